Context: an optimization exercise on an open-source flow, tuned for small area. The choices shown serve that exercise and are no tape-out recipe. Where RTL was checked, it was by simulation tests only, not by an equivalence proof against the original. Runs are listed by start time; runs that overlapped did not see each other's results, and the first one shown may already differ from the original design. Some runs may be left out. An edit can pass the tests and still lose a function that they never use. No functional check of the RTL was part of runs 1, 9 and 14. Power and IR drop assume default switching activity.

==> flow/run.sh <==
#!/bin/bash
# synth_recipe.tcl (not shown) runs the flow's synth.tcl, then flattens the netlist and writes it again
# the make line also repeats each setting of config.mk as NAME=value (left out here)
make -C /OpenROAD-flow-scripts/flow DESIGN_CONFIG=/design/flow/config.mk WORK_HOME=/design/flow/orfs CLKGATE_MAP_FILE= SYNTH_SCRIPT=/design/flow/synth_recipe.tcl finish
==> flow/design.v <==
module DIGITAL_CLOCK(
	RESETN, CLK,
	KEY,
	LCD_RS, LCD_RW,
	LCD_DATA, PIEZO
);
input RESETN, CLK;
input [4:0] KEY;
output reg LCD_RS, LCD_RW;
output reg [7:0] LCD_DATA;
output wire PIEZO;
wire rst = !RESETN;
localparam OP_MENU = 3'd1, OP_SETV = 3'd2, OP_SETC = 3'd3, OP_CANC = 3'd4,
           OP_INC = 3'd5, OP_DEC = 3'd6, OP_NOP = 3'd0;
reg [14:0] kcnt;
reg [1:0] ph;           
reg [2:0] op;           
reg [3:0] mode;         
reg [3:0] modep;        
reg meridian, ae;
wire k_menu = (KEY == 5'b10000);
wire k_set = (KEY == 5'b01000);
wire k_cancel = (KEY == 5'b00100);
wire k_up = (KEY == 5'b00010);
wire k_down = (KEY == 5'b00001);
wire kvalid = k_menu | k_set | k_cancel | k_up | k_down;
wire m_view = (mode[2:0] == 3'd0);
wire setc = (op == OP_SETC);
wire setting_ok = setc & ph[1];                  
wire s_or_as = setc & (ph[1] ^ ph[0]);           
wire kterm = (kcnt == 15'd23269);
wire act = kvalid & !setting_ok & kterm;
reg [2:0] eff_op;
always @(*) begin
	eff_op = OP_NOP;
	if (k_menu) eff_op = OP_MENU;
	if (k_set) eff_op = m_view ? OP_SETV : OP_SETC;
	if (k_cancel) eff_op = m_view ? OP_NOP : OP_CANC;
	if (k_up) eff_op = m_view ? OP_NOP : OP_INC;
	if (k_down) eff_op = m_view ? OP_NOP : OP_DEC;
end
always @(posedge CLK) begin
	if (rst) kcnt <= 0;
	else if (!setting_ok && kvalid) kcnt <= kterm ? 15'd0 : {kcnt[13:0], ~(kcnt[14] ^ kcnt[13])};
end
always @(posedge CLK) begin
	if (rst) ph <= 2'd0;
	else if (act) ph <= 2'd1;
	else if (ph != 2'd0) ph <= ph + 2'd1;
	if (act) op <= eff_op;
end
always @(posedge CLK) begin
	if (rst) begin
		meridian <= 1'b0;
		ae <= 1'b0;
	end else if (act && k_cancel && m_view) begin
		if (mode[3]) ae <= !ae;
		else meridian <= !meridian;
	end
end
reg [2:0] fnext;
always @(*) begin
	fnext = mode[2:0];
	case (op)
		OP_MENU: if (mode[3]) fnext = (mode[2:0] == 3'd3) ? 3'd1 : mode[2:0] + 3'd1;
		         else fnext = (mode[2:0] == 3'd6) ? 3'd1 : mode[2:0] + 3'd1;
		OP_SETV: fnext = 3'd1;
		OP_SETC, OP_CANC: fnext = 3'd0;
		default: ;
	endcase
end
always @(posedge CLK) begin
	if (rst) begin
		mode <= 4'd0;
		modep <= 4'd0;
	end else begin
		modep <= mode;
		if (ph == 2'd1) begin
			mode[2:0] <= (op == OP_MENU && m_view) ? 3'd0 : fnext;
			if (op == OP_MENU && m_view) mode[3] <= !mode[3];
		end
	end
end
wire ctl_d1 = !modep[3] & (modep[2:0] != 3'd0);    
reg ctl_d2;                                         
wire cont_start = (modep[2:0] != 3'd0);
always @(posedge CLK) begin
	if (rst) ctl_d2 <= 1'b0;
	else ctl_d2 <= ctl_d1;
end
reg [16:0] tcnt;
reg tick_d1, tick_d2;
wire tterm = (tcnt == 17'd117024);
always @(posedge CLK) begin
	if (rst || s_or_as || tterm) tcnt <= 0;
	else tcnt <= {tcnt[15:0], ~(tcnt[16] ^ tcnt[14])};
	if (rst) begin
		tick_d1 <= 1'b0;
		tick_d2 <= 1'b0;
	end else begin
		tick_d1 <= tterm;
		tick_d2 <= tick_d1;
	end
end
reg [5:0] k_sec, k_min;
reg [4:0] k_hour, k_day;
reg [6:0] k_year;
reg [3:0] k_mon;
reg [5:0] a_sec, a_min;
reg [4:0] a_hour;
reg [5:0] r_sec, r_min;
reg [4:0] r_hour, r_day;
reg [6:0] r_year;
reg [3:0] r_mon;
reg [6:0] e_val, e_hi, e_lo;
always @(*) begin
	case (mode[2:0])
		3'd1: begin e_val = mode[3] ? {2'd0, a_hour} : {2'd0, k_hour}; e_hi = 7'd23; e_lo = 7'd0; end
		3'd2: begin e_val = mode[3] ? {1'd0, a_min} : {1'd0, k_min}; e_hi = 7'd59; e_lo = 7'd0; end
		3'd3: begin e_val = mode[3] ? {1'd0, a_sec} : {1'd0, k_sec}; e_hi = 7'd59; e_lo = 7'd0; end
		3'd4: begin e_val = k_year; e_hi = 7'd99; e_lo = 7'd0; end
		3'd5: begin e_val = {3'd0, k_mon}; e_hi = 7'd12; e_lo = 7'd1; end
		default: begin e_val = {2'd0, k_day}; e_hi = 7'd31; e_lo = 7'd1; end
	endcase
end
wire e_up = (op == OP_INC);
wire [6:0] e_res = e_up ? ((e_val == e_hi) ? e_lo : e_val + 7'd1)
                        : ((e_val == e_lo) ? e_hi : e_val - 7'd1);
wire e_step = (op == OP_INC) | (op == OP_DEC);
wire k_edit = (ph == 2'd3) & e_step & !mode[3];
wire a_edit = (ph == 2'd2) & e_step & mode[3];
wire a_clr = (ph == 2'd2) & (op == OP_CANC) & mode[3];
reg [5:0] kn_sec, kn_min;
reg [4:0] kn_hour, kn_day;
reg [6:0] kn_year;
reg [3:0] kn_mon;
always @(*) begin
	kn_sec = k_sec; kn_min = k_min; kn_hour = k_hour;
	kn_day = k_day; kn_mon = k_mon; kn_year = k_year;
	if (k_edit) case (mode[2:0])
		3'd1: kn_hour = e_res[4:0];
		3'd2: kn_min = e_res[5:0];
		3'd3: kn_sec = e_res[5:0];
		3'd4: kn_year = e_res;
		3'd5: kn_mon = e_res[3:0];
		default: kn_day = e_res[4:0];
	endcase
end
reg [5:0] an_sec, an_min;
reg [4:0] an_hour;
always @(*) begin
	an_sec = a_sec; an_min = a_min; an_hour = a_hour;
	if (a_clr) begin
		an_sec = 6'd0; an_min = 6'd0; an_hour = 5'd0;
	end else if (a_edit) case (mode[2:0])
		3'd1: an_hour = e_res[4:0];
		3'd2: an_min = e_res[5:0];
		default: an_sec = e_res[5:0];
	endcase
end
wire r_load = (ph == 2'd3) & setc & !mode[3];
wire s59 = (r_sec == 6'd59);
wire m59 = (r_min == 6'd59);
wire h23 = (r_hour == 5'd23);
wire d31 = (r_day == 5'd31);
wire mo12 = (r_mon == 4'd12);
reg [5:0] rn_sec, rn_min;
reg [4:0] rn_hour, rn_day;
reg [6:0] rn_year;
reg [3:0] rn_mon;
always @(*) begin
	rn_sec = r_sec; rn_min = r_min; rn_hour = r_hour;
	rn_day = r_day; rn_mon = r_mon; rn_year = r_year;
	if (r_load) begin
		rn_sec = k_sec; rn_min = k_min; rn_hour = k_hour;
		rn_day = k_day; rn_mon = k_mon; rn_year = k_year;
	end else if (tick_d2) begin
		rn_sec = s59 ? 6'd0 : r_sec + 6'd1;
		if (s59) rn_min = m59 ? 6'd0 : r_min + 6'd1;
		if (s59 && m59) rn_hour = h23 ? 5'd0 : r_hour + 5'd1;
		if (s59 && m59 && h23) rn_day = d31 ? 5'd1 : r_day + 5'd1;
		if (s59 && m59 && h23 && d31) rn_mon = r_mon + 4'd1;
		if (s59 && m59 && h23 && d31 && mo12) rn_year = (r_year == 7'd99) ? 7'd0 : r_year + 7'd1;
	end
end
always @(posedge CLK) begin
	if (rst) begin
		k_sec <= 6'd1; k_min <= 6'd0; k_hour <= 5'd0;
		k_year <= 7'd16; k_mon <= 4'd1; k_day <= 5'd1;
		a_sec <= 6'd0; a_min <= 6'd0; a_hour <= 5'd0;
		r_sec <= 6'd0; r_min <= 6'd0; r_hour <= 5'd0;
		r_year <= 7'd16; r_mon <= 4'd1; r_day <= 5'd1;
	end else begin
		k_sec <= kn_sec; k_min <= kn_min; k_hour <= kn_hour;
		k_year <= kn_year; k_mon <= kn_mon; k_day <= kn_day;
		a_sec <= an_sec; a_min <= an_min; a_hour <= an_hour;
		r_sec <= rn_sec; r_min <= rn_min; r_hour <= rn_hour;
		r_year <= rn_year; r_mon <= rn_mon; r_day <= rn_day;
	end
end
wire [5:0] d_sec = ctl_d2 ? k_sec : r_sec;
wire [5:0] d_min = ctl_d2 ? k_min : r_min;
wire [4:0] d_hour = ctl_d2 ? k_hour : r_hour;
wire [6:0] d_year = ctl_d2 ? k_year : r_year;
wire [3:0] d_mon = ctl_d2 ? k_mon : r_mon;
wire [4:0] d_day = ctl_d2 ? k_day : r_day;
wire [16:0] o_time = ctl_d1 ? {kn_hour, kn_min, kn_sec} : {rn_hour, rn_min, rn_sec};
wire [16:0] o_alarm = {an_hour, an_min, an_sec};
wire eq = (o_time == o_alarm);
reg [21:0] ccnt;
reg stop, doing;
wire cterm = (ccnt == 22'd3906453);
always @(posedge CLK) begin
	if (rst) begin
		ccnt <= 0;
		stop <= 1'b0;
		doing <= 1'b0;
	end else begin
		if (doing) begin
			ccnt <= cterm ? 22'd0 : {ccnt[20:0], ~(ccnt[21] ^ ccnt[20])};
			if (cterm) stop <= 1'b1;
		end else
			stop <= 1'b0;
		if (ae && eq) doing <= 1'b1;
		else if (stop) doing <= 1'b0;
	end
end
reg [14:0] pcnt;
reg [6:0] ord;        
reg [7:0] snd_cnt;    
reg buff;
wire pterm = (pcnt == 15'd25566);
reg snd_ge;
always @(*) begin
	case (ord)
		7'd0: snd_ge = 1'b1;
		7'd1: snd_ge = (snd_cnt >= 8'd151);
		7'd2: snd_ge = (snd_cnt >= 8'd151);
		7'd3: snd_ge = (snd_cnt >= 8'd169);
		7'd4: snd_ge = (snd_cnt >= 8'd169);
		7'd5: snd_ge = (snd_cnt >= 8'd190);
		7'd6: snd_ge = (snd_cnt >= 8'd190);
		7'd7: snd_ge = (snd_cnt >= 8'd169);
		7'd8: snd_ge = (snd_cnt >= 8'd169);
		7'd9: snd_ge = (snd_cnt >= 8'd151);
		7'd10: snd_ge = 1'b1;
		7'd11: snd_ge = (snd_cnt >= 8'd151);
		7'd12: snd_ge = 1'b1;
		7'd13: snd_ge = (snd_cnt >= 8'd151);
		7'd14: snd_ge = 1'b1;
		7'd15: snd_ge = 1'b1;
		7'd16: snd_ge = 1'b1;
		7'd17: snd_ge = (snd_cnt >= 8'd169);
		7'd18: snd_ge = 1'b1;
		7'd19: snd_ge = (snd_cnt >= 8'd169);
		7'd20: snd_ge = 1'b1;
		7'd21: snd_ge = (snd_cnt >= 8'd169);
		7'd22: snd_ge = 1'b1;
		7'd23: snd_ge = 1'b1;
		7'd24: snd_ge = 1'b1;
		7'd25: snd_ge = (snd_cnt >= 8'd151);
		7'd26: snd_ge = 1'b1;
		7'd27: snd_ge = (snd_cnt >= 8'd127);
		7'd28: snd_ge = 1'b1;
		7'd29: snd_ge = (snd_cnt >= 8'd127);
		7'd30: snd_ge = 1'b1;
		7'd31: snd_ge = 1'b1;
		7'd32: snd_ge = 1'b1;
		7'd33: snd_ge = (snd_cnt >= 8'd151);
		7'd34: snd_ge = (snd_cnt >= 8'd151);
		7'd35: snd_ge = (snd_cnt >= 8'd169);
		7'd36: snd_ge = (snd_cnt >= 8'd169);
		7'd37: snd_ge = (snd_cnt >= 8'd190);
		7'd38: snd_ge = (snd_cnt >= 8'd190);
		7'd39: snd_ge = (snd_cnt >= 8'd169);
		7'd40: snd_ge = (snd_cnt >= 8'd169);
		7'd41: snd_ge = (snd_cnt >= 8'd151);
		7'd42: snd_ge = 1'b1;
		7'd43: snd_ge = (snd_cnt >= 8'd151);
		7'd44: snd_ge = 1'b1;
		7'd45: snd_ge = (snd_cnt >= 8'd151);
		7'd46: snd_ge = 1'b1;
		7'd47: snd_ge = 1'b1;
		7'd48: snd_ge = 1'b1;
		7'd49: snd_ge = (snd_cnt >= 8'd169);
		7'd50: snd_ge = 1'b1;
		7'd51: snd_ge = (snd_cnt >= 8'd169);
		7'd52: snd_ge = 1'b1;
		7'd53: snd_ge = (snd_cnt >= 8'd151);
		7'd54: snd_ge = (snd_cnt >= 8'd151);
		7'd55: snd_ge = (snd_cnt >= 8'd169);
		7'd56: snd_ge = (snd_cnt >= 8'd169);
		7'd57: snd_ge = (snd_cnt >= 8'd190);
		7'd58: snd_ge = (snd_cnt >= 8'd190);
		7'd59: snd_ge = (snd_cnt >= 8'd190);
		7'd60: snd_ge = (snd_cnt >= 8'd190);
		7'd61: snd_ge = 1'b1;
		7'd62: snd_ge = 1'b1;
		7'd63: snd_ge = 1'b1;
		7'd64: snd_ge = 1'b1;
		7'd65: snd_ge = 1'b1;
		7'd66: snd_ge = 1'b1;
		7'd67: snd_ge = 1'b1;
		7'd68: snd_ge = 1'b1;
		default: snd_ge = 1'b1;
	endcase
end
wire snd_hit = ae & snd_ge;
always @(posedge CLK) begin
	if (rst) begin
		pcnt <= 0;
		ord <= 7'd0;
		snd_cnt <= 8'd0;
		buff <= 1'b0;
	end else begin
		if (pterm) begin
			pcnt <= 0;
			ord <= (ord == 7'd68) ? 7'd2 : ord + 7'd1;
		end else
			pcnt <= {pcnt[13:0], ~(pcnt[14] ^ pcnt[13])};
		if (snd_hit) snd_cnt <= 8'd0;
		else if (snd_cnt != 8'd255) snd_cnt <= snd_cnt + 8'd1;
		if (snd_hit && doing) buff <= !buff;
	end
end
assign PIEZO = buff;
reg [14:0] bcnt;
reg blink;
wire bterm = (bcnt == 15'd30649);
always @(posedge CLK) begin
	if (rst) begin
		bcnt <= 0;
		blink <= 1'b0;
	end else if (cont_start) begin
		if (bterm) begin
			bcnt <= 0;
			blink <= !blink;
		end else
			bcnt <= {bcnt[13:0], ~(bcnt[14] ^ bcnt[13])};
	end else
		blink <= 1'b0;
end
reg [4:0] f_h;    
reg [5:0] f_m;    
reg [5:0] f_s;    
reg [6:0] f_y;    
reg [4:0] f_mo;   
reg [4:0] f_d;    
reg ap, merp, aep, doingp;
wire [2:0] f = mode[2:0];
wire al = mode[3];
reg [4:0] hc;
reg [5:0] mc, sc;
reg [6:0] yc;
reg [4:0] moc, dc;
always @(*) begin
	hc = f_h; mc = f_m; sc = f_s; yc = f_y; moc = f_mo; dc = f_d;
	if (m_view) begin
		hc = al ? a_hour : d_hour;
		mc = al ? a_min : d_min;
		sc = al ? a_sec : d_sec;
		yc = al ? 7'd127 : d_year;
		moc = al ? 5'd16 : {1'b0, d_mon};
		dc = al ? 5'd0 : d_day;
	end else begin
		if (f == 3'd1) hc = blink ? 5'd31 : (al ? a_hour : d_hour);
		if (f == 3'd2 && blink) hc = al ? a_hour : d_hour;
		if (f == 3'd2) mc = blink ? 6'd63 : (al ? a_min : d_min);
		if (f == 3'd3 && blink) mc = al ? a_min : d_min;
		if (f == 3'd3) sc = blink ? 6'd63 : (al ? a_sec : d_sec);
		if (((!al && f == 3'd4) || (al && f == 3'd1)) && blink) sc = al ? a_sec : d_sec;
		if (!al && f == 3'd4) yc = blink ? 7'd127 : d_year;
		if (!al && f == 3'd5 && blink) yc = d_year;
		if (!al && f == 3'd5) moc = blink ? 5'd16 : {1'b0, d_mon};
		if (!al && f == 3'd6 && blink) moc = {1'b0, d_mon};
		if (!al && f == 3'd6) dc = blink ? 5'd0 : d_day;
		if (!al && f == 3'd1 && blink) dc = d_day;
	end
end
wire h_blank = (hc == 5'd31);
wire pm = (d_hour >= 5'd12);
always @(posedge CLK) begin
	f_h <= (meridian && !h_blank && pm) ? d_hour - 5'd12 : hc;
	f_m <= mc; f_s <= sc; f_y <= yc; f_mo <= moc; f_d <= dc;
	if (meridian && !h_blank) ap <= pm;
	merp <= meridian;
	aep <= ae;
	doingp <= doing;
end
localparam S_DELAY = 3'd0, S_FSET = 3'd1, S_EMODE = 3'd2, S_DISP = 3'd3,
           S_LINE1 = 3'd4, S_LINE2 = 3'd5;
reg [2:0] state;
reg [6:0] lcnt;
always @(posedge CLK) begin
	if (rst) begin
		state <= S_DELAY;
		lcnt <= 7'd0;
	end else begin
		case (state)
			S_DELAY: begin
				if (lcnt == 7'd70) begin state <= S_FSET; lcnt <= 7'd0; end
				else lcnt <= lcnt + 7'd1;
			end
			S_FSET, S_DISP, S_EMODE: begin
				if (lcnt == 7'd30) begin
					state <= (state == S_FSET) ? S_DISP : (state == S_DISP) ? S_EMODE : S_LINE1;
					lcnt <= 7'd0;
				end else lcnt <= lcnt + 7'd1;
			end
			S_LINE1, S_LINE2: begin
				if (lcnt == 7'd17) begin state <= (state == S_LINE1) ? S_LINE2 : S_LINE1; lcnt <= 7'd0; end
				else lcnt <= lcnt + 7'd1;
			end
			default: begin state <= S_DELAY; lcnt <= 7'd0; end
		endcase
	end
end
wire line2 = (state == S_LINE2);
wire [3:0] pos = lcnt[3:0] - 4'd1;
reg [6:0] fv;
reg fblank, ftens;
reg [7:0] ch;
reg isdig;
always @(*) begin
	fv = 7'd0; fblank = 1'b1; ftens = 1'b0; isdig = 1'b0; ch = 8'h20;
	case ({line2, pos})
		5'd1, 5'd2: begin isdig = 1'b1; fv = {2'd0, f_h}; fblank = (f_h[4] & f_h[3]); end
		5'd4, 5'd5: begin isdig = 1'b1; fv = {1'd0, f_m}; fblank = (f_m[5:2] == 4'hf); end
		5'd7, 5'd8: begin isdig = 1'b1; fv = {1'd0, f_s}; fblank = (f_s[5:2] == 4'hf); end
		5'd19, 5'd20: begin isdig = 1'b1; fv = f_y; fblank = (f_y[6:4] == 3'h7); end
		5'd22, 5'd23: begin isdig = 1'b1; fv = {3'd0, f_mo[3:0]}; fblank = f_mo[4]; end
		5'd25, 5'd26: begin isdig = 1'b1; fv = {2'd0, f_d}; fblank = (f_d == 5'd0); end
		5'd3, 5'd6: ch = 8'h3a;
		5'd10: ch = merp ? (ap ? 8'h50 : 8'h41) : 8'h20;
		5'd11: ch = merp ? 8'h4d : 8'h20;
		5'd13: ch = modep[3] ? 8'h98 : 8'h20;
		5'd14: ch = cont_start ? 8'ha9 : 8'h20;
		5'd17: ch = modep[3] ? 8'h20 : 8'h32;
		5'd18: ch = modep[3] ? 8'h20 : 8'h30;
		5'd21: ch = modep[3] ? 8'h20 : 8'h59;
		5'd24: ch = modep[3] ? 8'h20 : 8'h4d;
		5'd27: ch = modep[3] ? 8'h20 : 8'h44;
		5'd29: ch = doingp ? 8'h91 : 8'h20;
		5'd30: ch = aep ? 8'h98 : 8'h20;
		default: ch = 8'h20;
	endcase
	ftens = ({line2, pos} == 5'd1) | ({line2, pos} == 5'd4) | ({line2, pos} == 5'd7) |
	        ({line2, pos} == 5'd19) | ({line2, pos} == 5'd22) | ({line2, pos} == 5'd25);
end
function [7:0] bcd7;
	input [6:0] b;
	integer i;
	reg [7:0] r;
	begin
		r = 8'd0;
		for (i = 6; i >= 0; i = i - 1) begin
			if (r[3:0] >= 4'd5) r[3:0] = r[3:0] + 4'd3;
			if (r[7:4] >= 4'd5) r[7:4] = r[7:4] + 4'd3;
			r = {r[6:0], b[i]};
		end
		bcd7 = r;
	end
endfunction
wire [7:0] fbcd = bcd7(fv);
wire [3:0] digit = ftens ? fbcd[7:4] : fbcd[3:0];
wire [7:0] chr = isdig ? (fblank ? 8'h20 : {4'h3, digit}) : ch;
always @(posedge CLK) begin
	if (rst) begin
		LCD_RS <= 1'b1;
		LCD_RW <= 1'b1;
		LCD_DATA <= 8'h00;
	end else begin
		case (state)
			S_FSET: begin LCD_RS <= 1'b0; LCD_RW <= 1'b0; LCD_DATA <= 8'h3c; end
			S_DISP: begin LCD_RS <= 1'b0; LCD_RW <= 1'b0; LCD_DATA <= 8'h0c; end
			S_EMODE: begin LCD_RS <= 1'b0; LCD_RW <= 1'b0; LCD_DATA <= 8'h06; end
			S_LINE1, S_LINE2: begin
				LCD_RW <= 1'b0;
				if (lcnt == 7'd0) begin
					LCD_RS <= 1'b0;
					LCD_DATA <= line2 ? 8'hc0 : 8'h80;
				end else if (lcnt <= 7'd16) begin
					LCD_RS <= 1'b1;
					LCD_DATA <= chr;
				end else begin
					LCD_RS <= 1'b1;
					LCD_DATA <= 8'h20;
				end
			end
			default: begin LCD_RS <= 1'b1; LCD_RW <= 1'b1; LCD_DATA <= 8'h00; end
		endcase
	end
end
endmodule
==> flow/config.mk <==
export PLATFORM = sky130hd
export DESIGN_NAME = DIGITAL_CLOCK
export DESIGN_NICKNAME = DIGITAL_CLOCK
export VERILOG_FILES = /design/flow/design.v
export SDC_FILE = /design/flow/constraint.sdc
export NUM_CORES = 4
export LEC_CHECK = 0
export CAP_MARGIN = 20
export CORE_MARGIN = 2
export CORE_UTILIZATION = 45
export SLEW_MARGIN = 20
==> flow/constraint.sdc <==
create_clock -name core_clock -period 10.0 [get_ports {CLK}]
set_input_delay 2.0000 -clock core_clock [delete_from_list [all_inputs] [get_ports {CLK}]]
set_output_delay 2.0000 -clock core_clock [all_outputs]
set_load 0.01 [all_outputs]
==> flow_summary_export.csv, run 1 <==
group,metric,value,unit
worst_setup_path,cp.required,10.44,ns
worst_setup_path,worstSetupStartpoint,"lcnt[0]",
worst_setup_path,endpoint,"LCD_DATA[2]",
logic_synthesis,synth-warning-count,1,
layout,fillers,3332,
clock_tree,path_clk_slew,0.06,ns
timing,slew_viol_final,0,
layout,diodes,0,
floorplanning,std_cell_rows,68,
power,power.switching,745,µW
logic_synthesis,avgSynthCellArea,8.20,µm²
global_routing,antenna_found_initial,0,
floorplanning,die_x,191,µm
floorplanning,ios,18,
worst_setup_path,critPathLaunchType,"flip-flop",
global_routing,overflow,0,
power,p_comb_frac,0.154,
power,clkPwrFrac,0.415,
logic_synthesis,ys_seq_area_frac,0.355,
timing,max_freq,153,MHz
timing,maxSlewHeadroom,0.337,
timing,post-route-min-period,6.52,ns
worst_setup_path,crit_fanout,13,
routing,postRouteAntennaNets,0,
clock_tree,cts.repair.resized,0,
worst_setup_path,slowest_delay,0.56,ns
floorplanning,core-area,0.0345,mm²
clock_tree,cts_tree,"done",
clock_tree,cts_setup_buffers,0,
layout,fin_nets,1928,
clock_tree,cts_root_buffer,"clkbuf_16",
worst_setup_path,crit_path_end_kind,"flip-flop",
global_routing,grt_start_max_net_pins,109,
layout,fin_cells,2348,
global_routing,grt_first_pass_wirelength,71300,µm
global_routing,grt_use_total,0.244,
worst_setup_path,critPathKind,"flip-flop to flip-flop",
placement,placed_cell_area,0.0161,mm²
routing,drt-total-wl,44500,µm
layout,drive_gt1_frac,0.0528,
logic_synthesis,synth_top_area_frac,0.292,
placement,hpwl,31900,µm
worst_setup_path,worstReg2RegStart,"lcnt[0]",
worst_setup_path,cp_slowest_cell,"dfxtp_1",
placement,routabilityCongestion,0.916,
placement,io_buffer_count,17,
power,internal_power,1.87,mW
routing,via_per_inst,5.95,
power,p_total,2.62,mW
routing,drc,0,
logic_synthesis,ys_seq_elements,262,
power,ir_drop,0.144,mV
timing,rsz0062_at_grt,"false",
logic_synthesis,yosys-top-cells-area,"dfxtp_1, edfxtp_1, nand2_1",
power,switching_share,0.285,
layout,post-route-util,0.497,
logic_synthesis,async_flop_share,0,
worst_setup_path,r2r.worst_path.cells,31,
logic_synthesis,syn_inst,1916,
logic_synthesis,yosysTopAreaCell,"dfxtp_1",
routing,wire_per_inst,18.9,µm
layout,design_area,0.0171,mm²
run_status,status,"complete, no violations",
logic_synthesis,syn_area,0.0157,mm²
clock_tree,hold_buffers,0,
clock_tree,cts_made_buffers,31,
layout,syn_to_final_growth,9.02,%
timing,tightest_slew,0.990,ns
routing,drt_iter0_drc,1319,
floorplanning,initial_core_util,0.456,
routing,vias,13971,
power,seq_power_share,0.431,
worst_setup_path,r2r_slack,3.48,ns
logic_synthesis,synth_nets,1973,
timing,hold_viol,0,
logic_synthesis,synth_ff_type,"dfxtp_1",
timing,setup_tns,0,ns
clock_tree,clk_latency,0.57,ns
timing,setup_viol,0,
worst_setup_path,worstPathArrival,6.95,ns
timing,hold_slack,0.437,ns
routing,first_pass_iters,7,
floorplanning,dieArea,0.0364,mm²
timing,fin_crit_sh,0.652,
power,leakage,6.40,nW
worst_setup_path,reg2reg_to,"LCD_DATA[2]",
clock_tree,cts.sinks,262,
timing,finClkSkew,0.0178,ns
floorplanning,die_h,191,µm
global_routing,grt_pass1_vias,13119,
logic_synthesis,synth_edf_count,33,
min_path,min-delay-path-class,"flip-flop to flip-flop",
clock_tree,clockBufferDepth,3,
placement,placed_cells,2293,
timing,finalWorstSetupSlack,3.48,ns
placement,pre_cts_slack,3.61,ns
power,power_per_cell_area,153,mW/mm²
clock_tree,htree_levels,1,
run,max_cap_viol_count,0,
logic_synthesis,synth_cell_types,95,
==> cells by family after synthesis <==
logic type | share of synthesized area
AOI/OAI and AO/OA | 0.209
xor gates and xnor gates | 0.0321
adders and majority gates | 0.0398
buffers and inverters | 0.0407
DFF | 0.355
muxes | 0.0665
and+or+nand+nor | 0.257
==> sequential cells by signal (all words and copies together), names as in the netlist, 8 cells and up <==
register and cells:
ccnt 22, tcnt 17, bcnt 15, kcnt 15, pcnt 15, LCD_DATA 8
snd_cnt 8
==> per-layer routing <==
metal,vias up,routed length [µm],track usage
met5,-,0,0
met4,0,1710,0.100
met3,115,2780,0.0397
met2,458,19600,0.381
met1,6569,20400,0.334
li1,6829,-,-
==> Yosys cell counts (7+ instances only) <==
library cell and count:
a22oi_1 16, a32oi_1 7, and2_1 65, nand4b_1 14
buf_1 8, nand3_1 71, inv_1 49, or3_1 9
nor3_1 65, mux2i_1 86, mux2_2 9, dfxtp_1 229
a22o_1 15, ha_1 50, nor3b_1 11, nor2b_1 48
a211oi_1 17, o21ai_0 90, and3_1 17, o211ai_1 20
nand4_1 23, a21oi_1 95, a31oi_1 16, a211o_1 7
a21boi_0 42, xnor2_1 36, nor2_1 174, nor4_1 15
nand2_1 230, nand2b_1 29, buf_2 12, o31ai_1 8
nand3b_1 8, edfxtp_1 33, clkbuf_1 84, o21a_1 15
o22ai_1 20, o211a_1 21, xor2_1 19
==> power by group through the flow <==
stage | clock network [mW] | registers [mW] | logic, mW
2_1_floorplan | 0 | 1.13 | 0.296
3_3_place_gp | 0 | 1.15 | 0.392
3_5_place_dp | 0 | 1.15 | 0.395
4_1_cts | 1.11 | 1.13 | 0.397
5_1_grt | 1.15 | 1.13 | 0.437
6_report | 1.08 | 1.13 | 0.403
==> worst max-delay path: cells and delay by family (launching register included) <==
family	cells	cell delay (ns)
and+or+nand+nor	7	0.97
DFF	1	0.56
AOI/OAI and AO/OA	11	2.63
muxes	1	0.22
adders and majority gates	6	1.43
buffers and inverters	6	0.58
==> layout by cell type (no fill, tap or decap), drive strengths merged, types with 15 or more instances in the layout <==
master,instances
nand3,72
a22o,15
mux2i,87
ha,50
dfxtp,229
o21ai,96
xor2,19
clkdlybuf4s50,16
nor4,16
a31oi,16
o21a,16
a211oi,17
a22oi,17
nor2b,48
inv,51
clkbuf,44
nor3,66
nand2b,30
xnor2,36
and3,17
nand4,23
o211a,21
o211ai,20
a21oi,97
o22ai,20
edfxtp,33
and2,65
nor2,175
a21boi,42
nand2,230
==> layout make-up <==
| cell class | count | area, µm² | area share |
|---|---|---|---|
| repair buffers | 30 | 278 | 0.0162 |
| multi-input cells | 1492 | 9510 | 0.555 |
| clock inverters | 11 | 88.8 | 0.00519 |
| clock buffers | 44 | 896 | 0.0523 |
| inverters | 54 | 203 | 0.0118 |
| well taps | 455 | 569 | 0.0332 |
| flip-flops and latches | 262 | 5580 | 0.326 |
==> worst min-delay path by stage <==
stage / from / to / cells after the start
detailed placement: tick_d1 / tick_d2 / 1
finish: tick_d1 / tick_d2 / 1
CTS: tick_d1 / tick_d2 / 1
floorplan: doing / doingp / 0
global route: tick_d1 / tick_d2 / 1
global placement: tick_d1 / tick_d2 / 1
==> run 2, diff against run 1 <==
--- a/flow/design.v
+++ b/flow/design.v
@@ -205,23 +205,23 @@
 wire [3:0] d_mon = ctl_d2 ? k_mon : r_mon;
 wire [4:0] d_day = ctl_d2 ? k_day : r_day;
-wire [16:0] o_time = ctl_d1 ? {kn_hour, kn_min, kn_sec} : {rn_hour, rn_min, rn_sec};
-wire [16:0] o_alarm = {an_hour, an_min, an_sec};
-wire eq = (o_time == o_alarm);
+wire eqp = ({d_hour, d_min, d_sec} == {a_hour, a_min, a_sec});
 reg [21:0] ccnt;
-reg stop, doing;
+reg stopp, doingp, aep;
 wire cterm = (ccnt == 22'd3906453);
+wire doing = (aep & eqp) | (!stopp & doingp);
 always @(posedge CLK) begin
 	if (rst) begin
 		ccnt <= 0;
-		stop <= 1'b0;
-		doing <= 1'b0;
+		stopp <= 1'b0;
+		doingp <= 1'b0;
+		aep <= 1'b0;
 	end else begin
-		if (doing) begin
+		if (doingp) begin
 			ccnt <= cterm ? 22'd0 : {ccnt[20:0], ~(ccnt[21] ^ ccnt[20])};
-			if (cterm) stop <= 1'b1;
+			if (cterm) stopp <= 1'b1;
 		end else
-			stop <= 1'b0;
-		if (ae && eq) doing <= 1'b1;
-		else if (stop) doing <= 1'b0;
+			stopp <= 1'b0;
+		doingp <= doing;
+		aep <= ae;
 	end
 end
@@ -231,79 +231,11 @@
 reg buff;
 wire pterm = (pcnt == 15'd25566);
-reg snd_ge;
-always @(*) begin
-	case (ord)
-		7'd0: snd_ge = 1'b1;
-		7'd1: snd_ge = (snd_cnt >= 8'd151);
-		7'd2: snd_ge = (snd_cnt >= 8'd151);
-		7'd3: snd_ge = (snd_cnt >= 8'd169);
-		7'd4: snd_ge = (snd_cnt >= 8'd169);
-		7'd5: snd_ge = (snd_cnt >= 8'd190);
-		7'd6: snd_ge = (snd_cnt >= 8'd190);
-		7'd7: snd_ge = (snd_cnt >= 8'd169);
-		7'd8: snd_ge = (snd_cnt >= 8'd169);
-		7'd9: snd_ge = (snd_cnt >= 8'd151);
-		7'd10: snd_ge = 1'b1;
-		7'd11: snd_ge = (snd_cnt >= 8'd151);
-		7'd12: snd_ge = 1'b1;
-		7'd13: snd_ge = (snd_cnt >= 8'd151);
-		7'd14: snd_ge = 1'b1;
-		7'd15: snd_ge = 1'b1;
-		7'd16: snd_ge = 1'b1;
-		7'd17: snd_ge = (snd_cnt >= 8'd169);
-		7'd18: snd_ge = 1'b1;
-		7'd19: snd_ge = (snd_cnt >= 8'd169);
-		7'd20: snd_ge = 1'b1;
-		7'd21: snd_ge = (snd_cnt >= 8'd169);
-		7'd22: snd_ge = 1'b1;
-		7'd23: snd_ge = 1'b1;
-		7'd24: snd_ge = 1'b1;
-		7'd25: snd_ge = (snd_cnt >= 8'd151);
-		7'd26: snd_ge = 1'b1;
-		7'd27: snd_ge = (snd_cnt >= 8'd127);
-		7'd28: snd_ge = 1'b1;
-		7'd29: snd_ge = (snd_cnt >= 8'd127);
-		7'd30: snd_ge = 1'b1;
-		7'd31: snd_ge = 1'b1;
-		7'd32: snd_ge = 1'b1;
-		7'd33: snd_ge = (snd_cnt >= 8'd151);
-		7'd34: snd_ge = (snd_cnt >= 8'd151);
-		7'd35: snd_ge = (snd_cnt >= 8'd169);
-		7'd36: snd_ge = (snd_cnt >= 8'd169);
-		7'd37: snd_ge = (snd_cnt >= 8'd190);
-		7'd38: snd_ge = (snd_cnt >= 8'd190);
-		7'd39: snd_ge = (snd_cnt >= 8'd169);
-		7'd40: snd_ge = (snd_cnt >= 8'd169);
-		7'd41: snd_ge = (snd_cnt >= 8'd151);
-		7'd42: snd_ge = 1'b1;
-		7'd43: snd_ge = (snd_cnt >= 8'd151);
-		7'd44: snd_ge = 1'b1;
-		7'd45: snd_ge = (snd_cnt >= 8'd151);
-		7'd46: snd_ge = 1'b1;
-		7'd47: snd_ge = 1'b1;
-		7'd48: snd_ge = 1'b1;
-		7'd49: snd_ge = (snd_cnt >= 8'd169);
-		7'd50: snd_ge = 1'b1;
-		7'd51: snd_ge = (snd_cnt >= 8'd169);
-		7'd52: snd_ge = 1'b1;
-		7'd53: snd_ge = (snd_cnt >= 8'd151);
-		7'd54: snd_ge = (snd_cnt >= 8'd151);
-		7'd55: snd_ge = (snd_cnt >= 8'd169);
-		7'd56: snd_ge = (snd_cnt >= 8'd169);
-		7'd57: snd_ge = (snd_cnt >= 8'd190);
-		7'd58: snd_ge = (snd_cnt >= 8'd190);
-		7'd59: snd_ge = (snd_cnt >= 8'd190);
-		7'd60: snd_ge = (snd_cnt >= 8'd190);
-		7'd61: snd_ge = 1'b1;
-		7'd62: snd_ge = 1'b1;
-		7'd63: snd_ge = 1'b1;
-		7'd64: snd_ge = 1'b1;
-		7'd65: snd_ge = 1'b1;
-		7'd66: snd_ge = 1'b1;
-		7'd67: snd_ge = 1'b1;
-		7'd68: snd_ge = 1'b1;
-		default: snd_ge = 1'b1;
-	endcase
-end
+wire [2:0] note;
+assign note[0] = (ord == 7'd1) | (ord == 7'd2) | (ord == 7'd5) | (ord == 7'd6) | (ord == 7'd9) | (ord == 7'd11) | (ord == 7'd13) | (ord == 7'd25) | (ord == 7'd33) | (ord == 7'd34) | (ord == 7'd37) | (ord == 7'd38) | (ord == 7'd41) | (ord == 7'd43) | (ord == 7'd45) | (ord == 7'd53) | (ord == 7'd54) | (ord == 7'd57) | (ord == 7'd58) | (ord == 7'd59) | (ord == 7'd60);
+assign note[1] = (ord == 7'd3) | (ord == 7'd4) | (ord == 7'd5) | (ord == 7'd6) | (ord == 7'd7) | (ord == 7'd8) | (ord == 7'd17) | (ord == 7'd19) | (ord == 7'd21) | (ord == 7'd35) | (ord == 7'd36) | (ord == 7'd37) | (ord == 7'd38) | (ord == 7'd39) | (ord == 7'd40) | (ord == 7'd49) | (ord == 7'd51) | (ord == 7'd55) | (ord == 7'd56) | (ord == 7'd57) | (ord == 7'd58) | (ord == 7'd59) | (ord == 7'd60);
+assign note[2] = (ord == 7'd27) | (ord == 7'd29);
+wire snd_ge = (note == 3'd0) | ((note == 3'd1) & (snd_cnt >= 8'd151)) |
+              ((note == 3'd2) & (snd_cnt >= 8'd169)) | ((note == 3'd3) & (snd_cnt >= 8'd190)) |
+              ((note == 3'd4) & (snd_cnt >= 8'd127));
 wire snd_hit = ae & snd_ge;
 always @(posedge CLK) begin
@@ -347,5 +279,5 @@
 reg [4:0] f_mo;   
 reg [4:0] f_d;    
-reg ap, merp, aep, doingp;
+reg ap, merp;
 wire [2:0] f = mode[2:0];
 wire al = mode[3];
@@ -385,6 +317,4 @@
 	if (meridian && !h_blank) ap <= pm;
 	merp <= meridian;
-	aep <= ae;
-	doingp <= doing;
 end
 localparam S_DELAY = 3'd0, S_FSET = 3'd1, S_EMODE = 3'd2, S_DISP = 3'd3,
@@ -417,34 +347,38 @@
 end
 wire line2 = (state == S_LINE2);
-wire [3:0] pos = lcnt[3:0] - 4'd1;
+wire [4:0] lc = lcnt[4:0];
 reg [6:0] fv;
-reg fblank, ftens;
+reg fblank, ftens, isdig;
 reg [7:0] ch;
-reg isdig;
 always @(*) begin
-	fv = 7'd0; fblank = 1'b1; ftens = 1'b0; isdig = 1'b0; ch = 8'h20;
-	case ({line2, pos})
-		5'd1, 5'd2: begin isdig = 1'b1; fv = {2'd0, f_h}; fblank = (f_h[4] & f_h[3]); end
-		5'd4, 5'd5: begin isdig = 1'b1; fv = {1'd0, f_m}; fblank = (f_m[5:2] == 4'hf); end
-		5'd7, 5'd8: begin isdig = 1'b1; fv = {1'd0, f_s}; fblank = (f_s[5:2] == 4'hf); end
-		5'd19, 5'd20: begin isdig = 1'b1; fv = f_y; fblank = (f_y[6:4] == 3'h7); end
-		5'd22, 5'd23: begin isdig = 1'b1; fv = {3'd0, f_mo[3:0]}; fblank = f_mo[4]; end
-		5'd25, 5'd26: begin isdig = 1'b1; fv = {2'd0, f_d}; fblank = (f_d == 5'd0); end
-		5'd3, 5'd6: ch = 8'h3a;
-		5'd10: ch = merp ? (ap ? 8'h50 : 8'h41) : 8'h20;
-		5'd11: ch = merp ? 8'h4d : 8'h20;
-		5'd13: ch = modep[3] ? 8'h98 : 8'h20;
-		5'd14: ch = cont_start ? 8'ha9 : 8'h20;
-		5'd17: ch = modep[3] ? 8'h20 : 8'h32;
-		5'd18: ch = modep[3] ? 8'h20 : 8'h30;
-		5'd21: ch = modep[3] ? 8'h20 : 8'h59;
-		5'd24: ch = modep[3] ? 8'h20 : 8'h4d;
-		5'd27: ch = modep[3] ? 8'h20 : 8'h44;
-		5'd29: ch = doingp ? 8'h91 : 8'h20;
-		5'd30: ch = aep ? 8'h98 : 8'h20;
+	fv = 7'd0; fblank = 1'b0; ftens = 1'b0; isdig = 1'b1; ch = 8'h20;
+	case ({line2, lc})
+		{1'b0, 5'd2}, {1'b0, 5'd3}: begin fv = {2'd0, f_h}; fblank = (f_h[4] & f_h[3]); end
+		{1'b0, 5'd5}, {1'b0, 5'd6}: begin fv = {1'd0, f_m}; fblank = (f_m[5:2] == 4'hf); end
+		{1'b0, 5'd8}, {1'b0, 5'd9}: begin fv = {1'd0, f_s}; fblank = (f_s[5:2] == 4'hf); end
+		{1'b1, 5'd4}, {1'b1, 5'd5}: begin fv = f_y; fblank = (f_y[6:4] == 3'h7); end
+		{1'b1, 5'd7}, {1'b1, 5'd8}: begin fv = {3'd0, f_mo[3:0]}; fblank = f_mo[4]; end
+		{1'b1, 5'd10}, {1'b1, 5'd11}: begin fv = {2'd0, f_d}; fblank = (f_d == 5'd0); end
+		default: isdig = 1'b0;
+	endcase
+	case ({line2, lc})
+		{1'b0, 5'd2}, {1'b0, 5'd5}, {1'b0, 5'd8}, {1'b1, 5'd4}, {1'b1, 5'd7}, {1'b1, 5'd10}: ftens = 1'b1;
+		default: ftens = 1'b0;
+	endcase
+	case ({line2, lc})
+		{1'b0, 5'd4}, {1'b0, 5'd7}: ch = 8'h3a;
+		{1'b0, 5'd11}: ch = merp ? (ap ? 8'h50 : 8'h41) : 8'h20;
+		{1'b0, 5'd12}: ch = merp ? 8'h4d : 8'h20;
+		{1'b0, 5'd14}: ch = modep[3] ? 8'h98 : 8'h20;
+		{1'b0, 5'd15}: ch = cont_start ? 8'ha9 : 8'h20;
+		{1'b1, 5'd2}: ch = modep[3] ? 8'h20 : 8'h32;
+		{1'b1, 5'd3}: ch = modep[3] ? 8'h20 : 8'h30;
+		{1'b1, 5'd6}: ch = modep[3] ? 8'h20 : 8'h59;
+		{1'b1, 5'd9}: ch = modep[3] ? 8'h20 : 8'h4d;
+		{1'b1, 5'd12}: ch = modep[3] ? 8'h20 : 8'h44;
+		{1'b1, 5'd14}: ch = doingp ? 8'h91 : 8'h20;
+		{1'b1, 5'd15}: ch = aep ? 8'h98 : 8'h20;
 		default: ch = 8'h20;
 	endcase
-	ftens = ({line2, pos} == 5'd1) | ({line2, pos} == 5'd4) | ({line2, pos} == 5'd7) |
-	        ({line2, pos} == 5'd19) | ({line2, pos} == 5'd22) | ({line2, pos} == 5'd25);
 end
 function [7:0] bcd7;
--- a/flow/config.mk
+++ b/flow/config.mk
@@ -6,6 +6,8 @@
 export NUM_CORES = 4
 export LEC_CHECK = 0
+export ABC_AREA = 1
 export CAP_MARGIN = 20
 export CORE_MARGIN = 2
 export CORE_UTILIZATION = 45
+export CTS_BUF_LIST = sky130_fd_sc_hd__clkbuf_4
 export SLEW_MARGIN = 20
==> run 2 against run 1 <==
  * Non-clock buffer count decreased by 3
  * Clock-buffer cell count increased by 68
  * Register-to-register slack better by 1.5 ns
  * Critical endpoint unchanged
  * Clock skew rose by 0.018 ns
  * Critical path depth grew 5
  * Synthesized area is 9.2% lower
  * Cell count grew 6.6%
  * Flip-flop and latch count decreased by 1
  * Sequential power is essentially flat
==> flow_summary_export.csv, run 2 <==
group,metric,value,unit
clock_tree,cts.repair.resized,0,
worst_setup_path,r2r.worst_path.cells,36,
worst_setup_path,crit_fanout,8,
layout,regMostFlops,"ccnt",
power,ir_drop,0.102,mV
logic_synthesis,synth_top_area_frac,0.320,
routing,vias,13461,
floorplanning,die_h,182,µm
clock_tree,clk_latency,0.74,ns
logic_synthesis,yosysTopAreaCell,"dfxtp_1",
global_routing,grt_first_pass_wirelength,64500,µm
clock_tree,cts.sinks,261,
global_routing,grt_pass1_vias,12676,
clock_tree,clockBufferDepth,3,
worst_setup_path,cp.required,10.60,ns
worst_setup_path,crit_top_cell,"nand2_1",
floorplanning,ios,18,
timing,maxSlewHeadroom,0.272,
global_routing,grt_use_total,0.241,
power,leakage,6.56,nW
worst_setup_path,worstReg2RegStart,"lcnt[0]",
layout,fillers,3210,
floorplanning,core-area,0.0314,mm²
timing,finClkSkew,0.0361,ns
layout,syn_to_final_growth,10.8,%
logic_synthesis,syn_area,0.0143,mm²
timing,fin_crit_sh,0.499,
global_routing,grt_start_max_net_pins,65,
logic_synthesis,ys_seq_area_frac,0.389,
placement,placed_cells,2367,
logic_synthesis,synth_cell_types,60,
floorplanning,die_x,182,µm
global_routing,overflow,0,
routing,drt-total-wl,39800,µm
logic_synthesis,synth-warning-count,1,
placement,io_buffer_count,17,
logic_synthesis,syn_inst,1991,
clock_tree,hold_buffers,0,
placement,hpwl,28700,µm
placement,placed_cell_area,0.0148,mm²
layout,largest_reg_flops,22,
timing,max_freq,200,MHz
min_path,hold_end,"tcnt[2]",
min_path,min-delay-path-class,"flip-flop to flip-flop",
timing,post-route-min-period,4.99,ns
worst_setup_path,slowest_delay,0.40,ns
timing,setup_tns,0,ns
logic_synthesis,synth_common_cells,"inv_1, nand2_1, dfxtp_1",
clock_tree,cts_setup_buffers,0,
clock_tree,cts_root_buffer,"clkbuf_4",
timing,hold_viol,0,
min_path,hold_start,"tcnt[1]",
layout,drive_gt1_frac,0.0964,
logic_synthesis,yosys-top-cells-area,"dfxtp_1, inv_1, nand2_1",
worst_setup_path,r2r_slack,5.01,ns
routing,wire_per_inst,15.9,µm
layout,final_common_cell,"inv_1",
power,p_total,2.54,mW
layout,design_area,0.0158,mm²
global_routing,antenna_found_initial,2,
placement,routabilityCongestion,0.959,
run_status,status,"complete, no violations",
floorplanning,initial_core_util,0.455,
worst_setup_path,critPathKind,"flip-flop to flip-flop",
worst_setup_path,reg2reg_to,"LCD_DATA[2]",
timing,rsz0062_at_grt,"false",
routing,postRouteAntennaNets,0,
worst_setup_path,crit_path_end_kind,"flip-flop",
logic_synthesis,yosysMostFrequentCell,"inv_1",
timing,slew_viol_final,0,
worst_setup_path,critPathLaunchType,"flip-flop",
logic_synthesis,synth_nets,2042,
timing,tightest_slew,1.08,ns
clock_tree,cts_made_buffers,76,
logic_synthesis,synth_ff_type,"dfxtp_1",
logic_synthesis,avgSynthCellArea,7.17,µm²
floorplanning,dieArea,0.0332,mm²
power,power_per_cell_area,161,mW/mm²
layout,fin_nets,2094,
clock_tree,htree_levels,3,
clock_tree,path_clk_slew,0.06,ns
floorplanning,std_cell_rows,65,
logic_synthesis,async_flop_share,0,
worst_setup_path,cp_slowest_cell,"dfxtp_1",
layout,fin_cells,2502,
routing,drt_iter0_drc,950,
run,max_cap_viol_count,0,
worst_setup_path,worstPathArrival,5.60,ns
routing,first_pass_iters,5,
routing,drc,0,
logic_synthesis,ys_seq_elements,261,
routing,via_per_inst,5.38,
clock_tree,cts_tree,"done",
min_path,hold_depth,2,
timing,setup_viol,0,
layout,final_cell_mix,"inv_1, nand2_1, dfxtp_1",
logic_synthesis,synth_edf_count,33,
layout,largest_registers,"ccnt: 22 flops, tcnt: 17 flops",
[run 2: report_power, final]
group          switching, mW  total, mW  leakage [nW]  internal (mW)
Sequential            0.0294       1.13          2.22           1.10
Combinational          0.261      0.356          3.75         0.0945
Clock                  0.464       1.05         0.590          0.586
Total                  0.755       2.54          6.56           1.79
[run 2: how the worst max path moves through the flow]
stage	to	startpoint
2_1_floorplan	LCD_DATA[2]	lcnt[0]
3_3_place_gp	LCD_DATA[1]	lcnt[0]
3_5_place_dp	LCD_DATA[1]	lcnt[0]
4_1_cts	LCD_DATA[2]	lcnt[0]
5_1_grt	LCD_DATA[2]	lcnt[0]
6_report	LCD_DATA[2]	lcnt[0]
[run 2: logic make-up (layout without fill, tap and decap cells)]
group / after synthesis / after routing / share of synthesized area
AND/OR/NAND/NOR: 777 / 777 / 0.240
adder cells (fa/ha/maj): 44 / 44 / 0.0386
multiplexers: 2 / 2 / 0.00140
flip-flops: 261 / 261 / 0.389
XOR/XNOR: 33 / 33 / 0.0203
other: 0 / 4 / 0
buffers and inverters: 397 / 502 / 0.105
AO/OA/AOI/OAI: 477 / 477 / 0.205
[run 2: layout make-up]
class	count	area [µm²]	area share
Multi-Input combinational cell	1333	7210	0.456
Sequential cell	261	5560	0.352
Inverter	344	1290	0.0817
Clock buffer	112	841	0.0532
Tap cell	402	503	0.0318
Timing Repair Buffer	27	243	0.0154
Clock inverter	19	151	0.00958
Antenna cell	4	10.0	0.000633
[run 2: per-stage QoR]
stage,utilization,setup WS (ns),hold slack (ns)
2_1_floorplan,-,5.59,0.361
3_3_place_gp,0.472,5.19,0.413
3_5_place_dp,0.472,5.01,0.401
4_1_cts,0.503,5.01,0.422
5_1_grt,0.503,4.42,0.431
6_report,0.504,5.01,0.420
[run 2: layer usage]
| layer | wire length, µm | track usage | vias to the layer above | share of wire |
|---|---|---|---|---|
| li1 | - | - | 6833 | - |
| met1 | 18400 | 0.321 | 6132 | 0.46 |
| met2 | 17900 | 0.383 | 409 | 0.45 |
| met3 | 2190 | 0.0471 | 87 | 0.055 |
| met4 | 1340 | 0.106 | 0 | 0.034 |
| met5 | 0 | 0 | - | 0 |
[run 2: worst max-delay path: cells and delay by family (launching register included)]
kind	cells	cell delay (ns)
AOI/OAI and AO/OA	2	0.41
DFF	1	0.40
adders and majority gates	6	1.21
and+or+nand+nor	23	2.51
buffers and inverters	5	0.34
==> run 3, diff against run 2 <==
--- a/flow/config.mk
+++ b/flow/config.mk
@@ -9,5 +9,6 @@
 export CAP_MARGIN = 20
 export CORE_MARGIN = 2
-export CORE_UTILIZATION = 45
-export CTS_BUF_LIST = sky130_fd_sc_hd__clkbuf_4
+export CORE_UTILIZATION = 60
+export CTS_BUF_LIST = sky130_fd_sc_hd__clkbuf_2
+export CTS_CLUSTER_SIZE = 30
 export SLEW_MARGIN = 20
==> run 3 against run 2 <==
  * Still clean
  * Cell area fell by 2.8%
  * Power fell by 11%
  * Clock skew rose by 0.041 ns
  * Critical path type unchanged
  * Largest cell class unchanged
==> flow_summary_export.csv, run 3 <==
group,metric,value,unit
run_status,status,"complete, no violations",
floorplanning,die_x,158,µm
floorplanning,std_cell_rows,56,
layout,fin_nets,2083,
power,switching_share,0.321,
clock_tree,hold_buffers,0,
global_routing,grt_pass1_vias,12395,
worst_setup_path,cp.required,10.67,ns
layout,final_common_cell,"inv_1",
power,clkPwrFrac,0.348,
clock_tree,cts_tree,"done",
min_path,hold_depth,2,
clock_tree,clockBufferDepth,3,
timing,post-route-min-period,5.06,ns
clock_tree,cts_made_buffers,68,
timing,maxSlewHeadroom,0.272,
floorplanning,die_h,158,µm
worst_setup_path,worstSetupStartpoint,"lcnt[0]",
worst_setup_path,cp_slowest_cell,"dfxtp_1",
clock_tree,cts.sinks,261,
clock_tree,cts_setup_buffers,0,
placement,hpwl,27100,µm
logic_synthesis,yosysTopAreaCell,"dfxtp_1",
layout,largest_reg_flops,22,
routing,via_per_inst,5.63,
logic_synthesis,yosysMostFrequentCell,"inv_1",
logic_synthesis,synth_nets,2042,
logic_synthesis,yosys-top-cells-area,"dfxtp_1, inv_1, nand2_1",
layout,regMostFlops,"ccnt",
timing,max_freq,198,MHz
routing,wire_per_inst,15.6,µm
layout,drive_gt1_frac,0.0910,
routing,vias,13542,
logic_synthesis,synth_cell_types,60,
floorplanning,dieArea,0.0250,mm²
layout,fillers,2190,
floorplanning,initial_core_util,0.610,
routing,postRouteAntennaNets,0,
logic_synthesis,synth_ff_type,"dfxtp_1",
clock_tree,htree_levels,3,
floorplanning,ios,18,
power,seq_power_share,0.500,
layout,fin_cells,2407,
timing,fin_crit_sh,0.506,
logic_synthesis,synth-warning-count,1,
logic_synthesis,synth_common_cells,"inv_1, nand2_1, dfxtp_1",
worst_setup_path,cp.depth,38,
power,leakage,6.46,nW
clock_tree,cts.repair.resized,0,
routing,drt-total-wl,37600,µm
power,p_comb_frac,0.152,
worst_setup_path,crit_family,"simple AND/OR/NAND/NOR gates",
placement,io_buffer_count,17,
timing,tightest_slew,1.09,ns
logic_synthesis,syn_inst,1991,
routing,drt_iter0_drc,1269,
worst_setup_path,r2r.worst_path.cells,38,
worst_setup_path,critPathBufInv,6,
min_path,hold_start,"pcnt[0]",
logic_synthesis,ys_seq_elements,261,
worst_setup_path,crit_fanout,8,
worst_setup_path,crit_top_cell,"nand2_1",
global_routing,grt_first_pass_wirelength,60600,µm
global_routing,overflow,0,
logic_synthesis,async_flop_share,0,
layout,largest_registers,"ccnt: 22 flops, tcnt: 17 flops",
timing,setup_tns,0,ns
logic_synthesis,avgSynthCellArea,7.17,µm²
timing,rsz0062_at_grt,"false",
power,power_per_cell_area,148,mW/mm²
power,ir_drop,0.103,mV
timing,hold_viol,0,
clock_tree,clk_latency,0.87,ns
worst_setup_path,slowest_delay,0.41,ns
layout,final_cell_mix,"inv_1, nand2_1, dfxtp_1",
timing,finClkSkew,0.0769,ns
routing,first_pass_iters,8,
min_path,min-delay-path-class,"flip-flop to flip-flop",
placement,placed_cells,2281,
global_routing,grt_start_max_net_pins,61,
timing,setup_viol,0,
power,p_total,2.27,mW
run,max_cap_viol_count,0,
layout,multi_input_area,0.00722,mm²
worst_setup_path,critPathKind,"flip-flop to flip-flop",
timing,slew_viol_final,0,
placement,routabilityCongestion,0.991,
floorplanning,core-area,0.0234,mm²
worst_setup_path,worstPathArrival,5.73,ns
layout,seqCellArea,0.00556,mm²
routing,drc,0,
layout,post-route-util,0.657,
clock_tree,cts_root_buffer,"clkbuf_2",
global_routing,grt_use_total,0.303,
clock_tree,path_clk_slew,0.11,ns
worst_setup_path,critPathLaunchType,"flip-flop",
layout,syn_to_final_growth,7.67,%
logic_synthesis,synth_top_area_frac,0.320,
power,power.switching,729,µW
worst_setup_path,crit_path_end_kind,"flip-flop",
logic_synthesis,ys_seq_area_frac,0.389,
worst_setup_path,worstReg2RegStart,"lcnt[0]",
global_routing,antenna_found_initial,2,
power,internal_power,1.54,mW
logic_synthesis,syn_area,0.0143,mm²
logic_synthesis,synth_edf_count,33,
==> run 3: changes by cell type in the layout (fill, tap and decap cells not counted), moves of 3 or more <==
cell      previous run  this run
clkinv_2             1         4
diode_2              4         1
buf_4               11         7
clkinv_1            16        21
clkbuf_4           112         0
clkbuf_2             0        99
==> run 3: path summary, 6_finish.rpt <==
check	end	slack [ns]
max reg2reg	LCD_DATA[2]	4.94
min reg2reg	pcnt[1]	0.43
min	pcnt[1]	0.43
max	LCD_DATA[2]	4.94
==> run 3: tightest hold or removal path: stages (launching register included) <==
cell and delay, ns:
dfxtp_1 0.31, inv_1 0.06, nor2_1 0.04
==> run 3: routing by layer <==
layer / track usage / part of all wire
met5: 0 / 0
met4: 0.112 / 0.032
met3: 0.0602 / 0.077
met2: 0.480 / 0.44
met1: 0.411 / 0.45
==> run 3: power by group through the flow <==
| stage | logic (mW) | registers, mW | clock network [mW] |
|---|---|---|---|
| 5_1_grt | 0.379 | 1.14 | 0.862 |
| 4_1_cts | 0.338 | 1.13 | 0.811 |
| 6_report | 0.345 | 1.13 | 0.790 |
| 3_3_place_gp | 0.334 | 1.16 | 0 |
| 3_5_place_dp | 0.337 | 1.16 | 0 |
| 2_1_floorplan | 0.239 | 1.15 | 0 |
==> run 3: logic make-up (layout without fill, tap and decap cells) <==
group,after synthesis,count (layout),share of synthesized area
AOI/OAI and AO/OA,477,477,0.205
xor gates and xnor gates,33,33,0.0203
adders and majority gates,44,44,0.0386
buffers and inverters,397,493,0.105
DFF,261,261,0.389
muxes,2,2,0.00140
other,0,1,0
and+or+nand+nor,777,777,0.240
==> run 3: final cells by class <==
class / count / area share
tap: 319 / 0.0260
inverter: 344 / 0.0840
antenna: 1 / 0.000163
sequential: 261 / 0.362
clock buffer: 99 / 0.0322
clock inverter: 26 / 0.0118
multi-input combinational: 1333 / 0.470
timing repair buffer: 24 / 0.0142
==> run 3: through the flow <==
step / setup slack, ns / area, µm² / hold WS (ns)
global route: 4.45 / 15400 / 0.431
global placement: 5.24 / 14700 / 0.406
detailed placement: 4.98 / 14700 / 0.406
floorplan: 5.59 / 14300 / 0.361
CTS: 4.97 / 15400 / 0.427
finish: 4.94 / 15400 / 0.425
==> run 4, diff against run 3 <==
==> flow/flow/run.sh (new file) <==
#!/bin/bash
# Own flow: the standard synthesis, then the combinational cells re-mapped by a stronger
# ABC script (flip-flops untouched), then the standard layout of that netlist.
set -euo pipefail
W=$(pwd)
R=$W/orfs/results/${FLOW_PLATFORM}/DIGITAL_CLOCK/base
YOSYS=$FLOW_HOME/../tools/install/yosys/bin/yosys
[ -x "$YOSYS" ] || YOSYS=yosys

bash standard.sh synth > std_synth.log 2>&1
cp "$R/1_2_yosys.v" "$W/std_synth_netlist.v"

export REOPT_LIB=$FLOW_HOME/platforms/${FLOW_PLATFORM}/lib/sky130_fd_sc_hd__tt_025C_1v80.lib
export REOPT_IN=$W/std_synth_netlist.v
export REOPT_OUT=$W/reopt_netlist.v
export REOPT_ABC=$W/flow/reopt.abc
"$YOSYS" -c "$W/flow/reopt.tcl" > reopt.log 2>&1

grep -oE '^\s*sky130_fd_sc_hd__\w*df\w*\s+\S+' "$REOPT_IN" | sort > ff_std.txt
grep -oE '^\s*sky130_fd_sc_hd__\w*df\w*\s+\S+' "$REOPT_OUT" | sort > ff_reopt.txt
cmp ff_std.txt ff_reopt.txt

cp "$REOPT_OUT" "$R/1_2_yosys.v"
touch "$R/1_2_yosys.v"
bash standard.sh > std_layout.log 2>&1
==> flow/flow/reopt.abc (new file) <==
strash
dch -f
map -a
mfs2
strash
dch -f
amap
topo
==> flow/flow/reopt.tcl (new file) <==
# Re-map the combinational cells of the standard synthesis netlist with a stronger ABC
# script. Flip-flops stay the same instances (names and cell types): they are made black
# boxes before the netlist is flattened, so only the logic between them changes.
yosys -import
set lib $::env(REOPT_LIB)
read_liberty -overwrite -ignore_miss_func -setattr liberty_cell $lib
foreach m [split [string trim [tee -q -s result.string select -list-mod A:liberty_cell]] "\n"] {
  if {[regexp {__(df|edf|sdf|dl|sdl|einv|ebuf|conb|tap|fill|decap|diode)} $m]} { blackbox $m }
}
read_verilog -overwrite $::env(REOPT_IN)
hierarchy -top DIGITAL_CLOCK
flatten
opt_clean -purge
set du {}
foreach c {sky130_fd_sc_hd__probe_p_8 sky130_fd_sc_hd__probec_p_8 sky130_fd_sc_hd__lpflow_bleeder_1 sky130_fd_sc_hd__lpflow_clkbufkapwr_1 sky130_fd_sc_hd__lpflow_clkbufkapwr_16 sky130_fd_sc_hd__lpflow_clkbufkapwr_2 sky130_fd_sc_hd__lpflow_clkbufkapwr_4 sky130_fd_sc_hd__lpflow_clkbufkapwr_8 sky130_fd_sc_hd__lpflow_clkinvkapwr_1 sky130_fd_sc_hd__lpflow_clkinvkapwr_16 sky130_fd_sc_hd__lpflow_clkinvkapwr_2 sky130_fd_sc_hd__lpflow_clkinvkapwr_4 sky130_fd_sc_hd__lpflow_clkinvkapwr_8 sky130_fd_sc_hd__lpflow_decapkapwr_12 sky130_fd_sc_hd__lpflow_decapkapwr_3 sky130_fd_sc_hd__lpflow_decapkapwr_4 sky130_fd_sc_hd__lpflow_decapkapwr_6 sky130_fd_sc_hd__lpflow_decapkapwr_8 sky130_fd_sc_hd__lpflow_inputiso0n_1 sky130_fd_sc_hd__lpflow_inputiso0p_1 sky130_fd_sc_hd__lpflow_inputiso1n_1 sky130_fd_sc_hd__lpflow_inputiso1p_1 sky130_fd_sc_hd__lpflow_inputisolatch_1 sky130_fd_sc_hd__lpflow_isobufsrc_1 sky130_fd_sc_hd__lpflow_isobufsrc_16 sky130_fd_sc_hd__lpflow_isobufsrc_2 sky130_fd_sc_hd__lpflow_isobufsrc_4 sky130_fd_sc_hd__lpflow_isobufsrc_8 sky130_fd_sc_hd__lpflow_isobufsrckapwr_16 sky130_fd_sc_hd__lpflow_lsbuf_lh_hl_isowell_tap_1 sky130_fd_sc_hd__lpflow_lsbuf_lh_hl_isowell_tap_2 sky130_fd_sc_hd__lpflow_lsbuf_lh_hl_isowell_tap_4 sky130_fd_sc_hd__lpflow_lsbuf_lh_isowell_4 sky130_fd_sc_hd__lpflow_lsbuf_lh_isowell_tap_1 sky130_fd_sc_hd__lpflow_lsbuf_lh_isowell_tap_2 sky130_fd_sc_hd__lpflow_lsbuf_lh_isowell_tap_4} { lappend du -dont_use $c }
abc -script $::env(REOPT_ABC) -liberty $lib {*}$du
select -assert-none t:$*
opt_clean -purge
hilomap -singleton -hicell sky130_fd_sc_hd__conb_1 HI -locell sky130_fd_sc_hd__conb_1 LO
splitnets
opt_clean -purge
tee -o $::env(REOPT_OUT).stat stat -liberty $lib
write_verilog -noattr -nohex -nodec $::env(REOPT_OUT)
==> flow/standard.sh (new file) <==
#!/bin/bash
# synth_recipe.tcl (not shown) runs the flow's synth.tcl, then flattens the netlist and writes it again
# the make line also repeats each setting of config.mk as NAME=value (left out here)
make -C /OpenROAD-flow-scripts/flow DESIGN_CONFIG=/design/flow/config.mk WORK_HOME=/design/flow/orfs CLKGATE_MAP_FILE= SYNTH_SCRIPT=/design/flow/synth_recipe.tcl "${@:-finish}"
--- a/flow/config.mk
+++ b/flow/config.mk
@@ -10,5 +10,5 @@
 export CORE_MARGIN = 2
 export CORE_UTILIZATION = 60
-export CTS_BUF_LIST = sky130_fd_sc_hd__clkbuf_2
+export CTS_BUF_LIST = sky130_fd_sc_hd__clkbuf_2 sky130_fd_sc_hd__clkbuf_4
 export CTS_CLUSTER_SIZE = 30
 export SLEW_MARGIN = 20
removed: flow/run.sh
==> run 4 against run 3 <==
  * Non-clock buffer count rose by 4
  * Clock power rose by 21%
  * Register-to-register slack got worse by 1.1 ns
  * Maximum frequency fell by 18%
  * Utilization rose by 3.6 points
  * First-iteration DRC count fell by 6.1%
  * Clock-buffer cell count rose by 2
  * Power fell by 4.9%
  * Cell area fell by 12%
  * Critical path type unchanged
  * Largest power group unchanged
  * Highest routed layer unchanged
==> flow_summary_export.csv, run 4 <==
group,metric,value,unit
placement,hpwl,24200,µm
layout,drive_gt1_frac,0.0756,
timing,setup_viol,0,
floorplanning,std_cell_rows,51,
timing,rsz0062_at_grt,"false",
logic_synthesis,synth_nets,1527,
run_status,status,"complete, no violations",
clock_tree,clk_latency,0.70,ns
placement,placed_cell_area,0.0126,mm²
routing,drc,0,
layout,syn_to_final_growth,12.4,%
clock_tree,cts_setup_buffers,0,
routing,drt_iter0_drc,1191,
routing,wire_per_inst,17.5,µm
worst_setup_path,critPathLaunchType,"flip-flop",
layout,fin_cells,1933,
clock_tree,htree_levels,3,
timing,fin_crit_sh,0.615,
routing,first_pass_iters,7,
timing,setup_tns,0,ns
run,max_cap_viol_count,0,
floorplanning,ios,18,
layout,design_area,0.0136,mm²
clock_tree,cts_root_buffer,"clkbuf_4",
layout,regMostFlops,"ccnt",
floorplanning,die_h,146,µm
floorplanning,core-area,0.0196,mm²
min_path,min-delay-path-class,"flip-flop to flip-flop",
global_routing,top_usage_layer,"met2",
layout,largest_reg_flops,22,
placement,io_buffer_count,17,
clock_tree,cts.sinks,261,
logic_synthesis,synth-warning-count,1,
layout,fin_nets,1627,
timing,post-route-min-period,6.15,ns
power,seq_power_share,0.501,
worst_setup_path,crit_path_end_kind,"flip-flop",
layout,fillers,1721,
worst_setup_path,worstPathArrival,6.67,ns
clock_tree,path_clk_slew,0.06,ns
worst_setup_path,cp.required,10.52,ns
power,ir_drop,0.123,mV
global_routing,overflow,0,
timing,finClkSkew,0.0409,ns
global_routing,grtUsageMet3,0.0627,
power,leakage,4.66,nW
clock_tree,cts.repair.resized,0,
worst_setup_path,slowest_delay,0.66,ns
floorplanning,dieArea,0.0213,mm²
clock_tree,cts_made_buffers,70,
layout,largest_registers,"ccnt: 22 flops, tcnt: 17 flops",
routing,postRouteAntennaNets,0,
routing,vias,11955,
timing,maxSlewHeadroom,0.194,
timing,slew_viol_final,0,
power,clkPwrFrac,0.443,
logic_synthesis,syn_area,0.0121,mm²
clock_tree,cts_tree,"done",
global_routing,use_met2,0.499,
global_routing,grt_start_max_net_pins,59,
worst_setup_path,crit_top_cell,"nor2_1",
power,switching_share,0.245,
logic_synthesis,syn_inst,1520,
placement,routabilityCongestion,0.948,
timing,hold_viol,0,
worst_setup_path,crit_fanout,7,
layout,post-route-util,0.692,
timing,max_freq,163,MHz
global_routing,grt_first_pass_wirelength,55300,µm
logic_synthesis,avgSynthCellArea,7.94,µm²
global_routing,antenna_found_initial,1,
floorplanning,initial_core_util,0.616,
power,internal_power,1.63,mW
placement,placed_cells,1812,
timing,tightest_slew,1.20,ns
layout,final_common_cell,"nor2_1",
power,p_comb_frac,0.056,
power,power.switching,530,µW
global_routing,grt_pass1_vias,11168,
clock_tree,clockBufferDepth,3,
routing,drt-total-wl,33900,µm
layout,final_cell_mix,"nor2_1, clkinv_1, dfxtp_1",
power,power_per_cell_area,159,mW/mm²
worst_setup_path,critPathKind,"flip-flop to flip-flop",
clock_tree,hold_buffers,0,
routing,via_per_inst,6.18,
worst_setup_path,cp_slowest_cell,"nor3_1",
floorplanning,die_x,146,µm
global_routing,grt_use_total,0.315,
global_routing,gr-usage-met1,0.418,
[run 4: cell types whose count changed in the layout (fill, tap and decap cells not counted), sizes merged, moves of 60 or more]
cell    previous run  this run
nand3            132        31
nand2            334        85
o22ai             22        82
a21oi            147        65
inv              342         2
clkinv            25       239
o21ai            154        62
nor2             216       338
[run 4: power by group through the flow]
stage / sequential, mW / clock, mW / combinational [mW]
CTS: 1.08 / 0.972 / 0.119
global route: 1.08 / 1.03 / 0.134
global placement: 1.10 / 0 / 0.120
floorplan: 1.10 / 0 / 0.0775
detailed placement: 1.10 / 0 / 0.118
finish: 1.08 / 0.957 / 0.120
[run 4: per-stage QoR]
stage	worst slack, ns	power (mW)	hold slack, ns
floorplan	4.04	1.18	0.338
global placement	4.37	1.22	0.354
detailed placement	4.03	1.22	0.357
CTS	4.00	2.17	0.359
global route	3.15	2.25	0.380
finish	3.85	2.16	0.380
[run 4: path summary, 6_finish.rpt]
kind / start / endpoint / slack [ns] / cells past startpoint
max: state[1] / LCD_DATA[2] / 3.85 / 31
min: meridian / merp / 0.38 / 0
max reg2reg: state[1] / LCD_DATA[2] / 3.85 / 31
min reg2reg: meridian / merp / 0.38 / 0
[run 4: final cells by class]
type	count	area, µm²	share of cell area
Inverter	226	848	0.0625
Tap cell	265	332	0.0244
Timing Repair Buffer	28	248	0.0183
Multi-Input combinational cell	1033	5680	0.419
Sequential cell	261	5560	0.410
Clock buffer	101	758	0.0559
Clock inverter	18	143	0.0105
Antenna cell	1	2.50	0.000185
[run 4: worst max-delay path, delay by kind of cell, from the launching register on]
kind                   cells  cell delay (ns)
AOI/OAI and AO/OA          9             2.01
buffers and inverters      6             1.02
DFF                        1             0.42
and+or+nand+nor           16             2.53
[run 4: per-layer routing]
layer	routed length (µm)	vias up
met3	2890	106
li1	-	5822
met2	15300	538
met5	0	-
met1	14400	5489
met4	1280	0
==> run 5, diff against run 4 <==
--- a/flow/design.v
+++ b/flow/design.v
@@ -12,10 +12,9 @@
 wire rst = !RESETN;
 localparam OP_MENU = 3'd1, OP_SETV = 3'd2, OP_SETC = 3'd3, OP_CANC = 3'd4,
-           OP_INC = 3'd5, OP_DEC = 3'd6, OP_NOP = 3'd0;
+           OP_INC = 3'd5, OP_DEC = 3'd6, OP_TOG = 3'd7, OP_NOP = 3'd0;
 reg [14:0] kcnt;
 reg [1:0] ph;           
 reg [2:0] op;           
 reg [3:0] mode;         
-reg [3:0] modep;        
 reg meridian, ae;
 wire k_menu = (KEY == 5'b10000);
@@ -36,5 +35,5 @@
 	if (k_menu) eff_op = OP_MENU;
 	if (k_set) eff_op = m_view ? OP_SETV : OP_SETC;
-	if (k_cancel) eff_op = m_view ? OP_NOP : OP_CANC;
+	if (k_cancel) eff_op = m_view ? OP_TOG : OP_CANC;
 	if (k_up) eff_op = m_view ? OP_NOP : OP_INC;
 	if (k_down) eff_op = m_view ? OP_NOP : OP_DEC;
@@ -73,7 +72,5 @@
 	if (rst) begin
 		mode <= 4'd0;
-		modep <= 4'd0;
 	end else begin
-		modep <= mode;
 		if (ph == 2'd1) begin
 			mode[2:0] <= (op == OP_MENU && m_view) ? 3'd0 : fnext;
@@ -82,24 +79,19 @@
 	end
 end
-wire ctl_d1 = !modep[3] & (modep[2:0] != 3'd0);    
-reg ctl_d2;                                         
-wire cont_start = (modep[2:0] != 3'd0);
-always @(posedge CLK) begin
-	if (rst) ctl_d2 <= 1'b0;
-	else ctl_d2 <= ctl_d1;
-end
+wire flip_ctl = (op == OP_SETV) | (op == OP_SETC) | (op == OP_CANC);    
+wire ph2 = (ph == 2'd2);
+wire alarm_d1 = mode[3] ^ (ph2 & (op == OP_MENU) & m_view);
+wire cont_start = !m_view ^ (ph2 & flip_ctl);                           
+wire ctl_d1 = (!mode[3] & !m_view) ^ (ph2 & flip_ctl & !mode[3]);       
+wire ctl_d2 = (!mode[3] & !m_view) ^ (ph[1] & flip_ctl & !mode[3]);     
+wire merp = meridian ^ ((ph == 2'd1) & (op == OP_TOG) & !mode[3]);
+wire aep = ae ^ ((ph == 2'd1) & (op == OP_TOG) & mode[3]);
 reg [16:0] tcnt;
-reg tick_d1, tick_d2;
-wire tterm = (tcnt == 17'd117024);
+wire tick_d2 = (tcnt == 17'd117024);
 always @(posedge CLK) begin
-	if (rst || s_or_as || tterm) tcnt <= 0;
+	if (rst) tcnt <= 17'd98304;
+	else if ((ph == 2'd3) && setc) tcnt <= 17'd65536;
+	else if (tick_d2) tcnt <= 0;
 	else tcnt <= {tcnt[15:0], ~(tcnt[16] ^ tcnt[14])};
-	if (rst) begin
-		tick_d1 <= 1'b0;
-		tick_d2 <= 1'b0;
-	end else begin
-		tick_d1 <= tterm;
-		tick_d2 <= tick_d1;
-	end
 end
 reg [5:0] k_sec, k_min;
@@ -207,5 +199,5 @@
 wire eqp = ({d_hour, d_min, d_sec} == {a_hour, a_min, a_sec});
 reg [21:0] ccnt;
-reg stopp, doingp, aep;
+reg stopp, doingp;
 wire cterm = (ccnt == 22'd3906453);
 wire doing = (aep & eqp) | (!stopp & doingp);
@@ -215,5 +207,4 @@
 		stopp <= 1'b0;
 		doingp <= 1'b0;
-		aep <= 1'b0;
 	end else begin
 		if (doingp) begin
@@ -223,5 +214,4 @@
 			stopp <= 1'b0;
 		doingp <= doing;
-		aep <= ae;
 	end
 end
@@ -279,5 +269,5 @@
 reg [4:0] f_mo;   
 reg [4:0] f_d;    
-reg ap, merp;
+reg ap;
 wire [2:0] f = mode[2:0];
 wire al = mode[3];
@@ -316,5 +306,4 @@
 	f_m <= mc; f_s <= sc; f_y <= yc; f_mo <= moc; f_d <= dc;
 	if (meridian && !h_blank) ap <= pm;
-	merp <= meridian;
 end
 localparam S_DELAY = 3'd0, S_FSET = 3'd1, S_EMODE = 3'd2, S_DISP = 3'd3,
@@ -370,11 +359,11 @@
 		{1'b0, 5'd11}: ch = merp ? (ap ? 8'h50 : 8'h41) : 8'h20;
 		{1'b0, 5'd12}: ch = merp ? 8'h4d : 8'h20;
-		{1'b0, 5'd14}: ch = modep[3] ? 8'h98 : 8'h20;
+		{1'b0, 5'd14}: ch = alarm_d1 ? 8'h98 : 8'h20;
 		{1'b0, 5'd15}: ch = cont_start ? 8'ha9 : 8'h20;
-		{1'b1, 5'd2}: ch = modep[3] ? 8'h20 : 8'h32;
-		{1'b1, 5'd3}: ch = modep[3] ? 8'h20 : 8'h30;
-		{1'b1, 5'd6}: ch = modep[3] ? 8'h20 : 8'h59;
-		{1'b1, 5'd9}: ch = modep[3] ? 8'h20 : 8'h4d;
-		{1'b1, 5'd12}: ch = modep[3] ? 8'h20 : 8'h44;
+		{1'b1, 5'd2}: ch = alarm_d1 ? 8'h20 : 8'h32;
+		{1'b1, 5'd3}: ch = alarm_d1 ? 8'h20 : 8'h30;
+		{1'b1, 5'd6}: ch = alarm_d1 ? 8'h20 : 8'h59;
+		{1'b1, 5'd9}: ch = alarm_d1 ? 8'h20 : 8'h4d;
+		{1'b1, 5'd12}: ch = alarm_d1 ? 8'h20 : 8'h44;
 		{1'b1, 5'd14}: ch = doingp ? 8'h91 : 8'h20;
 		{1'b1, 5'd15}: ch = aep ? 8'h98 : 8'h20;
--- a/flow/flow/run.sh
+++ b/flow/flow/run.sh
@@ -23,3 +23,7 @@
 cp "$REOPT_OUT" "$R/1_2_yosys.v"
 touch "$R/1_2_yosys.v"
+
+# port buffers: the smallest buffer; clock tree: small buffers, no dummy loads
+export BUFFER_PORTS_ARGS="-buffer_cell sky130_fd_sc_hd__buf_1"
+export CTS_ARGS="-sink_clustering_enable -repair_clock_nets -dont_use_dummy_load -buf_list {sky130_fd_sc_hd__clkbuf_16} -sink_clustering_size 40 -sink_clustering_max_diameter 80"
 bash standard.sh > std_layout.log 2>&1
--- a/flow/config.mk
+++ b/flow/config.mk
@@ -10,5 +10,3 @@
 export CORE_MARGIN = 2
 export CORE_UTILIZATION = 60
-export CTS_BUF_LIST = sky130_fd_sc_hd__clkbuf_2 sky130_fd_sc_hd__clkbuf_4
-export CTS_CLUSTER_SIZE = 30
 export SLEW_MARGIN = 20
==> run 5 against run 4 <==
  * Still clean on timing, DRC and antenna
  * Critical path depth fell by 5
  * Worst setup slack better by 0.89 ns
  * Wire length decreased by 0.74%
  * Utilization is 3.5 points lower
  * Non-clock buffer count up 4
  * Register-to-register slack better by 0.89 ns
  * Hold slack improved by 0.054 ns
  * Critical path type unchanged
  * Largest cell class unchanged
  * Largest power group unchanged
==> flow_summary_export.csv, run 5 <==
group,metric,value,unit
logic_synthesis,synth-warning-count,1,
timing,setup_tns,0,ns
layout,fillers,1726,
global_routing,overflow,0,
routing,drc,0,
placement,hpwl,25000,µm
layout,regMostFlops,"ccnt",
min_path,min-delay-path-class,"flip-flop to flip-flop",
routing,via_per_inst,6.34,
power,leakage,4.22,nW
global_routing,grt_start_max_net_pins,48,
routing,wire_per_inst,18.3,µm
timing,post-route-min-period,5.26,ns
worst_setup_path,worstPathArrival,5.64,ns
run_status,status,"complete, no violations",
timing,finClkSkew,0.0667,ns
global_routing,grt_first_pass_wirelength,54000,µm
floorplanning,std_cell_rows,51,
global_routing,antenna_found_initial,0,
worst_setup_path,crit_family,"simple AND/OR/NAND/NOR gates",
clock_tree,clk_latency,0.50,ns
clock_tree,clockBufferDepth,3,
layout,multi_input_area,0.00581,mm²
placement,routabilityCongestion,1.00,
floorplanning,initial_core_util,0.613,
logic_synthesis,avgSynthCellArea,7.82,µm²
global_routing,grt_pass1_vias,10496,
floorplanning,die_x,145,µm
placement,io_buffer_count,17,
timing,rsz0062_at_grt,"false",
layout,fin_cells,1837,
floorplanning,core-area,0.0195,mm²
routing,vias,11638,
logic_synthesis,syn_area,0.0119,mm²
worst_setup_path,cp.required,10.38,ns
clock_tree,cts.repair.resized,0,
routing,drt_iter0_drc,1172,
clock_tree,htree_levels,1,
worst_setup_path,crit_top_cell,"nor2_1",
routing,first_pass_iters,5,
routing,drt-total-wl,33600,µm
worst_setup_path,critPathBufInv,5,
worst_setup_path,crit_fanout,12,
timing,fin_crit_sh,0.526,
worst_setup_path,critPathKind,"flip-flop to flip-flop",
floorplanning,ios,18,
clock_tree,cts.sinks,252,
worst_setup_path,crit_path_end_kind,"flip-flop",
placement,placed_cells,1824,
layout,syn_to_final_growth,7.18,%
layout,fin_nets,1581,
timing,slew_viol_final,0,
timing,max_freq,190,MHz
routing,postRouteAntennaNets,0,
layout,largest_registers,"ccnt: 22 flops, tcnt: 17 flops",
timing,hold_viol,0,
layout,drive_gt1_frac,0.0223,
worst_setup_path,cp_slowest_cell,"nor3_1",
layout,diodes,0,
clock_tree,cts_setup_buffers,0,
timing,setup_viol,0,
clock_tree,path_clk_slew,0.12,ns
layout,final_cell_mix,"nor2_1, dfxtp_1, clkinv_1",
worst_setup_path,slowest_delay,0.77,ns
clock_tree,cts_root_buffer,"clkbuf_16",
floorplanning,dieArea,0.0210,mm²
power,power_per_cell_area,133,mW/mm²
global_routing,grt_use_total,0.311,
power,ir_drop,0.125,mV
logic_synthesis,syn_inst,1527,
floorplanning,die_h,145,µm
clock_tree,hold_buffers,0,
run,max_cap_viol_count,0,
logic_synthesis,synth_nets,1534,
layout,final_common_cell,"nor2_1",
layout,seqCellArea,0.00538,mm²
timing,maxSlewHeadroom,0.260,
timing,tightest_slew,1.10,ns
clock_tree,cts_tree,"done",
layout,largest_reg_flops,22,
clock_tree,cts_made_buffers,13,
worst_setup_path,critPathLaunchType,"flip-flop",
-- run 5: cell count changes in the layout (fill, tap and decap cells not counted), moves of 15 or more --
cell             before  now
clkbuf_4            102    0
clkinv_1            234  205
nor2_1              337  317
nand2_1              85  104
o21ai_0              59   77
buf_1                 0   16
clkdlybuf4s50_1      16    0
a22oi_1              22   37
-- run 5: where the power goes --
group / switching [mW] / internal (mW) / total, mW
clock network: 0.305 / 0.235 / 0.540
registers: 0.0141 / 1.04 / 1.05
logic: 0.0768 / 0.0343 / 0.111
-- run 5: final timing paths --
check	startpoint	endpoint	slack, ns	cells after the start
setup / recovery	state[0]	LCD_DATA[1]	4.74	26
hold / removal	tcnt[2]	tcnt[3]	0.43	2
setup reg to reg	state[0]	LCD_DATA[1]	4.74	26
hold reg to reg	tcnt[2]	tcnt[3]	0.43	2
-- run 5: cell type report --
cell class | instances | share of cell area
tap | 265 | 0.0259
timing repair buffer | 32 | 0.0139
clock buffer | 13 | 0.0254
inverter | 206 | 0.0604
multi-input combinational | 1069 | 0.454
sequential | 252 | 0.420
-- run 5: metal layers --
layer / share of wire / up-vias / wire (µm) / track usage
li1: - / 5701 / - / -
met1: 0.44 / 5397 / 14700 / 0.435
met2: 0.45 / 459 / 15200 / 0.504
met3: 0.080 / 81 / 2700 / 0.0406
met4: 0.031 / 0 / 1060 / 0.0995
met5: 0 / - / 0 / 0
-- run 5: worst min-delay path: stages (launching register included) --
cell and delay, ns:
dfxtp_1 0.32, clkinv_1 0.05, nor2_1 0.04
-- run 5: metrics by stage --
step	total power, mW	setup slack, ns	hold slack [ns]	util	cell area (µm²)
after global routing	1.76	4.06	0.469	0.657	12800
after global placement	1.18	5.05	0.404	0.641	12500
after detailed placement	1.18	4.88	0.419	0.641	12500
after CTS	1.71	4.81	0.438	0.657	12800
after floorplan	1.15	3.67	0.403	-	11900
final	1.70	4.74	0.434	0.657	12800
==> run 6, diff against run 5 <==
--- a/flow/flow/run.sh
+++ b/flow/flow/run.sh
@@ -26,4 +26,4 @@
 # port buffers: the smallest buffer; clock tree: small buffers, no dummy loads
 export BUFFER_PORTS_ARGS="-buffer_cell sky130_fd_sc_hd__buf_1"
-export CTS_ARGS="-sink_clustering_enable -repair_clock_nets -dont_use_dummy_load -buf_list {sky130_fd_sc_hd__clkbuf_16} -sink_clustering_size 40 -sink_clustering_max_diameter 80"
+export CTS_ARGS="-sink_clustering_enable -repair_clock_nets -dont_use_dummy_load -buf_list {sky130_fd_sc_hd__clkbuf_8} -sink_clustering_size 20 -sink_clustering_max_diameter 60"
 bash standard.sh > std_layout.log 2>&1
==> run 6 against run 5 <==
  * Still clean
  * Cell count rose by 0.49%
  * Power shrank 2.1%
  * Clock skew is 0.016 ns lower
  * Combinational power is essentially flat
  * Maximum frequency is 0.11% lower
  * Wire length is 0.41% higher
  * Critical path type unchanged
  * Critical endpoint is now LCD_DATA[2]
==> flow_summary_export.csv, run 6 <==
group,metric,value,unit
routing,drt-total-wl,33700,µm
logic_synthesis,avgSynthCellArea,7.82,µm²
global_routing,grt_first_pass_wirelength,54200,µm
clock_tree,path_clk_slew,0.10,ns
power,ir_drop,0.127,mV
min_path,hold_start,"tcnt[2]",
min_path,hold_end,"tcnt[3]",
placement,routabilityCongestion,1.00,
timing,max_freq,190,MHz
routing,drt_iter0_drc,1079,
timing,setup_viol,0,
worst_setup_path,critPathKind,"flip-flop to flip-flop",
min_path,hold_depth,2,
layout,final_common_cell,"nor2_1",
worst_setup_path,crit_path_end_kind,"flip-flop",
power,seq_power_share,0.631,
worst_setup_path,crit_fanout,12,
floorplanning,ios,18,
clock_tree,cts.sinks,252,
floorplanning,std_cell_rows,51,
power,internal_power,1.26,mW
global_routing,grt_pass1_vias,10578,
routing,drc,0,
floorplanning,die_h,145,µm
floorplanning,die_x,145,µm
power,power_per_cell_area,131,mW/mm²
min_path,min-delay-path-class,"flip-flop to flip-flop",
floorplanning,initial_core_util,0.613,
worst_setup_path,cp.required,10.43,ns
power,switching_share,0.244,
placement,placed_cells,1824,
clock_tree,clockBufferDepth,3,
run_status,status,"complete, no violations",
clock_tree,cts_made_buffers,21,
timing,rsz0062_at_grt,"false",
layout,drive_gt1_frac,0.0272,
layout,diodes,0,
timing,post-route-min-period,5.27,ns
worst_setup_path,r2r_slack,4.73,ns
floorplanning,dieArea,0.0210,mm²
layout,regMostFlops,"ccnt",
global_routing,antenna_found_initial,0,
layout,largest_registers,"ccnt: 22 flops, tcnt: 17 flops",
timing,hold_viol,0,
layout,seqCellArea,0.00538,mm²
logic_synthesis,syn_inst,1527,
routing,via_per_inst,6.34,
routing,vias,11698,
global_routing,overflow,0,
power,leakage,4.22,nW
timing,hold_slack,0.422,ns
worst_setup_path,worstReg2RegStart,"state[0]",
logic_synthesis,synth-warning-count,1,
timing,setup_tns,0,ns
clock_tree,hold_buffers,0,
layout,fin_cells,1846,
power,clkPwrFrac,0.303,
power,p_comb_frac,0.067,
worst_setup_path,critPathLaunchType,"flip-flop",
placement,io_buffer_count,17,
global_routing,grt_use_total,0.312,
logic_synthesis,synth_nets,1534,
placement,pre_cts_slack,4.88,ns
clock_tree,clk_latency,0.57,ns
layout,fin_nets,1590,
timing,finClkSkew,0.0503,ns
layout,multi_input_area,0.00581,mm²
power,power.switching,408,µW
timing,slew_viol_final,0,
clock_tree,htree_levels,1,
clock_tree,cts_root_buffer,"clkbuf_8",
clock_tree,cts.repair.resized,0,
routing,postRouteAntennaNets,0,
clock_tree,cts_setup_buffers,0,
timing,maxSlewHeadroom,0.248,
layout,syn_to_final_growth,6.92,%
layout,largest_reg_flops,22,
timing,tightest_slew,1.13,ns
timing,finalWorstSetupSlack,4.73,ns
worst_setup_path,r2r.worst_path.cells,26,
run,max_cap_viol_count,0,
routing,wire_per_inst,18.3,µm
logic_synthesis,syn_area,0.0119,mm²
timing,fin_crit_sh,0.527,
floorplanning,core-area,0.0195,mm²
placement,hpwl,25000,µm
layout,final_cell_mix,"nor2_1, dfxtp_1, clkinv_1",
routing,first_pass_iters,7,
power,p_total,1.67,mW
global_routing,grt_start_max_net_pins,48,
layout,fillers,1723,
worst_setup_path,worstPathArrival,5.70,ns
worst_setup_path,reg2reg_to,"LCD_DATA[2]",
clock_tree,cts_tree,"done",
[run 6: how the worst max path moves through the flow]
stage	startpoint	endpoint	slack, ns	cells past startpoint
after floorplan	mode[0]	buff	3.67	15
after global routing	state[0]	LCD_DATA[1]	4.11	26
after detailed placement	state[0]	LCD_DATA[2]	4.88	26
final	state[0]	LCD_DATA[2]	4.73	26
after global placement	state[0]	LCD_DATA[2]	5.05	24
after CTS	state[0]	LCD_DATA[2]	4.84	26
[run 6: routing by layer]
layer  GRT usage  routed length [µm]  part of all wire  up-vias
met1       0.435               14800              0.44     5414
met3      0.0472                2740             0.081       87
met4       0.101                1030             0.031        0
met5           0                   0                 0        -
li1            -                   -                 -     5718
met2       0.503               15100              0.45      479
[run 6: layout make-up]
| class | count | share of cell area |
|---|---|---|
| Timing Repair Buffer | 33 | 0.0145 |
| Tap cell | 265 | 0.0260 |
| Inverter | 206 | 0.0606 |
| Sequential cell | 252 | 0.421 |
| Multi-Input combinational cell | 1069 | 0.455 |
| Clock buffer | 21 | 0.0226 |
[run 6: worst max-delay path, stage by stage (launching register included)]
cell and delay, ns:
dfxtp_1 0.39, clkinv_1 0.12, nor3_1 0.33, clkinv_1 0.14, nor2_1 0.18, clkinv_1 0.29
nor3_1 0.80, a222oi_1 0.35, a21oi_1 0.32, nand2_1 0.10, o21ai_0 0.11, o21ai_0 0.15
nand2_1 0.15, clkinv_1 0.07, o22ai_1 0.18, nor2_1 0.06, nor2_1 0.14, nor2_1 0.09
nor2_1 0.09, a21oi_1 0.07, a21oi_1 0.21, nor2_1 0.09, nor2b_1 0.15, o22ai_1 0.09
o22ai_1 0.14, o21ai_0 0.09, a31o_1 0.23
[run 6: power by group through the flow]
stage	logic [mW]	registers (mW)	clock network (mW)
final	0.111	1.05	0.505
after global routing	0.125	1.05	0.550
after CTS	0.110	1.05	0.514
after detailed placement	0.109	1.07	0
after global placement	0.109	1.07	0
after floorplan	0.0744	1.07	0
[run 6: through the flow]
stage                     cell area [µm²]   util
after floorplan                     11900      -
after global placement              12500  0.641
after detailed placement            12500  0.641
after CTS                           12800  0.655
after global routing                12800  0.656
final                               12800  0.656
==> run 7, diff against run 6 <==
--- a/flow/flow/run.sh
+++ b/flow/flow/run.sh
@@ -26,4 +26,4 @@
 # port buffers: the smallest buffer; clock tree: small buffers, no dummy loads
 export BUFFER_PORTS_ARGS="-buffer_cell sky130_fd_sc_hd__buf_1"
-export CTS_ARGS="-sink_clustering_enable -repair_clock_nets -dont_use_dummy_load -buf_list {sky130_fd_sc_hd__clkbuf_8} -sink_clustering_size 20 -sink_clustering_max_diameter 60"
+export CTS_ARGS="-sink_clustering_enable -repair_clock_nets -dont_use_dummy_load -buf_list {sky130_fd_sc_hd__clkbuf_2 sky130_fd_sc_hd__clkbuf_4} -sink_clustering_size 30"
 bash standard.sh > std_layout.log 2>&1
==> run 7 against run 6 <==
  * Flip-flop and latch count unchanged
  * Cell count increased by 2.5%
  * Wire length increased by 1.5%
  * Cell area increased by 1.6%
  * Synthesized area unchanged
  * Sequential share of layout area decreased by 0.68 points
  * Utilization increased by 1.1 points
  * Critical path type unchanged
  * Combinational power about the same
==> flow_summary_export.csv, run 7 <==
group,metric,value,unit
global_routing,grt_use_total,0.319,
clock_tree,cts_root_buffer,"clkbuf_4",
floorplanning,die_h,145,µm
clock_tree,cts_setup_buffers,0,
clock_tree,cts.sinks,252,
layout,design_area,0.0130,mm²
placement,io_buffer_count,17,
worst_setup_path,crit_fanout,12,
floorplanning,std_cell_rows,51,
global_routing,grt_pass1_vias,10916,
routing,dr.max_layer_used,"met5",
timing,setup_tns,0,ns
worst_setup_path,crit_top_cell,"nor2_1",
run_status,status,"complete, no violations",
layout,fin_cells,1892,
routing,drc,0,
clock_tree,path_clk_slew,0.06,ns
worst_setup_path,critPathLaunchType,"flip-flop",
routing,drt-total-wl,34300,µm
clock_tree,clockBufferDepth,3,
logic_synthesis,synth-warning-count,1,
timing,setup_viol,0,
power,power_per_cell_area,141,mW/mm²
placement,placed_cell_area,0.0125,mm²
worst_setup_path,crit_path_end_kind,"flip-flop",
min_path,min-delay-path-class,"flip-flop to flip-flop",
floorplanning,initial_core_util,0.613,
timing,maxSlewHeadroom,0.266,
routing,postRouteAntennaNets,0,
floorplanning,core-area,0.0195,mm²
clock_tree,cts_made_buffers,67,
timing,finalWorstSetupSlack,4.77,ns
timing,fin_crit_sh,0.523,
placement,placed_cells,1824,
global_routing,grt_start_max_net_pins,48,
routing,met1Wirelength,14900,µm
power,leakage,4.37,nW
placement,pre_cts_slack,4.88,ns
timing,max_freq,191,MHz
global_routing,grt_first_pass_wirelength,54800,µm
layout,regMostFlops,"ccnt",
timing,post-route-min-period,5.23,ns
layout,syn_to_final_growth,8.67,%
layout,drive_gt1_frac,0.0541,
layout,final_cell_mix,"nor2_1, dfxtp_1, clkinv_1",
logic_synthesis,syn_inst,1527,
floorplanning,die_x,145,µm
global_routing,antenna_found_initial,2,
layout,fillers,1731,
power,ir_drop,0.123,mV
logic_synthesis,avgSynthCellArea,7.82,µm²
routing,wl_met3,2770,µm
placement,hpwl,25000,µm
placement,routabilityCongestion,1.00,
worst_setup_path,critPathKind,"flip-flop to flip-flop",
routing,via_per_inst,6.32,
floorplanning,dieArea,0.0210,mm²
layout,largest_reg_flops,22,
power,p_total,1.83,mW
timing,finClkSkew,0.0647,ns
routing,first_pass_iters,6,
floorplanning,ios,18,
timing,slew_viol_final,0,
timing,rsz0062_at_grt,"false",
worst_setup_path,worstPathArrival,5.75,ns
run,max_cap_viol_count,0,
routing,drt_iter0_drc,1146,
clock_tree,hold_buffers,0,
routing,wire_per_inst,18.1,µm
layout,fin_nets,1635,
routing,vias,11963,
layout,final_common_cell,"nor2_1",
timing,hold_slack,0.420,ns
clock_tree,htree_levels,3,
worst_setup_path,slowest_delay,0.78,ns
clock_tree,clk_latency,0.68,ns
layout,post-route-util,0.667,
global_routing,overflow,0,
timing,tightest_slew,1.09,ns
clock_tree,cts.repair.resized,0,
worst_setup_path,cp_slowest_cell,"nor3_1",
logic_synthesis,synth_nets,1534,
routing,routed-wl-met2,15300,µm
timing,hold_viol,0,
logic_synthesis,syn_area,0.0119,mm²
layout,largest_registers,"ccnt: 22 flops, tcnt: 17 flops",
worst_setup_path,cp.required,10.52,ns
clock_tree,cts_tree,"done",
[run 7: cell types whose count changed in the layout (fill, tap and decap cells not counted), sizes merged]
cell / delta
buf: -1
diode: +1
clkbuf: +46
[run 7: per-layer routing]
layer	GRT usage	vias up
met5	0	-
met4	0.128	2
met3	0.0673	111
met2	0.506	500
met1	0.426	5525
li1	-	5825
[run 7: path summary, 6_finish.rpt]
check                              start           to  slack [ns]  cells past startpoint
worst max-delay path            state[0]  LCD_DATA[2]        4.77                     26
worst max register to register  state[0]  LCD_DATA[2]        4.77                     26
worst min register to register   tcnt[2]      tcnt[3]        0.42                      2
worst min-delay path             tcnt[2]      tcnt[3]        0.42                      2
[run 7: worst max-delay path, delay by kind of cell, from the launching register on]
family	cells	cell delay, ns
buffers and inverters	4	0.63
DFF	1	0.39
and+or+nand+nor	11	2.16
AOI/OAI and AO/OA	11	1.93
[run 7: cell type report]
cell class	instances	area, µm²	area share
flip-flops and latches	252	5380	0.414
clock buffers	67	503	0.0388
diodes	1	2.50	0.000193
well taps	265	332	0.0256
multi-input cells	1069	5810	0.448
inverters	206	773	0.0596
repair buffers	32	178	0.0137
[run 7: power breakdown]
part	internal [mW]	switching [mW]	leakage, nW	total [mW]
logic	0.0343	0.0771	1.91	0.111
registers	1.04	0.0144	2.15	1.05
clock network	0.304	0.358	0.308	0.663
==> run 8, diff against run 7 <==
--- a/flow/flow/run.sh
+++ b/flow/flow/run.sh
@@ -26,4 +26,4 @@
 # port buffers: the smallest buffer; clock tree: small buffers, no dummy loads
 export BUFFER_PORTS_ARGS="-buffer_cell sky130_fd_sc_hd__buf_1"
-export CTS_ARGS="-sink_clustering_enable -repair_clock_nets -dont_use_dummy_load -buf_list {sky130_fd_sc_hd__clkbuf_2 sky130_fd_sc_hd__clkbuf_4} -sink_clustering_size 30"
+export CTS_ARGS="-sink_clustering_enable -repair_clock_nets -dont_use_dummy_load -buf_list {sky130_fd_sc_hd__clkbuf_4 sky130_fd_sc_hd__clkbuf_8} -sink_clustering_size 12 -sink_clustering_max_diameter 40"
 bash standard.sh > std_layout.log 2>&1
==> run 8 against run 7 <==
  * Cell count shrank 1.7%
  * Highest routed layer is now met4
  * Die area did not move
  * Clock skew fell by 0.023 ns
  * Clock power down 1%
  * Synthesized cell count unchanged
  * First-iteration DRC count is 4.4% higher
  * Cell area fell by 0.12%
  * Clock-buffer cell count shrank 32
  * Power fell by 0.46%
  * Largest power group unchanged
  * Sequential power about the same
  * Wire length is 1.1% lower
==> flow_summary_export.csv, run 8 <==
group,metric,value,unit
run_status,status,"complete, no violations",
timing,setup_tns,0,ns
floorplanning,die_x,145,µm
timing,finalWorstSetupSlack,4.78,ns
timing,finClkSkew,0.0414,ns
clock_tree,cts_setup_buffers,0,
min_path,hold_end,"tcnt[3]",
routing,wire_per_inst,18.2,µm
clock_tree,cts.sinks,252,
global_routing,grt_use_total,0.317,
clock_tree,htree_levels,2,
clock_tree,cts_made_buffers,35,
worst_setup_path,worstPathArrival,5.68,ns
floorplanning,std_cell_rows,51,
clock_tree,cts.repair.resized,0,
floorplanning,dieArea,0.0210,mm²
timing,hold_slack,0.411,ns
worst_setup_path,critPathKind,"flip-flop to flip-flop",
logic_synthesis,synth-warning-count,1,
worst_setup_path,reg2reg_to,"LCD_DATA[1]",
logic_synthesis,syn_area,0.0119,mm²
layout,drive_gt1_frac,0.0357,
logic_synthesis,synth_nets,1534,
routing,drc,0,
worst_setup_path,crit_fanout,12,
clock_tree,path_clk_slew,0.07,ns
layout,final_common_cell,"nor2_1",
timing,setup_viol,0,
run,max_cap_viol_count,0,
timing,fin_crit_sh,0.522,
worst_setup_path,critPathLaunchType,"flip-flop",
floorplanning,ios,18,
placement,io_buffer_count,17,
worst_setup_path,r2r.worst_path.cells,26,
routing,drt-total-wl,33900,µm
routing,drt_iter0_drc,1196,
timing,max_freq,191,MHz
worst_setup_path,cp.required,10.45,ns
global_routing,grt_pass1_vias,10772,
layout,diodes,0,
timing,tightest_slew,1.11,ns
floorplanning,die_h,145,µm
routing,first_pass_iters,8,
global_routing,overflow,0,
clock_tree,cts_root_buffer,"clkbuf_8",
logic_synthesis,avgSynthCellArea,7.82,µm²
worst_setup_path,r2r_slack,4.78,ns
worst_setup_path,worstReg2RegStart,"state[0]",
clock_tree,cts_tree,"done",
layout,regMostFlops,"ccnt",
clock_tree,clockBufferDepth,3,
clock_tree,hold_buffers,0,
min_path,min-delay-path-class,"flip-flop to flip-flop",
placement,routabilityCongestion,1.00,
placement,pre_cts_slack,4.88,ns
global_routing,grt_start_max_net_pins,48,
power,leakage,4.32,nW
min_path,hold_start,"tcnt[2]",
timing,maxSlewHeadroom,0.254,
global_routing,antenna_found_initial,0,
placement,hpwl,25000,µm
worst_setup_path,crit_path_end_kind,"flip-flop",
timing,post-route-min-period,5.22,ns
power,power_per_cell_area,140,mW/mm²
timing,rsz0062_at_grt,"false",
layout,final_cell_mix,"nor2_1, dfxtp_1, clkinv_1",
global_routing,grt_first_pass_wirelength,54600,µm
layout,largest_reg_flops,22,
timing,hold_viol,0,
floorplanning,initial_core_util,0.613,
timing,slew_viol_final,0,
power,ir_drop,0.112,mV
floorplanning,core-area,0.0195,mm²
layout,syn_to_final_growth,8.53,%
power,p_total,1.82,mW
layout,fin_nets,1604,
clock_tree,clk_latency,0.54,ns
logic_synthesis,syn_inst,1527,
min_path,hold_depth,2,
routing,vias,11868,
routing,postRouteAntennaNets,0,
layout,largest_registers,"ccnt: 22 flops, tcnt: 17 flops",
routing,via_per_inst,6.38,
## run 8: final cells by class
class,instances,area (µm²)
Sequential cell,252,5380
Timing Repair Buffer,33,185
Tap cell,265,332
Multi-Input combinational cell,1069,5810
Inverter,206,773
Clock buffer,35,482
Fill cell,1701,6510
## run 8: layer usage
layer / vias up / part of all wire / GRT usage / routed length, µm
met1: 5481 / 0.43 / 0.432 / 14500
met2: 537 / 0.45 / 0.505 / 15200
met5: - / 0 / 0 / 0
met3: 110 / 0.087 / 0.0522 / 2940
met4: 0 / 0.036 / 0.127 / 1240
li1: 5740 / - / - / -
## run 8: how the worst max path moves through the flow
stage	startpoint	endpoint	slack, ns	cells past startpoint
6_report	state[0]	LCD_DATA[1]	4.78	26
5_1_grt	state[0]	LCD_DATA[1]	4.11	26
4_1_cts	state[0]	LCD_DATA[2]	4.85	26
3_5_place_dp	state[0]	LCD_DATA[2]	4.88	26
3_3_place_gp	state[0]	LCD_DATA[2]	5.05	24
2_1_floorplan	mode[0]	buff	3.67	15
## run 8: worst max-delay path, stage by stage, from the launching register on
cell and delay, ns:
dfxtp_1 0.39, clkinv_1 0.12, nor3_1 0.34, clkinv_1 0.14
nor2_1 0.18, clkinv_1 0.30, nor3_1 0.77, a222oi_1 0.34
a21oi_1 0.31, o21ai_0 0.14, o21ai_0 0.26, nand2_1 0.14
clkinv_1 0.06, o22ai_1 0.08, nor2_1 0.09, nor2_1 0.06
nor2_1 0.19, nor2_1 0.06, a21oi_1 0.21, a21oi_1 0.12
nor2_1 0.16, clkinv_1 0.11, o21ai_0 0.15, o21ai_0 0.09
o21ai_0 0.15, nand3_1 0.09, nand2_1 0.08
## run 8: power by group
part | switching (mW) | internal [mW] | leakage, nW
clock | 0.345 | 0.310 | 0.252
combinational | 0.0767 | 0.0342 | 1.92
sequential | 0.0142 | 1.04 | 2.15
## run 8: through the flow
step,std cells,util,area (µm²)
after floorplan,1527,-,11900
after global placement,1824,0.641,12500
after detailed placement,1824,0.641,12500
after CTS,1859,0.665,12900
after global routing,1860,0.666,13000
final,1860,0.666,13000
==> run 9, diff against run 8 <==
--- a/flow/design.v
+++ b/flow/design.v
@@ -335,11 +335,14 @@
 	end
 end
+localparam C_SP = 5'd10, C_COL = 5'd11, C_A = 5'd12, C_P = 5'd13, C_M = 5'd14, C_Y = 5'd15,
+           C_D = 5'd16, C_BELL = 5'd17, C_SET = 5'd18, C_NOTE = 5'd19, C_INIT = 5'd20,
+           C_FSET = 5'd21, C_DISP = 5'd22, C_EMODE = 5'd23, C_L1 = 5'd24, C_L2 = 5'd25;
 wire line2 = (state == S_LINE2);
 wire [4:0] lc = lcnt[4:0];
 reg [6:0] fv;
 reg fblank, ftens, isdig;
-reg [7:0] ch;
+reg [4:0] ch;
 always @(*) begin
-	fv = 7'd0; fblank = 1'b0; ftens = 1'b0; isdig = 1'b1; ch = 8'h20;
+	fv = 7'd0; fblank = 1'b0; ftens = 1'b0; isdig = 1'b1; ch = C_SP;
 	case ({line2, lc})
 		{1'b0, 5'd2}, {1'b0, 5'd3}: begin fv = {2'd0, f_h}; fblank = (f_h[4] & f_h[3]); end
@@ -356,17 +359,17 @@
 	endcase
 	case ({line2, lc})
-		{1'b0, 5'd4}, {1'b0, 5'd7}: ch = 8'h3a;
-		{1'b0, 5'd11}: ch = merp ? (ap ? 8'h50 : 8'h41) : 8'h20;
-		{1'b0, 5'd12}: ch = merp ? 8'h4d : 8'h20;
-		{1'b0, 5'd14}: ch = alarm_d1 ? 8'h98 : 8'h20;
-		{1'b0, 5'd15}: ch = cont_start ? 8'ha9 : 8'h20;
-		{1'b1, 5'd2}: ch = alarm_d1 ? 8'h20 : 8'h32;
-		{1'b1, 5'd3}: ch = alarm_d1 ? 8'h20 : 8'h30;
-		{1'b1, 5'd6}: ch = alarm_d1 ? 8'h20 : 8'h59;
-		{1'b1, 5'd9}: ch = alarm_d1 ? 8'h20 : 8'h4d;
-		{1'b1, 5'd12}: ch = alarm_d1 ? 8'h20 : 8'h44;
-		{1'b1, 5'd14}: ch = doingp ? 8'h91 : 8'h20;
-		{1'b1, 5'd15}: ch = aep ? 8'h98 : 8'h20;
-		default: ch = 8'h20;
+		{1'b0, 5'd4}, {1'b0, 5'd7}: ch = C_COL;
+		{1'b0, 5'd11}: ch = merp ? (ap ? C_P : C_A) : C_SP;
+		{1'b0, 5'd12}: ch = merp ? C_M : C_SP;
+		{1'b0, 5'd14}: ch = alarm_d1 ? C_BELL : C_SP;
+		{1'b0, 5'd15}: ch = cont_start ? C_SET : C_SP;
+		{1'b1, 5'd2}: ch = alarm_d1 ? C_SP : 5'd2;
+		{1'b1, 5'd3}: ch = alarm_d1 ? C_SP : 5'd0;
+		{1'b1, 5'd6}: ch = alarm_d1 ? C_SP : C_Y;
+		{1'b1, 5'd9}: ch = alarm_d1 ? C_SP : C_M;
+		{1'b1, 5'd12}: ch = alarm_d1 ? C_SP : C_D;
+		{1'b1, 5'd14}: ch = doingp ? C_NOTE : C_SP;
+		{1'b1, 5'd15}: ch = aep ? C_BELL : C_SP;
+		default: ch = C_SP;
 	endcase
 end
@@ -387,31 +390,44 @@
 wire [7:0] fbcd = bcd7(fv);
 wire [3:0] digit = ftens ? fbcd[7:4] : fbcd[3:0];
-wire [7:0] chr = isdig ? (fblank ? 8'h20 : {4'h3, digit}) : ch;
+wire [4:0] chr = isdig ? (fblank ? C_SP : {1'b0, digit}) : ch;
+reg [4:0] lcd;
 always @(posedge CLK) begin
-	if (rst) begin
-		LCD_RS <= 1'b1;
-		LCD_RW <= 1'b1;
-		LCD_DATA <= 8'h00;
-	end else begin
+	if (rst) lcd <= C_INIT;
+	else begin
 		case (state)
-			S_FSET: begin LCD_RS <= 1'b0; LCD_RW <= 1'b0; LCD_DATA <= 8'h3c; end
-			S_DISP: begin LCD_RS <= 1'b0; LCD_RW <= 1'b0; LCD_DATA <= 8'h0c; end
-			S_EMODE: begin LCD_RS <= 1'b0; LCD_RW <= 1'b0; LCD_DATA <= 8'h06; end
+			S_FSET: lcd <= C_FSET;
+			S_DISP: lcd <= C_DISP;
+			S_EMODE: lcd <= C_EMODE;
 			S_LINE1, S_LINE2: begin
-				LCD_RW <= 1'b0;
-				if (lcnt == 7'd0) begin
-					LCD_RS <= 1'b0;
-					LCD_DATA <= line2 ? 8'hc0 : 8'h80;
-				end else if (lcnt <= 7'd16) begin
-					LCD_RS <= 1'b1;
-					LCD_DATA <= chr;
-				end else begin
-					LCD_RS <= 1'b1;
-					LCD_DATA <= 8'h20;
-				end
+				if (lcnt == 7'd0) lcd <= line2 ? C_L2 : C_L1;
+				else if (lcnt <= 7'd16) lcd <= chr;
+				else lcd <= C_SP;
 			end
-			default: begin LCD_RS <= 1'b1; LCD_RW <= 1'b1; LCD_DATA <= 8'h00; end
+			default: lcd <= C_INIT;
 		endcase
 	end
 end
+always @(*) begin
+	LCD_RS = 1'b1;
+	LCD_RW = 1'b0;
+	case (lcd)
+		C_SP: LCD_DATA = 8'h20;
+		C_COL: LCD_DATA = 8'h3a;
+		C_A: LCD_DATA = 8'h41;
+		C_P: LCD_DATA = 8'h50;
+		C_M: LCD_DATA = 8'h4d;
+		C_Y: LCD_DATA = 8'h59;
+		C_D: LCD_DATA = 8'h44;
+		C_BELL: LCD_DATA = 8'h98;
+		C_SET: LCD_DATA = 8'ha9;
+		C_NOTE: LCD_DATA = 8'h91;
+		C_INIT: begin LCD_RW = 1'b1; LCD_DATA = 8'h00; end
+		C_FSET: begin LCD_RS = 1'b0; LCD_DATA = 8'h3c; end
+		C_DISP: begin LCD_RS = 1'b0; LCD_DATA = 8'h0c; end
+		C_EMODE: begin LCD_RS = 1'b0; LCD_DATA = 8'h06; end
+		C_L1: begin LCD_RS = 1'b0; LCD_DATA = 8'h80; end
+		C_L2: begin LCD_RS = 1'b0; LCD_DATA = 8'hc0; end
+		default: LCD_DATA = {4'h3, lcd[3:0]};
+	endcase
+end
 endmodule
--- a/flow/flow/run.sh
+++ b/flow/flow/run.sh
@@ -26,4 +26,4 @@
 # port buffers: the smallest buffer; clock tree: small buffers, no dummy loads
 export BUFFER_PORTS_ARGS="-buffer_cell sky130_fd_sc_hd__buf_1"
-export CTS_ARGS="-sink_clustering_enable -repair_clock_nets -dont_use_dummy_load -buf_list {sky130_fd_sc_hd__clkbuf_4 sky130_fd_sc_hd__clkbuf_8} -sink_clustering_size 12 -sink_clustering_max_diameter 40"
+export CTS_ARGS="-sink_clustering_enable -repair_clock_nets -dont_use_dummy_load -buf_list {sky130_fd_sc_hd__clkbuf_2 sky130_fd_sc_hd__clkbuf_4} -sink_clustering_size 30"
 bash standard.sh > std_layout.log 2>&1
==> run 9 against run 8 <==
  * Utilization up 0.54 points
  * Highest routed layer unchanged
  * Synthesized cell count up 2.8%
  * Largest power group unchanged
  * Still clean on timing, DRC and antenna
  * Hold slack worse by 0.012 ns
  * Sequential share of layout area down 1.4 points
  * Clock skew up 0.032 ns
==> flow_summary_export.csv, run 9 <==
group,metric,value,unit
power,leakage,4.43,nW
worst_setup_path,worstPathArrival,6.59,ns
power,power_per_cell_area,135,mW/mm²
routing,vias,12166,
global_routing,grt_start_max_net_pins,53,
logic_synthesis,syn_area,0.0121,mm²
global_routing,grt_use_total,0.313,
run_status,status,"complete, no violations",
run,max_cap_viol_count,0,
clock_tree,cts_setup_buffers,0,
floorplanning,die_x,146,µm
timing,fin_crit_sh,0.604,
logic_synthesis,synth-warning-count,1,
clock_tree,cts_made_buffers,68,
worst_setup_path,critPathLaunchType,"flip-flop",
layout,regMostFlops,"ccnt",
power,p_total,1.78,mW
layout,fillers,1752,
floorplanning,dieArea,0.0213,mm²
worst_setup_path,slowest_delay,0.85,ns
global_routing,grt_pass1_vias,10855,
layout,fin_nets,1677,
clock_tree,htree_levels,3,
worst_setup_path,cp.required,10.55,ns
timing,max_freq,166,MHz
placement,io_buffer_count,17,
clock_tree,hold_buffers,0,
floorplanning,core-area,0.0196,mm²
floorplanning,std_cell_rows,51,
timing,rsz0062_at_grt,"false",
worst_setup_path,critPathKind,"flip-flop to flip-flop",
clock_tree,cts.repair.resized,0,
worst_setup_path,cp_slowest_cell,"nor3_1",
timing,finClkSkew,0.0735,ns
placement,routabilityCongestion,1.03,
layout,drive_gt1_frac,0.0516,
logic_synthesis,avgSynthCellArea,7.70,µm²
routing,postRouteAntennaNets,0,
timing,setup_tns,0,ns
routing,drc,0,
min_path,min-delay-path-class,"flip-flop to flip-flop",
clock_tree,cts.sinks,247,
global_routing,overflow,0,
worst_setup_path,crit_fanout,10,
clock_tree,clk_latency,0.68,ns
worst_setup_path,crit_top_cell,"clkinv_1",
logic_synthesis,synth_nets,1576,
timing,hold_slack,0.399,ns
timing,slew_viol_final,0,
logic_synthesis,syn_inst,1569,
layout,final_common_cell,"nor2_1",
clock_tree,clockBufferDepth,3,
routing,wire_per_inst,17.5,µm
timing,maxSlewHeadroom,0.288,
routing,drt-total-wl,33800,µm
power,ir_drop,0.0982,mV
floorplanning,die_h,146,µm
global_routing,grt_first_pass_wirelength,54500,µm
floorplanning,initial_core_util,0.617,
timing,setup_viol,0,
floorplanning,ios,18,
timing,tightest_slew,1.06,ns
layout,final_cell_mix,"nor2_1, clkinv_1, dfxtp_1",
routing,via_per_inst,6.29,
timing,post-route-min-period,6.04,ns
clock_tree,path_clk_slew,0.06,ns
routing,first_pass_iters,9,
timing,hold_viol,0,
clock_tree,cts_root_buffer,"clkbuf_4",
placement,hpwl,24900,µm
routing,drt_iter0_drc,1198,
layout,largest_reg_flops,22,
layout,syn_to_final_growth,8.85,%
layout,largest_registers,"ccnt: 22 flops, tcnt: 17 flops",
global_routing,antenna_found_initial,1,
worst_setup_path,crit_path_end_kind,"flip-flop",
clock_tree,cts_tree,"done",
## run 9: power breakdown
group | switching (mW) | internal [mW]
logic | 0.0653 | 0.0280
clock network | 0.359 | 0.309
registers | 0.00699 | 1.01
total | 0.431 | 1.35
## run 9: layer usage
metal,GRT usage,part of all wire,up-vias,routed length [µm]
met5,0,0,-,0
met4,0.128,0.031,0,1060
met3,0.0514,0.079,90,2660
met2,0.483,0.44,539,14800
met1,0.439,0.45,5592,15300
li1,-,-,5945,-
## run 9: path summary, 6_finish.rpt
kind,startpoint,end,slack [ns],cells after the start
worst max register to register,state[0],lcd[1],3.96,30
worst min register to register,tcnt[5],tcnt[6],0.40,2
worst min-delay path,tcnt[5],tcnt[6],0.40,2
worst max-delay path,state[0],lcd[1],3.96,30
## run 9: critical path, delay by kind of cell (launching register included)
| kind | cells | cell delay, ns |
|---|---|---|
| AND/OR/NAND/NOR | 11 | 2.28 |
| AO/OA/AOI/OAI | 11 | 2.15 |
| flip-flops | 1 | 0.35 |
| buffers and inverters | 8 | 1.15 |
## run 9: metrics by stage
step / utilization / area (µm²) / setup slack (ns) / instances
after floorplan: - / 12100 / 3.60 / 1569
after global placement: 0.643 / 12600 / 4.60 / 1863
after detailed placement: 0.643 / 12600 / 4.14 / 1864
after CTS: 0.669 / 13100 / 4.08 / 1932
after global routing: 0.671 / 13100 / 3.22 / 1935
final: 0.671 / 13100 / 3.96 / 1935
## run 9: cell type report
class / count / area, µm² / area share
flip-flops and latches: 247 / 5280 / 0.401
multi-input cells: 1102 / 6010 / 0.457
clock buffers: 68 / 510 / 0.0388
repair buffers: 31 / 190 / 0.0145
diodes: 2 / 5.00 / 0.000381
well taps: 265 / 332 / 0.0252
inverters: 220 / 826 / 0.0628
==> run 10, diff against run 9 <==
--- a/flow/design.v
+++ b/flow/design.v
@@ -307,37 +307,21 @@
 	if (meridian && !h_blank) ap <= pm;
 end
-localparam S_DELAY = 3'd0, S_FSET = 3'd1, S_EMODE = 3'd2, S_DISP = 3'd3,
-           S_LINE1 = 3'd4, S_LINE2 = 3'd5;
-reg [2:0] state;
-reg [6:0] lcnt;
+reg [7:0] lseq;
+wire lloop = lseq[7] & lseq[6];
+wire [4:0] lcnt5 = lseq[4:0];
 always @(posedge CLK) begin
-	if (rst) begin
-		state <= S_DELAY;
-		lcnt <= 7'd0;
-	end else begin
-		case (state)
-			S_DELAY: begin
-				if (lcnt == 7'd70) begin state <= S_FSET; lcnt <= 7'd0; end
-				else lcnt <= lcnt + 7'd1;
-			end
-			S_FSET, S_DISP, S_EMODE: begin
-				if (lcnt == 7'd30) begin
-					state <= (state == S_FSET) ? S_DISP : (state == S_DISP) ? S_EMODE : S_LINE1;
-					lcnt <= 7'd0;
-				end else lcnt <= lcnt + 7'd1;
-			end
-			S_LINE1, S_LINE2: begin
-				if (lcnt == 7'd17) begin state <= (state == S_LINE1) ? S_LINE2 : S_LINE1; lcnt <= 7'd0; end
-				else lcnt <= lcnt + 7'd1;
-			end
-			default: begin state <= S_DELAY; lcnt <= 7'd0; end
-		endcase
-	end
+	if (rst) lseq <= 8'd0;
+	else if (lseq == 8'd163) lseq <= 8'd192;
+	else if (lloop && lcnt5 == 5'd17) lseq <= {2'b11, !lseq[5], 5'd0};
+	else lseq <= lseq + 8'd1;
 end
+wire s_fset = !lloop && (lseq > 8'd70) && (lseq <= 8'd101);
+wire s_disp = !lloop && (lseq > 8'd101) && (lseq <= 8'd132);
+wire s_emode = !lloop && (lseq > 8'd132);
 localparam C_SP = 5'd10, C_COL = 5'd11, C_A = 5'd12, C_P = 5'd13, C_M = 5'd14, C_Y = 5'd15,
            C_D = 5'd16, C_BELL = 5'd17, C_SET = 5'd18, C_NOTE = 5'd19, C_INIT = 5'd20,
            C_FSET = 5'd21, C_DISP = 5'd22, C_EMODE = 5'd23, C_L1 = 5'd24, C_L2 = 5'd25;
-wire line2 = (state == S_LINE2);
-wire [4:0] lc = lcnt[4:0];
+wire line2 = lseq[5];
+wire [4:0] lc = lcnt5;
 reg [6:0] fv;
 reg fblank, ftens, isdig;
@@ -395,15 +379,12 @@
 	if (rst) lcd <= C_INIT;
 	else begin
-		case (state)
-			S_FSET: lcd <= C_FSET;
-			S_DISP: lcd <= C_DISP;
-			S_EMODE: lcd <= C_EMODE;
-			S_LINE1, S_LINE2: begin
-				if (lcnt == 7'd0) lcd <= line2 ? C_L2 : C_L1;
-				else if (lcnt <= 7'd16) lcd <= chr;
-				else lcd <= C_SP;
-			end
-			default: lcd <= C_INIT;
-		endcase
+		if (lloop) begin
+			if (lcnt5 == 5'd0) lcd <= line2 ? C_L2 : C_L1;
+			else if (lcnt5 <= 5'd16) lcd <= chr;
+			else lcd <= C_SP;
+		end else if (s_fset) lcd <= C_FSET;
+		else if (s_disp) lcd <= C_DISP;
+		else if (s_emode) lcd <= C_EMODE;
+		else lcd <= C_INIT;
 	end
 end
--- a/flow/flow/run.sh
+++ b/flow/flow/run.sh
@@ -26,4 +26,4 @@
 # port buffers: the smallest buffer; clock tree: small buffers, no dummy loads
 export BUFFER_PORTS_ARGS="-buffer_cell sky130_fd_sc_hd__buf_1"
-export CTS_ARGS="-sink_clustering_enable -repair_clock_nets -dont_use_dummy_load -buf_list {sky130_fd_sc_hd__clkbuf_2 sky130_fd_sc_hd__clkbuf_4} -sink_clustering_size 30"
+export CTS_ARGS="-sink_clustering_enable -repair_clock_nets -dont_use_dummy_load -buf_list {sky130_fd_sc_hd__clkbuf_16} -sink_clustering_size 20 -sink_clustering_max_diameter 50"
 bash standard.sh > std_layout.log 2>&1
--- a/flow/config.mk
+++ b/flow/config.mk
@@ -10,3 +10,4 @@
 export CORE_MARGIN = 2
 export CORE_UTILIZATION = 60
+export GPL_TIMING_DRIVEN = 0
 export SLEW_MARGIN = 20
==> run 10 against run 9 <==
  * Via count shrank 4.7%
  * Still clean on timing, DRC and antenna
  * Synthesized cell count shrank 3.3%
  * Largest power group unchanged
  * Die area shrank 2.2%
  * Clock power grew 23%
  * Hold slack gained 0.023 ns
  * Highest routed layer unchanged
  * Power grew 4.8%
  * Worst setup slack lost 0.17 ns
==> flow_summary_export.csv, run 10 <==
group,metric,value,unit
global_routing,grt_start_max_net_pins,74,
power,p_comb_frac,0.021,
logic_synthesis,synth_nets,1524,
timing,setup_tns,0,ns
run,max_cap_viol_count,0,
floorplanning,die_x,144,µm
routing,drt-total-wl,33500,µm
layout,largest_reg_flops,22,
logic_synthesis,syn_inst,1517,
clock_tree,hold_buffers,0,
power,internal_power,1.48,mW
clock_tree,htree_levels,1,
routing,first_pass_iters,9,
layout,final_common_cell,"nor2_1",
timing,max_freq,161,MHz
worst_setup_path,slowest_delay,1.09,ns
power,leakage,4.17,nW
worst_setup_path,worstPathArrival,6.58,ns
power,clkPwrFrac,0.441,
worst_setup_path,crit_path_end_kind,"flip-flop",
layout,fin_nets,1577,
clock_tree,cts_setup_buffers,0,
layout,syn_to_final_growth,10.4,%
timing,finClkSkew,0.0520,ns
min_path,min-delay-path-class,"flip-flop to flip-flop",
timing,setup_viol,0,
timing,maxSlewHeadroom,0.209,
worst_setup_path,crit_fanout,45,
clock_tree,cts.repair.resized,0,
layout,regMostFlops,"ccnt",
worst_setup_path,critPathKind,"flip-flop to flip-flop",
power,ir_drop,0.125,mV
power,seq_power_share,0.537,
layout,diodes,0,
worst_setup_path,critPathLaunchType,"flip-flop",
power,power.switching,386,µW
layout,largest_registers,"ccnt: 22 flops, tcnt: 17 flops",
worst_setup_path,cp_slowest_cell,"clkinv_1",
logic_synthesis,syn_area,0.0118,mm²
global_routing,grt_first_pass_wirelength,53000,µm
routing,postRouteAntennaNets,0,
layout,final_cell_mix,"nor2_1, clkinv_1, dfxtp_1",
layout,design_area,0.0130,mm²
worst_setup_path,cp.required,10.37,ns
floorplanning,core-area,0.0194,mm²
clock_tree,clk_latency,0.55,ns
power,power_per_cell_area,143,mW/mm²
placement,placed_cell_area,0.0123,mm²
global_routing,grt_use_total,0.320,
floorplanning,dieArea,0.0208,mm²
clock_tree,cts_root_buffer,"clkbuf_16",
routing,vias,11594,
placement,io_buffer_count,17,
run_status,status,"complete, no violations",
layout,drive_gt1_frac,0.0287,
timing,fin_crit_sh,0.621,
timing,slew_viol_final,0,
placement,hpwl,24400,µm
placement,routabilityCongestion,1.02,
timing,rsz0062_at_grt,"false",
floorplanning,initial_core_util,0.608,
timing,tightest_slew,1.17,ns
routing,wire_per_inst,18.3,µm
worst_setup_path,critPathBufInv,4,
global_routing,overflow,0,
routing,drt_iter0_drc,1257,
worst_setup_path,cp_cell_sequence,"clkinv_2 > nand2_1 > clkinv_1 > nor2_1 > clkinv_1 > o21ai_1 > nor2_1 > o21ai_0 > clkinv_1 > a22oi_1 > nor2_1",
clock_tree,path_clk_slew,0.07,ns
timing,hold_viol,0,
floorplanning,std_cell_rows,51,
global_routing,antenna_found_initial,0,
clock_tree,cts_tree,"done",
global_routing,grt_pass1_vias,10451,
worst_setup_path,crit_family,"buffers and inverters",
floorplanning,ios,18,
power,switching_share,0.207,
routing,via_per_inst,6.33,
clock_tree,clockBufferDepth,3,
logic_synthesis,avgSynthCellArea,7.78,µm²
logic_synthesis,synth-warning-count,1,
routing,drc,0,
floorplanning,die_h,144,µm
clock_tree,cts_made_buffers,27,
clock_tree,cts.sinks,245,
timing,post-route-min-period,6.21,ns
-- run 10: through the flow --
| stage | cells | hold WS [ns] | total power [mW] | utilization | worst slack, ns |
|---|---|---|---|---|---|
| finish | 1833 | 0.422 | 1.86 | 0.671 | 3.79 |
| CTS | 1833 | 0.424 | 1.87 | 0.671 | 3.37 |
| detailed placement | 1806 | 0.414 | 1.06 | 0.637 | 3.40 |
| global route | 1833 | 0.439 | 1.91 | 0.671 | 3.35 |
| floorplan | 1517 | 0.403 | 1.05 | - | 4.33 |
| global placement | 1799 | 0.412 | 1.06 | 0.629 | 1.01 |
-- run 10: cell type report --
cell class | count | area [µm²]
clock buffers | 27 | 676
fillers | 1702 | 6370
well taps | 265 | 332
multi-input cells | 1040 | 5750
inverters | 232 | 877
repair buffers | 24 | 154
flip-flops and latches | 245 | 5240
-- run 10: worst min-delay path: stages (launching register included) --
cell and delay, ns:
dfxtp_1 0.30, clkinv_1 0.05, nor2_1 0.03
-- run 10: path summary, 6_finish.rpt --
path / slack (ns) / endpoint / start / depth (start not counted)
worst max-delay path: 3.79 / r_day[2] / mode[3] / 11
worst min register to register: 0.42 / tcnt[8] / tcnt[7] / 2
worst min-delay path: 0.42 / tcnt[8] / tcnt[7] / 2
worst max register to register: 3.79 / r_day[2] / mode[3] / 11
-- run 10: power groups by stage --
stage / sequential (mW) / combinational, mW / clock (mW)
2_1_floorplan: 1.02 / 0.0237 / 0
3_3_place_gp: 1.02 / 0.0365 / 0
3_5_place_dp: 1.02 / 0.0389 / 0
4_1_cts: 1.00 / 0.0391 / 0.834
5_1_grt: 1.00 / 0.0436 / 0.870
6_report: 1.00 / 0.0396 / 0.823
-- run 10: routing by layer --
metal  routed length [µm]  global-route usage  part of all wire  vias to the layer above
li1                     -                   -                 -                     5642
met1                14500               0.428              0.43                     5322
met2                15000               0.519              0.45                      517
met3                 2460              0.0447             0.073                      113
met4                 1640               0.146             0.049                        0
met5                    0                   0                 0                        -
==> run 11, diff against run 10 <==
--- a/flow/flow/run.sh
+++ b/flow/flow/run.sh
@@ -26,4 +26,4 @@
 # port buffers: the smallest buffer; clock tree: small buffers, no dummy loads
 export BUFFER_PORTS_ARGS="-buffer_cell sky130_fd_sc_hd__buf_1"
-export CTS_ARGS="-sink_clustering_enable -repair_clock_nets -dont_use_dummy_load -buf_list {sky130_fd_sc_hd__clkbuf_16} -sink_clustering_size 20 -sink_clustering_max_diameter 50"
+export CTS_ARGS="-sink_clustering_enable -repair_clock_nets -dont_use_dummy_load -buf_list {sky130_fd_sc_hd__clkbuf_4} -sink_clustering_size 12 -sink_clustering_max_diameter 40"
 bash standard.sh > std_layout.log 2>&1
==> run 11 against run 10 <==
  * Still clean on timing, DRC and antenna
  * Synthesized area did not move
  * Power fell by 19%
  * Sequential share of layout area rose by 1.3 points
  * Sequential power barely moved
  * Hold slack improved by 0.0027 ns
  * Maximum frequency rose by 0.80%
  * Synthesized cell count did not move
  * Utilization fell by 2.2 points
  * Global-route usage fell by 0.22 points
  * Register-to-register slack improved by 0.05 ns
  * Wire length fell by 1.1%
==> flow_summary_export.csv, run 11 <==
group,metric,value,unit
min_path,hold_start,"pcnt[9]",
worst_setup_path,critPathBufInv,4,
layout,final_cell_mix,"nor2_1, clkinv_1, dfxtp_1",
placement,placed_cells,1806,
layout,regMostFlops,"ccnt",
timing,setup_viol,0,
routing,drc,0,
global_routing,antenna_found_initial,0,
worst_setup_path,crit_family,"buffers and inverters",
worst_setup_path,crit_path_end_kind,"flip-flop",
global_routing,grt_pass1_vias,10402,
worst_setup_path,worstReg2RegStart,"mode[3]",
global_routing,grt_start_max_net_pins,74,
timing,fin_crit_sh,0.616,
layout,seqCellArea,0.00524,mm²
timing,maxSlewHeadroom,0.201,
clock_tree,path_clk_slew,0.10,ns
worst_setup_path,worstSetupStartpoint,"mode[3]",
routing,vias,11591,
worst_setup_path,slowest_delay,1.08,ns
clock_tree,cts_setup_buffers,0,
routing,via_per_inst,6.30,
layout,final_common_cell,"nor2_1",
layout,fin_cells,1841,
routing,drt_iter0_drc,1151,
clock_tree,clockBufferDepth,3,
layout,syn_to_final_growth,6.83,%
layout,fillers,1777,
clock_tree,cts.sinks,245,
floorplanning,dieArea,0.0208,mm²
layout,largest_registers,"ccnt: 22 flops, tcnt: 17 flops",
floorplanning,ios,18,
layout,drive_gt1_frac,0.0330,
worst_setup_path,critPathKind,"flip-flop to flip-flop",
logic_synthesis,syn_area,0.0118,mm²
power,power_per_cell_area,120,mW/mm²
clock_tree,cts_tree,"done",
placement,routabilityCongestion,1.02,
run_status,status,"complete, no violations",
clock_tree,clk_latency,0.67,ns
power,ir_drop,0.0970,mV
worst_setup_path,cp_cell_sequence,"clkinv_2 > nand2_1 > clkinv_1 > nor2_1 > clkinv_1 > o21ai_1 > nor2_1 > o21ai_0 > clkinv_1 > a22oi_1 > nor2_1",
layout,post-route-util,0.650,
global_routing,grt_first_pass_wirelength,52500,µm
min_path,min-delay-path-class,"flip-flop to flip-flop",
power,p_total,1.51,mW
timing,setup_tns,0,ns
logic_synthesis,avgSynthCellArea,7.78,µm²
timing,tightest_slew,1.19,ns
routing,wire_per_inst,18.0,µm
global_routing,overflow,0,
routing,wl_met3,2370,µm
clock_tree,hold_buffers,0,
clock_tree,cts_root_buffer,"clkbuf_4",
layout,largest_reg_flops,22,
clock_tree,cts_made_buffers,34,
global_routing,grt_use_total,0.318,
run,max_cap_viol_count,0,
routing,routed-wl-met2,14600,µm
layout,fin_nets,1584,
clock_tree,htree_levels,2,
placement,hpwl,24400,µm
layout,multi_input_area,0.00575,mm²
floorplanning,std_cell_rows,51,
timing,slew_viol_final,0,
logic_synthesis,synth_nets,1524,
routing,drt-total-wl,33200,µm
worst_setup_path,critPathLaunchType,"flip-flop",
timing,finClkSkew,0.110,ns
timing,max_freq,162,MHz
floorplanning,initial_core_util,0.608,
floorplanning,core-area,0.0194,mm²
routing,met1Wirelength,14600,µm
timing,post-route-min-period,6.16,ns
floorplanning,die_x,144,µm
logic_synthesis,syn_inst,1517,
worst_setup_path,worstPathArrival,6.61,ns
routing,dr.max_layer_used,"met4",
placement,io_buffer_count,17,
worst_setup_path,crit_fanout,45,
logic_synthesis,synth-warning-count,1,
floorplanning,die_h,144,µm
worst_setup_path,cp_slowest_cell,"clkinv_1",
timing,hold_viol,0,
clock_tree,cts.repair.resized,0,
timing,rsz0062_at_grt,"false",
worst_setup_path,cp.required,10.45,ns
routing,postRouteAntennaNets,0,
power,leakage,4.00,nW
routing,first_pass_iters,6,
## run 11: final cells by class
cell class                      instances  share of cell area
Antenna cell                            1            0.000198
Sequential cell                       245               0.415
Clock buffer                           34              0.0202
Timing Repair Buffer                   24              0.0122
Multi-Input combinational cell       1040               0.456
Inverter                              232              0.0696
Tap cell                              265              0.0263
## run 11: path summary, 6_finish.rpt
| kind | endpoint | slack (ns) | cells after the start |
|---|---|---|---|
| setup / recovery | r_day[2] | 3.84 | 11 |
| hold / removal | pcnt[10] | 0.42 | 2 |
| setup reg to reg | r_day[2] | 3.84 | 11 |
| hold reg to reg | pcnt[10] | 0.42 | 2 |
## run 11: routing by layer
layer,up-vias,track usage
li1,5668,-
met1,5326,0.424
met2,481,0.502
met3,116,0.0586
met4,0,0.152
met5,-,0
## run 11: per-stage QoR
step	cell area, µm²	setup WS [ns]	hold WS [ns]
4_1_cts	12600	3.40	0.427
6_report	12600	3.84	0.424
5_1_grt	12600	3.37	0.436
3_5_place_dp	12300	3.40	0.414
3_3_place_gp	12200	1.01	0.412
2_1_floorplan	11800	4.33	0.403
## run 11: tightest hold or removal path: cells and delay by family (launching register included)
family	cells	cell delay, ns
buffers and inverters	1	0.05
DFF	1	0.31
and+or+nand+nor	1	0.04
## run 11: power breakdown
| part | internal [mW] | total (mW) | switching [mW] |
|---|---|---|---|
| clock network | 0.157 | 0.473 | 0.316 |
| registers | 0.997 | 1.00 | 0.00266 |
| logic | 0.00957 | 0.0394 | 0.0298 |
| total | 1.16 | 1.51 | 0.348 |
==> run 12, diff against run 11 <==
--- a/flow/flow/run.sh
+++ b/flow/flow/run.sh
@@ -26,4 +26,4 @@
 # port buffers: the smallest buffer; clock tree: small buffers, no dummy loads
 export BUFFER_PORTS_ARGS="-buffer_cell sky130_fd_sc_hd__buf_1"
-export CTS_ARGS="-sink_clustering_enable -repair_clock_nets -dont_use_dummy_load -buf_list {sky130_fd_sc_hd__clkbuf_4} -sink_clustering_size 12 -sink_clustering_max_diameter 40"
+export CTS_ARGS="-sink_clustering_enable -repair_clock_nets -dont_use_dummy_load -buf_list {sky130_fd_sc_hd__clkbuf_2 sky130_fd_sc_hd__clkbuf_4} -sink_clustering_size 30"
 bash standard.sh > std_layout.log 2>&1
--- a/flow/config.mk
+++ b/flow/config.mk
@@ -9,5 +9,5 @@
 export CAP_MARGIN = 20
 export CORE_MARGIN = 2
-export CORE_UTILIZATION = 60
+export CORE_UTILIZATION = 70
 export GPL_TIMING_DRIVEN = 0
 export SLEW_MARGIN = 20
==> run 12 against run 11 <==
  * Still clean
  * Power grew 9.3%
  * Maximum frequency shrank 8.8%
  * Sequential share of layout area shrank 0.43 points
  * Wire length is essentially flat
  * Clock skew shrank 0.044 ns
  * Utilization grew 12 points
  * Critical path depth is the same
  * Critical path type unchanged
  * Critical endpoint unchanged
==> flow_summary_export.csv, run 12 <==
group,metric,value,unit
worst_setup_path,crit_path_end_kind,"flip-flop",
run,max_cap_viol_count,0,
global_routing,grt_first_pass_wirelength,53900,µm
global_routing,grt_start_max_net_pins,74,
routing,drt-total-wl,33100,µm
clock_tree,hold_buffers,0,
clock_tree,cts.repair.resized,0,
timing,slew_viol_final,0,
worst_setup_path,crit_family,"buffers and inverters",
worst_setup_path,r2r.worst_path.cells,11,
placement,io_buffer_count,17,
timing,max_freq,148,MHz
worst_setup_path,critPathKind,"flip-flop to flip-flop",
logic_synthesis,avgSynthCellArea,7.78,µm²
layout,regMostFlops,"ccnt",
worst_setup_path,critPathLaunchType,"flip-flop",
layout,syn_to_final_growth,7.93,%
worst_setup_path,worstPathArrival,7.30,ns
routing,postRouteAntennaNets,0,
clock_tree,htree_levels,2,
worst_setup_path,cp_slowest_cell,"clkinv_1",
logic_synthesis,synth-warning-count,1,
worst_setup_path,reg2reg_to,"r_day[2]",
routing,vias,12079,
timing,maxSlewHeadroom,0.233,
timing,fin_crit_sh,0.675,
placement,routabilityCongestion,1.01,
power,power_per_cell_area,130,mW/mm²
global_routing,antenna_found_initial,1,
layout,design_area,0.0127,mm²
logic_synthesis,syn_area,0.0118,mm²
global_routing,overflow,0,
routing,drc,0,
layout,drive_gt1_frac,0.0475,
routing,drt_iter0_drc,1262,
timing,hold_viol,0,
worst_setup_path,cp.required,10.55,ns
floorplanning,die_x,134,µm
clock_tree,cts_setup_buffers,0,
timing,tightest_slew,1.15,ns
timing,finClkSkew,0.0659,ns
global_routing,grt_pass1_vias,11326,
worst_setup_path,cp.depth,11,
clock_tree,path_clk_slew,0.07,ns
routing,via_per_inst,6.63,
layout,final_common_cell,"nor2_1",
min_path,min-delay-path-class,"flip-flop to flip-flop",
worst_setup_path,r2r_slack,3.25,ns
timing,setup_viol,0,
layout,largest_registers,"ccnt: 22 flops, tcnt: 17 flops",
floorplanning,dieArea,0.0179,mm²
layout,post-route-util,0.771,
power,leakage,4.11,nW
min_path,hold_start,"pcnt[8]",
clock_tree,cts_root_buffer,"clkbuf_4",
layout,largest_reg_flops,22,
clock_tree,cts.sinks,245,
layout,fin_nets,1609,
worst_setup_path,critPathBufInv,4,
clock_tree,cts_made_buffers,59,
clock_tree,clockBufferDepth,3,
floorplanning,ios,18,
placement,placed_cell_area,0.0123,mm²
logic_synthesis,synth_nets,1524,
placement,hpwl,24100,µm
timing,setup_tns,0,ns
min_path,hold_depth,2,
global_routing,grt_use_total,0.369,
worst_setup_path,endpoint,"r_day[2]",
worst_setup_path,slowest_delay,1.07,ns
timing,post-route-min-period,6.75,ns
floorplanning,std_cell_rows,47,
worst_setup_path,worstReg2RegStart,"mode[3]",
routing,first_pass_iters,6,
run_status,status,"complete, no violations",
floorplanning,initial_core_util,0.714,
worst_setup_path,cp_cell_sequence,"clkinv_2 > nand2_1 > clkinv_1 > nor2_1 > clkinv_1 > o21ai_1 > nor2_1 > o21ai_0 > clkinv_1 > a22oi_1 > nor2_1",
worst_setup_path,worstSetupStartpoint,"mode[3]",
worst_setup_path,crit_fanout,45,
routing,wire_per_inst,18.2,µm
timing,rsz0062_at_grt,"false",
clock_tree,cts_tree,"done",
power,ir_drop,0.109,mV
logic_synthesis,syn_inst,1517,
floorplanning,core-area,0.0165,mm²
floorplanning,die_h,134,µm
layout,final_cell_mix,"nor2_1, clkinv_1, dfxtp_1",
clock_tree,clk_latency,0.71,ns
-- run 12: layout make-up --
class                   instances  area [µm²]
multi-input cells            1040        5750
flip-flops and latches        245        5240
fillers                      1264        3790
inverters                     232         877
clock buffers                  59         443
well taps                     220         275
repair buffers                 24         154
diodes                          1        2.50
-- run 12: routing by layer --
metal | vias up | track usage | wire length (µm)
met5 | - | 0 | 0
li1 | 5745 | - | -
met3 | 169 | 0.0639 | 3160
met4 | 0 | 0.226 | 2030
met1 | 5478 | 0.460 | 13000
met2 | 687 | 0.601 | 15000
-- run 12: how the worst min path moves through the flow --
stage / endpoint / slack [ns]
3_5_place_dp: tcnt[8] / 0.42
5_1_grt: pcnt[2] / 0.44
4_1_cts: pcnt[9] / 0.42
3_3_place_gp: tcnt[2] / 0.41
2_1_floorplan: tcnt[1] / 0.40
6_report: pcnt[9] / 0.41
-- run 12: metrics by stage --
step	power, mW	hold slack (ns)	instances	worst slack (ns)
4_1_cts	1.66	0.416	1820	3.53
3_3_place_gp	1.06	0.408	1754	1.34
5_1_grt	1.70	0.442	1821	2.80
2_1_floorplan	1.05	0.403	1517	4.33
6_report	1.65	0.409	1821	3.25
3_5_place_dp	1.06	0.415	1761	3.59
-- run 12: tightest hold or removal path, stage by stage (launching register included) --
cell	delay, ns
dfxtp_1	0.29
clkinv_1	0.05
nor2_1	0.04
-- run 12: power breakdown --
group,internal (mW),switching [mW],leakage [nW]
clock,0.266,0.346,0.271
sequential,0.998,0.00276,2.09
combinational,0.00989,0.0297,1.75
==> run 13, diff against run 12 <==
--- a/flow/flow/run.sh
+++ b/flow/flow/run.sh
@@ -1,5 +1,6 @@
 #!/bin/bash
-# Own flow: the standard synthesis, then the combinational cells re-mapped by a stronger
-# ABC script (flip-flops untouched), then the standard layout of that netlist.
+# Own flow: the standard synthesis, then the combinational cells re-mapped by stronger
+# ABC scripts (flip-flops untouched; the smallest result is kept), then the standard
+# layout of that netlist with small port buffers and a clock tree without dummy loads.
 set -euo pipefail
 W=$(pwd)
@@ -13,13 +14,25 @@
 export REOPT_LIB=$FLOW_HOME/platforms/${FLOW_PLATFORM}/lib/sky130_fd_sc_hd__tt_025C_1v80.lib
 export REOPT_IN=$W/std_synth_netlist.v
-export REOPT_OUT=$W/reopt_netlist.v
-export REOPT_ABC=$W/flow/reopt.abc
-"$YOSYS" -c "$W/flow/reopt.tcl" > reopt.log 2>&1
-
 grep -oE '^\s*sky130_fd_sc_hd__\w*df\w*\s+\S+' "$REOPT_IN" | sort > ff_std.txt
-grep -oE '^\s*sky130_fd_sc_hd__\w*df\w*\s+\S+' "$REOPT_OUT" | sort > ff_reopt.txt
-cmp ff_std.txt ff_reopt.txt
-
-cp "$REOPT_OUT" "$R/1_2_yosys.v"
+best=""
+best_area=""
+for i in 1 2 3; do
+  export REOPT_OUT=$W/reopt_netlist_$i.v
+  export REOPT_ABC=$W/flow/reopt$i.abc
+  if "$YOSYS" -c "$W/flow/reopt.tcl" > reopt_$i.log 2>&1; then
+    grep -oE '^\s*sky130_fd_sc_hd__\w*df\w*\s+\S+' "$REOPT_OUT" | sort > ff_reopt_$i.txt
+    if cmp -s ff_std.txt ff_reopt_$i.txt; then
+      a=$(awk '/Chip area/ {print $NF}' "$REOPT_OUT.stat")
+      echo "reopt $i: $a" >> reopt_choice.log
+      if [ -z "$best" ] || awk -v a="$a" -v b="$best_area" 'BEGIN {exit !(a < b)}'; then
+        best=$REOPT_OUT
+        best_area=$a
+      fi
+    fi
+  fi
+done
+[ -n "$best" ]
+echo "kept $best ($best_area)" >> reopt_choice.log
+cp "$best" "$R/1_2_yosys.v"
 touch "$R/1_2_yosys.v"
 
==> flow/flow/reopt1.abc (new file) <==
strash
dch -f
map -a
mfs2
strash
dch -f
amap
topo
==> flow/flow/reopt2.abc (new file) <==
strash
ifraig
dc2
strash
dch -f
map -a
mfs2
strash
dch -f
amap
topo
==> flow/flow/reopt3.abc (new file) <==
strash
dch -f
map -a
mfs2
strash
dch -f
map -a
mfs2
strash
dch -f
amap
topo
--- a/flow/config.mk
+++ b/flow/config.mk
@@ -9,5 +9,5 @@
 export CAP_MARGIN = 20
 export CORE_MARGIN = 2
-export CORE_UTILIZATION = 70
+export CORE_UTILIZATION = 80
 export GPL_TIMING_DRIVEN = 0
 export SLEW_MARGIN = 20
removed: flow/flow/reopt.abc
==> run 13 against run 12 <==
  * Sequential share of layout area increased by 0.33 points
  * First-iteration DRC count up 71%
  * Via count up 3.8%
  * Maximum frequency is 15% higher
  * Worst setup slack improved by 0.90 ns
  * Clock-buffer cell count shrank 3
  * Largest cell class unchanged
==> flow_summary_export.csv, run 13 <==
group,metric,value,unit
placement,routabilityCongestion,1.15,
placement,placed_cell_area,0.0122,mm²
run,max_cap_viol_count,0,
clock_tree,clockBufferDepth,3,
min_path,min-delay-path-class,"flip-flop to flip-flop",
clock_tree,cts_tree,"done",
worst_setup_path,critPathKind,"flip-flop to flip-flop",
floorplanning,initial_core_util,0.815,
layout,regMostFlops,"ccnt",
layout,final_cell_mix,"nor2_1, clkinv_1, dfxtp_1",
clock_tree,cts.repair.resized,0,
logic_synthesis,synth_nets,1511,
timing,tightest_slew,1.13,ns
layout,diodes,0,
timing,max_freq,171,MHz
routing,first_pass_iters,12,
clock_tree,htree_levels,2,
clock_tree,clk_latency,0.74,ns
clock_tree,cts_made_buffers,56,
floorplanning,die_x,125,µm
global_routing,grt_start_max_net_pins,53,
routing,vias,12537,
timing,setup_tns,0,ns
placement,hpwl,24700,µm
routing,wire_per_inst,19.7,µm
power,ir_drop,0.113,mV
global_routing,grt_first_pass_wirelength,56400,µm
global_routing,grt_pass1_vias,11671,
clock_tree,path_clk_slew,0.06,ns
timing,finClkSkew,0.134,ns
worst_setup_path,crit_fanout,31,
routing,drc,0,
global_routing,antenna_found_initial,0,
floorplanning,std_cell_rows,44,
floorplanning,ios,18,
timing,setup_viol,0,
floorplanning,core-area,0.0145,mm²
worst_setup_path,worstPathArrival,6.36,ns
layout,fin_nets,1592,
worst_setup_path,crit_path_end_kind,"flip-flop",
clock_tree,cts_root_buffer,"clkbuf_4",
worst_setup_path,critPathLaunchType,"flip-flop",
logic_synthesis,syn_area,0.0118,mm²
timing,maxSlewHeadroom,0.243,
logic_synthesis,syn_inst,1504,
routing,via_per_inst,7.10,
layout,post-route-util,0.873,
power,leakage,4.14,nW
run_status,status,"complete, no violations",
layout,final_common_cell,"nor2_1",
worst_setup_path,cp.required,10.51,ns
layout,largest_registers,"ccnt: 22 flops, tcnt: 17 flops",
clock_tree,hold_buffers,0,
power,power_per_cell_area,135,mW/mm²
global_routing,grt_use_total,0.434,
routing,drt_iter0_drc,2155,
layout,syn_to_final_growth,7.11,%
floorplanning,dieArea,0.0157,mm²
logic_synthesis,avgSynthCellArea,7.84,µm²
timing,rsz0062_at_grt,"false",
routing,drt-total-wl,34700,µm
timing,fin_crit_sh,0.585,
floorplanning,die_h,125,µm
clock_tree,cts_setup_buffers,0,
global_routing,overflow,0,
layout,design_area,0.0126,mm²
placement,io_buffer_count,17,
routing,postRouteAntennaNets,0,
clock_tree,cts.sinks,245,
layout,drive_gt1_frac,0.0455,
layout,largest_reg_flops,22,
timing,post-route-min-period,5.85,ns
timing,hold_viol,0,
logic_synthesis,synth-warning-count,1,
timing,slew_viol_final,0,
[run 13: path summary, 6_finish.rpt]
check / startpoint / to / slack [ns] / cells after the start
setup / recovery: mode[2] / f_h[3] / 4.15 / 16
hold / removal: ccnt[17] / ccnt[18] / 0.42 / 2
setup reg to reg: mode[2] / f_h[3] / 4.15 / 16
hold reg to reg: ccnt[17] / ccnt[18] / 0.42 / 2
[run 13: cell type report]
type	count	area [µm²]
Sequential cell	245	5240
Tap cell	184	230
Timing Repair Buffer	23	146
Clock buffer	56	420
Multi-Input combinational cell	1025	5720
Fill cell	792	1840
Inverter	234	880
[run 13: routing by layer]
layer  vias up  routed length (µm)  GRT usage
met5         -                   0          0
met4         0                2060      0.224
met3       230                4570      0.104
met2      1024               15600      0.693
met1      5591               12500      0.553
li1       5692                   -          -
[run 13: report_power, final]
group / leakage (nW) / internal [mW] / switching [mW]
Sequential: 2.09 / 1.01 / 0.00717
Combinational: 1.79 / 0.0231 / 0.0637
Clock: 0.258 / 0.254 / 0.349
[run 13: worst max-delay path, stage by stage (launching register included)]
cell and delay [ns]:
dfxtp_1 0.39, clkinv_1 0.13, nand2_1 0.07, nor2_1 0.38
clkinv_1 0.55, o21ai_2 0.56, buf_6 0.27, clkinv_1 0.74
o22ai_1 0.83, clkinv_1 0.20, nor2_1 0.13, o32ai_1 0.12
o41ai_1 0.51, clkinv_1 0.18, nand2_1 0.18, clkinv_1 0.19
o32ai_1 0.18
[run 13: per-stage QoR]
stage,total power [mW],std cells,hold WS [ns],setup WS (ns)
after floorplan,1.08,1504,0.403,4.33
after global placement,1.11,1705,0.410,1.95
after detailed placement,1.12,1711,0.416,4.19
after CTS,1.69,1767,0.391,4.10
after global routing,1.74,1767,0.426,3.83
final,1.70,1767,0.420,4.15
==> run 14, diff against run 13 <==
--- a/flow/design.v
+++ b/flow/design.v
@@ -324,35 +324,32 @@
 wire line2 = lseq[5];
 wire [4:0] lc = lcnt5;
-reg [6:0] fv;
-reg fblank, ftens, isdig;
+wire [5:0] lp = {line2, lc};
+wire sel_h = (lp == 6'd2) | (lp == 6'd3);
+wire sel_m = (lp == 6'd5) | (lp == 6'd6);
+wire sel_s = (lp == 6'd8) | (lp == 6'd9);
+wire sel_y = (lp == 6'd36) | (lp == 6'd37);
+wire sel_mo = (lp == 6'd39) | (lp == 6'd40);
+wire sel_d = (lp == 6'd42) | (lp == 6'd43);
+wire isdig = sel_h | sel_m | sel_s | sel_y | sel_mo | sel_d;
+wire ftens = (lp == 6'd2) | (lp == 6'd5) | (lp == 6'd8) | (lp == 6'd36) | (lp == 6'd39) | (lp == 6'd42);
+wire [6:0] fv = ({7{sel_h}} & {2'd0, f_h}) | ({7{sel_m}} & {1'd0, f_m}) | ({7{sel_s}} & {1'd0, f_s}) |
+                ({7{sel_y}} & f_y) | ({7{sel_mo}} & {3'd0, f_mo[3:0]}) | ({7{sel_d}} & {2'd0, f_d});
+wire fblank = (sel_h & f_h[4] & f_h[3]) | (sel_m & (f_m[5:2] == 4'hf)) | (sel_s & (f_s[5:2] == 4'hf)) |
+              (sel_y & (f_y[6:4] == 3'h7)) | (sel_mo & f_mo[4]) | (sel_d & (f_d == 5'd0));
 reg [4:0] ch;
 always @(*) begin
-	fv = 7'd0; fblank = 1'b0; ftens = 1'b0; isdig = 1'b1; ch = C_SP;
-	case ({line2, lc})
-		{1'b0, 5'd2}, {1'b0, 5'd3}: begin fv = {2'd0, f_h}; fblank = (f_h[4] & f_h[3]); end
-		{1'b0, 5'd5}, {1'b0, 5'd6}: begin fv = {1'd0, f_m}; fblank = (f_m[5:2] == 4'hf); end
-		{1'b0, 5'd8}, {1'b0, 5'd9}: begin fv = {1'd0, f_s}; fblank = (f_s[5:2] == 4'hf); end
-		{1'b1, 5'd4}, {1'b1, 5'd5}: begin fv = f_y; fblank = (f_y[6:4] == 3'h7); end
-		{1'b1, 5'd7}, {1'b1, 5'd8}: begin fv = {3'd0, f_mo[3:0]}; fblank = f_mo[4]; end
-		{1'b1, 5'd10}, {1'b1, 5'd11}: begin fv = {2'd0, f_d}; fblank = (f_d == 5'd0); end
-		default: isdig = 1'b0;
-	endcase
-	case ({line2, lc})
-		{1'b0, 5'd2}, {1'b0, 5'd5}, {1'b0, 5'd8}, {1'b1, 5'd4}, {1'b1, 5'd7}, {1'b1, 5'd10}: ftens = 1'b1;
-		default: ftens = 1'b0;
-	endcase
-	case ({line2, lc})
-		{1'b0, 5'd4}, {1'b0, 5'd7}: ch = C_COL;
-		{1'b0, 5'd11}: ch = merp ? (ap ? C_P : C_A) : C_SP;
-		{1'b0, 5'd12}: ch = merp ? C_M : C_SP;
-		{1'b0, 5'd14}: ch = alarm_d1 ? C_BELL : C_SP;
-		{1'b0, 5'd15}: ch = cont_start ? C_SET : C_SP;
-		{1'b1, 5'd2}: ch = alarm_d1 ? C_SP : 5'd2;
-		{1'b1, 5'd3}: ch = alarm_d1 ? C_SP : 5'd0;
-		{1'b1, 5'd6}: ch = alarm_d1 ? C_SP : C_Y;
-		{1'b1, 5'd9}: ch = alarm_d1 ? C_SP : C_M;
-		{1'b1, 5'd12}: ch = alarm_d1 ? C_SP : C_D;
-		{1'b1, 5'd14}: ch = doingp ? C_NOTE : C_SP;
-		{1'b1, 5'd15}: ch = aep ? C_BELL : C_SP;
+	case (lp)
+		6'd4, 6'd7: ch = C_COL;
+		6'd11: ch = merp ? (ap ? C_P : C_A) : C_SP;
+		6'd12: ch = merp ? C_M : C_SP;
+		6'd14: ch = alarm_d1 ? C_BELL : C_SP;
+		6'd15: ch = cont_start ? C_SET : C_SP;
+		6'd34: ch = alarm_d1 ? C_SP : 5'd2;
+		6'd35: ch = alarm_d1 ? C_SP : 5'd0;
+		6'd38: ch = alarm_d1 ? C_SP : C_Y;
+		6'd41: ch = alarm_d1 ? C_SP : C_M;
+		6'd44: ch = alarm_d1 ? C_SP : C_D;
+		6'd46: ch = doingp ? C_NOTE : C_SP;
+		6'd47: ch = aep ? C_BELL : C_SP;
 		default: ch = C_SP;
 	endcase
--- a/flow/flow/run.sh
+++ b/flow/flow/run.sh
@@ -39,4 +39,4 @@
 # port buffers: the smallest buffer; clock tree: small buffers, no dummy loads
 export BUFFER_PORTS_ARGS="-buffer_cell sky130_fd_sc_hd__buf_1"
-export CTS_ARGS="-sink_clustering_enable -repair_clock_nets -dont_use_dummy_load -buf_list {sky130_fd_sc_hd__clkbuf_2 sky130_fd_sc_hd__clkbuf_4} -sink_clustering_size 30"
+export CTS_ARGS="-sink_clustering_enable -repair_clock_nets -dont_use_dummy_load -buf_list {sky130_fd_sc_hd__clkbuf_4} -sink_clustering_size 8 -sink_clustering_max_diameter 30"
 bash standard.sh > std_layout.log 2>&1
--- a/flow/config.mk
+++ b/flow/config.mk
@@ -9,5 +9,5 @@
 export CAP_MARGIN = 20
 export CORE_MARGIN = 2
-export CORE_UTILIZATION = 80
+export CORE_UTILIZATION = 70
 export GPL_TIMING_DRIVEN = 0
 export SLEW_MARGIN = 20
==> run 14 against run 13 <==
  * Still clean on timing, DRC and antenna
  * Cell area grew 0.23%
  * Die area grew 14%
  * Non-clock buffer count shrank 1
  * Worst setup slack lost 0.19 ns
  * Clock power shrank 7.8%
  * Largest power group unchanged
==> flow_summary_export.csv, run 14 <==
group,metric,value,unit
run_status,status,"complete, no violations",
clock_tree,clockBufferDepth,3,
layout,fin_cells,1807,
routing,first_pass_iters,9,
worst_setup_path,crit_fanout,42,
logic_synthesis,synth_nets,1522,
logic_synthesis,synth-warning-count,1,
clock_tree,cts_tree,"done",
clock_tree,clk_latency,0.69,ns
floorplanning,std_cell_rows,47,
placement,hpwl,23600,µm
power,power_per_cell_area,126,mW/mm²
timing,post-route-min-period,6.03,ns
floorplanning,dieArea,0.0180,mm²
routing,drt_iter0_drc,1388,
floorplanning,core-area,0.0166,mm²
global_routing,overflow,0,
floorplanning,ios,18,
placement,placed_cells,1757,
worst_setup_path,critPathKind,"flip-flop to flip-flop",
layout,largest_registers,"ccnt: 22 flops, tcnt: 17 flops",
worst_setup_path,reg2reg_to,"r_year[6]",
floorplanning,die_h,134,µm
placement,pre_cts_slack,1.83,ns
timing,hold_viol,0,
clock_tree,path_clk_slew,0.07,ns
logic_synthesis,syn_inst,1515,
min_path,hold_depth,2,
worst_setup_path,worstPathArrival,6.54,ns
clock_tree,cts_setup_buffers,0,
routing,via_per_inst,6.65,
timing,rsz0062_at_grt,"false",
timing,maxSlewHeadroom,0.179,
power,clkPwrFrac,0.348,
clock_tree,cts_made_buffers,48,
clock_tree,cts.repair.resized,0,
placement,routabilityCongestion,1.00,
floorplanning,initial_core_util,0.715,
worst_setup_path,worstReg2RegStart,"mode[3]",
worst_setup_path,crit_path_end_kind,"flip-flop",
routing,postRouteAntennaNets,0,
power,switching_share,0.232,
worst_setup_path,r2r_slack,3.97,ns
timing,fin_crit_sh,0.603,
power,leakage,4.15,nW
layout,final_cell_mix,"nor2_1, clkinv_1, dfxtp_1",
timing,finalWorstSetupSlack,3.97,ns
timing,setup_tns,0,ns
routing,wire_per_inst,18.3,µm
clock_tree,cts.sinks,245,
layout,syn_to_final_growth,6.84,%
power,internal_power,1.23,mW
logic_synthesis,avgSynthCellArea,7.82,µm²
placement,io_buffer_count,17,
power,seq_power_share,0.627,
timing,tightest_slew,1.23,ns
routing,vias,12010,
floorplanning,die_x,134,µm
power,ir_drop,0.126,mV
timing,finClkSkew,0.0920,ns
worst_setup_path,critPathLaunchType,"flip-flop",
min_path,min-delay-path-class,"flip-flop to flip-flop",
timing,slew_viol_final,0,
layout,regMostFlops,"ccnt",
run,max_cap_viol_count,0,
layout,post-route-util,0.764,
clock_tree,cts_root_buffer,"clkbuf_4",
routing,drt-total-wl,33000,µm
timing,max_freq,166,MHz
global_routing,grt_use_total,0.367,
power,power.switching,370,µW
worst_setup_path,cp.required,10.51,ns
min_path,hold_end,"tcnt[7]",
timing,setup_viol,0,
logic_synthesis,syn_area,0.0119,mm²
power,p_comb_frac,0.025,
clock_tree,hold_buffers,0,
worst_setup_path,worstSetupStartpoint,"mode[3]",
layout,largest_reg_flops,22,
global_routing,antenna_found_initial,2,
min_path,hold_start,"tcnt[6]",
worst_setup_path,r2r.worst_path.cells,13,
global_routing,grt_first_pass_wirelength,53800,µm
global_routing,grt_start_max_net_pins,96,
clock_tree,htree_levels,2,
layout,drive_gt1_frac,0.0397,
layout,final_common_cell,"nor2_1",
routing,drc,0,
global_routing,grt_pass1_vias,11014,
layout,fin_nets,1594,
run 14: through the flow:
step           hold WS [ns]  power (mW)  cell area [µm²]
2_1_floorplan         0.398        1.05            11900
3_3_place_gp          0.405        1.06            12200
3_5_place_dp          0.412        1.06            12300
4_1_cts               0.426        1.60            12600
5_1_grt               0.436        1.64            12700
6_report              0.424        1.60            12700
run 14: worst max-delay path by stage:
stage           endpoint  depth (start not counted)
2_1_floorplan     f_h[4]                         16
3_3_place_gp    a_min[4]                          5
3_5_place_dp   r_year[2]                         13
4_1_cts        r_year[2]                         13
5_1_grt        r_year[6]                         13
6_report       r_year[6]                         13
run 14: cell type report:
class | instances | area [µm²]
multi-input cells | 1043 | 5800
flip-flops and latches | 245 | 5240
fillers | 1260 | 3920
inverters | 227 | 857
clock buffers | 48 | 360
well taps | 220 | 275
repair buffers | 22 | 128
diodes | 2 | 5.00
run 14: metal layers:
layer	share of wire	up-vias	routed length (µm)	GRT usage
li1	-	5724	-	-
met1	0.41	5476	13700	0.495
met2	0.44	645	14400	0.566
met3	0.096	165	3170	0.0718
met4	0.054	0	1790	0.182
met5	0	-	0	0
run 14: power groups by stage:
| stage | Clock (mW) | Sequential, mW | Combinational [mW] |
|---|---|---|---|
| after global placement | 0 | 1.02 | 0.0365 |
| after floorplan | 0 | 1.02 | 0.0249 |
| after detailed placement | 0 | 1.02 | 0.0388 |
| final | 0.556 | 1.00 | 0.0401 |
| after global routing | 0.597 | 1.00 | 0.0445 |
| after CTS | 0.558 | 1.00 | 0.0389 |
run 14: critical path: stages (launching register included):
cell and delay, ns:
dfxtp_2 0.75, inv_2 0.48, nand2_1 0.80, inv_2 0.53, o21ai_0 0.90, nor2_1 0.32, o21ai_0 0.39, clkinv_1 0.24
nand2_1 0.23, clkinv_1 0.15, o21ai_1 0.42, clkinv_1 0.32, o21ai_0 0.26, a31oi_1 0.07
==> run 15, diff against run 14 <==
==> flow/design.v: back to that of run 10 <==
==> run 15 against run 14 <==
  * Sequential power is essentially flat
  * Sequential share of layout area grew 0.18 points
  * Worst setup slack gained 0.29 ns
  * Utilization shrank 0.084 points
  * Combinational power grew 110%
  * Power grew 2.6%
  * Wire length shrank 0.86%
  * Flip-flop and latch count is the same
  * Largest power group unchanged
  * Highest routed layer unchanged
  * Register-to-register slack gained 0.29 ns
  * Clock-buffer cell count shrank 2
  * Critical endpoint is now f_h[2]
==> flow_summary_export.csv, run 15 <==
group,metric,value,unit
worst_setup_path,cp.depth,16,
clock_tree,cts.repair.resized,0,
clock_tree,cts_setup_buffers,0,
layout,final_cell_mix,"nor2_1, clkinv_1, dfxtp_1",
placement,placed_cell_area,0.0122,mm²
worst_setup_path,critPathBufInv,6,
timing,slew_viol_final,0,
global_routing,antenna_found_initial,2,
timing,fin_crit_sh,0.575,
logic_synthesis,avgSynthCellArea,7.84,µm²
timing,maxSlewHeadroom,0.207,
logic_synthesis,syn_inst,1504,
worst_setup_path,slowest_delay,0.87,ns
layout,final_common_cell,"nor2_1",
layout,largest_registers,"ccnt: 22 flops, tcnt: 17 flops",
worst_setup_path,crit_top_cell,"clkinv_1",
run_status,status,"complete, no violations",
routing,drt_iter0_drc,1284,
min_path,hold_start,"tcnt[6]",
clock_tree,clockBufferDepth,3,
clock_tree,htree_levels,2,
floorplanning,std_cell_rows,47,
layout,largest_reg_flops,22,
logic_synthesis,synth-warning-count,1,
global_routing,grt_use_total,0.363,
timing,tightest_slew,1.19,ns
timing,setup_tns,0,ns
layout,drive_gt1_frac,0.0394,
worst_setup_path,cp.required,10.51,ns
worst_setup_path,r2r_slack,4.25,ns
timing,setup_viol,0,
logic_synthesis,synth_nets,1511,
timing,finalWorstSetupSlack,4.25,ns
worst_setup_path,worstPathArrival,6.26,ns
global_routing,grt_start_max_net_pins,49,
placement,routabilityCongestion,1.03,
floorplanning,initial_core_util,0.714,
layout,design_area,0.0126,mm²
worst_setup_path,crit_family,"compound AO/OA/AOI/OAI gates",
power,power_per_cell_area,130,mW/mm²
run,max_cap_viol_count,0,
routing,drt-total-wl,32700,µm
routing,via_per_inst,6.58,
global_routing,grt_first_pass_wirelength,52700,µm
routing,wire_per_inst,18.2,µm
global_routing,grt_pass1_vias,10794,
routing,vias,11819,
timing,finClkSkew,0.117,ns
layout,regMostFlops,"ccnt",
floorplanning,die_h,134,µm
placement,pre_cts_slack,3.94,ns
clock_tree,cts.sinks,245,
placement,hpwl,24100,µm
worst_setup_path,cp_slowest_cell,"o22ai_1",
worst_setup_path,endpoint,"f_h[2]",
clock_tree,clk_latency,0.70,ns
clock_tree,cts_tree,"done",
timing,hold_viol,0,
worst_setup_path,worstReg2RegStart,"mode[0]",
floorplanning,dieArea,0.0179,mm²
routing,drc,0,
worst_setup_path,critPathKind,"flip-flop to flip-flop",
layout,syn_to_final_growth,6.85,%
clock_tree,cts_root_buffer,"clkbuf_4",
timing,rsz0062_at_grt,"false",
power,leakage,4.09,nW
floorplanning,core-area,0.0165,mm²
worst_setup_path,crit_fanout,31,
min_path,min-delay-path-class,"flip-flop to flip-flop",
floorplanning,ios,18,
clock_tree,path_clk_slew,0.08,ns
placement,io_buffer_count,17,
floorplanning,die_x,134,µm
layout,fin_nets,1582,
worst_setup_path,critPathLaunchType,"flip-flop",
timing,max_freq,174,MHz
power,ir_drop,0.126,mV
timing,post-route-min-period,5.75,ns
clock_tree,hold_buffers,0,
worst_setup_path,r2r.worst_path.cells,16,
routing,postRouteAntennaNets,0,
routing,first_pass_iters,9,
worst_setup_path,worstSetupStartpoint,"mode[0]",
worst_setup_path,reg2reg_to,"f_h[2]",
worst_setup_path,cp_cell_sequence,"clkinv_1 > nand2_1 > nor2_1 > clkinv_1 > o21ai_2 > clkinv_1 > o22ai_1 > clkinv_1 > nor2_1 > o32ai_1 > o41ai_1 > clkinv_1 > nand2_1 > clkinv_1 > nor2_1 > a21oi_1",
clock_tree,cts_made_buffers,46,
worst_setup_path,crit_path_end_kind,"flip-flop",
global_routing,overflow,0,
logic_synthesis,syn_area,0.0118,mm²
==> run 15: worst min path at each step <==
stage / endpoint / slack [ns] / cells after the start
CTS: tcnt[7] / 0.40 / 2
detailed placement: tcnt[8] / 0.41 / 2
global route: tcnt[7] / 0.41 / 2
finish: tcnt[7] / 0.40 / 2
global placement: tcnt[8] / 0.41 / 2
floorplan: tcnt[1] / 0.40 / 2
==> run 15: tightest hold or removal path: stages (launching register included) <==
cell,delay (ns)
dfxtp_1,0.30
clkinv_1,0.05
nor2_1,0.04
==> run 15: routing by layer <==
metal,up-vias,track usage,share of wire
met5,-,0,0
met4,0,0.182,0.045
met3,124,0.0695,0.095
met2,620,0.569,0.44
met1,5392,0.482,0.42
li1,5683,-,-
==> run 15: metrics by stage <==
stage	instances	util	hold WS [ns]	power (mW)
6_report	1795	0.763	0.396	1.64
4_1_cts	1792	0.761	0.403	1.64
2_1_floorplan	1504	-	0.403	1.08
5_1_grt	1794	0.763	0.413	1.69
3_3_place_gp	1741	0.734	0.405	1.11
3_5_place_dp	1746	0.741	0.412	1.11
==> run 15: report_power, final <==
part           switching (mW)  total [mW]  internal [mW]
Sequential            0.00716        1.01           1.00
Clock                   0.331       0.541          0.210
Combinational          0.0621      0.0851         0.0230
==> run 15: layout make-up <==
cell class                      count  area (µm²)
Inverter                          234         880
Tap cell                          220         275
Antenna cell                        2        5.00
Multi-Input combinational cell   1025        5720
Timing Repair Buffer               23         143
Sequential cell                   245        5240
Fill cell                        1278        3920
Clock buffer                       46         345
==> run 16, diff against run 15 <==
--- a/flow/flow/run.sh
+++ b/flow/flow/run.sh
@@ -39,4 +39,4 @@
 # port buffers: the smallest buffer; clock tree: small buffers, no dummy loads
 export BUFFER_PORTS_ARGS="-buffer_cell sky130_fd_sc_hd__buf_1"
-export CTS_ARGS="-sink_clustering_enable -repair_clock_nets -dont_use_dummy_load -buf_list {sky130_fd_sc_hd__clkbuf_4} -sink_clustering_size 8 -sink_clustering_max_diameter 30"
+export CTS_ARGS="-sink_clustering_enable -repair_clock_nets -dont_use_dummy_load -buf_list {sky130_fd_sc_hd__clkbuf_2} -sink_clustering_size 6 -sink_clustering_max_diameter 25"
 bash standard.sh > std_layout.log 2>&1
==> run 16 against run 15 <==
  * Die area unchanged
  * Utilization down 0.24 points
  * Wire length up 0.12%
  * Maximum frequency decreased by 0.40%
  * Non-clock buffer count is the same
  * Critical endpoint unchanged
  * Clock power shrank 6.7%
  * Sequential power about the same
  * Largest cell class unchanged
  * Combinational power about the same
  * Highest routed layer unchanged
  * Synthesized cell count did not move
  * Via count rose by 0.92%
  * Hold slack improved by 0.021 ns
==> flow_summary_export.csv, run 16 <==
group,metric,value,unit
run_status,status,"complete, no violations",
timing,finalWorstSetupSlack,4.23,ns
timing,finClkSkew,0.177,ns
clock_tree,cts.repair.resized,0,
global_routing,grt_first_pass_wirelength,52700,µm
power,power.switching,416,µW
worst_setup_path,crit_fanout,31,
floorplanning,std_cell_rows,47,
logic_synthesis,avgSynthCellArea,7.84,µm²
clock_tree,path_clk_slew,0.11,ns
power,p_total,1.60,mW
placement,hpwl,24100,µm
global_routing,grt_start_max_net_pins,49,
timing,setup_tns,0,ns
global_routing,overflow,0,
power,ir_drop,0.118,mV
timing,tightest_slew,1.19,ns
layout,syn_to_final_growth,6.51,%
layout,final_common_cell,"nor2_1",
routing,drt_iter0_drc,1357,
worst_setup_path,critPathKind,"flip-flop to flip-flop",
routing,first_pass_iters,9,
global_routing,antenna_found_initial,3,
power,p_comb_frac,0.053,
floorplanning,initial_core_util,0.714,
min_path,min-delay-path-class,"flip-flop to flip-flop",
worst_setup_path,worstReg2RegStart,"mode[2]",
timing,setup_viol,0,
worst_setup_path,crit_path_end_kind,"flip-flop",
worst_setup_path,critPathLaunchType,"flip-flop",
min_path,hold_start,"pcnt[12]",
layout,fin_nets,1597,
logic_synthesis,synth_nets,1511,
clock_tree,cts_made_buffers,61,
timing,maxSlewHeadroom,0.206,
worst_setup_path,worstPathArrival,6.43,ns
timing,slew_viol_final,0,
layout,drive_gt1_frac,0.0485,
run,max_cap_viol_count,0,
global_routing,grt_use_total,0.363,
floorplanning,die_h,134,µm
layout,regMostFlops,"ccnt",
routing,drt-total-wl,32800,µm
power,switching_share,0.260,
clock_tree,cts_setup_buffers,0,
logic_synthesis,syn_area,0.0118,mm²
logic_synthesis,syn_inst,1504,
placement,pre_cts_slack,3.94,ns
layout,largest_registers,"ccnt: 22 flops, tcnt: 17 flops",
worst_setup_path,r2r_slack,4.23,ns
worst_setup_path,reg2reg_to,"f_h[2]",
power,seq_power_share,0.632,
clock_tree,hold_buffers,0,
layout,largest_reg_flops,22,
power,leakage,4.13,nW
routing,via_per_inst,6.59,
clock_tree,cts.sinks,245,
floorplanning,ios,18,
timing,rsz0062_at_grt,"false",
min_path,hold_depth,2,
floorplanning,dieArea,0.0179,mm²
clock_tree,clk_latency,0.90,ns
power,clkPwrFrac,0.315,
timing,fin_crit_sh,0.577,
power,internal_power,1.19,mW
layout,final_cell_mix,"nor2_1, clkinv_1, dfxtp_1",
placement,io_buffer_count,17,
timing,post-route-min-period,5.77,ns
routing,drc,0,
worst_setup_path,cp.required,10.66,ns
placement,routabilityCongestion,1.03,
min_path,hold_end,"pcnt[13]",
logic_synthesis,synth-warning-count,1,
timing,hold_viol,0,
power,power_per_cell_area,127,mW/mm²
clock_tree,cts_root_buffer,"clkbuf_2",
floorplanning,die_x,134,µm
routing,vias,11928,
global_routing,grt_pass1_vias,10932,
routing,postRouteAntennaNets,0,
routing,wire_per_inst,18.1,µm
clock_tree,clockBufferDepth,3,
worst_setup_path,r2r.worst_path.cells,16,
timing,max_freq,173,MHz
floorplanning,core-area,0.0165,mm²
clock_tree,cts_tree,"done",
clock_tree,htree_levels,2,
[run 16: how the worst max path moves through the flow]
stage	slack, ns	start	cells after the start	end
detailed placement	3.94	mode[3]	13	k_hour[3]
global placement	1.77	RESETN	5	a_sec[3]
floorplan	4.33	mode[2]	15	f_h[0]
CTS	3.77	mode[3]	13	k_year[3]
finish	4.23	mode[2]	16	f_h[2]
global route	3.98	mode[2]	16	f_h[2]
[run 16: worst max-delay path, cell delays in order, from the launching register on]
cell,delay [ns]
dfxtp_1,0.40
clkinv_1,0.13
nand2_1,0.07
nor2_1,0.41
clkinv_1,0.53
o21ai_2,0.60
clkinv_1,0.85
o22ai_1,0.87
clkinv_1,0.22
nor2_1,0.13
o32ai_1,0.11
o41ai_1,0.55
clkinv_1,0.18
nand2_1,0.17
clkinv_1,0.18
nor2_1,0.12
a21oi_1,0.05
[run 16: area by class of cell]
type                       count  area, µm²
multi-input combinational   1025       5720
fill                        1281       3960
antenna                        2       5.00
clock buffer                  61        305
inverter                     234        880
tap                          220        275
sequential                   245       5240
timing repair buffer          23        143
[run 16: power by group through the flow]
| stage | combinational [mW] | sequential [mW] | clock, mW |
|---|---|---|---|
| final | 0.0853 | 1.01 | 0.505 |
| after global routing | 0.0909 | 1.01 | 0.551 |
| after CTS | 0.0806 | 1.01 | 0.509 |
| after detailed placement | 0.0803 | 1.03 | 0 |
| after global placement | 0.0746 | 1.03 | 0 |
| after floorplan | 0.0505 | 1.03 | 0 |
[run 16: metal layers]
| layer | GRT usage | vias up | wire length (µm) |
|---|---|---|---|
| li1 | - | 5715 | - |
| met1 | 0.483 | 5410 | 13700 |
| met2 | 0.576 | 675 | 14500 |
| met3 | 0.0669 | 128 | 3120 |
| met4 | 0.172 | 0 | 1410 |
| met5 | 0 | - | 0 |
[run 16: metrics by stage]
step                 util  instances  hold slack [ns]  cell area, µm²
floorplan               -       1504            0.403           11800
global placement    0.734       1741            0.405           12100
detailed placement  0.741       1746            0.412           12200
CTS                 0.759       1807            0.407           12500
global route        0.760       1809            0.432           12600
finish              0.760       1810            0.417           12600
==> run 17, diff against run 16 <==
--- a/flow/flow/run.sh
+++ b/flow/flow/run.sh
@@ -39,4 +39,4 @@
 # port buffers: the smallest buffer; clock tree: small buffers, no dummy loads
 export BUFFER_PORTS_ARGS="-buffer_cell sky130_fd_sc_hd__buf_1"
-export CTS_ARGS="-sink_clustering_enable -repair_clock_nets -dont_use_dummy_load -buf_list {sky130_fd_sc_hd__clkbuf_2} -sink_clustering_size 6 -sink_clustering_max_diameter 25"
+export CTS_ARGS="-sink_clustering_enable -repair_clock_nets -dont_use_dummy_load -buf_list {sky130_fd_sc_hd__clkbuf_4} -sink_clustering_size 10 -sink_clustering_max_diameter 35"
 bash standard.sh > std_layout.log 2>&1
==> run 17 against run 16 <==
  * Power decreased by 0.59%
  * Utilization down 0.12 points
  * First-iteration DRC count shrank 4.1%
  * Via count is 1.3% lower
  * Flip-flop and latch count stayed put
  * Maximum frequency rose by 1.6%
  * Critical path type unchanged
==> flow_summary_export.csv, run 17 <==
group,metric,value,unit
worst_setup_path,worstSetupStartpoint,"mode[0]",
clock_tree,cts.sinks,245,
power,power_per_cell_area,127,mW/mm²
min_path,hold_start,"tcnt[1]",
worst_setup_path,worstReg2RegStart,"mode[0]",
clock_tree,htree_levels,2,
global_routing,overflow,0,
layout,largest_registers,"ccnt: 22 flops, tcnt: 17 flops",
global_routing,gr-usage-met1,0.486,
routing,vias,11775,
floorplanning,ios,18,
min_path,min-delay-path-class,"flip-flop to flip-flop",
worst_setup_path,worstPathArrival,6.21,ns
clock_tree,cts.repair.resized,0,
timing,max_freq,176,MHz
layout,fin_nets,1574,
worst_setup_path,critPathKind,"flip-flop to flip-flop",
routing,drt-total-wl,32700,µm
worst_setup_path,slowest_delay,0.85,ns
layout,final_cell_mix,"nor2_1, clkinv_1, dfxtp_1",
layout,final_common_cell,"nor2_1",
timing,tightest_slew,1.18,ns
clock_tree,cts_tree,"done",
timing,hold_viol,0,
clock_tree,clk_latency,0.66,ns
clock_tree,clockBufferDepth,3,
routing,drt_iter0_drc,1301,
placement,hpwl,24100,µm
timing,fin_crit_sh,0.568,
worst_setup_path,crit_path_end_kind,"flip-flop",
global_routing,top_usage_layer,"met2",
routing,wire_per_inst,18.3,µm
floorplanning,dieArea,0.0179,mm²
global_routing,grt_first_pass_wirelength,52600,µm
floorplanning,die_h,134,µm
worst_setup_path,cp_slowest_cell,"clkinv_1",
worst_setup_path,crit_fanout,31,
timing,setup_tns,0,ns
worst_setup_path,crit_top_cell,"clkinv_1",
logic_synthesis,synth_nets,1511,
timing,maxSlewHeadroom,0.209,
global_routing,grt_pass1_vias,10781,
routing,postRouteAntennaNets,0,
timing,finClkSkew,0.0641,ns
routing,first_pass_iters,8,
worst_setup_path,cp.required,10.53,ns
global_routing,grt_start_max_net_pins,49,
global_routing,grtUsageMet3,0.0624,
floorplanning,std_cell_rows,47,
layout,largest_reg_flops,22,
floorplanning,core-area,0.0165,mm²
clock_tree,cts_made_buffers,38,
floorplanning,die_x,134,µm
logic_synthesis,avgSynthCellArea,7.84,µm²
layout,drive_gt1_frac,0.0345,
run_status,status,"complete, no violations",
timing,slew_viol_final,0,
power,ir_drop,0.135,mV
clock_tree,path_clk_slew,0.11,ns
floorplanning,initial_core_util,0.714,
routing,via_per_inst,6.59,
routing,drc,0,
timing,setup_viol,0,
layout,regMostFlops,"ccnt",
clock_tree,hold_buffers,0,
placement,io_buffer_count,17,
logic_synthesis,syn_area,0.0118,mm²
clock_tree,cts_root_buffer,"clkbuf_4",
timing,post-route-min-period,5.68,ns
global_routing,antenna_found_initial,2,
global_routing,use_met2,0.572,
logic_synthesis,synth-warning-count,1,
layout,post-route-util,0.759,
layout,syn_to_final_growth,6.34,%
logic_synthesis,syn_inst,1504,
worst_setup_path,cp_cell_sequence,"clkinv_1 > nand2_1 > nor2_1 > clkinv_1 > o21ai_2 > clkinv_1 > o22ai_1 > clkinv_1 > nor2_1 > o32ai_1 > o41ai_1 > clkinv_1 > nand2_1 > clkinv_1 > o22a_1",
clock_tree,cts_setup_buffers,0,
global_routing,grt_use_total,0.363,
run,max_cap_viol_count,0,
timing,rsz0062_at_grt,"false",
power,leakage,4.05,nW
placement,routabilityCongestion,1.03,
worst_setup_path,critPathLaunchType,"flip-flop",
==> run 17: critical path, delay by kind of cell, from the launching register on <==
| kind | cells | cell delay [ns] |
|---|---|---|
| AND/OR/NAND/NOR | 4 | 0.75 |
| flip-flops | 1 | 0.39 |
| buffers and inverters | 6 | 2.08 |
| AO/OA/AOI/OAI | 5 | 2.35 |
==> run 17: final timing paths <==
path | depth (start not counted) | to | slack, ns
worst max-delay path | 15 | f_h[0] | 4.32
worst min-delay path | 2 | tcnt[2] | 0.42
worst max register to register | 15 | f_h[0] | 4.32
worst min register to register | 2 | tcnt[2] | 0.42
==> run 17: routing by layer <==
layer,vias to the layer above,part of all wire,wire length [µm]
met5,-,0,0
met2,629,0.44,14500
li1,5664,-,-
met3,121,0.095,3100
met4,0,0.046,1510
met1,5361,0.42,13600
==> run 17: report_power, final <==
group | internal [mW] | switching [mW] | total [mW]
Clock | 0.175 | 0.320 | 0.495
Combinational | 0.0231 | 0.0622 | 0.0853
Sequential | 1.00 | 0.00717 | 1.01
Total | 1.20 | 0.390 | 1.59
==> run 17: layout make-up <==
| cell class | count | area (µm²) |
|---|---|---|
| tap | 220 | 275 |
| clock buffer | 38 | 285 |
| multi-input combinational | 1025 | 5720 |
| sequential | 245 | 5240 |
| inverter | 234 | 880 |
| fill | 1286 | 3980 |
| timing repair buffer | 23 | 143 |
| antenna | 2 | 5.00 |
==> run 17: stage by stage <==
stage	setup WS (ns)	std cells	instance area, µm²	power, mW	hold slack, ns
2_1_floorplan	4.33	1504	11800	1.08	0.403
3_3_place_gp	1.77	1741	12100	1.11	0.405
3_5_place_dp	3.94	1746	12200	1.11	0.412
4_1_cts	3.80	1784	12500	1.59	0.426
5_1_grt	4.01	1786	12500	1.64	0.438
6_report	4.32	1787	12500	1.59	0.421
==> run 18, diff against run 17 <==
--- a/flow/flow/run.sh
+++ b/flow/flow/run.sh
@@ -17,5 +17,5 @@
 best=""
 best_area=""
-for i in 1 2 3; do
+for i in 1 2 3 4 5; do
   export REOPT_OUT=$W/reopt_netlist_$i.v
   export REOPT_ABC=$W/flow/reopt$i.abc
==> flow/flow/reopt4.abc (new file) <==
strash
dch -f
map -a
mfs2
strash
dch -f
map -a
mfs2
strash
dch -f
map -a
mfs2
strash
dch -f
amap
topo
==> flow/flow/reopt5.abc (new file) <==
strash
dc2
dch -f
map -a
mfs2
strash
dch -f
map -a
mfs2
strash
dch -f
amap
topo
--- a/flow/config.mk
+++ b/flow/config.mk
@@ -7,7 +7,7 @@
 export LEC_CHECK = 0
 export ABC_AREA = 1
-export CAP_MARGIN = 20
+export CAP_MARGIN = 10
 export CORE_MARGIN = 2
 export CORE_UTILIZATION = 70
 export GPL_TIMING_DRIVEN = 0
-export SLEW_MARGIN = 20
+export SLEW_MARGIN = 10
==> run 18 against run 17 <==
  * Worst setup slack got worse by 1.8 ns
  * Wire length decreased by 1.7%
  * Clock skew up 0.033 ns
  * Maximum frequency decreased by 24%
  * Clock power grew 1%
  * Global-route usage decreased by 0.30 points
  * Sequential share of layout area increased by 0.23 points
  * Die area is 0.27% lower
==> flow_summary_export.csv, run 18 <==
group,metric,value,unit
global_routing,grt_pass1_vias,10700,
min_path,min-delay-path-class,"flip-flop to flip-flop",
timing,hold_viol,0,
layout,fin_nets,1574,
worst_setup_path,worstPathArrival,8.05,ns
clock_tree,cts_setup_buffers,0,
routing,vias,11779,
floorplanning,std_cell_rows,47,
logic_synthesis,syn_inst,1506,
run,max_cap_viol_count,0,
layout,largest_reg_flops,22,
layout,design_area,0.0125,mm²
placement,routabilityCongestion,1.04,
timing,fin_crit_sh,0.749,
logic_synthesis,synth-warning-count,1,
worst_setup_path,cp_slowest_cell,"clkinv_1",
logic_synthesis,synth_nets,1513,
clock_tree,cts_tree,"done",
power,ir_drop,0.113,mV
clock_tree,cts.sinks,245,
floorplanning,initial_core_util,0.712,
worst_setup_path,cp_cell_sequence,"clkinv_1 > nand2_1 > clkinv_1 > nor3_1 > nand2_1 > nor2_1 > clkinv_1 > o21ai_2 > buf_8 > clkinv_1 > o22ai_1 > o22a_1 > o221ai_1 > a2111oi_0 > nand4_1 > o32a_1 > nor4_1 > nor2_1 > a211oi_1",
worst_setup_path,slowest_delay,0.70,ns
floorplanning,dieArea,0.0179,mm²
floorplanning,die_h,134,µm
timing,tightest_slew,1.37,ns
worst_setup_path,cp.required,10.56,ns
global_routing,grt_first_pass_wirelength,52200,µm
layout,drive_gt1_frac,0.0307,
clock_tree,path_clk_slew,0.10,ns
clock_tree,cts.repair.resized,0,
global_routing,overflow,0,
worst_setup_path,crit_path_end_kind,"flip-flop",
timing,post-route-min-period,7.49,ns
floorplanning,ios,18,
global_routing,grt_use_total,0.360,
routing,postRouteAntennaNets,0,
global_routing,grt_start_max_net_pins,49,
placement,hpwl,23100,µm
placement,io_buffer_count,17,
clock_tree,cts_root_buffer,"clkbuf_4",
timing,hold_slack,0.386,ns
worst_setup_path,critPathBufInv,5,
layout,syn_to_final_growth,6.05,%
routing,wire_per_inst,18.0,µm
power,power_per_cell_area,129,mW/mm²
worst_setup_path,critPathKind,"flip-flop to flip-flop",
worst_setup_path,crit_top_cell,"clkinv_1",
layout,final_common_cell,"nor2_1",
routing,drc,0,
clock_tree,clk_latency,0.69,ns
global_routing,antenna_found_initial,1,
power,leakage,4.11,nW
clock_tree,cts_made_buffers,39,
worst_setup_path,crit_family,"compound AO/OA/AOI/OAI gates",
timing,slew_viol_final,0,
run_status,status,"complete, no violations",
placement,placed_cell_area,0.0122,mm²
clock_tree,htree_levels,2,
clock_tree,hold_buffers,0,
floorplanning,die_x,134,µm
layout,largest_registers,"ccnt: 22 flops, tcnt: 17 flops",
timing,setup_viol,0,
routing,drt_iter0_drc,1355,
logic_synthesis,syn_area,0.0118,mm²
timing,rsz0062_at_grt,"false",
worst_setup_path,critPathLaunchType,"flip-flop",
layout,regMostFlops,"ccnt",
timing,max_freq,134,MHz
clock_tree,clockBufferDepth,3,
routing,via_per_inst,6.60,
layout,final_cell_mix,"nor2_1, clkinv_1, dfxtp_1",
worst_setup_path,crit_fanout,28,
routing,first_pass_iters,7,
routing,drt-total-wl,32100,µm
timing,finClkSkew,0.0973,ns
timing,setup_tns,0,ns
logic_synthesis,avgSynthCellArea,7.81,µm²
timing,maxSlewHeadroom,0.0889,
floorplanning,core-area,0.0165,mm²
==> run 18: metal layers <==
metal / global-route usage / part of all wire
met5: 0 / 0
met2: 0.556 / 0.44
met1: 0.485 / 0.42
met4: 0.187 / 0.047
met3: 0.0658 / 0.091
==> run 18: through the flow <==
step / std cells / utilization / setup WS, ns / total power [mW]
final: 1786 / 0.755 / 2.51 / 1.61
after global routing: 1786 / 0.755 / 2.24 / 1.67
after CTS: 1785 / 0.755 / 2.91 / 1.62
after detailed placement: 1746 / 0.737 / 2.95 / 1.13
after global placement: 1743 / 0.732 / -0.125 / 1.13
after floorplan: 1506 / - / 3.15 / 1.10
==> run 18: power by group <==
group / total [mW] / internal (mW) / switching [mW]
Sequential: 1.02 / 1.01 / 0.00864
Clock: 0.500 / 0.179 / 0.320
Combinational: 0.0952 / 0.0256 / 0.0696
Total: 1.61 / 1.22 / 0.399
==> run 18: tightest hold or removal path, delay by kind of cell, from the launching register on <==
kind          cells  cell delay [ns]
simple gates      1             0.04
buf+inv           1             0.05
flops             1             0.30
==> run 18: area by class of cell <==
cell class,count,area [µm²]
Clock buffer,39,293
Multi-Input combinational cell,1021,5650
Sequential cell,245,5240
Inverter,240,902
Timing Repair Buffer,20,120
Fill cell,1297,4050
Tap cell,220,275
Antenna cell,1,2.50
==> run 18: final timing paths <==
kind	end	startpoint	slack (ns)	depth (start not counted)
min	pcnt[5]	pcnt[4]	0.39	2
max reg2reg	buff	mode[2]	2.51	19
max	buff	mode[2]	2.51	19
min reg2reg	pcnt[5]	pcnt[4]	0.39	2
==> run 19, diff against run 18 <==
--- a/flow/config.mk
+++ b/flow/config.mk
@@ -7,7 +7,7 @@
 export LEC_CHECK = 0
 export ABC_AREA = 1
-export CAP_MARGIN = 10
+export CAP_MARGIN = 5
 export CORE_MARGIN = 2
 export CORE_UTILIZATION = 70
 export GPL_TIMING_DRIVEN = 0
-export SLEW_MARGIN = 10
+export SLEW_MARGIN = 5
==> run 19 against run 18 <==
  * Now fails the layout checks on max-capacitance violations, max-slew violations
  * Synthesized area unchanged
  * Wire length down 0.29%
  * Die area unchanged
  * Clock-buffer cell count unchanged
  * Utilization down 0.11 points
  * Combinational power down 0.5%
  * Flip-flop and latch count unchanged
  * Sequential share of layout area up 0.063 points
  * Largest cell class unchanged
  * Critical path type unchanged
  * Critical path depth unchanged
  * Cell area down 0.15%
==> flow_summary_export.csv, run 19 <==
group,metric,value,unit
worst_setup_path,crit_fanout,28,
power,power_per_cell_area,130,mW/mm²
timing,setup_viol,0,
layout,syn_to_final_growth,5.89,%
clock_tree,hold_buffers,0,
clock_tree,cts_root_buffer,"clkbuf_4",
clock_tree,cts_made_buffers,39,
worst_setup_path,cp_slowest_cell,"clkinv_1",
floorplanning,dieArea,0.0179,mm²
timing,fin_crit_sh,0.753,
global_routing,grt_start_max_net_pins,49,
routing,drc,0,
routing,via_per_inst,6.59,
clock_tree,clockBufferDepth,3,
clock_tree,cts.sinks,245,
worst_setup_path,crit_top_cell,"clkinv_1",
timing,hold_viol,0,
floorplanning,die_h,134,µm
floorplanning,core-area,0.0165,mm²
layout,largest_registers,"ccnt: 22 flops, tcnt: 17 flops",
clock_tree,cts.repair.resized,0,
run_status,so_faults,"max-capacitance violations, max-slew violations",
worst_setup_path,cp.required,10.54,ns
layout,final_cell_mix,"nor2_1, clkinv_1, dfxtp_1",
worst_setup_path,worstPathArrival,8.07,ns
timing,setup_tns,0,ns
floorplanning,initial_core_util,0.712,
layout,design_area,0.0125,mm²
layout,post-route-util,0.754,
worst_setup_path,crit_family,"compound AO/OA/AOI/OAI gates",
worst_setup_path,crit_path_end_kind,"flip-flop",
clock_tree,htree_levels,2,
routing,wire_per_inst,17.9,µm
global_routing,grt_first_pass_wirelength,52200,µm
logic_synthesis,syn_area,0.0118,mm²
global_routing,overflow,0,
worst_setup_path,slowest_delay,0.71,ns
worst_setup_path,cp_cell_sequence,"clkinv_1 > nand2_1 > clkinv_1 > nor3_1 > nand2_1 > nor2_1 > clkinv_1 > o21ai_2 > buf_8 > clkinv_1 > o22ai_1 > o22a_1 > o221ai_1 > a2111oi_0 > nand4_1 > o32a_1 > nor4_1 > nor2_1 > a211oi_1",
run_status,status,"complete, but fails checks",
clock_tree,cts_tree,"done",
routing,drt_iter0_drc,1251,
min_path,min-delay-path-class,"flip-flop to flip-flop",
routing,drt-total-wl,32000,µm
layout,largest_reg_flops,22,
timing,rsz0062_at_grt,"false",
worst_setup_path,critPathBufInv,5,
worst_setup_path,critPathLaunchType,"flip-flop",
placement,routabilityCongestion,1.04,
logic_synthesis,syn_inst,1506,
layout,multi_input_area,0.00564,mm²
routing,vias,11763,
floorplanning,std_cell_rows,47,
timing,maxSlewHeadroom,-0.0457,
timing,finClkSkew,0.0875,ns
logic_synthesis,synth-warning-count,1,
power,leakage,4.11,nW
layout,regMostFlops,"ccnt",
logic_synthesis,avgSynthCellArea,7.81,µm²
worst_setup_path,critPathKind,"flip-flop to flip-flop",
layout,fin_nets,1574,
placement,hpwl,23000,µm
routing,first_pass_iters,7,
layout,fillers,1314,
timing,post-route-min-period,7.53,ns
routing,postRouteAntennaNets,0,
placement,placed_cell_area,0.0121,mm²
layout,drive_gt1_frac,0.0300,
clock_tree,path_clk_slew,0.08,ns
logic_synthesis,synth_nets,1513,
placement,placed_cells,1745,
run,max_cap_viol_count,1,
clock_tree,clk_latency,0.67,ns
global_routing,grt_pass1_vias,10609,
layout,fin_cells,1786,
layout,final_common_cell,"nor2_1",
global_routing,grt_use_total,0.359,
global_routing,antenna_found_initial,1,
floorplanning,die_x,134,µm
timing,max_freq,133,MHz
placement,io_buffer_count,17,
power,ir_drop,0.0981,mV
layout,seqCellArea,0.00524,mm²
floorplanning,ios,18,
clock_tree,cts_setup_buffers,0,
timing,slew_viol_final,9,
timing,tightest_slew,1.55,ns
run 19: metrics by stage:
stage	power [mW]	setup WS (ns)	hold slack [ns]
finish	1.61	2.47	0.406
global route	1.66	2.22	0.416
CTS	1.61	2.92	0.409
detailed placement	1.13	2.96	0.416
global placement	1.13	-0.125	0.408
floorplan	1.10	3.15	0.403
run 19: report_power, final:
group	internal, mW	total, mW	leakage (nW)	switching, mW
combinational	0.0250	0.0947	1.84	0.0697
sequential	1.01	1.02	2.09	0.00829
clock	0.179	0.500	0.179	0.320
total	1.22	1.61	4.11	0.398
run 19: per-layer routing:
| metal | track usage | up-vias | part of all wire |
|---|---|---|---|
| li1 | - | 5623 | - |
| met1 | 0.480 | 5328 | 0.41 |
| met2 | 0.562 | 680 | 0.44 |
| met3 | 0.0746 | 132 | 0.10 |
| met4 | 0.165 | 0 | 0.048 |
| met5 | 0 | - | 0 |
run 19: worst reg2reg max path, cell delays in order (launching register included):
cell,delay [ns]
dfxtp_1,0.55
clkinv_1,0.18
nand2_1,0.19
clkinv_1,0.26
nor3_1,0.56
nand2_1,0.35
nor2_1,0.48
clkinv_1,0.54
o21ai_2,0.67
buf_8,0.26
clkinv_1,0.72
o22ai_1,0.68
o22a_1,0.18
o221ai_1,0.13
a2111oi_0,0.49
nand4_1,0.26
o32a_1,0.39
nor4_1,0.28
nor2_1,0.07
a211oi_1,0.20
run 19: final timing paths:
check	start	endpoint	slack, ns	cells after the start
worst max-delay path	mode[2]	buff	2.47	19
worst min register to register	pcnt[4]	pcnt[5]	0.41	2
worst max register to register	mode[2]	buff	2.47	19
worst min-delay path	pcnt[4]	pcnt[5]	0.41	2
run 19: cell type report:
| class | count | area share |
|---|---|---|
| flip-flops and latches | 245 | 0.420 |
| repair buffers | 20 | 0.00864 |
| inverters | 240 | 0.0724 |
| diodes | 1 | 0.000201 |
| clock buffers | 39 | 0.0235 |
| multi-input cells | 1021 | 0.453 |
| well taps | 220 | 0.0221 |
==> run 20, diff against run 19 <==
--- a/flow/config.mk
+++ b/flow/config.mk
@@ -7,7 +7,7 @@
 export LEC_CHECK = 0
 export ABC_AREA = 1
-export CAP_MARGIN = 5
+export CAP_MARGIN = 10
 export CORE_MARGIN = 2
-export CORE_UTILIZATION = 70
+export CORE_UTILIZATION = 75
 export GPL_TIMING_DRIVEN = 0
-export SLEW_MARGIN = 5
+export SLEW_MARGIN = 10
==> run 20 against run 19 <==
  * Now clean on timing, DRC and antenna
  * Combinational power rose by 0.4%
  * Hold slack got worse by 0.0072 ns
  * Power rose by 0.66%
  * Wire length rose by 5.0%
  * Synthesized cell count did not move
  * Largest cell class unchanged
==> flow_summary_export.csv, run 20 <==
group,metric,value,unit
run_status,status,"complete, no violations",
placement,io_buffer_count,17,
routing,vias,12117,
power,clkPwrFrac,0.313,
worst_setup_path,worstPathArrival,7.98,ns
floorplanning,die_x,129,µm
floorplanning,core-area,0.0153,mm²
min_path,hold_start,"pcnt[2]",
timing,finalWorstSetupSlack,2.59,ns
power,seq_power_share,0.628,
global_routing,grt_start_max_net_pins,50,
logic_synthesis,avgSynthCellArea,7.81,µm²
clock_tree,clk_latency,0.68,ns
placement,routabilityCongestion,1.03,
worst_setup_path,reg2reg_to,"buff",
routing,drt-total-wl,33600,µm
power,leakage,4.11,nW
timing,max_freq,135,MHz
timing,rsz0062_at_grt,"false",
routing,postRouteAntennaNets,0,
floorplanning,die_h,129,µm
timing,maxSlewHeadroom,0.143,
global_routing,antenna_found_initial,2,
routing,drc,0,
timing,tightest_slew,1.27,ns
power,p_comb_frac,0.059,
floorplanning,std_cell_rows,45,
power,ir_drop,0.119,mV
floorplanning,dieArea,0.0167,mm²
power,power_per_cell_area,130,mW/mm²
run,max_cap_viol_count,0,
routing,drt_iter0_drc,1380,
worst_setup_path,r2r.worst_path.cells,20,
timing,slew_viol_final,0,
clock_tree,clockBufferDepth,3,
worst_setup_path,critPathKind,"flip-flop to flip-flop",
layout,largest_reg_flops,22,
clock_tree,path_clk_slew,0.11,ns
layout,largest_registers,"ccnt: 22 flops, tcnt: 17 flops",
clock_tree,hold_buffers,0,
timing,fin_crit_sh,0.741,
worst_setup_path,crit_path_end_kind,"flip-flop",
layout,syn_to_final_growth,5.87,%
logic_synthesis,syn_inst,1506,
routing,first_pass_iters,6,
min_path,hold_end,"pcnt[3]",
global_routing,grt_use_total,0.400,
clock_tree,cts_setup_buffers,0,
worst_setup_path,r2r_slack,2.59,ns
timing,hold_viol,0,
clock_tree,cts.sinks,245,
layout,drive_gt1_frac,0.0307,
timing,finClkSkew,0.0910,ns
global_routing,grt_first_pass_wirelength,53100,µm
global_routing,grt_pass1_vias,10939,
timing,setup_tns,0,ns
routing,via_per_inst,6.81,
floorplanning,initial_core_util,0.771,
worst_setup_path,worstReg2RegStart,"mode[2]",
power,internal_power,1.22,mW
power,switching_share,0.249,
layout,fin_nets,1574,
clock_tree,htree_levels,2,
global_routing,overflow,0,
worst_setup_path,cp.required,10.58,ns
placement,pre_cts_slack,3.12,ns
clock_tree,cts_tree,"done",
clock_tree,cts_root_buffer,"clkbuf_4",
layout,regMostFlops,"ccnt",
min_path,min-delay-path-class,"flip-flop to flip-flop",
timing,post-route-min-period,7.41,ns
timing,hold_slack,0.399,ns
placement,hpwl,24500,µm
layout,final_common_cell,"nor2_1",
worst_setup_path,crit_fanout,28,
logic_synthesis,synth-warning-count,1,
routing,wire_per_inst,18.9,µm
min_path,hold_depth,2,
clock_tree,cts_made_buffers,40,
layout,fillers,992,
logic_synthesis,syn_area,0.0118,mm²
power,power.switching,405,µW
clock_tree,cts.repair.resized,0,
worst_setup_path,critPathLaunchType,"flip-flop",
timing,setup_viol,0,
logic_synthesis,synth_nets,1513,
floorplanning,ios,18,
layout,final_cell_mix,"nor2_1, clkinv_1, dfxtp_1",
run 20: power groups by stage:
stage	sequential, mW	combinational [mW]	clock (mW)
after detailed placement	1.04	0.0904	0
after CTS	1.02	0.0913	0.506
after global placement	1.04	0.0868	0
after floorplan	1.04	0.0598	0
final	1.02	0.0951	0.509
after global routing	1.02	0.102	0.550
run 20: area by class of cell:
class	count	area (µm²)	share of cell area
multi-input combinational	1021	5650	0.454
clock buffer	40	300	0.0241
antenna	2	5.00	0.000402
tap	211	264	0.0212
inverter	240	902	0.0724
sequential	245	5240	0.420
timing repair buffer	19	100	0.00804
run 20: critical path, cell delays in order (launching register included):
cell and delay (ns):
dfxtp_1 0.51, clkinv_1 0.16, nand2_1 0.21, clkinv_1 0.28, nor3_1 0.49, nand2_1 0.35, nor2_1 0.43, clkinv_1 0.58
o21ai_2 0.63, buf_8 0.25, clkinv_1 0.67, o22ai_1 0.68, o22ai_1 0.13, a221oi_1 0.30, o211ai_1 0.14, a211oi_1 0.24
o2111ai_1 0.16, o32a_1 0.44, nor4_1 0.31, nor2_1 0.09, a211oi_1 0.25
run 20: worst max path at each step:
stage	startpoint	end	slack, ns	depth (start not counted)
after floorplan	mode[2]	buff	3.15	19
after global placement	mode[2]	buff	0.03	19
after detailed placement	mode[2]	buff	3.12	20
after CTS	mode[2]	buff	3.09	20
after global routing	mode[2]	buff	2.39	20
final	mode[2]	buff	2.59	20
run 20: through the flow:
step / total power, mW / instances / utilization / cell area [µm²]
floorplan: 1.10 / 1506 / - / 11800
global placement: 1.13 / 1734 / 0.793 / 12100
detailed placement: 1.13 / 1736 / 0.795 / 12100
CTS: 1.62 / 1776 / 0.815 / 12400
global route: 1.67 / 1777 / 0.816 / 12500
finish: 1.62 / 1778 / 0.816 / 12500
run 20: layer usage:
layer	vias up	global-route usage	routed length [µm]	part of all wire
li1	5640	-	-	-
met1	5537	0.531	13300	0.40
met2	806	0.645	15200	0.45
met3	134	0.0834	3850	0.11
met4	0	0.159	1320	0.039
met5	-	0	0	0

## re-timing with driven ports
Ports are ideal in the flow. The routed layouts listed here were re-timed in OpenROAD.
Step 1 assumes that a clkbuf_16 drives the clock port and a buf_2 every other input.
Step 2 times the ports against the registers' clock, not the clock port: input delays grow and output delays shrink by t, the midpoint of the rising clock arrivals with the driver on.
Slacks: no drivers / after step 1 / after step 2; pairs: no drivers / after step 1.
run	shift t [ns]	slack for setup (ns)	slew at the worst register clock pin (ns)
run 1	0.615	3.483 / 3.483 / 3.483	0.06 / 0.06
run 2	0.774	5.007 / 5.007 / 5.007	0.07 / 0.07
run 3	0.865	4.940 / 4.940 / 4.940	0.12 / 0.12
run 4	0.724	3.853 / 3.853 / 3.853	0.07 / 0.07
run 5	0.525	4.741 / 4.741 / 4.741	0.12 / 0.12
run 6	0.593	4.735 / 4.735 / 4.735	0.12 / 0.12
run 7	0.688	4.775 / 4.775 / 4.775	0.07 / 0.07
run 8	0.571	4.777 / 4.777 / 4.777	0.08 / 0.08
run 9	0.681	3.961 / 3.961 / 3.961	0.07 / 0.07
run 10	0.571	3.791 / 3.791 / 3.791	0.07 / 0.07
run 11	0.650	3.841 / 3.841 / 3.841	0.12 / 0.12
run 12	0.715	3.247 / 3.247 / 3.247	0.07 / 0.07
run 13	0.712	4.151 / 4.151 / 4.151	0.08 / 0.08
run 14	0.690	3.966 / 3.966 / 3.966	0.09 / 0.09
run 15	0.685	4.252 / 4.252 / 4.252	0.10 / 0.10
run 16	0.855	4.229 / 4.229 / 4.229	0.12 / 0.12
run 17	0.671	4.321 / 4.321 / 4.321	0.11 / 0.11
run 18	0.684	2.514 / 2.514 / 2.514	0.11 / 0.11
run 19	0.663	2.474 / 2.474 / 2.474	0.11 / 0.11
run 20	0.673	2.593 / 2.593 / 2.593	0.11 / 0.11
